Background: an optimization exercise with open tools, aiming at a short achievable clock period. Do not read the settings as production practice.
At most, simulation tests tie the RTL to the original design; equivalence was not proved.
Order is by start time. A run may have started before the one above it ended, and the first run may already hold edits.
The series may have gaps, and a smaller design here may also do less where the tests do not look.
Only the layout flow was run in runs 3, 7, 12 and 16; the RTL was not checked for function there.
Power and IR drop assume default switching activity.

==> design.v <==
module RegFile(
     output logic [15:0] rdata1,   
     output logic [15:0] rdata2,   
     input logic clock,		
     input logic [15:0] wdata,    
     input logic [2:0] waddr,    
     input logic [2:0] raddr1,   
     input logic [2:0] raddr2,   
     input logic write     
     );			
reg [15:0] regcell[0:7];		 
always_ff @(posedge clock) 
     if (write==1) regcell[waddr]<=wdata;
always_comb
     begin
     if (raddr1 == 7) 	rdata1 = 0;
     else rdata1 = regcell[raddr1];
     end
always_comb
     begin
     if (raddr2 == 7) 	rdata2 = 0;
     else rdata2 = regcell[raddr2];
     end
endmodule
module ALU(
     output logic [15:0] result,  
     output logic zero_result,  
     input logic [15:0] indata0,      
     input logic [15:0] indata1,      
     input logic [2:0] select        
     );		
always_comb
	case(select)
	0: result = indata0 + indata1;
	1: result = indata0 - indata1;
	2: result = indata0;
	3: result = indata0 | indata1;
	4: result = indata0 & indata1;
	default: result = 0;
	endcase
always_comb  
	if (result == 0) 	zero_result = 1;
	else 			  	zero_result = 0;
endmodule
module MUX2(
     output logic [15:0] result,    
     input logic [15:0] indata0,   
     input logic [15:0] indata1,   
     input logic select     
     );	
always_comb
	case(select)
	0: result = indata0;
	1: result = indata1;
	endcase
endmodule
module Control(
     output logic reg2loc,
     output logic uncondbranch,
     output logic branch,
     output logic memread,
     output logic memtoreg,
     output logic [2:0] alu_select,
     output logic memwrite,
     output logic alusrc,
     output logic regwrite,
     input logic [3:0] opcode
     );
always_comb
	case(opcode)
	0:	 
		begin
		reg2loc = 0;		 
		uncondbranch = 0;	 
		branch = 0;   		 
		memread = 0;  		 
		memtoreg = 0;		 
		alu_select = 0; 	 
		memwrite = 0; 		 
		alusrc = 0; 		 
		regwrite = 1;		 
		end
	1:	 
		begin
		reg2loc = 0;		 
		uncondbranch = 0;	 
		branch = 0;   		 
		memread = 0;  		 
		memtoreg = 0;		 
		alu_select = 1; 	 
		memwrite = 0; 		 
		alusrc = 0; 		 
		regwrite = 1;		 
		end
	4:	 
		begin
		reg2loc = 1;		 
		uncondbranch = 1;	 
		branch = 1;   		 
		memread = 0;  		 
		memtoreg = 0;		 
		alu_select = 0; 	 
		memwrite = 0; 		 
		alusrc = 0; 		 
		regwrite = 0;		 
		end
	5:	 
		begin
		reg2loc = 1;		 
		uncondbranch = 0;	 
		branch = 0;   		 
		memread = 1;  		 
		memtoreg = 1;		 
		alu_select = 0; 	 
		memwrite = 0; 		 
		alusrc = 1; 		 
		regwrite = 1;		 
		end
	6:	 
		begin
		reg2loc = 1;		 
		uncondbranch = 0;	 
		branch = 0;   		 
		memread = 0;  		 
		memtoreg = 0;		 
		alu_select = 0; 	 
		memwrite = 1; 		 
		alusrc = 1; 		 
		regwrite = 0;		 
		end
	7:	 
		begin
		reg2loc = 1;		 
		uncondbranch = 0;	 
		branch = 1;   		 
		memread = 0;  		 
		memtoreg = 0;		 
		alu_select = 2; 	 
		memwrite = 0; 		 
		alusrc = 1; 		 
		regwrite = 0;		 
		end
	8:	 
		begin
		reg2loc = 0;		 
		uncondbranch = 0;	 
		branch = 0;   		 
		memread = 0;  		 
		memtoreg = 0;		 
		alu_select = 0; 	 
		memwrite = 0; 		 
		alusrc = 1; 		 
		regwrite = 1;		 
		end
	9:	 
		begin
		reg2loc = 0;		 
		uncondbranch = 0;	 
		branch = 0;   		 
		memread = 0;  		 
		memtoreg = 0;		 
		alu_select = 4; 	 
		memwrite = 0; 		 
		alusrc = 1; 		 
		regwrite = 1;		 
		end
	10:	 
		begin
		reg2loc = 0;		 
		uncondbranch = 0;	 
		branch = 0;   		 
		memread = 0;  		 
		memtoreg = 0;		 
		alu_select = 1; 	 
		memwrite = 0; 		 
		alusrc = 1; 		 
		regwrite = 1;		 
		end
	default:
		begin
		reg2loc = 0;
		uncondbranch = 0;
		branch = 0;   
		memread = 0;   
		memtoreg = 0;  
		alu_select = 0; 
		memwrite = 0; 
		alusrc = 0;    
		regwrite = 0;
		end
	endcase
endmodule
module PCLogic(
     output logic [15:0] pc,   
     input logic clock,  
     input logic [15:0] signext,	 
     input logic uncondbranch,
     input logic branch,	
     input logic alu_zero,	
     input logic reset	
     );
always_ff @(posedge clock)
	begin
	if (reset==1) 
		pc <= 0;
    else if(branch == 1 && alu_zero ==1) 
		pc <= pc + (signext << 1) ;
   	else if( uncondbranch == 1) 
		pc <= pc + (signext << 1) ;
	else 
		pc <= pc+2;  
	end
endmodule
module LEGLiteSingle(
	iaddr,		 
	daddr,		 
	dwrite,		 
	dread,		 
	dwdata,		 
	alu_out,	 
	clock,
	idata,		 
	ddata,		 
	reset,
	probe
	);
output [15:0] iaddr; 	 
output [15:0] daddr;	 
output dwrite;			 
output dread;			 
output [15:0] dwdata;	 
output [15:0] alu_out;	 
input clock;			 
input [15:0] idata; 	 
input [15:0] ddata;		 
input reset;
output [15:0] probe;
wire reg2loc;
wire uncondbranch;
wire branch;
wire memtoreg;
wire [2:0] alu_selec;
wire alusrc;
wire regwrite;
wire [15:0] rdata1;
wire [15:0] rdata2;
wire [15:0] readReg1;
wire [15:0] readReg2;
wire [15:0] writeDataReg;
wire [15:0] ALU_input2;
wire  mainALU_z_out;
assign alu_out = daddr;
wire [15:0] signextension;
assign signextension = {{10{idata[11]}}, idata[11:6]};
assign probe = signextension;
assign dwdata = rdata2;
Control legv8_control(
	reg2loc, 
	uncondbranch, 
	branch, 
	dread, 
	memtoreg, 
	alu_selec, 
	dwrite, 
	alusrc , 
	regwrite, 
	{idata [15:12]}
	);
RegFile legv8_register(
	rdata1, 
	rdata2, 
	clock, 
	writeDataReg, 
	{idata [2:0]}, 
	{idata [5:3]},  
	readReg2[2:0], 		 
	regwrite
	);
MUX2 reg2loc_mux(
	readReg2, 
	{{13'b0},idata [11:9]}, 
	{{13'b0},idata [2:0]}, 
	reg2loc
	);
MUX2 alusrc_mux(
	ALU_input2, 
	rdata2, 
	signextension, 
	alusrc
	);
MUX2 memtoreg_mux(
	writeDataReg,
	daddr,
  	ddata,
	memtoreg
	);
ALU legv8_mainALU(
	daddr,
	mainALU_z_out,
	rdata1,
	ALU_input2,
	alu_selec
	);
PCLogic legv8_pclogic(
	iaddr,
	clock,
	signextension,
	uncondbranch,
	branch,
	mainALU_z_out,
	reset
	);
endmodule
==> run.sh <==
#!/bin/bash
# synth_recipe.tcl (not shown) runs the flow's synth.tcl, then flattens the netlist and writes it again
# the make line also repeats each setting of config.mk as NAME=value (left out here)
make -C /OpenROAD-flow-scripts/flow DESIGN_CONFIG=/design/flow/config.mk WORK_HOME=/design/flow/orfs CLKGATE_MAP_FILE= SYNTH_SCRIPT=/design/flow/synth_recipe.tcl finish
==> config.mk <==
export PLATFORM = sky130hd
export DESIGN_NAME = LEGLiteSingle
export DESIGN_NICKNAME = LEGLiteSingle
export VERILOG_FILES = /design/flow/design.v
export SDC_FILE = /design/flow/constraint.sdc
export NUM_CORES = 4
export LEC_CHECK = 0
export CAP_MARGIN = 20
export CORE_MARGIN = 2
export CORE_UTILIZATION = 40
export SETUP_SLACK_MARGIN = 2.0
export SLEW_MARGIN = 20
==> constraint.sdc <==
create_clock -name core_clock -period 8.5 [get_ports {clock}]
set_input_delay 1.7000 -clock core_clock [delete_from_list [all_inputs] [get_ports {clock}]]
set_output_delay 1.7000 -clock core_clock [all_outputs]
set_load 0.01 [all_outputs]
==> results of run 1 <==
==> through the flow <==
step / util, % / area (µm²) / instances / hold WS, ns
5_1_grt: 59.00 / 14430 / 1578 / 0.6742
6_report: 59.01 / 14440 / 1579 / 0.6365
3_5_place_dp: 50.76 / 12420 / 1474 / 0.6055
4_1_cts: 56.97 / 13940 / 1557 / 0.6349
2_1_floorplan: - / 10220 / 954 / 0.6225
3_3_place_gp: 50.76 / 12420 / 1474 / 0.6097
==> cells by family (layout without fill, tap and decap cells) <==
logic type / Yosys count / count (layout) / synth area share (%)
AND/OR/NAND/NOR: 276 / 276 / 14.00
other: 1 / 2 / 0.03749
multiplexers: 94 / 95 / 13.06
XOR/XNOR: 46 / 46 / 4.028
flip-flops: 136 / 136 / 39.33
adder cells (fa/ha/maj): 41 / 41 / 5.279
buffers and inverters: 110 / 409 / 6.905
AO/OA/AOI/OAI: 250 / 250 / 17.36
==> worst max-delay path, cell delays in order <==
cell and delay [ns]:
buf_8 0.10, and3b_2 0.26, buf_6 0.11, a21oi_4 0.04, buf_12 0.14, buf_6 0.11, buf_6 0.12, a211oi_4 0.17
o21ai_2 0.10, a31oi_2 0.22, ha_2 0.23, buf_4 0.11, buf_6 0.09, nor2_2 0.04, xor2_1 0.18, ha_1 0.31
o21a_1 0.18, o31a_1 0.11, o31a_1 0.32, o311a_1 0.33, a31oi_2 0.20, o311a_1 0.25, or2_1 0.17, o311ai_4 0.10
nor3b_4 0.37, inv_4 0.08, buf_6 0.13
==> path summary, 6_finish.rpt <==
kind / from / slack [ns] / endpoint
worst max register to register: legv8_register.regcell[0][1]$_DFFE_PP_ / 3.21 / legv8_pclogic.pc[7]$_SDFF_PP0_
worst max-delay path: idata[15] / 0.53 / alu_out[15]
worst min register to register: legv8_pclogic.pc[13]$_SDFF_PP0_ / 0.64 / legv8_pclogic.pc[13]$_SDFF_PP0_
worst min-delay path: legv8_pclogic.pc[13]$_SDFF_PP0_ / 0.64 / legv8_pclogic.pc[13]$_SDFF_PP0_
==> cell usage after synthesis, drive strengths merged, types with 7 or more instances <==
| library cell | count | area, µm² |
|---|---|---|
| a211oi | 34 | 260.3 |
| a21o | 15 | 113.9 |
| a21oi | 53 | 272.8 |
| a22oi | 7 | 52.55 |
| a31oi | 17 | 106.4 |
| and2 | 9 | 58.80 |
| and3 | 13 | 81.33 |
| buf | 59 | 446.7 |
| clkbuf | 21 | 118.9 |
| dfxtp | 15 | 300.3 |
| edfxtp | 121 | 3633 |
| ha | 39 | 488.0 |
| inv | 28 | 105.1 |
| mux2 | 19 | 214.0 |
| mux2i | 49 | 503.0 |
| mux4 | 26 | 589.3 |
| nand2 | 77 | 301.5 |
| nand2b | 15 | 101.3 |
| nand3 | 20 | 100.1 |
| nor2 | 73 | 274.0 |
| nor3 | 19 | 95.09 |
| nor4 | 8 | 77.57 |
| o211ai | 14 | 105.1 |
| o21a | 7 | 52.55 |
| o21ai | 38 | 193.9 |
| o31ai | 7 | 52.55 |
| o32ai | 8 | 70.07 |
| or2 | 9 | 56.31 |
| or3 | 8 | 52.55 |
| xnor2 | 19 | 166.4 |
| xor2 | 27 | 236.5 |
==> routing by layer <==
metal	share of wire [%]	vias up
met5	0	-
met1	43	4481
met2	47	415
li1	-	4202
met3	7.2	70
met4	3.0	0
==> flip-flops by register name (all words and copies together), names as in the netlist <==
register	flops
legv8_register.regcell	121
legv8_pclogic.pc	15
==> where the power goes <==
| group | total [µW] | internal (µW) | switching (µW) | leakage, µW |
|---|---|---|---|---|
| Sequential | 886 | 859 | 26.9 | 0.00122 |
| Combinational | 1810 | 887 | 921 | 0.00419 |
| Clock | 724 | 409 | 315 | 0.000275 |
| Total | 3420 | 2160 | 1260 | 0.00569 |
==> area by class of cell <==
cell class	instances	area, µm²
Multi-Input combinational cell	709	6309
Clock buffer	18	429.2
Sequential cell	136	3934
Timing Repair Buffer	349	3109
Tap cell	324	405.4
Inverter	28	107.6
Antenna cell	1	2.502
Fill cell	2002	10030
Clock inverter	14	138.9
==> repair_timing <==
| item | in CTS | in global routing |
|---|---|---|
| hold buffers | 0 | 0 |
| pin swaps | 74 | 51 |
| endpoints found under the setup margin | 69 | 52 |
| cloned | 2 | 0 |
| setup buffers | 49 | 21 |
| resized for setup | 270 | 67 |
==> reports/summary.txt, run 1 <==
Pleak: 0.005689 µW
Worst Setup Path Type: primary input to output port
Post-synth EDFFs: 121
WP data arrival: 6.27 ns
Initial Utilization: 40.89%
fin nets: 1316
CTS sink cnt: 136
worst setup margin: 0.5273 ns
pre-CTS WS: -0.3710 ns
All-Layer GR Usage: 27.06%
Max-Slew Margin vs Limit: 28.15%
Vias/cell: 5.806
Initial DRT Pass Iterations: 7
Reg clk slew, reported paths: 0.07 ns
YS warnings: 5
Hold Vio Cnt, Final: 0
cell area after synthesis: 0.01000 mm²
Worst Hold Class: register to register
Die W: 162.1 µm
outcome: timing/DRC/antenna clean
Post-synth ARST share: 0%
register bit total from synthesis: 136
Final HPWL DP: 25.56 mm
max_cap viols: 0
DRC viols: 0
H-Tree Depth: 4
Startpoint Class: primary input
Skew-Pair Late Insertion Delay: 0.44 ns
CTS max path bufs: 2
P&R area growth vs syn: 44.32%
Num CTS Buffers: 17
number of global-route vias before repair: 9083
CTS tree: built
Pwr Density: 236.8 mW/mm²
most frequent cells in the layout: buf_4, edfxtp_1, clkdlybuf4s50_1
num rows: 57
Hold Path Cell Cnt: 2
initial antenna violation count: 0
met3 Use GR: 5.797%
share of layout cells above drive strength 1: 40.59%
RD Place Congestion: 0.9244
Seq/Total Area, Yosys: 39.33%
Die Area: 0.02629 mm²
GR Overflow Total: 0
worst slew pin tran: 1.074 ns
number of placed I/O pins: 116
Post-Syn Instances: 954
clk_skew: 0.01467 ns
Main synth FF type: edfxtp_1
met2 Use GR: 43.52%
crit path capture type: output port
fin. max-slew vios: 0
Critical Path RT: 6.80 ns
post-route ant nets: 0
PortBufs: 114
Synth cell types: 91
Fmax: 125.4 MHz
Core Area: 0.02446 mm²
final period utilization: 93.80%
most used routing layer: met2
first-pass GRT wire length: 53.37 mm
Iter 0 DRT Violations: 760
TNS Setup: 0 ns
commonest non-fill, non-tap cell in the layout: buf_4
Final Power: 3418 µW
GR Layer Usage met1: 35.93%
R2R cell count: 33
syn_area_per_cell: 10.48 µm²
vias: 9168
post-route minimum period: 7.973 ns
critical-path maximum fanout: 5
Final setup viols: 0
clk root buf: clkbuf_16
RSZ-0062 raised after global routing: yes
WL final: 35.90 mm
die height: 162.1 µm
largest net degree at the start of global routing: 28
drt wl/cell: 22.74 µm
VDD IR-drop max: 171.5 µV
==> run 2: changes to the inputs <==
==> design.v (replaced) <==
module RegFile(
     output logic [7:0][15:0] x,      
     output logic [7:0][9:0]  hi_m,   
     output logic [7:0][9:0]  hi_p,   
     output logic [7:0]  zero,        
     input  logic        clock,
     input  logic [15:0] wdata,
     input  logic [2:0]  waddr,
     input  logic        write
     );
logic [15:0] regcell [0:6];
always_ff @(posedge clock)
	if (write && waddr != 3'd7) regcell[waddr] <= wdata;
genvar i;
generate
	for (i = 0; i < 8; i = i + 1) begin : pre
		if (i == 7) begin : xzr
			assign x[i] = 16'd0;
		end else begin : xreg
			assign x[i] = regcell[i];
		end
		assign hi_m[i] = x[i][15:6] - 10'd1;
		assign hi_p[i] = x[i][15:6] + 10'd1;
		assign zero[i] = (x[i] == 16'd0);
	end
endgenerate
endmodule
module ImmAdd(
     output logic [15:0] result,
     input  logic [15:0] x,
     input  logic [9:0]  hi_m,
     input  logic [9:0]  hi_p,
     input  logic [5:0]  imm,
     input  logic        sub
     );
wire [5:0] b   = sub ? ~imm : imm;
wire [6:0] low = {1'b0, x[5:0]} + {1'b0, b} + {6'd0, sub};
assign result[15:6] = (low[6] == b[5]) ? x[15:6] : (low[6] ? hi_p : hi_m);
assign result[5:0]  = low[5:0];
endmodule
module Control(
     output logic       memread,
     output logic       memwrite,
     output logic       regwrite,
     output logic       taken_uncond,   
     output logic       cbz,            
     output logic       cls_reg,        
     output logic       cls_addi,       
     output logic       cls_andi,       
     output logic       cls_subi,       
     input  logic [3:0] opcode
     );
assign memread      = (opcode == 4'd5);
assign memwrite     = (opcode == 4'd6);
assign taken_uncond = (opcode == 4'd4);
assign cbz          = (opcode == 4'd7);
assign regwrite     = (opcode == 4'd0) | (opcode == 4'd1) | (opcode == 4'd5) |
                      (opcode == 4'd8) | (opcode == 4'd9) | (opcode == 4'd10);
assign cls_reg  = ~opcode[3] & ~opcode[2];
assign cls_addi = (~opcode[3] & opcode[2]) | (opcode[3] & ~opcode[1] & ~opcode[0]);
assign cls_andi = opcode[3] & opcode[0];
assign cls_subi = opcode[3] & opcode[1];
endmodule
module PCLogic(
     output logic [15:0] pc,
     input  logic        clock,
     input  logic [15:0] signext,
     input  logic        taken,
     input  logic        reset
     );
always_ff @(posedge clock)
	if (reset)
		pc <= 16'd0;
	else if (taken)
		pc <= pc + {signext[14:0], 1'b0};
	else
		pc <= pc + 16'd2;
endmodule
module LEGLiteSingle(
	iaddr,		 
	daddr,		 
	dwrite,		 
	dread,		 
	dwdata,		 
	alu_out,	 
	clock,
	idata,		 
	ddata,		 
	reset,
	probe
	);
output [15:0] iaddr;
output [15:0] daddr;
output dwrite;
output dread;
output [15:0] dwdata;
output [15:0] alu_out;
input clock;
input [15:0] idata;
input [15:0] ddata;
input reset;
output [15:0] probe;
wire [3:0] op  = idata[15:12];
wire [5:0] imm = idata[11:6];
wire [2:0] rm  = idata[11:9];
wire [2:0] rn  = idata[5:3];
wire [2:0] rd  = idata[2:0];
wire [15:0] simm = {{10{imm[5]}}, imm};
assign probe = simm;
wire regwrite, taken_uncond, cbz, cls_reg, cls_addi, cls_andi, cls_subi;
Control legv8_control(
	.memread(dread), .memwrite(dwrite), .regwrite(regwrite),
	.taken_uncond(taken_uncond), .cbz(cbz),
	.cls_reg(cls_reg), .cls_addi(cls_addi), .cls_andi(cls_andi),
	.cls_subi(cls_subi), .opcode(op));
wire [7:0][15:0] x;
wire [7:0][9:0]  hi_m;
wire [7:0][9:0]  hi_p;
wire [7:0]  zero;
wire [15:0] wdata;
RegFile legv8_register(
	.x(x), .hi_m(hi_m), .hi_p(hi_p), .zero(zero),
	.clock(clock), .wdata(wdata), .waddr(rd), .write(regwrite));
wire [7:0][15:0] addi_r;
wire [7:0][15:0] subi_r;
genvar i;
generate
	for (i = 0; i < 8; i = i + 1) begin : imm_ops
		ImmAdd add_i(.result(addi_r[i]), .x(x[i]), .hi_m(hi_m[i]),
			.hi_p(hi_p[i]), .imm(imm), .sub(1'b0));
		ImmAdd sub_i(.result(subi_r[i]), .x(x[i]), .hi_m(hi_m[i]),
			.hi_p(hi_p[i]), .imm(imm), .sub(1'b1));
	end
endgenerate
wire [15:0] xn = x[rn];
wire [15:0] xm = x[rm];
wire [15:0] addi_res  = addi_r[rn];
wire [15:0] addi_res2 = addi_r[rn];   
wire [15:0] subi_res  = subi_r[rn];
wire [15:0] reg_res   = op[0] ? (xn - xm) : (xn + xm);
wire [15:0] andi_res  = xn & simm;
logic [15:0] result;
always_comb begin
	result = 16'd0;
	if (cls_reg)  result = result | reg_res;
	if (cls_addi) result = result | addi_res;
	if (cls_andi) result = result | andi_res;
	if (cls_subi) result = result | subi_res;
end
assign alu_out = result;
assign daddr   = addi_res2;
assign dwdata  = x[rd];
assign wdata   = dread ? ddata : result;
PCLogic legv8_pclogic(
	.pc(iaddr), .clock(clock), .signext(simm),
	.taken(taken_uncond | (cbz & zero[rn])), .reset(reset));
endmodule
--- a/config.mk
+++ b/config.mk
@@ -6,7 +6,9 @@
 export NUM_CORES = 4
 export LEC_CHECK = 0
+export ABC_CLOCK_PERIOD_IN_PS = 10
 export CAP_MARGIN = 20
 export CORE_MARGIN = 2
 export CORE_UTILIZATION = 40
-export SETUP_SLACK_MARGIN = 2.0
+export SETUP_SLACK_MARGIN = 5
 export SLEW_MARGIN = 20
+export TNS_END_PERCENT = 100
==> reports/summary.txt, run 2 <==
outcome: timing/DRC/antenna clean
register bit total from synthesis: 127
YS warnings: 3
PortBufs: 114
Pwr Density: 115.9 mW/mm²
P&R area growth vs syn: 45.44%
H-Tree Depth: 4
VDD IR-drop max: 159.6 µV
WP data arrival: 5.21 ns
number of placed I/O pins: 116
largest register by flop count: legv8_register.regcell
Initial Utilization: 40.24%
Reg clk slew, reported paths: 0.07 ns
RD Place Congestion: 1.032
DRC viols: 0
fin area: 0.02847 mm²
Hold Vio Cnt, Final: 0
Synth cell types: 101
RSZ-0062 raised after global routing: yes
R2R cell count: 27
Hold Path Cell Cnt: 2
area leader, netlist: edfxtp_1
max_cap viols: 0
CTS tree: built
cell area after synthesis: 0.01958 mm²
initial antenna violation count: 3
syn_area_per_cell: 8.236 µm²
drt wl/cell: 33.27 µm
largest net degree at the start of global routing: 73
Post-synth ARST share: 0%
Fmax: 144.7 MHz
Die W: 225.2 µm
worst reg2reg startpoint: legv8_register.regcell[4][1]$_DFFE_PP_
Iter 0 DRT Violations: 3268
Skew-Pair Late Insertion Delay: 0.46 ns
Core Area: 0.04865 mm²
WL final: 110.6 mm
vias: 22710
CTS max path bufs: 2
Startpoint Class: primary input
post-route minimum period: 6.909 ns
post-route ant nets: 0
worst r2r dst: legv8_register.regcell[2][13]$_DFFE_PP_
Post-Syn Instances: 2377
number of global-route vias before repair: 21460
Critical Path RT: 6.80 ns
Hold-fix buffers, CTS: 0
Num CTS Buffers: 17
most frequent cells in the layout: buf_4, nand2_1, nor2_1
register-to-register path setup slack: 3.45 ns
crit path capture type: output port
fin. max-slew vios: 0
Pleak: 0.01097 µW
Max-Slew Margin vs Limit: 30.11%
Post-synth EDFFs: 112
max FFs per register: 112
Final setup viols: 0
clk root buf: clkbuf_16
post-synth top area share: 17.18%
share of layout cells above drive strength 1: 37.99%
Worst Setup Path Type: primary input to output port
worst slew pin tran: 1.039 ns
clk_skew: 0.01548 ns
CTS sink cnt: 127
Layout Utilization: 58.53%
GR Overflow Total: 0
All-Layer GR Usage: 42.72%
fin nets: 2875
crit path launch: idata[9]
Initial DRT Pass Iterations: 8
Top Registers: legv8_register.regcell (112), legv8_pclogic.pc (15)
Area contributors post-synth: edfxtp_1, ha_1, mux4_2
final period utilization: 81.29%
Seq/Total Area, Yosys: 18.71%
die height: 225.2 µm
first-pass GRT wire length: 154.8 mm
fillcell total: 4277
most frequent cell after synthesis: nand2_1
TNS Setup: 0 ns
top cells by count, synth: nand2_1, nor2_1, a21oi_1
Die Area: 0.05073 mm²
Main synth FF type: edfxtp_1
Vias/cell: 6.829
commonest non-fill, non-tap cell in the layout: buf_4
num rows: 81
Final HPWL DP: 77.89 mm
Area after DPL: 0.02215 mm²
Worst Hold Class: register to register
Worst Hold End: legv8_pclogic.pc[1]$_SDFF_PP0_
critical-path maximum fanout: 7
hold wc startpoint: legv8_pclogic.pc[1]$_SDFF_PP0_
[run 2: worst max path at each step]
stage                     slack, ns          end
after floorplan                2.15  alu_out[15]
after global placement         0.30  alu_out[11]
after detailed placement       0.34  alu_out[11]
after CTS                      1.69  alu_out[15]
after global routing           1.52  alu_out[13]
final                          1.59  alu_out[15]
[run 2: what timing repair did]
item | in CTS | in global routing
gates resized for setup | 710 | 243
setup endpoints to repair | 305 | 226
buffers inserted | 190 | 80
gates cloned | 16 | 2
endpoints found under the hold margin | 0 | 0
pin swaps | 158 | 137
[run 2: per-stage QoR]
stage | power [µW] | hold WS (ns) | worst slack [ns] | instances
after floorplan | 1547 | 0.6604 | 2.148 | 2377
after global placement | 2013 | 0.6133 | 0.2972 | 3002
after detailed placement | 2014 | 0.6619 | 0.3435 | 3003
after CTS | 3108 | 0.6777 | 1.687 | 3241
after global routing | 3381 | 0.7045 | 1.524 | 3323
final | 3299 | 0.6798 | 1.591 | 3325
[run 2: cells by family (layout without fill, tap and decap cells)]
group           Yosys count  in the layout  synth area share, %
simple gates            782            784                19.95
buf+inv                 308            630                6.902
flops                   127            127                18.71
fa+ha+maj               153            153                10.39
mux                     198            198                13.86
compound gates          616            616                21.58
other cells               1              3              0.01915
xor+xnor                192            192                8.589
[run 2: where the power goes]
group / internal [µW] / total (µW) / switching [µW]
registers: 729 / 778 / 48.9
clock network: 439 / 767 / 328
logic: 791 / 1750 / 963
[run 2: critical path: stages]
cell      delay, ns
buf_16         0.14
mux2i_4        0.20
a22oi_2        0.37
nand2_2        0.13
ha_4           0.28
inv_2          0.03
o21ai_4        0.14
inv_1          0.06
ha_1           0.29
nor2b_4        0.13
o31a_1         0.29
o211ai_1       0.20
buf_4          0.19
nand3_4        0.09
buf_4          0.15
a31oi_4        0.18
nor2_2         0.06
mux2i_4        0.22
o221ai_2       0.16
buf_2          0.18
[run 2: metal layers]
metal,share of wire [%],vias to the layer above,GRT usage [%]
li1,-,9475,-
met4,7.0,0,25.36
met2,42,1692,62.77
met3,13,383,12.40
met5,0,-,0
met1,38,11160,55.46
[run 2: cell type report]
class | count | area, µm² | area share [%]
Antenna cell | 2 | 5.005 | 0.01758
Clock buffer | 21 | 514.2 | 1.806
Clock inverter | 11 | 87.58 | 0.3076
Inverter | 102 | 459.2 | 1.613
Multi-Input combinational cell | 1944 | 17600 | 61.82
Sequential cell | 127 | 3664 | 12.87
Tap cell | 622 | 778.2 | 2.733
Timing Repair Buffer | 496 | 5363 | 18.83
==> run 3: changes to the inputs <==
--- a/design.v
+++ b/design.v
@@ -138,5 +138,19 @@
 wire [15:0] addi_res2 = addi_r[rn];   
 wire [15:0] subi_res  = subi_r[rn];
-wire [15:0] reg_res   = op[0] ? (xn - xm) : (xn + xm);
+wire [127:0][15:0] pair_t;
+genvar n, m;
+generate
+	for (n = 0; n < 8; n = n + 1) begin : pn
+		for (m = 0; m < 8; m = m + 1) begin : pm
+			if (m < n) begin : share
+				assign pair_t[n*8+m] = pair_t[m*8+n];
+			end else begin : own
+				assign pair_t[n*8+m] = x[n] + x[m];
+			end
+			assign pair_t[64+n*8+m] = x[n] - x[m];
+		end
+	end
+endgenerate
+wire [15:0] reg_res = pair_t[{op[0], rn, rm}];
 wire [15:0] andi_res  = xn & simm;
 logic [15:0] result;
--- a/config.mk
+++ b/config.mk
@@ -6,9 +6,7 @@
 export NUM_CORES = 4
 export LEC_CHECK = 0
-export ABC_CLOCK_PERIOD_IN_PS = 10
 export CAP_MARGIN = 20
 export CORE_MARGIN = 2
 export CORE_UTILIZATION = 40
-export SETUP_SLACK_MARGIN = 5
+export SETUP_SLACK_MARGIN = 2.0
 export SLEW_MARGIN = 20
-export TNS_END_PERCENT = 100
==> reports/summary.txt, run 3 <==
Die W: 444.3 µm
H-Tree Depth: 4
Area contributors post-synth: ha_1, xnor2_1, a21oi_1
register bit total from synthesis: 127
CTS max path bufs: 2
Seq/Total Area, Yosys: 4.724%
post-synth top area share: 18.67%
simple-gate share of the synthesized area: 18.60%
die height: 444.3 µm
Area after DPL: 0.08632 mm²
All-Layer GR Usage: 70.31%
clk root buf: clkbuf_16
Post-synth EDFFs: 112
top cells by count, synth: ha_1, nor2_1, a21oi_1
Synth cell types: 100
area leader, netlist: ha_1
num rows: 161
Post-Syn Instances: 10700
Synth Area in Compound Gates: 31.36%
cell area after synthesis: 0.07755 mm²
Post-synth ARST share: 0%
pre-CTS WS: -0.007507 ns
largest family of logic cells by synthesized area: compound AO/OA/AOI/OAI gates
outcome: stopped before the end
fraction of the mapped netlist area in adder cells: 20.68%
Post-Synth XOR/XNOR Area: 11.57%
Num CTS Buffers: 17
largest net degree at the start of global routing: 118
Final HPWL DP: 517.0 mm
GR Overflow Total: 1
RD Place Congestion: 1.368
tool error: [ERROR GRT-0232] Routing congestion too high. Check the congestion heatmap in the GUI.
PortBufs: 114
most frequent cell after synthesis: ha_1
number of placed I/O pins: 116
syn_area_per_cell: 7.248 µm²
Initial Utilization: 40.27%
post-synthesis mux area share: 6.722%
YS warnings: 3
Fail Step: global routing
Main synth FF type: edfxtp_1
Hold-fix buffers, CTS: 0
CTS sink cnt: 127
run 3: changes by cell type after synthesis, sizes merged, moves of 371 or more:
cell / previous run / this run
nor2: 186 / 1005
a21oi: 141 / 985
nand2: 205 / 658
clkbuf: 107 / 510
ha: 137 / 1157
o21ai: 122 / 721
xnor2: 119 / 854
inv: 101 / 472
run 3: what timing repair did:
| item | in CTS |
|---|---|
| pin swaps | 121 |
| gates resized for setup | 850 |
| endpoints found under the hold margin | 0 |
| cloned | 7 |
| setup endpoints to repair | 51 |
| setup buffers | 226 |
run 3: through the flow:
step             TNS, ns  std cells
4_1_cts                0      13690
3_5_place_dp   -0.007507      13430
3_3_place_gp    -0.02989      13430
2_1_floorplan          0      10700
run 3: per-layer routing:
metal / GRT usage, % / GRT overflow
met5: 25.25 / 0
met3: 54.05 / 0
met2: 87.07 / 1
met1: 71.02 / 0
met4: 68.78 / 0
run 3: power by group through the flow:
stage | Combinational (µW) | Clock, µW | Sequential (µW)
after floorplan | 2330 | 0 | 784
after global placement | 4410 | 0 | 763
after detailed placement | 4410 | 0 | 763
after CTS | 4730 | 960 | 741
run 3: cells by family after synthesis:
| group | count (synthesis) |
|---|---|
| AOI/OAI and AO/OA | 3691 |
| and+or+nand+nor | 3039 |
| buffers and inverters | 1272 |
| adders and majority gates | 1235 |
| xor gates and xnor gates | 1024 |
| muxes | 310 |
| DFF | 127 |
| other | 1 |
run 3: worst min path at each step:
| stage | to | startpoint | slack, ns |
|---|---|---|---|
| detailed placement | legv8_pclogic.pc[1]$_SDFF_PP0_ | legv8_pclogic.pc[1]$_SDFF_PP0_ | 0.60 |
| floorplan | legv8_pclogic.pc[1]$_SDFF_PP0_ | legv8_pclogic.pc[1]$_SDFF_PP0_ | 0.63 |
| global placement | legv8_pclogic.pc[1]$_SDFF_PP0_ | legv8_pclogic.pc[1]$_SDFF_PP0_ | 0.58 |
| CTS | legv8_pclogic.pc[1]$_SDFF_PP0_ | legv8_pclogic.pc[1]$_SDFF_PP0_ | 0.63 |
==> run 4: changes to the inputs <==
--- a/design.v
+++ b/design.v
@@ -138,19 +138,5 @@
 wire [15:0] addi_res2 = addi_r[rn];   
 wire [15:0] subi_res  = subi_r[rn];
-wire [127:0][15:0] pair_t;
-genvar n, m;
-generate
-	for (n = 0; n < 8; n = n + 1) begin : pn
-		for (m = 0; m < 8; m = m + 1) begin : pm
-			if (m < n) begin : share
-				assign pair_t[n*8+m] = pair_t[m*8+n];
-			end else begin : own
-				assign pair_t[n*8+m] = x[n] + x[m];
-			end
-			assign pair_t[64+n*8+m] = x[n] - x[m];
-		end
-	end
-endgenerate
-wire [15:0] reg_res = pair_t[{op[0], rn, rm}];
+wire [15:0] reg_res   = op[0] ? (xn - xm) : (xn + xm);
 wire [15:0] andi_res  = xn & simm;
 logic [15:0] result;
==> flow/run.sh (new file) <==
#!/bin/bash
# The standard layout, with yosys's full/half adder extraction turned
# off so that abc maps the adders itself.
bash standard.sh ADDER_MAP_FILE= finish > standard.log 2>&1
==> standard.sh (new file) <==
#!/bin/bash
# synth_recipe.tcl (not shown) runs the flow's synth.tcl, then flattens the netlist and writes it again
# the make line also repeats each setting of config.mk as NAME=value (left out here)
make -C /OpenROAD-flow-scripts/flow DESIGN_CONFIG=/design/flow/config.mk WORK_HOME=/design/flow/orfs CLKGATE_MAP_FILE= SYNTH_SCRIPT=/design/flow/synth_recipe.tcl "${@:-finish}"
removed: run.sh
==> reports/summary.txt, run 4 <==
outcome: timing/DRC/antenna clean
Seq/Total Area, Yosys: 19.85%
critical-path maximum fanout: 7
Post-Syn Instances: 2339
Critical Path RT: 6.80 ns
CTS sink cnt: 127
clk_skew: 0.01458 ns
num rows: 78
TNS Setup: 0 ns
Initial DRT Pass Iterations: 6
VDD IR-drop max: 156.0 µV
Hold Vio Cnt, Final: 0
Worst Hold Class: register to register
post-route ant nets: 0
post-route minimum period: 7.016 ns
Iter 0 DRT Violations: 3175
top cells by count, synth: nand2_1, nor2_1, xnor2_1
YS warnings: 3
most frequent cells in the layout: nand2_1, buf_4, nor2_1
first-pass GRT wire length: 139.1 mm
Fmax: 142.5 MHz
DRC viols: 0
PortBufs: 114
Area contributors post-synth: edfxtp_1, xnor2_1, mux2i_1
hold wc startpoint: legv8_pclogic.pc[15]$_SDFF_PP0_
Num CTS Buffers: 17
Main synth FF type: edfxtp_1
Final HPWL DP: 70.29 mm
post-synth top area share: 18.22%
final period utilization: 82.54%
crit path launch: idata[9]
largest register by flop count: legv8_register.regcell
syn_area_per_cell: 7.890 µm²
worst slew pin tran: 1.304 ns
worst reg2reg startpoint: legv8_register.regcell[3][6]$_DFFE_PP_
Synth cell types: 103
Pwr Density: 120.0 mW/mm²
initial antenna violation count: 1
RD Place Congestion: 1.089
most frequent cell after synthesis: nand2_1
register bit total from synthesis: 127
crit path capture type: output port
Skew-Pair Late Insertion Delay: 0.45 ns
vias: 21740
P&R area growth vs syn: 26.70%
worst setup margin: 1.484 ns
Post-synth EDFFs: 112
Initial Utilization: 40.58%
CTS max path bufs: 2
Top Registers: legv8_register.regcell (112), legv8_pclogic.pc (15)
Max-Slew Margin vs Limit: 12.30%
Die Area: 0.04787 mm²
max_cap viols: 0
Core Area: 0.04548 mm²
H-Tree Depth: 4
pre-CTS WS: 0.1897 ns
Worst Setup Path Type: primary input to output port
register-to-register path setup slack: 3.16 ns
drt wl/cell: 32.07 µm
WL final: 98.41 mm
number of placed I/O pins: 116
cell area after synthesis: 0.01845 mm²
area leader, netlist: edfxtp_1
commonest non-fill, non-tap cell in the layout: nand2_1
number of global-route vias before repair: 20220
Pleak: 0.008310 µW
clk root buf: clkbuf_16
Vias/cell: 7.083
fin nets: 2489
Post-synth ARST share: 0%
Startpoint Class: primary input
Die W: 218.8 µm
share of layout cells above drive strength 1: 25.65%
WP data arrival: 5.32 ns
Layout Utilization: 51.41%
All-Layer GR Usage: 39.90%
largest net degree at the start of global routing: 43
Final setup viols: 0
CTS tree: built
max FFs per register: 112
RSZ-0062 raised after global routing: yes
final hold slack: 0.5741 ns
GR Overflow Total: 0
die height: 218.8 µm
Reg clk slew, reported paths: 0.06 ns
fin. max-slew vios: 0
Hold-fix buffers, CTS: 0
run 4: changes by cell type after synthesis, sizes merged, moves of 235 or more:
cell / delta
clkbuf: -340
o21ai: -605
inv: -416
nand2: -461
ha: -1157
nor3: -235
a21oi: -878
nor2: -815
xnor2: -682
run 4: path summary, 6_finish.rpt:
| check | endpoint | cells past startpoint |
|---|---|---|
| worst max-delay path | alu_out[14] | 15 |
| worst min-delay path | legv8_pclogic.pc[15]$_SDFF_PP0_ | 2 |
| worst max register to register | legv8_pclogic.pc[15]$_SDFF_PP0_ | 10 |
| worst min register to register | legv8_pclogic.pc[15]$_SDFF_PP0_ | 2 |
run 4: cells by family (layout without fill, tap and decap cells):
| family | count (synthesis) | in the layout | share of synthesized area [%] |
|---|---|---|---|
| mux | 189 | 189 | 13.09 |
| xor+xnor | 250 | 250 | 11.87 |
| flops | 127 | 127 | 19.85 |
| compound gates | 680 | 680 | 26.58 |
| other cells | 1 | 2 | 0.02032 |
| fa+ha+maj | 21 | 21 | 1.153 |
| buf+inv | 312 | 441 | 7.221 |
| simple gates | 759 | 759 | 20.22 |
run 4: what timing repair did:
action	in CTS	in global routing
buffers inserted	76	39
endpoints found under the setup margin	33	27
hold endpoints to repair	0	0
gates cloned	13	0
pin swaps	88	70
resized for setup	318	113
run 4: layout make-up:
| type | instances | area, µm² |
|---|---|---|
| fillers | 4428 | 22100 |
| multi-input cells | 1900 | 14800 |
| flip-flops and latches | 127 | 3664 |
| repair buffers | 348 | 3323 |
| well taps | 600 | 750.7 |
| clock buffers | 17 | 425.4 |
| inverters | 61 | 246.5 |
| clock inverters | 15 | 166.4 |
| diodes | 1 | 2.502 |
run 4: metal layers:
metal | share of wire (%) | GRT usage [%] | routed length [µm]
met3 | 15 | 14.89 | 14990
met1 | 37 | 50.87 | 36460
met5 | 0 | 0 | 0
met4 | 5.8 | 18.92 | 5683
met2 | 42 | 59.43 | 41270
run 4: worst max-delay path: stages:
cell and delay, ns:
buf_12 0.11, buf_12 0.13, mux2i_1 0.46, o221ai_1 0.28
a22oi_2 0.21, buf_6 0.17, a41oi_4 0.13, mux2_4 0.35
buf_6 0.12, maj3_2 0.31, a221o_1 0.37, a31oi_4 0.20
nor2_1 0.08, or4_4 0.53, buf_6 0.14
run 4: report_power, final:
| part | total [µW] | internal, µW | switching, µW | leakage (µW) |
|---|---|---|---|---|
| Clock | 747 | 416 | 331 | 0.000282 |
| Combinational | 1260 | 528 | 735 | 0.00689 |
| Sequential | 796 | 730 | 66.5 | 0.00114 |
run 4: through the flow:
stage / cells / power, µW / area [µm²]
after global placement: 2908 / 1808 / 20100
after global routing: 3068 / 2882 / 23380
after detailed placement: 2908 / 1811 / 20100
final: 3069 / 2807 / 23380
after CTS: 3029 / 2694 / 22670
after floorplan: 2339 / 1405 / 18470
==> run 5: changes to the inputs <==
==> run.sh (new file) <==
#!/bin/bash
# synth_recipe.tcl (not shown) runs the flow's synth.tcl, then flattens the netlist and writes it again
# the make line also repeats each setting of config.mk as NAME=value (left out here)
make -C /OpenROAD-flow-scripts/flow DESIGN_CONFIG=/design/flow/config.mk WORK_HOME=/design/flow/orfs CLKGATE_MAP_FILE= SYNTH_SCRIPT=/design/flow/synth_recipe.tcl finish
removed: flow/run.sh
removed: standard.sh
==> reports/summary.txt, run 5 <==
Seq/Total Area, Yosys: 18.71%
Final HPWL DP: 71.05 mm
Hold Vio Cnt, Final: 0
Post-synth EDFFs: 112
CTS sink cnt: 127
Worst Setup Path Type: primary input to output port
syn_area_per_cell: 8.236 µm²
GR Layer Usage met1: 48.19%
RSZ-0062 raised after global routing: yes
GR Overflow Total: 0
Vias/cell: 6.853
number of global-route vias before repair: 20230
Pleak: 0.009467 µW
H-Tree Depth: 4
area leader, netlist: edfxtp_1
cell area after synthesis: 0.01958 mm²
crit path capture type: output port
TNS Setup: 0 ns
largest net degree at the start of global routing: 80
Fmax: 147.2 MHz
post-route ant nets: 0
Initial Utilization: 40.24%
drt wl/cell: 30.88 µm
YS warnings: 3
All-Layer GR Usage: 37.18%
most used routing layer: met2
Pwr Density: 120.3 mW/mm²
Initial DRT Pass Iterations: 8
first-pass GRT wire length: 137.2 mm
post-route minimum period: 6.792 ns
Post-Syn Instances: 2377
P&R area growth vs syn: 27.23%
commonest non-fill, non-tap cell in the layout: nand2_1
met3 Use GR: 8.670%
RD Place Congestion: 1.064
fin nets: 2717
Post-synth ARST share: 0%
Worst Hold Class: register to register
fillcell total: 4495
num rows: 81
Die W: 225.2 µm
clk root buf: clkbuf_16
vias: 21700
initial antenna violation count: 7
largest register by flop count: legv8_register.regcell
Top Registers: legv8_register.regcell (112), legv8_pclogic.pc (15)
critical-path maximum fanout: 5
CTS tree: built
Final setup viols: 0
met2 Use GR: 55.41%
share of layout cells above drive strength 1: 25.95%
Core Area: 0.04865 mm²
max_cap viols: 0
Num CTS Buffers: 17
Die Area: 0.05073 mm²
most frequent cell after synthesis: nand2_1
clk_skew: 0.02062 ns
PortBufs: 114
WL final: 97.79 mm
Final Power: 2998 µW
max FFs per register: 112
Hold-fix buffers, CTS: 0
VDD IR-drop max: 105.6 µV
number of placed I/O pins: 116
DRC viols: 0
Main synth FF type: edfxtp_1
final hold slack: 0.6057 ns
top cells by count, synth: nand2_1, nor2_1, a21oi_1
post-synth top area share: 17.18%
outcome: timing/DRC/antenna clean
Iter 0 DRT Violations: 3444
most frequent cells in the layout: nand2_1, buf_4, nor2_1
WP data arrival: 5.09 ns
Max-Slew Margin vs Limit: 25.48%
Reg clk slew, reported paths: 0.07 ns
Area contributors post-synth: edfxtp_1, ha_1, mux4_2
worst slew pin tran: 1.114 ns
Synth cell types: 101
CTS max path bufs: 2
Startpoint Class: primary input
register bit total from synthesis: 127
Critical Path RT: 6.80 ns
final period utilization: 79.90%
fin. max-slew vios: 0
Skew-Pair Late Insertion Delay: 0.48 ns
die height: 225.2 µm
[run 5: changes by cell type after synthesis, sizes merged, moves of 20 or more]
cell,change
a22oi,-25
xnor2,-53
mux2,-25
clkbuf,-63
inv,+45
nor3,+22
maj3,-21
a21oi,+34
ha,+137
mux4,+20
[run 5: final timing paths]
path	startpoint	endpoint	slack, ns	depth (start not counted)
setup / recovery	idata[10]	alu_out[13]	1.71	21
hold / removal	legv8_pclogic.pc[1]$_SDFF_PP0_	legv8_pclogic.pc[1]$_SDFF_PP0_	0.61	2
setup reg to reg	legv8_register.regcell[3][0]$_DFFE_PP_	legv8_register.regcell[0][8]$_DFFE_PP_	2.59	32
hold reg to reg	legv8_pclogic.pc[1]$_SDFF_PP0_	legv8_pclogic.pc[1]$_SDFF_PP0_	0.61	2
[run 5: worst max-delay path, cell delays in order]
cell,delay [ns]
buf_12,0.12
nor2b_4,0.12
buf_6,0.12
a22oi_2,0.21
nand2_2,0.12
ha_4,0.28
inv_2,0.03
o21ai_2,0.14
inv_1,0.06
ha_1,0.28
nor2b_4,0.13
o31a_1,0.31
buf_4,0.16
o211ai_1,0.15
buf_4,0.17
nand3_4,0.10
a21oi_2,0.18
xnor2_1,0.08
a222oi_1,0.36
nand2_1,0.11
buf_2,0.15
[run 5: layout make-up]
type,instances,area (µm²),share of cell area [%]
tap,622,778.2,3.124
sequential,127,3664,14.71
inverter,102,395.4,1.587
clock buffer,17,425.4,1.708
multi-input combinational,1943,16170,64.93
clock inverter,15,163.9,0.6580
timing repair buffer,339,3303,13.26
antenna,2,5.005,0.02009
[run 5: routing by layer]
metal  part of all wire [%]  up-vias
li1                       -     9134
met1                     38    10560
met2                     42     1619
met3                     12      385
met4                    7.9        6
met5                  0.032        -
[run 5: cells by family (layout without fill, tap and decap cells)]
family          after synthesis  after routing  share of synthesized area (%)
buf+inv                     308            473                          6.902
flops                       127            127                          18.71
xor+xnor                    192            192                          8.589
simple gates                782            783                          19.95
other cells                   1              3                        0.01915
mux                         198            198                          13.86
compound gates              616            616                          21.58
fa+ha+maj                   153            153                          10.39
[run 5: metrics by stage]
| step | cells | utilization, % | setup WS [ns] | instance area [µm²] |
|---|---|---|---|---|
| floorplan | 2377 | - | 2.018 | 19650 |
| global placement | 2991 | 43.64 | 0.6457 | 21230 |
| detailed placement | 2991 | 43.66 | 0.5511 | 21240 |
| CTS | 3127 | 49.20 | 1.670 | 23940 |
| global route | 3165 | 51.19 | 1.614 | 24900 |
| finish | 3167 | 51.20 | 1.708 | 24910 |
[run 5: where the power goes]
part / internal (µW) / total, µW / switching (µW)
clock: 394 / 766 / 372
sequential: 729 / 780 / 50.4
combinational: 615 / 1450 / 837
[run 5: what timing repair did]
| item | CTS | global route |
|---|---|---|
| endpoints found under the setup margin | 27 | 31 |
| resized for setup | 355 | 133 |
| setup buffers | 102 | 32 |
| cloned | 2 | 6 |
| pin swaps | 111 | 89 |
==> run 6: changes to the inputs <==
==> flow/run.sh (new file) <==
#!/bin/bash
# The standard layout with two synthesis changes, both for speed:
#  - no yosys full/half adder extraction (ADDER_MAP_FILE empty), so abc maps
#    the adders itself;
#  - the slow non-inverting complex cells (and4, or4, mux2, maj3, a221o, ...)
#    added to the platform's don't-use list, so abc and the resizer build the
#    logic from faster inverting gates.
PLATFORM_DONT_USE="sky130_fd_sc_hd__probe_p_8 sky130_fd_sc_hd__probec_p_8 sky130_fd_sc_hd__lpflow_bleeder_1 sky130_fd_sc_hd__lpflow_clkbufkapwr_1 sky130_fd_sc_hd__lpflow_clkbufkapwr_16 sky130_fd_sc_hd__lpflow_clkbufkapwr_2 sky130_fd_sc_hd__lpflow_clkbufkapwr_4 sky130_fd_sc_hd__lpflow_clkbufkapwr_8 sky130_fd_sc_hd__lpflow_clkinvkapwr_1 sky130_fd_sc_hd__lpflow_clkinvkapwr_16 sky130_fd_sc_hd__lpflow_clkinvkapwr_2 sky130_fd_sc_hd__lpflow_clkinvkapwr_4 sky130_fd_sc_hd__lpflow_clkinvkapwr_8 sky130_fd_sc_hd__lpflow_decapkapwr_12 sky130_fd_sc_hd__lpflow_decapkapwr_3 sky130_fd_sc_hd__lpflow_decapkapwr_4 sky130_fd_sc_hd__lpflow_decapkapwr_6 sky130_fd_sc_hd__lpflow_decapkapwr_8 sky130_fd_sc_hd__lpflow_inputiso0n_1 sky130_fd_sc_hd__lpflow_inputiso0p_1 sky130_fd_sc_hd__lpflow_inputiso1n_1 sky130_fd_sc_hd__lpflow_inputiso1p_1 sky130_fd_sc_hd__lpflow_inputisolatch_1 sky130_fd_sc_hd__lpflow_isobufsrc_1 sky130_fd_sc_hd__lpflow_isobufsrc_16 sky130_fd_sc_hd__lpflow_isobufsrc_2 sky130_fd_sc_hd__lpflow_isobufsrc_4 sky130_fd_sc_hd__lpflow_isobufsrc_8 sky130_fd_sc_hd__lpflow_isobufsrckapwr_16 sky130_fd_sc_hd__lpflow_lsbuf_lh_hl_isowell_tap_1 sky130_fd_sc_hd__lpflow_lsbuf_lh_hl_isowell_tap_2 sky130_fd_sc_hd__lpflow_lsbuf_lh_hl_isowell_tap_4 sky130_fd_sc_hd__lpflow_lsbuf_lh_isowell_4 sky130_fd_sc_hd__lpflow_lsbuf_lh_isowell_tap_1 sky130_fd_sc_hd__lpflow_lsbuf_lh_isowell_tap_2 sky130_fd_sc_hd__lpflow_lsbuf_lh_isowell_tap_4"
SLOW_CELLS="sky130_fd_sc_hd__a2111o_1 sky130_fd_sc_hd__a2111o_2 sky130_fd_sc_hd__a2111o_4 sky130_fd_sc_hd__a2111oi_0 sky130_fd_sc_hd__a2111oi_1 sky130_fd_sc_hd__a2111oi_2 sky130_fd_sc_hd__a2111oi_4 sky130_fd_sc_hd__a211o_1 sky130_fd_sc_hd__a211o_2 sky130_fd_sc_hd__a211o_4 sky130_fd_sc_hd__a211oi_1 sky130_fd_sc_hd__a211oi_2 sky130_fd_sc_hd__a211oi_4 sky130_fd_sc_hd__a21boi_0 sky130_fd_sc_hd__a21boi_1 sky130_fd_sc_hd__a21boi_2 sky130_fd_sc_hd__a21boi_4 sky130_fd_sc_hd__a221o_1 sky130_fd_sc_hd__a221o_2 sky130_fd_sc_hd__a221o_4 sky130_fd_sc_hd__a221oi_1 sky130_fd_sc_hd__a221oi_2 sky130_fd_sc_hd__a221oi_4 sky130_fd_sc_hd__a222oi_1 sky130_fd_sc_hd__a2bb2o_1 sky130_fd_sc_hd__a2bb2o_2 sky130_fd_sc_hd__a2bb2o_4 sky130_fd_sc_hd__a2bb2oi_1 sky130_fd_sc_hd__a2bb2oi_2 sky130_fd_sc_hd__a2bb2oi_4 sky130_fd_sc_hd__a311o_1 sky130_fd_sc_hd__a311o_2 sky130_fd_sc_hd__a311o_4 sky130_fd_sc_hd__a311oi_1 sky130_fd_sc_hd__a311oi_2 sky130_fd_sc_hd__a311oi_4 sky130_fd_sc_hd__a32o_1 sky130_fd_sc_hd__a32o_2 sky130_fd_sc_hd__a32o_4 sky130_fd_sc_hd__a32oi_1 sky130_fd_sc_hd__a32oi_2 sky130_fd_sc_hd__a32oi_4 sky130_fd_sc_hd__a41o_1 sky130_fd_sc_hd__a41o_2 sky130_fd_sc_hd__a41o_4 sky130_fd_sc_hd__a41oi_1 sky130_fd_sc_hd__a41oi_2 sky130_fd_sc_hd__a41oi_4 sky130_fd_sc_hd__and3b_1 sky130_fd_sc_hd__and3b_2 sky130_fd_sc_hd__and3b_4 sky130_fd_sc_hd__and4_1 sky130_fd_sc_hd__and4_2 sky130_fd_sc_hd__and4_4 sky130_fd_sc_hd__and4b_1 sky130_fd_sc_hd__and4b_2 sky130_fd_sc_hd__and4b_4 sky130_fd_sc_hd__and4bb_1 sky130_fd_sc_hd__and4bb_2 sky130_fd_sc_hd__and4bb_4 sky130_fd_sc_hd__maj3_1 sky130_fd_sc_hd__maj3_2 sky130_fd_sc_hd__maj3_4 sky130_fd_sc_hd__mux2_1 sky130_fd_sc_hd__mux2_2 sky130_fd_sc_hd__mux2_4 sky130_fd_sc_hd__mux2_8 sky130_fd_sc_hd__mux2i_1 sky130_fd_sc_hd__mux2i_2 sky130_fd_sc_hd__mux2i_4 sky130_fd_sc_hd__mux4_1 sky130_fd_sc_hd__mux4_2 sky130_fd_sc_hd__mux4_4 sky130_fd_sc_hd__nor4_1 sky130_fd_sc_hd__nor4_2 sky130_fd_sc_hd__nor4_4 sky130_fd_sc_hd__nor4b_1 sky130_fd_sc_hd__nor4b_2 sky130_fd_sc_hd__nor4b_4 sky130_fd_sc_hd__nor4bb_1 sky130_fd_sc_hd__nor4bb_2 sky130_fd_sc_hd__nor4bb_4 sky130_fd_sc_hd__o2111a_1 sky130_fd_sc_hd__o2111a_2 sky130_fd_sc_hd__o2111a_4 sky130_fd_sc_hd__o2111ai_1 sky130_fd_sc_hd__o2111ai_2 sky130_fd_sc_hd__o2111ai_4 sky130_fd_sc_hd__o211a_1 sky130_fd_sc_hd__o211a_2 sky130_fd_sc_hd__o211a_4 sky130_fd_sc_hd__o211ai_1 sky130_fd_sc_hd__o211ai_2 sky130_fd_sc_hd__o211ai_4 sky130_fd_sc_hd__o21ba_1 sky130_fd_sc_hd__o21ba_2 sky130_fd_sc_hd__o21ba_4 sky130_fd_sc_hd__o21bai_1 sky130_fd_sc_hd__o21bai_2 sky130_fd_sc_hd__o21bai_4 sky130_fd_sc_hd__o221a_1 sky130_fd_sc_hd__o221a_2 sky130_fd_sc_hd__o221a_4 sky130_fd_sc_hd__o221ai_1 sky130_fd_sc_hd__o221ai_2 sky130_fd_sc_hd__o221ai_4 sky130_fd_sc_hd__o2bb2a_1 sky130_fd_sc_hd__o2bb2a_2 sky130_fd_sc_hd__o2bb2a_4 sky130_fd_sc_hd__o2bb2ai_1 sky130_fd_sc_hd__o2bb2ai_2 sky130_fd_sc_hd__o2bb2ai_4 sky130_fd_sc_hd__o311a_1 sky130_fd_sc_hd__o311a_2 sky130_fd_sc_hd__o311a_4 sky130_fd_sc_hd__o311ai_0 sky130_fd_sc_hd__o311ai_1 sky130_fd_sc_hd__o311ai_2 sky130_fd_sc_hd__o311ai_4 sky130_fd_sc_hd__o32a_1 sky130_fd_sc_hd__o32a_2 sky130_fd_sc_hd__o32a_4 sky130_fd_sc_hd__o32ai_1 sky130_fd_sc_hd__o32ai_2 sky130_fd_sc_hd__o32ai_4 sky130_fd_sc_hd__o41a_1 sky130_fd_sc_hd__o41a_2 sky130_fd_sc_hd__o41a_4 sky130_fd_sc_hd__o41ai_1 sky130_fd_sc_hd__o41ai_2 sky130_fd_sc_hd__o41ai_4 sky130_fd_sc_hd__or2b_1 sky130_fd_sc_hd__or2b_2 sky130_fd_sc_hd__or2b_4 sky130_fd_sc_hd__or3_1 sky130_fd_sc_hd__or3_2 sky130_fd_sc_hd__or3_4 sky130_fd_sc_hd__or3b_1 sky130_fd_sc_hd__or3b_2 sky130_fd_sc_hd__or3b_4 sky130_fd_sc_hd__or4_1 sky130_fd_sc_hd__or4_2 sky130_fd_sc_hd__or4_4 sky130_fd_sc_hd__or4b_1 sky130_fd_sc_hd__or4b_2 sky130_fd_sc_hd__or4b_4 sky130_fd_sc_hd__or4bb_1 sky130_fd_sc_hd__or4bb_2 sky130_fd_sc_hd__or4bb_4 sky130_fd_sc_hd__xnor3_1 sky130_fd_sc_hd__xnor3_2 sky130_fd_sc_hd__xnor3_4 sky130_fd_sc_hd__xor3_1 sky130_fd_sc_hd__xor3_2 sky130_fd_sc_hd__xor3_4"
bash standard.sh ADDER_MAP_FILE= "DONT_USE_CELLS=$PLATFORM_DONT_USE $SLOW_CELLS" finish > standard.log 2>&1
==> standard.sh (new file) <==
#!/bin/bash
# synth_recipe.tcl (not shown) runs the flow's synth.tcl, then flattens the netlist and writes it again
# the make line also repeats each setting of config.mk as NAME=value (left out here)
make -C /OpenROAD-flow-scripts/flow DESIGN_CONFIG=/design/flow/config.mk WORK_HOME=/design/flow/orfs CLKGATE_MAP_FILE= SYNTH_SCRIPT=/design/flow/synth_recipe.tcl "${@:-finish}"
removed: run.sh
==> reports/summary.txt, run 6 <==
outcome: timing/DRC/antenna clean
critical-path maximum fanout: 20
Hold Vio Cnt, Final: 0
post-route minimum period: 6.606 ns
VDD IR-drop max: 135.4 µV
sequential cell area: 0.003664 mm²
hold wc startpoint: legv8_pclogic.pc[15]$_SDFF_PP0_
Skew-Pair Late Insertion Delay: 0.51 ns
Cells after DPL: 3571
number of global-route vias before repair: 21770
vias: 24370
final period utilization: 77.72%
Critical Path RT: 6.80 ns
largest register by flop count: legv8_register.regcell
fin nets: 3106
Fmax: 151.4 MHz
Main synth FF type: edfxtp_1
R2R cell count: 13
crit path capture type: output port
area occupied by multi-input gates: 0.01552 mm²
top cells by count, synth: nand2_1, o21ai_0, nor2_1
Final HPWL DP: 80.87 mm
clk_skew: 0.02131 ns
clk root buf: clkbuf_16
Num CTS Buffers: 17
Vias/cell: 6.581
PortBufs: 114
RSZ-0062 raised after global routing: yes
max_cap viols: 0
Iter 0 DRT Violations: 3532
commonest non-fill, non-tap cell in the layout: nand2_1
Pleak: 0.008778 µW
largest net degree at the start of global routing: 69
DRC viols: 0
register bit total from synthesis: 127
worst reg2reg startpoint: legv8_register.regcell[4][6]$_DFFE_PP_
post-route ant nets: 0
WP data arrival: 4.91 ns
Top Registers: legv8_register.regcell (112), legv8_pclogic.pc (15)
largest stage delay on the critical path: 0.29 ns
Startpoint Class: primary input
Core Area: 0.04765 mm²
TNS Setup: 0 ns
number of placed I/O pins: 116
Hold Path Cell Cnt: 2
max FFs per register: 112
RD Place Congestion: 1.017
H-Tree Depth: 4
fin area: 0.02396 mm²
Post-Syn Instances: 2991
Synth cell types: 63
P&R area growth vs syn: 24.12%
All-Layer GR Usage: 42.29%
Seq/Total Area, Yosys: 18.98%
Final setup viols: 0
fillcell total: 4830
Post-synth EDFFs: 112
Finished Layout Cells: 3703
CTS max path bufs: 2
drt wl/cell: 29.62 µm
Worst Hold Class: register to register
Pwr Density: 121.0 mW/mm²
YS warnings: 3
critical-path cell list: buf_16, buf_12, nand2b_1, and3_4, a31oi_4, a22oi_2, a21oi_1, xnor2_2, o22ai_1, o22ai_1, buf_4, nand3_1, a21oi_2, o21a_1, nor3_1, buf_4, nand2b_1, dlygate4sd2_1
Final Power: 2899 µW
area leader, netlist: edfxtp_1
Post-synth ARST share: 0%
Critical Path Stages: 18
share of layout cells above drive strength 1: 18.06%
Worst Path Buf+Inv: 5
GR Overflow Total: 0
worst slew pin tran: 1.290 ns
WL final: 109.7 mm
Layout Utilization: 50.29%
crit path launch: idata[9]
Max-Slew Margin vs Limit: 14.02%
syn_area_per_cell: 6.455 µm²
CTS sink cnt: 127
post-synth top area share: 17.42%
most frequent cell after synthesis: nand2_1
fin. max-slew vios: 0
Reg clk slew, reported paths: 0.07 ns
Worst Setup Path Type: primary input to output port
cell area after synthesis: 0.01931 mm²
Die W: 223.7 µm
initial antenna violation count: 10
die height: 223.7 µm
most frequent cells in the layout: nand2_1, nor2_1, o21ai_0
Area contributors post-synth: edfxtp_1, nand2_1, o21ai_0
Initial DRT Pass Iterations: 8
num rows: 80
critical path's slowest cell: dlygate4sd2_1
first-pass GRT wire length: 153.6 mm
Die Area: 0.05004 mm²
CTS tree: built
Area after DPL: 0.02085 mm²
crit-path leading delay family: compound AO/OA/AOI/OAI gates
Initial Utilization: 40.52%
==> run 6: per-layer routing <==
metal  vias to the layer above  wire length, µm  GRT usage, %
met2                      1696            47160         63.98
met5                         -               24             0
met1                     11680            43020         55.73
li1                      10680                -             -
met4                         4             5609         18.67
met3                       307            13850         12.37
==> run 6: worst reg2reg max path: stages (launching register included) <==
cell and delay, ns:
edfxtp_1 0.86, inv_1 0.48, o21ai_0 0.28, nand2_1 0.13
a21oi_4 0.34, xnor2_1 0.13, and2_1 0.16, o21ai_0 0.23
nand2_1 0.12, a21oi_2 0.21, a21o_1 0.20, and3_1 0.18
o21ai_2 0.09, a31oi_1 0.97
==> run 6: cell families (layout without fill, tap and decap cells) <==
group,Yosys count,in the layout,synth area share [%]
simple gates,1377,1378,34.52
compound gates,909,909,27.95
buf+inv,343,436,7.848
xor+xnor,234,234,10.69
flops,127,127,18.98
other cells,1,4,0.01942
==> run 6: area by class of cell <==
type                            count  share of cell area [%]
Antenna cell                        3                 0.03133
Clock buffer                       18                   1.880
Timing Repair Buffer              313                   12.71
Sequential cell                   127                   15.29
Inverter                           91                   1.478
Tap cell                          615                   3.211
Clock inverter                     14                  0.6370
Multi-Input combinational cell   2522                   64.76
==> run 6: final timing paths <==
path,end,slack (ns)
max,alu_out[10],1.89
min,legv8_pclogic.pc[15]$_SDFF_PP0_,0.55
max reg2reg,legv8_register.regcell[2][12]$_DFFE_PP_,3.73
min reg2reg,legv8_pclogic.pc[15]$_SDFF_PP0_,0.55
==> run 6: timing repair <==
item	CTS	global route
setup buffers	62	25
pin swaps	66	51
gates resized for setup	309	124
hold buffers	0	0
gates cloned	8	2
setup endpoints to repair	27	25
==> run 6: per-stage QoR <==
step	hold WS [ns]	setup WS (ns)
detailed placement	0.5378	0.4669
CTS	0.5508	1.929
floorplan	0.5495	2.560
finish	0.5462	1.894
global route	0.5736	1.827
global placement	0.5057	0.4659
==> run 6: where the power goes <==
part | switching, µW | internal [µW]
logic | 831 | 485
registers | 55.7 | 730
clock network | 386 | 411
total | 1270 | 1630
==> run 7: changes to the inputs <==
--- a/design.v
+++ b/design.v
@@ -138,5 +138,5 @@
 wire [15:0] addi_res2 = addi_r[rn];   
 wire [15:0] subi_res  = subi_r[rn];
-wire [15:0] reg_res   = op[0] ? (xn - xm) : (xn + xm);
+wire [15:0] reg_res   = xn + (op[0] ? ~xm : xm) + {15'd0, op[0]};
 wire [15:0] andi_res  = xn & simm;
 logic [15:0] result;
==> flow/run.sh (replaced) <==
#!/bin/bash
# The standard layout with two synthesis changes, both for speed:
#  - no yosys full/half adder extraction (ADDER_MAP_FILE empty), so abc maps
#    the adders itself;
#  - slow cells added to the platform's don't-use list: the non-inverting
#    complex gates (and4, or4, mux2, maj3, a221o, ...), so abc builds the logic
#    from faster inverting gates, and the delay cells (clkdlybuf4s*, dlygate*,
#    dlymetal*), which the resizer would otherwise pick as port buffers.
PLATFORM_DONT_USE="sky130_fd_sc_hd__probe_p_8 sky130_fd_sc_hd__probec_p_8 sky130_fd_sc_hd__lpflow_bleeder_1 sky130_fd_sc_hd__lpflow_clkbufkapwr_1 sky130_fd_sc_hd__lpflow_clkbufkapwr_16 sky130_fd_sc_hd__lpflow_clkbufkapwr_2 sky130_fd_sc_hd__lpflow_clkbufkapwr_4 sky130_fd_sc_hd__lpflow_clkbufkapwr_8 sky130_fd_sc_hd__lpflow_clkinvkapwr_1 sky130_fd_sc_hd__lpflow_clkinvkapwr_16 sky130_fd_sc_hd__lpflow_clkinvkapwr_2 sky130_fd_sc_hd__lpflow_clkinvkapwr_4 sky130_fd_sc_hd__lpflow_clkinvkapwr_8 sky130_fd_sc_hd__lpflow_decapkapwr_12 sky130_fd_sc_hd__lpflow_decapkapwr_3 sky130_fd_sc_hd__lpflow_decapkapwr_4 sky130_fd_sc_hd__lpflow_decapkapwr_6 sky130_fd_sc_hd__lpflow_decapkapwr_8 sky130_fd_sc_hd__lpflow_inputiso0n_1 sky130_fd_sc_hd__lpflow_inputiso0p_1 sky130_fd_sc_hd__lpflow_inputiso1n_1 sky130_fd_sc_hd__lpflow_inputiso1p_1 sky130_fd_sc_hd__lpflow_inputisolatch_1 sky130_fd_sc_hd__lpflow_isobufsrc_1 sky130_fd_sc_hd__lpflow_isobufsrc_16 sky130_fd_sc_hd__lpflow_isobufsrc_2 sky130_fd_sc_hd__lpflow_isobufsrc_4 sky130_fd_sc_hd__lpflow_isobufsrc_8 sky130_fd_sc_hd__lpflow_isobufsrckapwr_16 sky130_fd_sc_hd__lpflow_lsbuf_lh_hl_isowell_tap_1 sky130_fd_sc_hd__lpflow_lsbuf_lh_hl_isowell_tap_2 sky130_fd_sc_hd__lpflow_lsbuf_lh_hl_isowell_tap_4 sky130_fd_sc_hd__lpflow_lsbuf_lh_isowell_4 sky130_fd_sc_hd__lpflow_lsbuf_lh_isowell_tap_1 sky130_fd_sc_hd__lpflow_lsbuf_lh_isowell_tap_2 sky130_fd_sc_hd__lpflow_lsbuf_lh_isowell_tap_4"
SLOW_CELLS="sky130_fd_sc_hd__a2111o_1 sky130_fd_sc_hd__a2111o_2 sky130_fd_sc_hd__a2111o_4 sky130_fd_sc_hd__a2111oi_0 sky130_fd_sc_hd__a2111oi_1 sky130_fd_sc_hd__a2111oi_2 sky130_fd_sc_hd__a2111oi_4 sky130_fd_sc_hd__a211o_1 sky130_fd_sc_hd__a211o_2 sky130_fd_sc_hd__a211o_4 sky130_fd_sc_hd__a211oi_1 sky130_fd_sc_hd__a211oi_2 sky130_fd_sc_hd__a211oi_4 sky130_fd_sc_hd__a21boi_0 sky130_fd_sc_hd__a21boi_1 sky130_fd_sc_hd__a21boi_2 sky130_fd_sc_hd__a21boi_4 sky130_fd_sc_hd__a221o_1 sky130_fd_sc_hd__a221o_2 sky130_fd_sc_hd__a221o_4 sky130_fd_sc_hd__a221oi_1 sky130_fd_sc_hd__a221oi_2 sky130_fd_sc_hd__a221oi_4 sky130_fd_sc_hd__a222oi_1 sky130_fd_sc_hd__a2bb2o_1 sky130_fd_sc_hd__a2bb2o_2 sky130_fd_sc_hd__a2bb2o_4 sky130_fd_sc_hd__a2bb2oi_1 sky130_fd_sc_hd__a2bb2oi_2 sky130_fd_sc_hd__a2bb2oi_4 sky130_fd_sc_hd__a311o_1 sky130_fd_sc_hd__a311o_2 sky130_fd_sc_hd__a311o_4 sky130_fd_sc_hd__a311oi_1 sky130_fd_sc_hd__a311oi_2 sky130_fd_sc_hd__a311oi_4 sky130_fd_sc_hd__a32o_1 sky130_fd_sc_hd__a32o_2 sky130_fd_sc_hd__a32o_4 sky130_fd_sc_hd__a32oi_1 sky130_fd_sc_hd__a32oi_2 sky130_fd_sc_hd__a32oi_4 sky130_fd_sc_hd__a41o_1 sky130_fd_sc_hd__a41o_2 sky130_fd_sc_hd__a41o_4 sky130_fd_sc_hd__a41oi_1 sky130_fd_sc_hd__a41oi_2 sky130_fd_sc_hd__a41oi_4 sky130_fd_sc_hd__and3b_1 sky130_fd_sc_hd__and3b_2 sky130_fd_sc_hd__and3b_4 sky130_fd_sc_hd__and4_1 sky130_fd_sc_hd__and4_2 sky130_fd_sc_hd__and4_4 sky130_fd_sc_hd__and4b_1 sky130_fd_sc_hd__and4b_2 sky130_fd_sc_hd__and4b_4 sky130_fd_sc_hd__and4bb_1 sky130_fd_sc_hd__and4bb_2 sky130_fd_sc_hd__and4bb_4 sky130_fd_sc_hd__maj3_1 sky130_fd_sc_hd__maj3_2 sky130_fd_sc_hd__maj3_4 sky130_fd_sc_hd__mux2_1 sky130_fd_sc_hd__mux2_2 sky130_fd_sc_hd__mux2_4 sky130_fd_sc_hd__mux2_8 sky130_fd_sc_hd__mux2i_1 sky130_fd_sc_hd__mux2i_2 sky130_fd_sc_hd__mux2i_4 sky130_fd_sc_hd__mux4_1 sky130_fd_sc_hd__mux4_2 sky130_fd_sc_hd__mux4_4 sky130_fd_sc_hd__nor4_1 sky130_fd_sc_hd__nor4_2 sky130_fd_sc_hd__nor4_4 sky130_fd_sc_hd__nor4b_1 sky130_fd_sc_hd__nor4b_2 sky130_fd_sc_hd__nor4b_4 sky130_fd_sc_hd__nor4bb_1 sky130_fd_sc_hd__nor4bb_2 sky130_fd_sc_hd__nor4bb_4 sky130_fd_sc_hd__o2111a_1 sky130_fd_sc_hd__o2111a_2 sky130_fd_sc_hd__o2111a_4 sky130_fd_sc_hd__o2111ai_1 sky130_fd_sc_hd__o2111ai_2 sky130_fd_sc_hd__o2111ai_4 sky130_fd_sc_hd__o211a_1 sky130_fd_sc_hd__o211a_2 sky130_fd_sc_hd__o211a_4 sky130_fd_sc_hd__o211ai_1 sky130_fd_sc_hd__o211ai_2 sky130_fd_sc_hd__o211ai_4 sky130_fd_sc_hd__o21ba_1 sky130_fd_sc_hd__o21ba_2 sky130_fd_sc_hd__o21ba_4 sky130_fd_sc_hd__o21bai_1 sky130_fd_sc_hd__o21bai_2 sky130_fd_sc_hd__o21bai_4 sky130_fd_sc_hd__o221a_1 sky130_fd_sc_hd__o221a_2 sky130_fd_sc_hd__o221a_4 sky130_fd_sc_hd__o221ai_1 sky130_fd_sc_hd__o221ai_2 sky130_fd_sc_hd__o221ai_4 sky130_fd_sc_hd__o2bb2a_1 sky130_fd_sc_hd__o2bb2a_2 sky130_fd_sc_hd__o2bb2a_4 sky130_fd_sc_hd__o2bb2ai_1 sky130_fd_sc_hd__o2bb2ai_2 sky130_fd_sc_hd__o2bb2ai_4 sky130_fd_sc_hd__o311a_1 sky130_fd_sc_hd__o311a_2 sky130_fd_sc_hd__o311a_4 sky130_fd_sc_hd__o311ai_0 sky130_fd_sc_hd__o311ai_1 sky130_fd_sc_hd__o311ai_2 sky130_fd_sc_hd__o311ai_4 sky130_fd_sc_hd__o32a_1 sky130_fd_sc_hd__o32a_2 sky130_fd_sc_hd__o32a_4 sky130_fd_sc_hd__o32ai_1 sky130_fd_sc_hd__o32ai_2 sky130_fd_sc_hd__o32ai_4 sky130_fd_sc_hd__o41a_1 sky130_fd_sc_hd__o41a_2 sky130_fd_sc_hd__o41a_4 sky130_fd_sc_hd__o41ai_1 sky130_fd_sc_hd__o41ai_2 sky130_fd_sc_hd__o41ai_4 sky130_fd_sc_hd__or2b_1 sky130_fd_sc_hd__or2b_2 sky130_fd_sc_hd__or2b_4 sky130_fd_sc_hd__or3_1 sky130_fd_sc_hd__or3_2 sky130_fd_sc_hd__or3_4 sky130_fd_sc_hd__or3b_1 sky130_fd_sc_hd__or3b_2 sky130_fd_sc_hd__or3b_4 sky130_fd_sc_hd__or4_1 sky130_fd_sc_hd__or4_2 sky130_fd_sc_hd__or4_4 sky130_fd_sc_hd__or4b_1 sky130_fd_sc_hd__or4b_2 sky130_fd_sc_hd__or4b_4 sky130_fd_sc_hd__or4bb_1 sky130_fd_sc_hd__or4bb_2 sky130_fd_sc_hd__or4bb_4 sky130_fd_sc_hd__xnor3_1 sky130_fd_sc_hd__xnor3_2 sky130_fd_sc_hd__xnor3_4 sky130_fd_sc_hd__xor3_1 sky130_fd_sc_hd__xor3_2 sky130_fd_sc_hd__xor3_4 sky130_fd_sc_hd__clkdlybuf4s15_1 sky130_fd_sc_hd__clkdlybuf4s15_2 sky130_fd_sc_hd__clkdlybuf4s18_1 sky130_fd_sc_hd__clkdlybuf4s18_2 sky130_fd_sc_hd__clkdlybuf4s25_1 sky130_fd_sc_hd__clkdlybuf4s25_2 sky130_fd_sc_hd__clkdlybuf4s50_1 sky130_fd_sc_hd__clkdlybuf4s50_2 sky130_fd_sc_hd__dlygate4sd1_1 sky130_fd_sc_hd__dlygate4sd2_1 sky130_fd_sc_hd__dlygate4sd3_1 sky130_fd_sc_hd__dlymetal6s2s_1 sky130_fd_sc_hd__dlymetal6s4s_1 sky130_fd_sc_hd__dlymetal6s6s_1"
bash standard.sh ADDER_MAP_FILE= "DONT_USE_CELLS=$PLATFORM_DONT_USE $SLOW_CELLS" finish > standard.log 2>&1
==> reports/summary.txt, run 7 <==
outcome: timing/DRC/antenna clean
R2R cell count: 12
largest register by flop count: legv8_register.regcell
final period utilization: 76.14%
Reg clk slew, reported paths: 0.07 ns
sequential cell area: 0.003664 mm²
Synth cell types: 69
worst slew pin tran: 1.207 ns
CTS tree: built
VDD IR-drop max: 139.1 µV
most frequent cell after synthesis: nand2_1
largest stage delay on the critical path: 0.55 ns
Worst Path Buf+Inv: 5
register-to-register path setup slack: 3.75 ns
RD Place Congestion: 1.106
area occupied by multi-input gates: 0.01542 mm²
most frequent cells in the layout: nand2_1, nor2_1, o21ai_0
H-Tree Depth: 4
RSZ-0062 raised after global routing: yes
worst setup margin: 2.028 ns
Post-Syn Instances: 3055
area leader, netlist: edfxtp_1
die height: 226.9 µm
post-synth top area share: 16.92%
WP data arrival: 4.77 ns
All-Layer GR Usage: 43.38%
Layout Utilization: 46.04%
YS warnings: 3
fin. max-slew vios: 0
max_cap viols: 0
Seq pwr share: 28.4%
pre-CTS WS: 0.9840 ns
top cells by count, synth: nand2_1, nor2_1, o21ai_0
critical path's slowest cell: buf_2
Iter 0 DRT Violations: 3677
P&R area growth vs syn: 13.39%
Net Sw Frac: 44.55%
fin nets: 3111
TNS Setup: 0 ns
Area contributors post-synth: edfxtp_1, nand2_1, o21ai_0
max FFs per register: 112
critical-path maximum fanout: 15
worst reg2reg startpoint: legv8_register.regcell[5][6]$_DFFE_PP_
Worst Hold Class: register to register
Die W: 226.9 µm
Worst Hold End: legv8_pclogic.pc[14]$_SDFF_PP0_
Hold-fix buffers, CTS: 0
Skew-Pair Late Insertion Delay: 0.50 ns
logic gate share of total power: 42.7%
clock share of power: 28.9%
Seq/Total Area, Yosys: 18.43%
Hold Path Cell Cnt: 2
Main synth FF type: edfxtp_1
fillcell total: 5228
cell area after synthesis: 0.01988 mm²
Vias/cell: 6.658
Worst Setup Path Type: primary input to output port
Pwr Density: 124.2 mW/mm²
first-pass GRT wire length: 159.0 mm
num rows: 81
syn_area_per_cell: 6.506 µm²
vias: 25040
clk_skew: 0.01709 ns
Top Registers: legv8_register.regcell (112), legv8_pclogic.pc (15)
commonest non-fill, non-tap cell in the layout: nand2_1
hold wc startpoint: legv8_pclogic.pc[14]$_SDFF_PP0_
GR Overflow Total: 0
internal power: 1553 µW
Fmax: 154.5 MHz
PortBufs: 114
Max-Slew Margin vs Limit: 19.55%
Post-synth EDFFs: 112
number of global-route vias before repair: 21960
crit path capture type: output port
CTS sink cnt: 127
clk root buf: clkbuf_16
Initial DRT Pass Iterations: 9
post-route minimum period: 6.472 ns
drt wl/cell: 30.50 µm
Pleak: 0.007763 µW
WL final: 114.7 mm
CTS max path bufs: 2
Post-synth ARST share: 0%
Die Area: 0.05149 mm²
number of placed I/O pins: 116
Hold Vio Cnt, Final: 0
DRC viols: 0
post-route ant nets: 0
largest net degree at the start of global routing: 71
register bit total from synthesis: 127
worst r2r dst: legv8_register.regcell[3][15]$_DFFE_PP_
Critical Path RT: 6.80 ns
Startpoint Class: primary input
crit-path leading delay family: buffers and inverters
Initial Utilization: 40.61%
Final setup viols: 0
Core Area: 0.04895 mm²
P_sw: 1247 µW
initial antenna violation count: 7
critical-path cell list: clkbuf_2, clkinvlp_4, buf_2, buf_2, nand2_1, o31ai_4, a31oi_2, nand2_1, nand3_1, or2_1, clkbuf_2
share of layout cells above drive strength 1: 12.59%
Num CTS Buffers: 17
Final HPWL DP: 86.58 mm
-- run 7: worst max-delay path by stage --
stage,start,end,slack [ns],depth (start not counted)
2_1_floorplan,idata[8],alu_out[10],2.85,15
3_3_place_gp,idata[6],alu_out[15],1.00,14
3_5_place_dp,idata[6],alu_out[15],0.98,14
4_1_cts,idata[10],alu_out[6],1.96,15
5_1_grt,idata[10],alu_out[10],1.97,18
6_report,idata[5],alu_out[10],2.03,11
-- run 7: through the flow --
stage | hold slack (ns) | instances | area, µm² | total power, µW
floorplan | 0.5157 | 3055 | 19880 | 1442
global placement | 0.5099 | 3658 | 20290 | 1838
detailed placement | 0.5247 | 3658 | 20300 | 1842
CTS | 0.5348 | 3713 | 21610 | 2692
global route | 0.5522 | 3754 | 22520 | 2885
finish | 0.5200 | 3761 | 22540 | 2800
-- run 7: worst reg2reg max path: stages, from the launching register on --
cell and delay (ns):
edfxtp_1 0.75, inv_1 0.32, nor3_1 0.61, and3_1 0.43
nand4_1 0.21, nor2_1 0.17, nand2_1 0.07, a31oi_1 0.17
a21oi_1 0.10, a22oi_1 0.33, and2_1 0.23, a31oi_4 0.07
a31oi_2 0.92
-- run 7: kinds of logic after synthesis --
group | count (synthesis) | synth area share [%]
XOR/XNOR | 193 | 8.731
AND/OR/NAND/NOR | 1414 | 35.00
buffers and inverters | 360 | 8.485
other | 1 | 0.01887
AO/OA/AOI/OAI | 960 | 29.33
flip-flops | 127 | 18.43
-- run 7: final cells by class --
class	count	area share (%)
antenna	7	0.07772
clock buffer	22	2.348
clock inverter	10	0.3720
inverter	90	1.643
multi-input combinational	2568	68.44
sequential	127	16.25
tap	664	3.686
timing repair buffer	273	7.178
-- run 7: per-layer routing --
| metal | part of all wire [%] | track usage, % | up-vias |
|---|---|---|---|
| li1 | - | - | 10920 |
| met1 | 39 | 57.15 | 11940 |
| met2 | 42 | 65.41 | 1827 |
| met3 | 13 | 12.56 | 352 |
| met4 | 5.5 | 19.57 | 4 |
| met5 | 0.024 | 0 | - |
-- run 7: power by group through the flow --
stage	sequential [µW]	combinational, µW	clock (µW)
detailed placement	804	1040	0
floorplan	758	684	0
global route	796	1250	836
global placement	804	1030	0
finish	796	1190	809
CTS	791	1080	816
-- run 7: timing repair --
action	CTS	global route
resized for setup	139	160
setup buffers	22	37
pin swaps	13	25
setup endpoints to repair	23	19
cloned	1	4
==> run 8: changes to the inputs <==
--- a/design.v
+++ b/design.v
@@ -135,17 +135,9 @@
 wire [15:0] xn = x[rn];
 wire [15:0] xm = x[rm];
-wire [15:0] addi_res  = addi_r[rn];
 wire [15:0] addi_res2 = addi_r[rn];   
-wire [15:0] subi_res  = subi_r[rn];
-wire [15:0] reg_res   = xn + (op[0] ? ~xm : xm) + {15'd0, op[0]};
-wire [15:0] andi_res  = xn & simm;
-logic [15:0] result;
-always_comb begin
-	result = 16'd0;
-	if (cls_reg)  result = result | reg_res;
-	if (cls_addi) result = result | addi_res;
-	if (cls_andi) result = result | andi_res;
-	if (cls_subi) result = result | subi_res;
-end
+wire        sub     = cls_reg ? op[0] : cls_subi;
+wire [15:0] op2     = cls_reg ? xm : simm;
+wire [15:0] sum     = xn + (sub ? ~op2 : op2) + {15'd0, sub};
+wire [15:0] result  = cls_andi ? (xn & simm) : sum;
 assign alu_out = result;
 assign daddr   = addi_res2;
--- a/config.mk
+++ b/config.mk
@@ -9,4 +9,4 @@
 export CORE_MARGIN = 2
 export CORE_UTILIZATION = 40
-export SETUP_SLACK_MARGIN = 2.0
+export SETUP_SLACK_MARGIN = 4.0
 export SLEW_MARGIN = 20
==> reports/summary.txt, run 8 <==
Skew-Pair Late Insertion Delay: 0.46 ns
Worst Hold Class: register to register
Post-Syn Instances: 2073
top cells by count, synth: nand2_1, nor2_1, a21oi_1
clk_skew: 0.01561 ns
clk root buf: clkbuf_16
Fmax: 163.7 MHz
Worst Setup Path Type: primary input to output port
WL final: 69.73 mm
initial antenna violation count: 2
largest register by flop count: legv8_register.regcell
Hold Vio Cnt, Final: 0
WP data arrival: 4.41 ns
post-synth top area share: 23.63%
CTS max path bufs: 2
Seq/Total Area, Yosys: 25.74%
Startpoint Class: primary input
worst slew pin tran: 1.148 ns
area leader, netlist: edfxtp_1
P&R area growth vs syn: 40.70%
PortBufs: 114
fin. max-slew vios: 0
outcome: timing/DRC/antenna clean
first-pass GRT wire length: 99.35 mm
Final Power: 2777 µW
Num CTS Buffers: 17
Critical Path RT: 6.80 ns
Worst Path Buf+Inv: 6
cell area after synthesis: 0.01423 mm²
DRC viols: 0
fin nets: 2362
critical-path cell list: clkbuf_16, buf_12, buf_6, nor3_4, o21a_1, buf_1, o21a_1, nand4bb_4, buf_2, a21oi_2, or2_4, and3_4, o21ai_4, a31oi_4, nand4bb_1, o21a_1, nand2_2, buf_2
num rows: 69
register bit total from synthesis: 127
drt wl/cell: 24.88 µm
Max-Slew Margin vs Limit: 23.49%
crit path capture type: output port
Pwr Density: 138.7 mW/mm²
Vias/cell: 6.337
most frequent cell after synthesis: nand2_1
Post-synth EDFFs: 112
Top Registers: legv8_register.regcell (112), legv8_pclogic.pc (15)
YS warnings: 2
Die W: 192.6 µm
area occupied by multi-input gates: 0.01164 mm²
post-route ant nets: 0
sequential cell area: 0.003664 mm²
number of global-route vias before repair: 16260
GR Overflow Total: 0
Final HPWL DP: 43.43 mm
crit-path leading delay family: simple AND/OR/NAND/NOR gates
most frequent cells in the layout: nand2_1, nor2_1, buf_1
Synth cell types: 58
commonest non-fill, non-tap cell in the layout: nand2_1
number of placed I/O pins: 116
largest net degree at the start of global routing: 47
Initial Utilization: 40.30%
max_cap viols: 0
RD Place Congestion: 1.027
final hold slack: 0.5164 ns
Post-synth ARST share: 0%
critical-path maximum fanout: 7
Iter 0 DRT Violations: 2852
share of layout cells above drive strength 1: 27.77%
Die Area: 0.03710 mm²
Reg clk slew, reported paths: 0.06 ns
Final setup viols: 0
vias: 17760
fillcell total: 3163
max FFs per register: 112
post-route minimum period: 6.110 ns
Initial DRT Pass Iterations: 9
Core Area: 0.03531 mm²
Area contributors post-synth: edfxtp_1, nand2_1, xnor2_1
CTS tree: built
most frequent CP cell: o21a_1
critical path's slowest cell: nor3_4
RSZ-0062 raised after global routing: yes
Pleak: 0.007318 µW
Main synth FF type: edfxtp_1
largest stage delay on the critical path: 0.25 ns
H-Tree Depth: 4
syn_area_per_cell: 6.865 µm²
die height: 192.6 µm
VDD IR-drop max: 125.4 µV
All-Layer GR Usage: 36.22%
TNS Setup: 0 ns
final period utilization: 71.88%
CTS sink cnt: 127
## run 8: cell families (layout without fill, tap and decap cells)
kind of cell    Yosys count  after routing  share of synthesized area, %
simple gates            944            946                         32.19
compound gates          610            610                         24.98
buf+inv                 238            504                         7.543
xor+xnor                153            153                         9.522
flops                   127            127                         25.74
other cells               1              2                       0.02635
## run 8: path summary, 6_finish.rpt
| path | start | endpoint | slack, ns | cells after the start |
|---|---|---|---|---|
| max | idata[10] | alu_out[15] | 2.39 | 18 |
| min | legv8_pclogic.pc[15]$_SDFF_PP0_ | legv8_pclogic.pc[15]$_SDFF_PP0_ | 0.52 | 2 |
| max reg2reg | legv8_register.regcell[1][5]$_DFFE_PP_ | legv8_pclogic.pc[15]$_SDFF_PP0_ | 4.90 | 12 |
| min reg2reg | legv8_pclogic.pc[15]$_SDFF_PP0_ | legv8_pclogic.pc[15]$_SDFF_PP0_ | 0.52 | 2 |
## run 8: timing repair
action,4_1_cts,5_1_grt
gates cloned,25,2
resized for setup,432,214
pin swaps,160,138
buffers inserted,181,69
hold buffers,0,0
endpoints found under the setup margin,183,107
## run 8: layer usage
layer / track usage, % / wire, µm / up-vias
met5: 0 / 0 / -
met4: 24.28 / 5584 / 0
met3: 8.674 / 8771 / 409
met2: 54.71 / 29830 / 1344
met1: 45.75 / 25550 / 8249
li1: - / - / 7762
## run 8: final cells by class
type / instances / area share (%)
Multi-Input combinational cell: 1710 / 58.13
Sequential cell: 127 / 18.30
Timing Repair Buffer: 419 / 16.45
Tap cell: 461 / 2.881
Clock buffer: 17 / 2.125
Inverter: 53 / 1.112
Clock inverter: 15 / 0.9873
Antenna cell: 1 / 0.01250
## run 8: where the power goes
group	total, µW	internal [µW]	switching (µW)
Sequential	817	753	64.3
Clock	809	471	337
Combinational	1150	492	659
## run 8: worst reg2reg max path, stage by stage (launching register included)
cell	delay [ns]
edfxtp_1	0.66
nor3_2	0.39
nand4_1	0.23
o21ai_0	0.27
a31oi_1	0.11
o22a_1	0.28
a21o_4	0.29
o22a_4	0.29
o21a_1	0.24
and2_4	0.21
a22oi_1	0.27
xor2_1	0.17
nor2_1	0.05
## run 8: stage by stage
step                      utilization (%)  instance area (µm²)  setup slack, ns  std cells
after detailed placement            42.67                15070            1.526       2493
after floorplan                         -                15060            3.036       2073
final                               56.71                20020            2.390       2803
after global routing                56.70                20020            2.265       2802
after global placement              42.66                15060            1.479       2493
after CTS                           53.49                18890            2.525       2731
==> run 9: changes to the inputs <==
--- a/config.mk
+++ b/config.mk
@@ -8,5 +8,7 @@
 export CAP_MARGIN = 20
 export CORE_MARGIN = 2
-export CORE_UTILIZATION = 40
-export SETUP_SLACK_MARGIN = 4.0
+export CORE_UTILIZATION = 50
+export SETUP_SLACK_MARGIN = 5.0
 export SLEW_MARGIN = 20
+export SYNTH_HIERARCHICAL = 1
+export SYNTH_MINIMUM_KEEP_SIZE = 0
==> reports/summary.txt, run 9 <==
outcome: timing/DRC/antenna clean
WP data arrival: 4.66 ns
Worst Path Buf+Inv: 4
CTS sink cnt: 127
fin nets: 3979
clock share of power: 20.4%
Die Area: 0.05001 mm²
cell area after synthesis: 0.02412 mm²
crit path capture type: output port
vias: 28380
Final HPWL DP: 64.85 mm
max_cap viols: 0
Hold Vio Cnt, Final: 0
PortBufs: 114
Vias/cell: 6.204
Critical Path RT: 6.80 ns
internal power: 2061 µW
Core Area: 0.04765 mm²
Initial Utilization: 50.62%
crit-path leading delay family: compound AO/OA/AOI/OAI gates
Layout Utilization: 64.91%
WL final: 103.8 mm
Top Registers: legv8_register.regcell (112), legv8_pclogic.pc (15)
largest register by flop count: legv8_register.regcell
DRC viols: 0
critical path's slowest cell: o31ai_4
post-route minimum period: 6.360 ns
GR Overflow Total: 0
initial antenna violation count: 2
Reg clk slew, reported paths: 0.06 ns
Seq pwr share: 22.6%
largest net degree at the start of global routing: 77
first-pass GRT wire length: 150.6 mm
Net Sw Frac: 45.01%
RD Place Congestion: 0.9289
largest stage delay on the critical path: 0.32 ns
die height: 223.6 µm
critical-path maximum fanout: 8
Pwr Density: 121.2 mW/mm²
Die W: 223.6 µm
Iter 0 DRT Violations: 3463
TNS Setup: 0 ns
Fmax: 157.2 MHz
Pleak: 0.01237 µW
H-Tree Depth: 4
Post-Syn Instances: 3708
RSZ-0062 raised after global routing: yes
P_sw: 1688 µW
max FFs per register: 112
All-Layer GR Usage: 39.17%
num rows: 80
fin. max-slew vios: 0
Worst Setup Path Type: primary input to output port
number of global-route vias before repair: 25220
Hold-fix buffers, CTS: 0
Skew-Pair Late Insertion Delay: 0.48 ns
final period utilization: 74.83%
worst slew pin tran: 0.9765 ns
drt wl/cell: 22.70 µm
Final setup viols: 0
Startpoint Class: primary input
CTS tree: built
Num CTS Buffers: 17
number of placed I/O pins: 116
post-route ant nets: 0
most frequent cells in the layout: nand2_1, nand2b_1, inv_1
final hold slack: 0.6402 ns
share of layout cells above drive strength 1: 23.60%
syn_area_per_cell: 6.505 µm²
Initial DRT Pass Iterations: 8
critical-path cell list: buf_12, nor2_4, buf_2, nand2_4, nand2_4, clkbuf_4, nand4_1, nand4b_4, xor2_2, nand2_2, o31ai_4, a31oi_4, a22oi_4, nand4_1, a21oi_2, xnor2_1, o21ai_1, buf_2
YS warnings: 8
VDD IR-drop max: 161.8 µV
CTS max path bufs: 2
Worst Hold Class: register to register
logic gate share of total power: 57.0%
P&R area growth vs syn: 28.22%
clk_skew: 0.02364 ns
clk root buf: clkbuf_16
Max-Slew Margin vs Limit: 34.69%
commonest non-fill, non-tap cell in the layout: nand2_1
## run 9: final timing paths
kind / start / endpoint / slack, ns / cells after the start
worst min register to register: legv8_pclogic.pc[2]$_SDFF_PP0_ / legv8_pclogic.pc[2]$_SDFF_PP0_ / 0.64 / 2
worst max-delay path: idata[15] / alu_out[15] / 2.14 / 18
worst max register to register: legv8_register.regcell[2][6]$_DFFE_PP_ / legv8_pclogic.pc[10]$_SDFF_PP0_ / 4.39 / 21
worst min-delay path: legv8_pclogic.pc[2]$_SDFF_PP0_ / legv8_pclogic.pc[2]$_SDFF_PP0_ / 0.64 / 2
## run 9: per-stage QoR
step                      area (µm²)  cells  total power, µW  setup WS [ns]
after global placement         25100   4227             2379          1.526
after global routing           30920   4573             3901          2.040
after CTS                      29210   4449             3511          2.415
after floorplan                25860   3758             2006          2.887
after detailed placement       25100   4227             2395          1.525
final                          30920   4574             3749          2.140
## run 9: what timing repair did
| item | 4_1_cts | 5_1_grt |
|---|---|---|
| resized for setup | 409 | 246 |
| setup endpoints to repair | 282 | 227 |
| cloned | 40 | 7 |
| buffers inserted | 150 | 116 |
| hold endpoints to repair | 0 | 0 |
| pin swaps | 131 | 92 |
## run 9: worst reg2reg max path, delay by kind of cell (launching register included)
| kind | cells | cell delay, ns |
|---|---|---|
| buf+inv | 4 | 0.50 |
| xor+xnor | 1 | 0.17 |
| compound gates | 8 | 1.04 |
| simple gates | 8 | 1.54 |
| flops | 1 | 0.72 |
## run 9: final cells by class
class | count | area (µm²)
sequential | 127 | 3664
clock inverter | 15 | 148.9
inverter | 299 | 1134
multi-input combinational | 3034 | 20480
tap | 615 | 769.5
timing repair buffer | 466 | 4300
clock buffer | 17 | 425.4
fill | 4164 | 16720
antenna | 1 | 2.502
## run 9: power groups by stage
stage / registers [µW] / clock network, µW / logic [µW]
after detailed placement: 858 / 0 / 1540
after global placement: 857 / 0 / 1520
after global routing: 851 / 798 / 2250
after floorplan: 812 / 0 / 1190
final: 848 / 765 / 2140
after CTS: 843 / 770 / 1900
## run 9: layer usage
metal	part of all wire (%)	global-route usage (%)	up-vias	wire length, µm
met1	40	52.30	13380	41720
met2	45	62.07	1648	46620
met4	4.7	16.82	2	4870
met5	0.013	0	-	14
met3	10	7.109	304	10620
li1	-	-	13050	-
==> run 10: changes to the inputs <==
--- a/config.mk
+++ b/config.mk
@@ -11,4 +11,2 @@
 export SETUP_SLACK_MARGIN = 5.0
 export SLEW_MARGIN = 20
-export SYNTH_HIERARCHICAL = 1
-export SYNTH_MINIMUM_KEEP_SIZE = 0
==> reports/summary.txt, run 10 <==
outcome: timing/DRC/antenna clean
Vias/cell: 6.767
Seq/Total Area, Yosys: 25.74%
first-pass GRT wire length: 103.8 mm
number of global-route vias before repair: 17010
Core Area: 0.02793 mm²
RSZ-0062 raised after global routing: yes
Hold-fix buffers, CTS: 0
Worst Hold Class: register to register
Post-synth EDFFs: 112
Worst Hold End: legv8_pclogic.pc[15]$_SDFF_PP0_
post-route minimum period: 6.094 ns
most frequent cell after synthesis: nand2_1
Die W: 172.7 µm
largest register by flop count: legv8_register.regcell
Main synth FF type: edfxtp_1
share of layout cells above drive strength 1: 33.39%
Synth cell types: 58
YS warnings: 2
RD Place Congestion: 1.019
die height: 172.7 µm
All-Layer GR Usage: 45.63%
TNS Setup: 0 ns
max FFs per register: 112
worst reg2reg startpoint: legv8_register.regcell[3][0]$_DFFE_PP_
CTS sink cnt: 127
wl on met1: 26.34 mm
VDD IR-drop max: 130.6 µV
largest net degree at the start of global routing: 44
GR Overflow Total: 0
worst r2r dst: legv8_register.regcell[2][0]$_DFFE_PP_
H-Tree Depth: 4
Pleak: 0.007939 µW
DRC viols: 0
Skew-Pair Late Insertion Delay: 0.46 ns
register bit total from synthesis: 127
Hold Path Cell Cnt: 2
Routed met3 length: 11.14 mm
top routing layer in use: met5
WL met2: 31.50 mm
CTS max path bufs: 2
post-route ant nets: 0
P&R area growth vs syn: 48.87%
Layout Utilization: 75.84%
syn_area_per_cell: 6.865 µm²
initial antenna violation count: 3
top cells by count, synth: nand2_1, nor2_1, a21oi_1
post-synth top area share: 23.63%
PortBufs: 114
pre-CTS WS: 1.519 ns
most frequent cells in the layout: nand2_1, nor2_1, buf_1
fin. max-slew vios: 0
Max-Slew Margin vs Limit: 31.73%
Reg clk slew, reported paths: 0.07 ns
clk_skew: 0.02245 ns
final period utilization: 71.70%
hold wc startpoint: legv8_pclogic.pc[15]$_SDFF_PP0_
crit path capture type: output port
Area contributors post-synth: edfxtp_1, nand2_1, xnor2_1
fin nets: 2456
register-to-register path setup slack: 4.41 ns
max_cap viols: 0
Hold Vio Cnt, Final: 0
WP data arrival: 4.39 ns
worst setup margin: 2.406 ns
commonest non-fill, non-tap cell in the layout: nand2_1
drt wl/cell: 26.85 µm
Fmax: 164.1 MHz
cell area after synthesis: 0.01423 mm²
Finished Layout Cells: 2815
Worst Setup Path Type: primary input to output port
Die Area: 0.02983 mm²
CTS tree: built
Post-synth ARST share: 0%
number of placed I/O pins: 116
Iter 0 DRT Violations: 3229
Post-Syn Instances: 2073
Pwr Density: 135.1 mW/mm²
Initial Utilization: 50.95%
Top Registers: legv8_register.regcell (112), legv8_pclogic.pc (15)
vias: 19050
Final setup viols: 0
R2R cell count: 24
crit path launch: idata[11]
Cells after DPL: 2411
critical-path maximum fanout: 18
Startpoint Class: primary input
Final HPWL DP: 43.91 mm
worst slew pin tran: 1.020 ns
Num CTS Buffers: 17
area leader, netlist: edfxtp_1
Initial DRT Pass Iterations: 7
num rows: 61
Critical Path RT: 6.80 ns
WL final: 75.58 mm
clk root buf: clkbuf_16
run 10: cell count changes in the layout (fill, tap and decap cells not counted), sizes merged, moves of 62 or more:
cell,before,now
nand2b,333,63
inv,307,52
o21ai,450,221
nand2,462,307
nand3,185,78
a21oi,292,186
o22ai,128,24
xor2,123,36
and3,101,36
buf,416,478
run 10: cell type report:
cell class / instances / area [µm²]
diodes: 2 / 5.005
fillers: 2012 / 6749
repair inverters: 3 / 27.53
clock buffers: 18 / 429.2
inverters: 53 / 250.2
flip-flops and latches: 127 / 3664
multi-input cells: 1711 / 11970
repair buffers: 509 / 4189
well taps: 378 / 473.0
clock inverters: 14 / 181.4
run 10: critical path: stages:
cell	delay, ns
buf_16	0.16
clkinvlp_4	0.14
buf_2	0.19
a21oi_1	0.25
o21ai_2	0.12
a31oi_2	0.20
xnor2_2	0.11
buf_4	0.15
a31oi_4	0.21
o21ai_4	0.13
o21ai_4	0.23
buf_2	0.16
nand4_1	0.11
nand4_1	0.15
xnor2_1	0.13
o21ai_1	0.07
buf_2	0.16
run 10: cell families after synthesis:
family	share of synthesized area, %
simple gates	32.19
xor+xnor	9.522
flops	25.74
buf+inv	7.543
other cells	0.02635
compound gates	24.98
run 10: worst max-delay path by stage:
stage	depth (start not counted)	slack (ns)	end
floorplan	14	3.04	daddr[14]
global placement	13	1.59	alu_out[13]
detailed placement	14	1.52	alu_out[11]
CTS	16	2.58	alu_out[13]
global route	17	2.39	alu_out[12]
finish	17	2.41	alu_out[12]
run 10: per-stage QoR:
step                area, µm²  hold slack, ns  total power, µW
detailed placement      15220          0.4988             1599
CTS                     19670          0.5152             2664
floorplan               15610          0.5194             1410
global route            21180          0.5771             2938
finish                  21190          0.5131             2862
global placement        15220          0.4904             1591
run 10: where the power goes:
part	switching [µW]	total (µW)	internal, µW
Combinational	705	1250	544
Sequential	71.9	825	753
Clock	322	788	466
run 10: timing repair:
item                                    in CTS  in global routing
pin swaps                                  174                171
setup buffers                              224                111
endpoints found under the setup margin     260                243
resized for setup                          552                251
gates cloned                                30                  5
hold endpoints to repair                     0                  0
run 10: metal layers:
metal	track usage, %	up-vias
li1	-	7953
met1	58.33	8770
met2	68.93	1826
met3	11.65	494
met4	28.81	6
met5	0	-
==> run 11: changes to the inputs <==
--- a/flow/run.sh
+++ b/flow/run.sh
@@ -6,6 +6,7 @@
 #    complex gates (and4, or4, mux2, maj3, a221o, ...), so abc builds the logic
 #    from faster inverting gates, and the delay cells (clkdlybuf4s*, dlygate*,
-#    dlymetal*), which the resizer would otherwise pick as port buffers.
+#    dlymetal*), which the resizer would otherwise pick as port buffers;
+#  - flow/io.tcl puts the instruction and ALU output pins on one edge.
 PLATFORM_DONT_USE="sky130_fd_sc_hd__probe_p_8 sky130_fd_sc_hd__probec_p_8 sky130_fd_sc_hd__lpflow_bleeder_1 sky130_fd_sc_hd__lpflow_clkbufkapwr_1 sky130_fd_sc_hd__lpflow_clkbufkapwr_16 sky130_fd_sc_hd__lpflow_clkbufkapwr_2 sky130_fd_sc_hd__lpflow_clkbufkapwr_4 sky130_fd_sc_hd__lpflow_clkbufkapwr_8 sky130_fd_sc_hd__lpflow_clkinvkapwr_1 sky130_fd_sc_hd__lpflow_clkinvkapwr_16 sky130_fd_sc_hd__lpflow_clkinvkapwr_2 sky130_fd_sc_hd__lpflow_clkinvkapwr_4 sky130_fd_sc_hd__lpflow_clkinvkapwr_8 sky130_fd_sc_hd__lpflow_decapkapwr_12 sky130_fd_sc_hd__lpflow_decapkapwr_3 sky130_fd_sc_hd__lpflow_decapkapwr_4 sky130_fd_sc_hd__lpflow_decapkapwr_6 sky130_fd_sc_hd__lpflow_decapkapwr_8 sky130_fd_sc_hd__lpflow_inputiso0n_1 sky130_fd_sc_hd__lpflow_inputiso0p_1 sky130_fd_sc_hd__lpflow_inputiso1n_1 sky130_fd_sc_hd__lpflow_inputiso1p_1 sky130_fd_sc_hd__lpflow_inputisolatch_1 sky130_fd_sc_hd__lpflow_isobufsrc_1 sky130_fd_sc_hd__lpflow_isobufsrc_16 sky130_fd_sc_hd__lpflow_isobufsrc_2 sky130_fd_sc_hd__lpflow_isobufsrc_4 sky130_fd_sc_hd__lpflow_isobufsrc_8 sky130_fd_sc_hd__lpflow_isobufsrckapwr_16 sky130_fd_sc_hd__lpflow_lsbuf_lh_hl_isowell_tap_1 sky130_fd_sc_hd__lpflow_lsbuf_lh_hl_isowell_tap_2 sky130_fd_sc_hd__lpflow_lsbuf_lh_hl_isowell_tap_4 sky130_fd_sc_hd__lpflow_lsbuf_lh_isowell_4 sky130_fd_sc_hd__lpflow_lsbuf_lh_isowell_tap_1 sky130_fd_sc_hd__lpflow_lsbuf_lh_isowell_tap_2 sky130_fd_sc_hd__lpflow_lsbuf_lh_isowell_tap_4"
 SLOW_CELLS="sky130_fd_sc_hd__a2111o_1 sky130_fd_sc_hd__a2111o_2 sky130_fd_sc_hd__a2111o_4 sky130_fd_sc_hd__a2111oi_0 sky130_fd_sc_hd__a2111oi_1 sky130_fd_sc_hd__a2111oi_2 sky130_fd_sc_hd__a2111oi_4 sky130_fd_sc_hd__a211o_1 sky130_fd_sc_hd__a211o_2 sky130_fd_sc_hd__a211o_4 sky130_fd_sc_hd__a211oi_1 sky130_fd_sc_hd__a211oi_2 sky130_fd_sc_hd__a211oi_4 sky130_fd_sc_hd__a21boi_0 sky130_fd_sc_hd__a21boi_1 sky130_fd_sc_hd__a21boi_2 sky130_fd_sc_hd__a21boi_4 sky130_fd_sc_hd__a221o_1 sky130_fd_sc_hd__a221o_2 sky130_fd_sc_hd__a221o_4 sky130_fd_sc_hd__a221oi_1 sky130_fd_sc_hd__a221oi_2 sky130_fd_sc_hd__a221oi_4 sky130_fd_sc_hd__a222oi_1 sky130_fd_sc_hd__a2bb2o_1 sky130_fd_sc_hd__a2bb2o_2 sky130_fd_sc_hd__a2bb2o_4 sky130_fd_sc_hd__a2bb2oi_1 sky130_fd_sc_hd__a2bb2oi_2 sky130_fd_sc_hd__a2bb2oi_4 sky130_fd_sc_hd__a311o_1 sky130_fd_sc_hd__a311o_2 sky130_fd_sc_hd__a311o_4 sky130_fd_sc_hd__a311oi_1 sky130_fd_sc_hd__a311oi_2 sky130_fd_sc_hd__a311oi_4 sky130_fd_sc_hd__a32o_1 sky130_fd_sc_hd__a32o_2 sky130_fd_sc_hd__a32o_4 sky130_fd_sc_hd__a32oi_1 sky130_fd_sc_hd__a32oi_2 sky130_fd_sc_hd__a32oi_4 sky130_fd_sc_hd__a41o_1 sky130_fd_sc_hd__a41o_2 sky130_fd_sc_hd__a41o_4 sky130_fd_sc_hd__a41oi_1 sky130_fd_sc_hd__a41oi_2 sky130_fd_sc_hd__a41oi_4 sky130_fd_sc_hd__and3b_1 sky130_fd_sc_hd__and3b_2 sky130_fd_sc_hd__and3b_4 sky130_fd_sc_hd__and4_1 sky130_fd_sc_hd__and4_2 sky130_fd_sc_hd__and4_4 sky130_fd_sc_hd__and4b_1 sky130_fd_sc_hd__and4b_2 sky130_fd_sc_hd__and4b_4 sky130_fd_sc_hd__and4bb_1 sky130_fd_sc_hd__and4bb_2 sky130_fd_sc_hd__and4bb_4 sky130_fd_sc_hd__maj3_1 sky130_fd_sc_hd__maj3_2 sky130_fd_sc_hd__maj3_4 sky130_fd_sc_hd__mux2_1 sky130_fd_sc_hd__mux2_2 sky130_fd_sc_hd__mux2_4 sky130_fd_sc_hd__mux2_8 sky130_fd_sc_hd__mux2i_1 sky130_fd_sc_hd__mux2i_2 sky130_fd_sc_hd__mux2i_4 sky130_fd_sc_hd__mux4_1 sky130_fd_sc_hd__mux4_2 sky130_fd_sc_hd__mux4_4 sky130_fd_sc_hd__nor4_1 sky130_fd_sc_hd__nor4_2 sky130_fd_sc_hd__nor4_4 sky130_fd_sc_hd__nor4b_1 sky130_fd_sc_hd__nor4b_2 sky130_fd_sc_hd__nor4b_4 sky130_fd_sc_hd__nor4bb_1 sky130_fd_sc_hd__nor4bb_2 sky130_fd_sc_hd__nor4bb_4 sky130_fd_sc_hd__o2111a_1 sky130_fd_sc_hd__o2111a_2 sky130_fd_sc_hd__o2111a_4 sky130_fd_sc_hd__o2111ai_1 sky130_fd_sc_hd__o2111ai_2 sky130_fd_sc_hd__o2111ai_4 sky130_fd_sc_hd__o211a_1 sky130_fd_sc_hd__o211a_2 sky130_fd_sc_hd__o211a_4 sky130_fd_sc_hd__o211ai_1 sky130_fd_sc_hd__o211ai_2 sky130_fd_sc_hd__o211ai_4 sky130_fd_sc_hd__o21ba_1 sky130_fd_sc_hd__o21ba_2 sky130_fd_sc_hd__o21ba_4 sky130_fd_sc_hd__o21bai_1 sky130_fd_sc_hd__o21bai_2 sky130_fd_sc_hd__o21bai_4 sky130_fd_sc_hd__o221a_1 sky130_fd_sc_hd__o221a_2 sky130_fd_sc_hd__o221a_4 sky130_fd_sc_hd__o221ai_1 sky130_fd_sc_hd__o221ai_2 sky130_fd_sc_hd__o221ai_4 sky130_fd_sc_hd__o2bb2a_1 sky130_fd_sc_hd__o2bb2a_2 sky130_fd_sc_hd__o2bb2a_4 sky130_fd_sc_hd__o2bb2ai_1 sky130_fd_sc_hd__o2bb2ai_2 sky130_fd_sc_hd__o2bb2ai_4 sky130_fd_sc_hd__o311a_1 sky130_fd_sc_hd__o311a_2 sky130_fd_sc_hd__o311a_4 sky130_fd_sc_hd__o311ai_0 sky130_fd_sc_hd__o311ai_1 sky130_fd_sc_hd__o311ai_2 sky130_fd_sc_hd__o311ai_4 sky130_fd_sc_hd__o32a_1 sky130_fd_sc_hd__o32a_2 sky130_fd_sc_hd__o32a_4 sky130_fd_sc_hd__o32ai_1 sky130_fd_sc_hd__o32ai_2 sky130_fd_sc_hd__o32ai_4 sky130_fd_sc_hd__o41a_1 sky130_fd_sc_hd__o41a_2 sky130_fd_sc_hd__o41a_4 sky130_fd_sc_hd__o41ai_1 sky130_fd_sc_hd__o41ai_2 sky130_fd_sc_hd__o41ai_4 sky130_fd_sc_hd__or2b_1 sky130_fd_sc_hd__or2b_2 sky130_fd_sc_hd__or2b_4 sky130_fd_sc_hd__or3_1 sky130_fd_sc_hd__or3_2 sky130_fd_sc_hd__or3_4 sky130_fd_sc_hd__or3b_1 sky130_fd_sc_hd__or3b_2 sky130_fd_sc_hd__or3b_4 sky130_fd_sc_hd__or4_1 sky130_fd_sc_hd__or4_2 sky130_fd_sc_hd__or4_4 sky130_fd_sc_hd__or4b_1 sky130_fd_sc_hd__or4b_2 sky130_fd_sc_hd__or4b_4 sky130_fd_sc_hd__or4bb_1 sky130_fd_sc_hd__or4bb_2 sky130_fd_sc_hd__or4bb_4 sky130_fd_sc_hd__xnor3_1 sky130_fd_sc_hd__xnor3_2 sky130_fd_sc_hd__xnor3_4 sky130_fd_sc_hd__xor3_1 sky130_fd_sc_hd__xor3_2 sky130_fd_sc_hd__xor3_4 sky130_fd_sc_hd__clkdlybuf4s15_1 sky130_fd_sc_hd__clkdlybuf4s15_2 sky130_fd_sc_hd__clkdlybuf4s18_1 sky130_fd_sc_hd__clkdlybuf4s18_2 sky130_fd_sc_hd__clkdlybuf4s25_1 sky130_fd_sc_hd__clkdlybuf4s25_2 sky130_fd_sc_hd__clkdlybuf4s50_1 sky130_fd_sc_hd__clkdlybuf4s50_2 sky130_fd_sc_hd__dlygate4sd1_1 sky130_fd_sc_hd__dlygate4sd2_1 sky130_fd_sc_hd__dlygate4sd3_1 sky130_fd_sc_hd__dlymetal6s2s_1 sky130_fd_sc_hd__dlymetal6s4s_1 sky130_fd_sc_hd__dlymetal6s6s_1"
-bash standard.sh ADDER_MAP_FILE= "DONT_USE_CELLS=$PLATFORM_DONT_USE $SLOW_CELLS" finish > standard.log 2>&1
+bash standard.sh ADDER_MAP_FILE= IO_CONSTRAINTS=$PWD/flow/io.tcl "DONT_USE_CELLS=$PLATFORM_DONT_USE $SLOW_CELLS" finish > standard.log 2>&1
==> flow/io.tcl (new file) <==
# Pin placement: the instruction input and the two ALU outputs (alu_out,
# daddr), which the longest paths join, all on the top edge, so that the
# logic between them sits close to all of them.
set_io_pin_constraint -region top:* -pin_names {idata[0] idata[1] idata[2] idata[3] idata[4] idata[5] idata[6] idata[7] idata[8] idata[9] idata[10] idata[11] idata[12] idata[13] idata[14] idata[15] alu_out[0] alu_out[1] alu_out[2] alu_out[3] alu_out[4] alu_out[5] alu_out[6] alu_out[7] alu_out[8] alu_out[9] alu_out[10] alu_out[11] alu_out[12] alu_out[13] alu_out[14] alu_out[15] daddr[0] daddr[1] daddr[2] daddr[3] daddr[4] daddr[5] daddr[6] daddr[7] daddr[8] daddr[9] daddr[10] daddr[11] daddr[12] daddr[13] daddr[14] daddr[15]}
--- a/config.mk
+++ b/config.mk
@@ -8,5 +8,5 @@
 export CAP_MARGIN = 20
 export CORE_MARGIN = 2
-export CORE_UTILIZATION = 50
+export CORE_UTILIZATION = 40
 export SETUP_SLACK_MARGIN = 5.0
 export SLEW_MARGIN = 20
==> reports/summary.txt, run 11 <==
Vias/cell: 6.428
top routing layer in use: met4
register bit total from synthesis: 127
cell area after synthesis: 0.01423 mm²
Final Power: 2894 µW
WP data arrival: 4.50 ns
YS warnings: 2
Skew-Pair Late Insertion Delay: 0.46 ns
Pwr Density: 140.2 mW/mm²
Hold Vio Cnt, Final: 0
Top Registers: legv8_register.regcell (112), legv8_pclogic.pc (15)
Die Area: 0.03710 mm²
Max-Slew Margin vs Limit: 32.03%
max_cap viols: 0
num rows: 69
Fmax: 161.3 MHz
max FFs per register: 112
most frequent cell after synthesis: nand2_1
Initial Utilization: 40.30%
Core Area: 0.03531 mm²
Hold-fix buffers, CTS: 0
Die W: 192.6 µm
Iter 0 DRT Violations: 2554
All-Layer GR Usage: 39.73%
H-Tree Depth: 4
initial antenna violation count: 1
Post-synth ARST share: 0%
Synth cell types: 58
Area contributors post-synth: edfxtp_1, nand2_1, xnor2_1
number of global-route vias before repair: 16220
Routed met3 length: 9.489 mm
clk root buf: clkbuf_16
Startpoint Class: primary input
worst slew pin tran: 1.016 ns
critical path's slowest cell: or2_4
worst reg2reg startpoint: legv8_register.regcell[3][0]$_DFFE_PP_
register-to-register path setup slack: 4.48 ns
PortBufs: 114
post-route ant nets: 0
WL final: 76.74 mm
post-route minimum period: 6.200 ns
outcome: timing/DRC/antenna clean
drt wl/cell: 27.23 µm
WL met2: 33.39 mm
commonest non-fill, non-tap cell in the layout: nand2_1
most frequent cells in the layout: nand2_1, nor2_1, buf_1
crit path capture type: output port
post-synth top area share: 23.63%
RSZ-0062 raised after global routing: yes
largest register by flop count: legv8_register.regcell
Worst Hold Class: register to register
vias: 18110
first-pass GRT wire length: 106.5 mm
CTS tree: built
Critical Path RT: 6.80 ns
Post-synth EDFFs: 112
die height: 192.6 µm
Pleak: 0.007608 µW
Worst Setup Path Type: primary input to output port
fin nets: 2377
Reg clk slew, reported paths: 0.07 ns
wl on met1: 27.25 mm
largest stage delay on the critical path: 0.32 ns
fin. max-slew vios: 0
Final HPWL DP: 48.80 mm
Post-Syn Instances: 2073
GR Overflow Total: 0
Main synth FF type: edfxtp_1
number of placed I/O pins: 116
R2R cell count: 23
RD Place Congestion: 1.029
CTS sink cnt: 127
TNS Setup: 0 ns
CTS max path bufs: 2
critical-path maximum fanout: 7
clk_skew: 0.01315 ns
Num CTS Buffers: 17
worst r2r dst: legv8_register.regcell[0][0]$_DFFE_PP_
fillcell total: 3080
syn_area_per_cell: 6.865 µm²
crit path launch: idata[14]
VDD IR-drop max: 171.5 µV
final period utilization: 72.94%
area leader, netlist: edfxtp_1
Final setup viols: 0
P&R area growth vs syn: 45.02%
largest net degree at the start of global routing: 40
Seq/Total Area, Yosys: 25.74%
DRC viols: 0
top cells by count, synth: nand2_1, nor2_1, a21oi_1
crit path to: alu_out[8]
critical-path cell list: buf_16, or2_4, buf_6, o31ai_4, nand2_2, o21ai_1, nand4_1, buf_1, buf_1, o21a_1, a21oi_2, o21ai_1, xnor2_1, a22o_2, buf_6
Initial DRT Pass Iterations: 19
share of layout cells above drive strength 1: 31.66%
run 11: metrics by stage:
step | std cells | util (%) | area (µm²) | hold slack (ns) | setup WS [ns]
2_1_floorplan | 2073 | - | 15610 | 0.5194 | 3.036
3_3_place_gp | 2493 | 43.42 | 15330 | 0.4917 | 1.557
3_5_place_dp | 2493 | 43.42 | 15330 | 0.5036 | 1.501
4_1_cts | 2752 | 55.25 | 19510 | 0.5194 | 2.476
5_1_grt | 2817 | 58.44 | 20640 | 0.5402 | 2.318
6_report | 2818 | 58.45 | 20640 | 0.5143 | 2.300
run 11: worst min path at each step:
| stage | start | endpoint | cells past startpoint |
|---|---|---|---|
| finish | legv8_pclogic.pc[15]$_SDFF_PP0_ | legv8_pclogic.pc[15]$_SDFF_PP0_ | 2 |
| global route | legv8_pclogic.pc[15]$_SDFF_PP0_ | legv8_pclogic.pc[15]$_SDFF_PP0_ | 2 |
| CTS | legv8_pclogic.pc[15]$_SDFF_PP0_ | legv8_pclogic.pc[15]$_SDFF_PP0_ | 2 |
| detailed placement | legv8_pclogic.pc[15]$_SDFF_PP0_ | legv8_pclogic.pc[15]$_SDFF_PP0_ | 2 |
| global placement | legv8_pclogic.pc[15]$_SDFF_PP0_ | legv8_pclogic.pc[15]$_SDFF_PP0_ | 2 |
| floorplan | legv8_pclogic.pc[14]$_SDFF_PP0_ | legv8_pclogic.pc[14]$_SDFF_PP0_ | 2 |
run 11: cells by family (layout without fill, tap and decap cells):
group / Yosys count / in the layout / synth area share [%]
and+or+nand+nor: 944 / 945 / 32.19
AOI/OAI and AO/OA: 610 / 610 / 24.98
buffers and inverters: 238 / 520 / 7.543
xor gates and xnor gates: 153 / 153 / 9.522
DFF: 127 / 127 / 25.74
other: 1 / 2 / 0.02635
run 11: timing repair:
action                                  4_1_cts  5_1_grt
resized for setup                           498      216
hold endpoints to repair                      0        0
gates cloned                                 27        1
buffers inserted                            200       64
pin swaps                                   143      141
endpoints found under the setup margin      270      239
run 11: area by class of cell:
cell class                      count  area (µm²)  area share [%]
Tap cell                          461       576.8           2.795
Sequential cell                   127        3664           17.75
Inverter                           53       245.2           1.188
Timing Repair Buffer              433        3706           17.96
Antenna cell                        1       2.502         0.01212
Clock inverter                     15       196.4          0.9518
Timing Repair inverter              2       17.52         0.08487
Multi-Input combinational cell   1709       11810           57.20
Clock buffer                       17       425.4           2.061
run 11: per-layer routing:
metal  up-vias  track usage, %
met2      1375           61.19
met1      8552           48.60
met3       378           11.00
met5         -               0
met4         0           25.90
li1       7809               -
run 11: critical path: cells and delay by family:
| family | cells | cell delay [ns] |
|---|---|---|
| xor+xnor | 1 | 0.13 |
| compound gates | 6 | 1.27 |
| buf+inv | 5 | 0.66 |
| simple gates | 3 | 0.71 |
run 11: power by group:
part	internal [µW]	total (µW)	switching [µW]	leakage (µW)
logic	552	1280	732	0.00617
clock network	423	786	363	0.000298
registers	752	823	70.4	0.00114
total	1730	2890	1170	0.00761
==> run 12: changes to the inputs <==
--- a/design.v
+++ b/design.v
@@ -135,9 +135,17 @@
 wire [15:0] xn = x[rn];
 wire [15:0] xm = x[rm];
+wire [15:0] addi_res  = addi_r[rn];
 wire [15:0] addi_res2 = addi_r[rn];   
-wire        sub     = cls_reg ? op[0] : cls_subi;
-wire [15:0] op2     = cls_reg ? xm : simm;
-wire [15:0] sum     = xn + (sub ? ~op2 : op2) + {15'd0, sub};
-wire [15:0] result  = cls_andi ? (xn & simm) : sum;
+wire [15:0] subi_res  = subi_r[rn];
+wire [15:0] reg_res   = xn + (op[0] ? ~xm : xm) + {15'd0, op[0]};
+wire [15:0] andi_res  = xn & simm;
+logic [15:0] result;
+always_comb begin
+	result = 16'd0;
+	if (cls_reg)  result = result | reg_res;
+	if (cls_addi) result = result | addi_res;
+	if (cls_andi) result = result | andi_res;
+	if (cls_subi) result = result | subi_res;
+end
 assign alu_out = result;
 assign daddr   = addi_res2;
==> flow/run.sh: back to that of run 7 <==
--- a/config.mk
+++ b/config.mk
@@ -8,5 +8,5 @@
 export CAP_MARGIN = 20
 export CORE_MARGIN = 2
-export CORE_UTILIZATION = 40
+export CORE_UTILIZATION = 50
 export SETUP_SLACK_MARGIN = 5.0
 export SLEW_MARGIN = 20
removed: flow/io.tcl
==> reports/summary.txt, run 12 <==
Synth Area in Compound Gates: 29.33%
register bit total from synthesis: 127
pre-CTS WS: 0.8860 ns
largest family of logic cells by synthesized area: simple AND/OR/NAND/NOR gates
Post-Syn Instances: 3055
CTS max path bufs: 2
Synth cell types: 69
PortBufs: 114
Hold-fix buffers, CTS: 0
Final HPWL DP: 80.11 mm
tool error: [ERROR GRT-0232] Routing congestion too high. Check the congestion heatmap in the GUI.
post-synth top area share: 16.92%
Fail Step: global routing
CTS sink cnt: 127
Die W: 203.4 µm
Seq/Total Area, Yosys: 18.43%
simple-gate share of the synthesized area: 35.00%
H-Tree Depth: 4
Cells after DPL: 3480
clk root buf: clkbuf_16
Post-Synth XOR/XNOR Area: 8.731%
Main synth FF type: edfxtp_1
top cells by count, synth: nand2_1, nor2_1, o21ai_0
Area contributors post-synth: edfxtp_1, nand2_1, o21ai_0
All-Layer GR Usage: 79.08%
cell area after synthesis: 0.01988 mm²
num rows: 73
most frequent cell after synthesis: nand2_1
largest net degree at the start of global routing: 37
Post-synth ARST share: 0%
Num CTS Buffers: 17
number of placed I/O pins: 116
RD Place Congestion: 1.091
Initial Utilization: 50.37%
YS warnings: 3
outcome: stopped before the end
die height: 203.4 µm
syn_area_per_cell: 6.506 µm²
area leader, netlist: edfxtp_1
post-synthesis mux area share: 0%
Post-synth EDFFs: 112
GR Overflow Total: 135
Area after DPL: 0.02099 mm²
fraction of the mapped netlist area in adder cells: 0%
## run 12: cell count changes after synthesis, moves of 44 or more
| cell | change |
|---|---|
| nor3_1 | +53 |
| nor2_1 | +77 |
| a21oi_1 | +44 |
| o21ai_0 | +105 |
| nand3_1 | +102 |
| nand2_1 | +114 |
| o22ai_1 | +50 |
## run 12: kinds of logic after synthesis
kind of cell              after synthesis
AOI/OAI and AO/OA                     960
xor gates and xnor gates              193
buffers and inverters                 360
DFF                                   127
other                                   1
and+or+nand+nor                      1414
## run 12: layer usage
metal  overflow  global-route usage [%]
met2         65                   92.05
met5          0                   40.48
met1          3                   82.76
met3          9                   64.97
met4         58                   73.15
## run 12: metrics by stage
stage,hold slack [ns],utilization [%]
4_1_cts,0.5418,69.30
2_1_floorplan,0.5157,-
3_3_place_gp,0.5209,53.10
3_5_place_dp,0.5331,53.19
## run 12: worst min path at each step
stage / startpoint / endpoint / slack, ns / cells past startpoint
2_1_floorplan: legv8_pclogic.pc[14]$_SDFF_PP0_ / legv8_pclogic.pc[14]$_SDFF_PP0_ / 0.52 / 2
3_5_place_dp: legv8_pclogic.pc[14]$_SDFF_PP0_ / legv8_pclogic.pc[14]$_SDFF_PP0_ / 0.53 / 2
4_1_cts: legv8_pclogic.pc[14]$_SDFF_PP0_ / legv8_pclogic.pc[14]$_SDFF_PP0_ / 0.54 / 2
3_3_place_gp: legv8_pclogic.pc[14]$_SDFF_PP0_ / legv8_pclogic.pc[14]$_SDFF_PP0_ / 0.52 / 2
## run 12: power groups by stage
stage | clock, µW | combinational [µW] | sequential (µW)
floorplan | 0 | 782 | 758
global placement | 0 | 1070 | 804
detailed placement | 0 | 1080 | 804
CTS | 745 | 1500 | 793
## run 12: what timing repair did
item	4_1_cts
setup endpoints to repair	305
buffers inserted	311
pin swaps	214
resized for setup	759
gates cloned	47
==> run 13: changes to the inputs <==
--- a/design.v
+++ b/design.v
@@ -135,17 +135,9 @@
 wire [15:0] xn = x[rn];
 wire [15:0] xm = x[rm];
-wire [15:0] addi_res  = addi_r[rn];
 wire [15:0] addi_res2 = addi_r[rn];   
-wire [15:0] subi_res  = subi_r[rn];
-wire [15:0] reg_res   = xn + (op[0] ? ~xm : xm) + {15'd0, op[0]};
-wire [15:0] andi_res  = xn & simm;
-logic [15:0] result;
-always_comb begin
-	result = 16'd0;
-	if (cls_reg)  result = result | reg_res;
-	if (cls_addi) result = result | addi_res;
-	if (cls_andi) result = result | andi_res;
-	if (cls_subi) result = result | subi_res;
-end
+wire        sub     = cls_reg ? op[0] : cls_subi;
+wire [15:0] op2     = cls_reg ? xm : simm;
+wire [15:0] sum     = xn + (sub ? ~op2 : op2) + {15'd0, sub};
+wire [15:0] result  = cls_andi ? (xn & simm) : sum;
 assign alu_out = result;
 assign daddr   = addi_res2;
--- a/flow/run.sh
+++ b/flow/run.sh
@@ -3,4 +3,7 @@
 #  - no yosys full/half adder extraction (ADDER_MAP_FILE empty), so abc maps
 #    the adders itself;
+#  - abc maps with flow/abc_speed.script, which adds two rounds of the
+#    classic delay mapper (dch; map) to ORFS's speed script; the ORFS scripts
+#    folder is mirrored with links in ./scripts_abc with only that file replaced;
 #  - slow cells added to the platform's don't-use list: the non-inverting
 #    complex gates (and4, or4, mux2, maj3, a221o, ...), so abc builds the logic
@@ -9,3 +12,8 @@
 PLATFORM_DONT_USE="sky130_fd_sc_hd__probe_p_8 sky130_fd_sc_hd__probec_p_8 sky130_fd_sc_hd__lpflow_bleeder_1 sky130_fd_sc_hd__lpflow_clkbufkapwr_1 sky130_fd_sc_hd__lpflow_clkbufkapwr_16 sky130_fd_sc_hd__lpflow_clkbufkapwr_2 sky130_fd_sc_hd__lpflow_clkbufkapwr_4 sky130_fd_sc_hd__lpflow_clkbufkapwr_8 sky130_fd_sc_hd__lpflow_clkinvkapwr_1 sky130_fd_sc_hd__lpflow_clkinvkapwr_16 sky130_fd_sc_hd__lpflow_clkinvkapwr_2 sky130_fd_sc_hd__lpflow_clkinvkapwr_4 sky130_fd_sc_hd__lpflow_clkinvkapwr_8 sky130_fd_sc_hd__lpflow_decapkapwr_12 sky130_fd_sc_hd__lpflow_decapkapwr_3 sky130_fd_sc_hd__lpflow_decapkapwr_4 sky130_fd_sc_hd__lpflow_decapkapwr_6 sky130_fd_sc_hd__lpflow_decapkapwr_8 sky130_fd_sc_hd__lpflow_inputiso0n_1 sky130_fd_sc_hd__lpflow_inputiso0p_1 sky130_fd_sc_hd__lpflow_inputiso1n_1 sky130_fd_sc_hd__lpflow_inputiso1p_1 sky130_fd_sc_hd__lpflow_inputisolatch_1 sky130_fd_sc_hd__lpflow_isobufsrc_1 sky130_fd_sc_hd__lpflow_isobufsrc_16 sky130_fd_sc_hd__lpflow_isobufsrc_2 sky130_fd_sc_hd__lpflow_isobufsrc_4 sky130_fd_sc_hd__lpflow_isobufsrc_8 sky130_fd_sc_hd__lpflow_isobufsrckapwr_16 sky130_fd_sc_hd__lpflow_lsbuf_lh_hl_isowell_tap_1 sky130_fd_sc_hd__lpflow_lsbuf_lh_hl_isowell_tap_2 sky130_fd_sc_hd__lpflow_lsbuf_lh_hl_isowell_tap_4 sky130_fd_sc_hd__lpflow_lsbuf_lh_isowell_4 sky130_fd_sc_hd__lpflow_lsbuf_lh_isowell_tap_1 sky130_fd_sc_hd__lpflow_lsbuf_lh_isowell_tap_2 sky130_fd_sc_hd__lpflow_lsbuf_lh_isowell_tap_4"
 SLOW_CELLS="sky130_fd_sc_hd__a2111o_1 sky130_fd_sc_hd__a2111o_2 sky130_fd_sc_hd__a2111o_4 sky130_fd_sc_hd__a2111oi_0 sky130_fd_sc_hd__a2111oi_1 sky130_fd_sc_hd__a2111oi_2 sky130_fd_sc_hd__a2111oi_4 sky130_fd_sc_hd__a211o_1 sky130_fd_sc_hd__a211o_2 sky130_fd_sc_hd__a211o_4 sky130_fd_sc_hd__a211oi_1 sky130_fd_sc_hd__a211oi_2 sky130_fd_sc_hd__a211oi_4 sky130_fd_sc_hd__a21boi_0 sky130_fd_sc_hd__a21boi_1 sky130_fd_sc_hd__a21boi_2 sky130_fd_sc_hd__a21boi_4 sky130_fd_sc_hd__a221o_1 sky130_fd_sc_hd__a221o_2 sky130_fd_sc_hd__a221o_4 sky130_fd_sc_hd__a221oi_1 sky130_fd_sc_hd__a221oi_2 sky130_fd_sc_hd__a221oi_4 sky130_fd_sc_hd__a222oi_1 sky130_fd_sc_hd__a2bb2o_1 sky130_fd_sc_hd__a2bb2o_2 sky130_fd_sc_hd__a2bb2o_4 sky130_fd_sc_hd__a2bb2oi_1 sky130_fd_sc_hd__a2bb2oi_2 sky130_fd_sc_hd__a2bb2oi_4 sky130_fd_sc_hd__a311o_1 sky130_fd_sc_hd__a311o_2 sky130_fd_sc_hd__a311o_4 sky130_fd_sc_hd__a311oi_1 sky130_fd_sc_hd__a311oi_2 sky130_fd_sc_hd__a311oi_4 sky130_fd_sc_hd__a32o_1 sky130_fd_sc_hd__a32o_2 sky130_fd_sc_hd__a32o_4 sky130_fd_sc_hd__a32oi_1 sky130_fd_sc_hd__a32oi_2 sky130_fd_sc_hd__a32oi_4 sky130_fd_sc_hd__a41o_1 sky130_fd_sc_hd__a41o_2 sky130_fd_sc_hd__a41o_4 sky130_fd_sc_hd__a41oi_1 sky130_fd_sc_hd__a41oi_2 sky130_fd_sc_hd__a41oi_4 sky130_fd_sc_hd__and3b_1 sky130_fd_sc_hd__and3b_2 sky130_fd_sc_hd__and3b_4 sky130_fd_sc_hd__and4_1 sky130_fd_sc_hd__and4_2 sky130_fd_sc_hd__and4_4 sky130_fd_sc_hd__and4b_1 sky130_fd_sc_hd__and4b_2 sky130_fd_sc_hd__and4b_4 sky130_fd_sc_hd__and4bb_1 sky130_fd_sc_hd__and4bb_2 sky130_fd_sc_hd__and4bb_4 sky130_fd_sc_hd__maj3_1 sky130_fd_sc_hd__maj3_2 sky130_fd_sc_hd__maj3_4 sky130_fd_sc_hd__mux2_1 sky130_fd_sc_hd__mux2_2 sky130_fd_sc_hd__mux2_4 sky130_fd_sc_hd__mux2_8 sky130_fd_sc_hd__mux2i_1 sky130_fd_sc_hd__mux2i_2 sky130_fd_sc_hd__mux2i_4 sky130_fd_sc_hd__mux4_1 sky130_fd_sc_hd__mux4_2 sky130_fd_sc_hd__mux4_4 sky130_fd_sc_hd__nor4_1 sky130_fd_sc_hd__nor4_2 sky130_fd_sc_hd__nor4_4 sky130_fd_sc_hd__nor4b_1 sky130_fd_sc_hd__nor4b_2 sky130_fd_sc_hd__nor4b_4 sky130_fd_sc_hd__nor4bb_1 sky130_fd_sc_hd__nor4bb_2 sky130_fd_sc_hd__nor4bb_4 sky130_fd_sc_hd__o2111a_1 sky130_fd_sc_hd__o2111a_2 sky130_fd_sc_hd__o2111a_4 sky130_fd_sc_hd__o2111ai_1 sky130_fd_sc_hd__o2111ai_2 sky130_fd_sc_hd__o2111ai_4 sky130_fd_sc_hd__o211a_1 sky130_fd_sc_hd__o211a_2 sky130_fd_sc_hd__o211a_4 sky130_fd_sc_hd__o211ai_1 sky130_fd_sc_hd__o211ai_2 sky130_fd_sc_hd__o211ai_4 sky130_fd_sc_hd__o21ba_1 sky130_fd_sc_hd__o21ba_2 sky130_fd_sc_hd__o21ba_4 sky130_fd_sc_hd__o21bai_1 sky130_fd_sc_hd__o21bai_2 sky130_fd_sc_hd__o21bai_4 sky130_fd_sc_hd__o221a_1 sky130_fd_sc_hd__o221a_2 sky130_fd_sc_hd__o221a_4 sky130_fd_sc_hd__o221ai_1 sky130_fd_sc_hd__o221ai_2 sky130_fd_sc_hd__o221ai_4 sky130_fd_sc_hd__o2bb2a_1 sky130_fd_sc_hd__o2bb2a_2 sky130_fd_sc_hd__o2bb2a_4 sky130_fd_sc_hd__o2bb2ai_1 sky130_fd_sc_hd__o2bb2ai_2 sky130_fd_sc_hd__o2bb2ai_4 sky130_fd_sc_hd__o311a_1 sky130_fd_sc_hd__o311a_2 sky130_fd_sc_hd__o311a_4 sky130_fd_sc_hd__o311ai_0 sky130_fd_sc_hd__o311ai_1 sky130_fd_sc_hd__o311ai_2 sky130_fd_sc_hd__o311ai_4 sky130_fd_sc_hd__o32a_1 sky130_fd_sc_hd__o32a_2 sky130_fd_sc_hd__o32a_4 sky130_fd_sc_hd__o32ai_1 sky130_fd_sc_hd__o32ai_2 sky130_fd_sc_hd__o32ai_4 sky130_fd_sc_hd__o41a_1 sky130_fd_sc_hd__o41a_2 sky130_fd_sc_hd__o41a_4 sky130_fd_sc_hd__o41ai_1 sky130_fd_sc_hd__o41ai_2 sky130_fd_sc_hd__o41ai_4 sky130_fd_sc_hd__or2b_1 sky130_fd_sc_hd__or2b_2 sky130_fd_sc_hd__or2b_4 sky130_fd_sc_hd__or3_1 sky130_fd_sc_hd__or3_2 sky130_fd_sc_hd__or3_4 sky130_fd_sc_hd__or3b_1 sky130_fd_sc_hd__or3b_2 sky130_fd_sc_hd__or3b_4 sky130_fd_sc_hd__or4_1 sky130_fd_sc_hd__or4_2 sky130_fd_sc_hd__or4_4 sky130_fd_sc_hd__or4b_1 sky130_fd_sc_hd__or4b_2 sky130_fd_sc_hd__or4b_4 sky130_fd_sc_hd__or4bb_1 sky130_fd_sc_hd__or4bb_2 sky130_fd_sc_hd__or4bb_4 sky130_fd_sc_hd__xnor3_1 sky130_fd_sc_hd__xnor3_2 sky130_fd_sc_hd__xnor3_4 sky130_fd_sc_hd__xor3_1 sky130_fd_sc_hd__xor3_2 sky130_fd_sc_hd__xor3_4 sky130_fd_sc_hd__clkdlybuf4s15_1 sky130_fd_sc_hd__clkdlybuf4s15_2 sky130_fd_sc_hd__clkdlybuf4s18_1 sky130_fd_sc_hd__clkdlybuf4s18_2 sky130_fd_sc_hd__clkdlybuf4s25_1 sky130_fd_sc_hd__clkdlybuf4s25_2 sky130_fd_sc_hd__clkdlybuf4s50_1 sky130_fd_sc_hd__clkdlybuf4s50_2 sky130_fd_sc_hd__dlygate4sd1_1 sky130_fd_sc_hd__dlygate4sd2_1 sky130_fd_sc_hd__dlygate4sd3_1 sky130_fd_sc_hd__dlymetal6s2s_1 sky130_fd_sc_hd__dlymetal6s4s_1 sky130_fd_sc_hd__dlymetal6s6s_1"
-bash standard.sh ADDER_MAP_FILE= "DONT_USE_CELLS=$PLATFORM_DONT_USE $SLOW_CELLS" finish > standard.log 2>&1
+rm -rf scripts_abc
+mkdir scripts_abc
+for f in "$FLOW_HOME"/scripts/*; do ln -s "$f" scripts_abc/; done
+rm scripts_abc/abc_speed.script
+cp flow/abc_speed.script scripts_abc/abc_speed.script
+bash standard.sh SCRIPTS_DIR=$PWD/scripts_abc ADDER_MAP_FILE= "DONT_USE_CELLS=$PLATFORM_DONT_USE $SLOW_CELLS" finish > standard.log 2>&1
==> flow/abc_speed.script (new file) <==
strash
&get -n
&st
&syn2
&if -g -K 6
&synch2
&put
dch -f
map -D 10
strash
dch -f
map -D 10
&get -n
&st
&syn2
&if -g -K 6
&synch2
&nf
&put
buffer -c
topo
stime -c
upsize -c
dnsize -c
--- a/config.mk
+++ b/config.mk
@@ -8,5 +8,5 @@
 export CAP_MARGIN = 20
 export CORE_MARGIN = 2
-export CORE_UTILIZATION = 50
+export CORE_UTILIZATION = 40
 export SETUP_SLACK_MARGIN = 5.0
 export SLEW_MARGIN = 20
==> reports/summary.txt, run 13 <==
Worst Setup Path Type: primary input to register
Top Registers: legv8_register.regcell (112), legv8_pclogic.pc (15)
fraction of the mapped netlist area in adder cells: 0%
worst reg2reg startpoint: legv8_register.regcell[4][5]$_DFFE_PP_
Area contributors post-synth: edfxtp_1, nand2_1, nand3_1
CTS tree: built
largest family of logic cells by synthesized area: simple AND/OR/NAND/NOR gates
WP data arrival: 6.30 ns
Critical Path RT: 8.69 ns
Fmax: 163.5 MHz
post-route minimum period: 6.117 ns
Post-Synth XOR/XNOR Area: 5.181%
logic gate share of total power: 48.2%
R2R cell count: 34
GR Overflow Total: 0
Net Sw Frac: 42.11%
Startpoint Class: primary input
largest register by flop count: legv8_register.regcell
Synth cell types: 68
initial antenna violation count: 1
crit-path leading delay family: buffers and inverters
CTS sink cnt: 127
num rows: 74
vias: 22800
Synth Area in Compound Gates: 23.98%
Post-synth ARST share: 0%
simple-gate share of the synthesized area: 40.09%
RD Place Congestion: 1.022
Pleak: 0.009398 µW
Post-Syn Instances: 2537
Initial DRT Pass Iterations: 9
number of placed I/O pins: 116
outcome: timing/DRC/antenna clean
worst slew pin tran: 1.219 ns
critical-path maximum fanout: 7
crit path to: legv8_register.regcell[6][15]$_DFFE_PP_
number of global-route vias before repair: 20670
fin nets: 2979
Die W: 206.5 µm
most frequent CP cell: buf_2
largest stage delay on the critical path: 0.27 ns
Area after DPL: 0.01750 mm²
fin area: 0.02458 mm²
Final HPWL DP: 59.46 mm
hold wc startpoint: legv8_pclogic.pc[15]$_SDFF_PP0_
Num CTS Buffers: 17
die height: 206.5 µm
YS warnings: 2
most frequent cells in the layout: nand2_1, nor2_1, buf_1
crit path launch: idata[11]
top cells by count, synth: nand2_1, nand3_1, nor2_1
share of layout cells above drive strength 1: 33.67%
max_cap viols: 0
Worst Hold Class: register to register
Worst Path Buf+Inv: 23
Seq pwr share: 27.2%
register-to-register path setup slack: 2.67 ns
drt wl/cell: 26.94 µm
post-synth top area share: 20.51%
Skew-Pair Late Insertion Delay: 0.46 ns
register bit total from synthesis: 127
CTS max path bufs: 2
Final setup viols: 0
first-pass GRT wire length: 131.6 mm
internal power: 1703 µW
P_sw: 1239 µW
Main synth FF type: edfxtp_1
All-Layer GR Usage: 42.11%
Die Area: 0.04263 mm²
area leader, netlist: edfxtp_1
worst r2r dst: legv8_register.regcell[3][12]$_DFFE_PP_
Pwr Density: 119.7 mW/mm²
WL final: 94.07 mm
clk root buf: clkbuf_16
Core Area: 0.04065 mm²
Post-synth EDFFs: 112
final period utilization: 71.97%
post-synthesis mux area share: 0%
largest net degree at the start of global routing: 41
syn_area_per_cell: 6.464 µm²
H-Tree Depth: 4
Iter 0 DRT Violations: 3577
Vias/cell: 6.528
most frequent cell after synthesis: nand2_1
clk_skew: 0.01245 ns
critical path's slowest cell: a22oi_2
Initial Utilization: 40.34%
commonest non-fill, non-tap cell in the layout: nand2_1
DRC viols: 0
max FFs per register: 112
PortBufs: 114
Max-Slew Margin vs Limit: 18.10%
VDD IR-drop max: 153.9 µV
TNS Setup: 0 ns
Hold Vio Cnt, Final: 0
Critical Path Stages: 35
RSZ-0062 raised after global routing: yes
cell area after synthesis: 0.01640 mm²
P&R area growth vs syn: 49.88%
clock share of power: 24.6%
post-route ant nets: 0
Seq/Total Area, Yosys: 22.34%
fillcell total: 3585
crit path capture type: register
Reg clk slew, reported paths: 0.07 ns
fin. max-slew vios: 0
## run 13: changes by cell type after synthesis, moves of 48 or more
cell,before,now
nor3_1,120,72
nor2_1,298,222
nand2_1,421,556
a21oi_1,229,167
o21ai_0,285,186
clkbuf_1,128,74
xnor2_1,152,26
## run 13: area by class of cell
| cell class | instances | area (µm²) | share of cell area (%) |
|---|---|---|---|
| Antenna cell | 2 | 5.005 | 0.02036 |
| Clock buffer | 17 | 425.4 | 1.731 |
| Clock inverter | 15 | 140.1 | 0.5702 |
| Inverter | 84 | 396.6 | 1.614 |
| Multi-Input combinational cell | 2138 | 14580 | 59.31 |
| Sequential cell | 127 | 3664 | 14.91 |
| Tap cell | 532 | 665.6 | 2.708 |
| Timing Repair Buffer | 577 | 4705 | 19.14 |
## run 13: power groups by stage
stage	logic, µW	registers, µW	clock network, µW
2_1_floorplan	671	769	0
3_3_place_gp	868	806	0
3_5_place_dp	872	806	0
4_1_cts	1220	794	719
5_1_grt	1480	801	750
6_report	1420	801	723
## run 13: worst min-delay path, delay by kind of cell (launching register included)
kind | cells | cell delay [ns]
DFF | 1 | 0.34
and+or+nand+nor | 1 | 0.07
xor gates and xnor gates | 1 | 0.09
AOI/OAI and AO/OA | 1 | 0.06
## run 13: cell families (layout without fill, tap and decap cells)
group / Yosys count / after routing
AO/OA/AOI/OAI: 645 / 646
buffers and inverters: 282 / 693
flip-flops: 127 / 127
XOR/XNOR: 97 / 97
AND/OR/NAND/NOR: 1385 / 1394
other: 1 / 3
## run 13: timing repair
| action | 4_1_cts | 5_1_grt |
|---|---|---|
| setup buffers | 289 | 108 |
| endpoints found under the setup margin | 304 | 212 |
| hold buffers | 0 | 0 |
| pin swaps | 215 | 194 |
| gates resized for setup | 668 | 312 |
| cloned | 43 | 1 |
## run 13: worst min-delay path by stage
| stage | end | slack (ns) | depth (start not counted) |
|---|---|---|---|
| after global routing | legv8_pclogic.pc[15]$_SDFF_PP0_ | 0.67 | 3 |
| after global placement | legv8_pclogic.pc[15]$_SDFF_PP0_ | 0.57 | 3 |
| after detailed placement | legv8_pclogic.pc[15]$_SDFF_PP0_ | 0.59 | 3 |
| after CTS | legv8_pclogic.pc[15]$_SDFF_PP0_ | 0.60 | 3 |
| final | legv8_pclogic.pc[15]$_SDFF_PP0_ | 0.60 | 3 |
| after floorplan | legv8_pclogic.pc[15]$_SDFF_PP0_ | 0.62 | 3 |
## run 13: per-layer routing
metal	track usage, %	part of all wire (%)	vias up
li1	-	-	9795
met5	0	0.11	-
met3	12.58	13	541
met2	62.72	42	1782
met4	29.87	8.5	4
met1	51.68	36	10670
## run 13: stage by stage
step | util, % | instances | total power, µW | hold slack, ns | setup WS [ns]
after floorplan | - | 2537 | 1440 | 0.6189 | 3.195
after global placement | 43.02 | 3016 | 1674 | 0.5697 | 1.582
after detailed placement | 43.05 | 3017 | 1679 | 0.5891 | 1.522
after CTS | 56.39 | 3381 | 2738 | 0.6049 | 2.671
after global routing | 60.45 | 3490 | 3029 | 0.6747 | 2.320
final | 60.47 | 3492 | 2942 | 0.5974 | 2.383
==> run 14: changes to the inputs <==
--- a/design.v
+++ b/design.v
@@ -123,5 +123,4 @@
 	.clock(clock), .wdata(wdata), .waddr(rd), .write(regwrite));
 wire [7:0][15:0] addi_r;
-wire [7:0][15:0] subi_r;
 genvar i;
 generate
@@ -129,11 +128,8 @@
 		ImmAdd add_i(.result(addi_r[i]), .x(x[i]), .hi_m(hi_m[i]),
 			.hi_p(hi_p[i]), .imm(imm), .sub(1'b0));
-		ImmAdd sub_i(.result(subi_r[i]), .x(x[i]), .hi_m(hi_m[i]),
-			.hi_p(hi_p[i]), .imm(imm), .sub(1'b1));
 	end
 endgenerate
 wire [15:0] xn = x[rn];
 wire [15:0] xm = x[rm];
-wire [15:0] addi_res2 = addi_r[rn];   
 wire        sub     = cls_reg ? op[0] : cls_subi;
 wire [15:0] op2     = cls_reg ? xm : simm;
@@ -141,5 +137,5 @@
 wire [15:0] result  = cls_andi ? (xn & simm) : sum;
 assign alu_out = result;
-assign daddr   = addi_res2;
+assign daddr   = addi_r[rn];
 assign dwdata  = x[rd];
 assign wdata   = dread ? ddata : result;
--- a/flow/run.sh
+++ b/flow/run.sh
@@ -1,4 +1,4 @@
 #!/bin/bash
-# The standard layout with two synthesis changes, both for speed:
+# The standard layout with three synthesis changes, all for speed:
 #  - no yosys full/half adder extraction (ADDER_MAP_FILE empty), so abc maps
 #    the adders itself;
--- a/config.mk
+++ b/config.mk
@@ -9,4 +9,4 @@
 export CORE_MARGIN = 2
 export CORE_UTILIZATION = 40
-export SETUP_SLACK_MARGIN = 5.0
+export SETUP_SLACK_MARGIN = 4.0
 export SLEW_MARGIN = 20
==> reports/summary.txt, run 14 <==
post-synth top area share: 22.13%
Net Sw Frac: 39.91%
YS warnings: 2
clock share of power: 28.3%
Worst Hold Class: register to register
fin nets: 2711
Iter 0 DRT Violations: 3240
Area contributors post-synth: edfxtp_1, nand2_1, o21ai_0
post-route ant nets: 0
Seq pwr share: 29.6%
internal power: 1635 µW
Hold Path Cell Cnt: 2
Finished Layout Cells: 3200
hold wc startpoint: legv8_pclogic.pc[11]$_SDFF_PP0_
Startpoint Class: primary input
largest register by flop count: legv8_register.regcell
All-Layer GR Usage: 39.53%
WL final: 81.83 mm
worst r2r dst: legv8_register.regcell[2][4]$_DFFE_PP_
first-pass GRT wire length: 115.1 mm
vias: 20500
CTS max path bufs: 2
cell area after synthesis: 0.01520 mm²
Worst Hold End: legv8_pclogic.pc[11]$_SDFF_PP0_
commonest non-fill, non-tap cell in the layout: nand2_1
Seq/Total Area, Yosys: 24.10%
P&R area growth vs syn: 38.91%
worst reg2reg startpoint: legv8_register.regcell[2][1]$_DFFE_PP_
final hold slack: 0.5326 ns
Hold Vio Cnt, Final: 0
register bit total from synthesis: 127
Critical Path RT: 6.80 ns
initial antenna violation count: 1
diode count: 0
P_sw: 1086 µW
Top Registers: legv8_register.regcell (112), legv8_pclogic.pc (15)
crit path capture type: output port
DRC viols: 0
max_cap viols: 0
Hold-fix buffers, CTS: 0
GR Overflow Total: 0
Die Area: 0.03958 mm²
worst slew pin tran: 1.202 ns
PortBufs: 114
Main synth FF type: edfxtp_1
Die W: 198.9 µm
Max-Slew Margin vs Limit: 19.87%
Synth cell types: 57
Core Area: 0.03758 mm²
H-Tree Depth: 4
fin. max-slew vios: 0
most frequent cell after synthesis: nand2_1
logic gate share of total power: 42.2%
R2R cell count: 31
clk_skew: 0.01738 ns
CTS tree: built
RD Place Congestion: 1.023
num rows: 71
final period utilization: 70.46%
max FFs per register: 112
register-to-register path setup slack: 3.57 ns
Worst Setup Path Type: primary input to output port
Num CTS Buffers: 17
Reg clk slew, reported paths: 0.07 ns
Skew-Pair Late Insertion Delay: 0.45 ns
syn_area_per_cell: 6.406 µm²
Initial DRT Pass Iterations: 8
RSZ-0062 raised after global routing: yes
Pwr Density: 128.8 mW/mm²
VDD IR-drop max: 118.2 µV
number of global-route vias before repair: 18360
Fmax: 167.0 MHz
Post-Syn Instances: 2373
die height: 198.9 µm
drt wl/cell: 25.57 µm
Post-synth ARST share: 0%
CTS sink cnt: 127
Initial Utilization: 40.45%
Post-synth EDFFs: 112
Pleak: 0.008085 µW
top cells by count, synth: nand2_1, nor2_1, o21ai_0
largest net degree at the start of global routing: 38
Final HPWL DP: 54.27 mm
share of layout cells above drive strength 1: 26.33%
Final setup viols: 0
TNS Setup: 0 ns
WP data arrival: 4.29 ns
Cells after DPL: 2856
outcome: timing/DRC/antenna clean
number of placed I/O pins: 116
most frequent cells in the layout: nand2_1, buf_1, nor2_1
critical-path maximum fanout: 8
clk root buf: clkbuf_16
area leader, netlist: edfxtp_1
fillcell total: 3587
post-route minimum period: 5.989 ns
Vias/cell: 6.406
-- run 14: cell families after synthesis --
logic type	Yosys count	synth area share (%)
flops	127	24.10
other cells	1	0.02467
xor+xnor	100	5.762
simple gates	1204	36.46
compound gates	673	25.69
buf+inv	268	7.960
-- run 14: worst max path at each step --
stage | endpoint | cells after the start | slack (ns) | startpoint
6_report | alu_out[7] | 17 | 2.51 | idata[4]
5_1_grt | alu_out[10] | 17 | 2.44 | idata[4]
4_1_cts | alu_out[12] | 17 | 2.69 | idata[5]
3_5_place_dp | alu_out[15] | 14 | 1.56 | idata[15]
3_3_place_gp | alu_out[15] | 14 | 1.61 | idata[15]
2_1_floorplan | alu_out[15] | 13 | 3.25 | idata[15]
-- run 14: power by group through the flow --
stage / combinational (µW) / sequential, µW / clock [µW]
floorplan: 604 / 774 / 0
global placement: 805 / 811 / 0
detailed placement: 807 / 811 / 0
CTS: 1010 / 798 / 766
global route: 1210 / 804 / 793
finish: 1150 / 805 / 769
-- run 14: critical path, stage by stage --
cell and delay [ns]:
clkbuf_16 0.19, buf_8 0.16, nand2_1 0.11, a21oi_2 0.08, o21ai_2 0.23, nand4_1 0.25
buf_1 0.18, buf_1 0.11, a21oi_2 0.20, nor3_2 0.06, nand4_1 0.19, buf_2 0.16
nand4_1 0.13, and3_1 0.20, o21ai_2 0.14, nand2_1 0.06, buf_2 0.13
-- run 14: area by class of cell --
type / instances / area [µm²] / area share [%]
clock buffers: 17 / 425.4 / 2.015
repair inverters: 1 / 8.758 / 0.04148
repair buffers: 460 / 3272 / 15.50
inverters: 89 / 396.6 / 1.878
well taps: 511 / 639.4 / 3.028
clock inverters: 14 / 166.4 / 0.7881
multi-input cells: 1981 / 12540 / 59.40
flip-flops and latches: 127 / 3664 / 17.35
-- run 14: through the flow --
step | total power [µW] | utilization [%] | setup WS [ns] | area [µm²]
floorplan | 1378 | - | 3.246 | 16340
global placement | 1616 | 43.57 | 1.609 | 16370
detailed placement | 1617 | 43.58 | 1.561 | 16370
CTS | 2576 | 52.55 | 2.689 | 19750
global route | 2810 | 56.19 | 2.443 | 21120
finish | 2721 | 56.19 | 2.511 | 21120
-- run 14: routing by layer --
metal / vias up / track usage (%) / wire (µm)
li1: 8945 / - / -
met5: - / 0.2554 / 0
met4: 0 / 21.39 / 5495
met3: 363 / 9.393 / 11180
met2: 1711 / 59.74 / 34780
met1: 9479 / 51.95 / 30380
-- run 14: repair_timing --
item	in CTS	in global routing
pin swaps	115	131
endpoints found under the setup margin	171	106
buffers inserted	188	95
gates cloned	20	10
resized for setup	406	218
==> run 15: changes to the inputs <==
--- a/config.mk
+++ b/config.mk
@@ -9,4 +9,4 @@
 export CORE_MARGIN = 2
 export CORE_UTILIZATION = 40
-export SETUP_SLACK_MARGIN = 4.0
+export SETUP_SLACK_MARGIN = 3.0
 export SLEW_MARGIN = 20
==> reports/summary.txt, run 15 <==
share of layout cells above drive strength 1: 20.78%
H-Tree Depth: 4
vias: 19850
die height: 198.9 µm
TNS Setup: 0 ns
RD Place Congestion: 1.002
Die W: 198.9 µm
PortBufs: 114
fin nets: 2615
CTS max path bufs: 2
commonest non-fill, non-tap cell in the layout: nand2_1
Top Registers: legv8_register.regcell (112), legv8_pclogic.pc (15)
Initial Utilization: 40.45%
Skew-Pair Late Insertion Delay: 0.46 ns
Final setup viols: 0
Pleak: 0.007463 µW
Hold-fix buffers, CTS: 0
Fmax: 168.2 MHz
Seq/Total Area, Yosys: 24.10%
max_cap viols: 0
Die Area: 0.03958 mm²
crit path capture type: output port
Pwr Density: 131.9 mW/mm²
fillcell total: 3816
Reg clk slew, reported paths: 0.07 ns
post-route ant nets: 0
Critical Path RT: 6.80 ns
Post-Syn Instances: 2373
Num CTS Buffers: 17
WL final: 81.37 mm
Iter 0 DRT Violations: 3133
most frequent cells in the layout: nand2_1, nor2_1, buf_1
post-route minimum period: 5.944 ns
Post-synth ARST share: 0%
VDD IR-drop max: 98.52 µV
Hold Vio Cnt, Final: 0
Post-synth EDFFs: 112
drt wl/cell: 26.19 µm
most frequent cell after synthesis: nand2_1
Vias/cell: 6.389
syn_area_per_cell: 6.406 µm²
Final Power: 2608 µW
max FFs per register: 112
All-Layer GR Usage: 40.08%
YS warnings: 2
largest net degree at the start of global routing: 73
outcome: timing/DRC/antenna clean
register bit total from synthesis: 127
first-pass GRT wire length: 115.7 mm
fin. max-slew vios: 0
Worst Setup Path Type: primary input to output port
Core Area: 0.03758 mm²
final hold slack: 0.5256 ns
CTS tree: built
Startpoint Class: primary input
top cells by count, synth: nand2_1, nor2_1, o21ai_0
Synth cell types: 57
clk_skew: 0.008843 ns
cell area after synthesis: 0.01520 mm²
worst slew pin tran: 1.183 ns
Final HPWL DP: 56.47 mm
num rows: 71
P&R area growth vs syn: 30.10%
post-synth top area share: 22.13%
Cells after DPL: 2863
clk root buf: clkbuf_16
final period utilization: 69.92%
largest register by flop count: legv8_register.regcell
GR Overflow Total: 0
initial antenna violation count: 2
Initial DRT Pass Iterations: 8
Main synth FF type: edfxtp_1
number of placed I/O pins: 116
area leader, netlist: edfxtp_1
RSZ-0062 raised after global routing: yes
DRC viols: 0
WP data arrival: 4.24 ns
Area contributors post-synth: edfxtp_1, nand2_1, o21ai_0
Finished Layout Cells: 3107
critical-path maximum fanout: 8
Max-Slew Margin vs Limit: 20.85%
CTS sink cnt: 127
number of global-route vias before repair: 17800
Worst Hold Class: register to register
run 15: cell counts after synthesis:
Identical to the previous run, type by type.
run 15: cell type report:
cell class | instances | area, µm² | area share [%]
Timing Repair Buffer | 366 | 2469 | 12.48
Tap cell | 511 | 639.4 | 3.233
Clock buffer | 18 | 429.2 | 2.170
Inverter | 89 | 381.6 | 1.930
Multi-Input combinational cell | 1979 | 12040 | 60.86
Timing Repair inverter | 1 | 8.758 | 0.04429
Sequential cell | 127 | 3664 | 18.52
Clock inverter | 14 | 143.9 | 0.7276
Antenna cell | 2 | 5.005 | 0.02531
run 15: layer usage:
layer	track usage (%)	share of wire (%)	wire [µm]
met5	0	0.011	9
met4	19.54	6.2	5016
met3	9.105	13	10210
met2	60.81	43	34600
met1	53.60	39	31530
run 15: where the power goes:
group          leakage (µW)  switching [µW]  total (µW)  internal [µW]
Sequential          0.00114            58.3         802            744
Clock              0.000275             339         751            412
Combinational       0.00605             689        1060            367
run 15: final timing paths:
kind / startpoint / endpoint / slack, ns / cells after the start
worst min-delay path: legv8_pclogic.pc[11]$_SDFF_PP0_ / legv8_pclogic.pc[11]$_SDFF_PP0_ / 0.53 / 2
worst max register to register: legv8_register.regcell[0][5]$_DFFE_PP_ / legv8_register.regcell[1][6]$_DFFE_PP_ / 4.36 / 15
worst max-delay path: idata[6] / daddr[13] / 2.56 / 19
worst min register to register: legv8_pclogic.pc[11]$_SDFF_PP0_ / legv8_pclogic.pc[11]$_SDFF_PP0_ / 0.53 / 2
run 15: kinds of logic after synthesis:
kind of cell / count (synthesis) / share of synthesized area, %
DFF: 127 / 24.10
other: 1 / 0.02467
and+or+nand+nor: 1204 / 36.46
AOI/OAI and AO/OA: 673 / 25.69
xor gates and xnor gates: 100 / 5.762
buffers and inverters: 268 / 7.960
run 15: critical path, cell delays in order:
cell	delay [ns]
buf_12	0.11
buf_8	0.14
buf_2	0.12
a22oi_2	0.07
o22ai_2	0.24
nand3_1	0.13
nand2_2	0.12
a31oi_4	0.11
buf_6	0.14
o21ai_4	0.28
nor2_1	0.08
nand2_1	0.12
o31ai_2	0.08
nand2b_1	0.14
nand3_1	0.08
nand2_1	0.07
a21oi_2	0.22
nand3_2	0.13
buf_6	0.14
run 15: timing repair:
| item | 4_1_cts | 5_1_grt |
|---|---|---|
| cloned | 16 | 2 |
| gates resized for setup | 409 | 179 |
| endpoints found under the setup margin | 86 | 32 |
| buffers inserted | 143 | 49 |
| pin swaps | 100 | 78 |
run 15: per-stage QoR:
| stage | utilization [%] | setup slack [ns] | instance area, µm² |
|---|---|---|---|
| final | 52.63 | 2.556 | 19780 |
| after CTS | 50.15 | 2.608 | 18840 |
| after floorplan | - | 3.049 | 15200 |
| after detailed placement | 41.65 | 1.404 | 15650 |
| after global placement | 41.62 | 1.452 | 15640 |
| after global routing | 52.62 | 2.435 | 19770 |
==> run 16: changes to the inputs <==
--- a/design.v
+++ b/design.v
@@ -123,4 +123,5 @@
 	.clock(clock), .wdata(wdata), .waddr(rd), .write(regwrite));
 wire [7:0][15:0] addi_r;
+wire [7:0][15:0] subi_r;
 genvar i;
 generate
@@ -128,14 +129,25 @@
 		ImmAdd add_i(.result(addi_r[i]), .x(x[i]), .hi_m(hi_m[i]),
 			.hi_p(hi_p[i]), .imm(imm), .sub(1'b0));
+		ImmAdd sub_i(.result(subi_r[i]), .x(x[i]), .hi_m(hi_m[i]),
+			.hi_p(hi_p[i]), .imm(imm), .sub(1'b1));
 	end
 endgenerate
 wire [15:0] xn = x[rn];
 wire [15:0] xm = x[rm];
-wire        sub     = cls_reg ? op[0] : cls_subi;
-wire [15:0] op2     = cls_reg ? xm : simm;
-wire [15:0] sum     = xn + (sub ? ~op2 : op2) + {15'd0, sub};
-wire [15:0] result  = cls_andi ? (xn & simm) : sum;
+wire [15:0] addi_res  = addi_r[rn];
+wire [15:0] addi_res2 = addi_r[rn];   
+wire [15:0] subi_res  = subi_r[rn];
+wire [15:0] reg_res   = xn + (op[0] ? ~xm : xm) + {15'd0, op[0]};
+wire [15:0] andi_res  = xn & simm;
+logic [15:0] result;
+always_comb begin
+	result = 16'd0;
+	if (cls_reg)  result = result | reg_res;
+	if (cls_addi) result = result | addi_res;
+	if (cls_andi) result = result | andi_res;
+	if (cls_subi) result = result | subi_res;
+end
 assign alu_out = result;
-assign daddr   = addi_r[rn];
+assign daddr   = addi_res2;
 assign dwdata  = x[rd];
 assign wdata   = dread ? ddata : result;
--- a/config.mk
+++ b/config.mk
@@ -8,5 +8,5 @@
 export CAP_MARGIN = 20
 export CORE_MARGIN = 2
-export CORE_UTILIZATION = 40
-export SETUP_SLACK_MARGIN = 3.0
+export CORE_UTILIZATION = 35
+export SETUP_SLACK_MARGIN = 4.0
 export SLEW_MARGIN = 20
==> reports/summary.txt, run 16 <==
Post-synth ARST share: 0%
largest net degree at the start of global routing: 46
P&R area growth vs syn: 37.57%
WL final: 143.8 mm
largest family of logic cells by synthesized area: simple AND/OR/NAND/NOR gates
Initial DRT Pass Iterations: 13
most frequent CP cell: buf_1
critical-path maximum fanout: 16
Worst Hold Class: register to register
GR Layer Usage met1: 52.49%
met2 Use GR: 57.54%
DRC viols: 0
Worst Path Buf+Inv: 29
Core Area: 0.06308 mm²
Synth Area in Compound Gates: 22.19%
area leader, netlist: edfxtp_1
Worst Setup Path Type: primary input to register
Seq pwr share: 23.7%
Net Sw Frac: 45.55%
drt wl/cell: 28.92 µm
Post-synth EDFFs: 112
Final Power: 3315 µW
Pwr Density: 108.1 mW/mm²
most frequent cells in the layout: nand2_1, nand3_1, nor2_1
H-Tree Depth: 4
worst slew pin tran: 1.147 ns
initial antenna violation count: 4
CTS sink cnt: 127
Main synth FF type: edfxtp_1
max FFs per register: 112
Fmax: 155.0 MHz
GR Overflow Total: 0
YS warnings: 3
Critical Path RT: 8.87 ns
Num CTS Buffers: 17
largest stage delay on the critical path: 0.40 ns
fin area: 0.03067 mm²
hold wc startpoint: legv8_pclogic.pc[10]$_SDFF_PP0_
Post-Syn Instances: 3779
cell area after synthesis: 0.02229 mm²
Layout Utilization: 48.62%
critical path's slowest cell: buf_4
share of layout cells above drive strength 1: 25.24%
most used routing layer: met2
Synth cell types: 64
RSZ-0062 raised after global routing: yes
VDD IR-drop max: 139.0 µV
internal power: 1805 µW
CTS max path bufs: 2
number of placed I/O pins: 116
fin nets: 4146
number of global-route vias before repair: 29260
Area contributors post-synth: edfxtp_1, nand2_1, nand3_1
Vias/cell: 6.672
Hold Vio Cnt, Final: 0
largest register by flop count: legv8_register.regcell
P_sw: 1510 µW
Skew-Pair Late Insertion Delay: 0.52 ns
first-pass GRT wire length: 202.0 mm
post-route minimum period: 6.452 ns
Iter 0 DRT Violations: 5831
Final HPWL DP: 93.74 mm
Die Area: 0.06573 mm²
max_cap viols: 0
Initial Utilization: 35.34%
fin. max-slew vios: 0
PortBufs: 114
crit path launch: idata[3]
fraction of the mapped netlist area in adder cells: 0%
Top Registers: legv8_register.regcell (112), legv8_pclogic.pc (15)
Hold-fix buffers, CTS: 0
vias: 33180
die height: 256.4 µm
post-route ant nets: 0
Post-Synth XOR/XNOR Area: 2.121%
outcome: timing/DRC/antenna clean
WP data arrival: 6.82 ns
All-Layer GR Usage: 41.35%
Final setup viols: 0
num rows: 92
crit-path leading delay family: buffers and inverters
crit path capture type: register
CTS tree: built
met3 Use GR: 15.32%
final period utilization: 75.91%
post-synth top area share: 15.09%
Pleak: 0.01193 µW
clock share of power: 25.4%
worst reg2reg startpoint: legv8_register.regcell[6][3]$_DFFE_PP_
simple-gate share of the synthesized area: 50.09%
commonest non-fill, non-tap cell in the layout: nand2_1
TNS Setup: 0 ns
logic gate share of total power: 50.8%
register bit total from synthesis: 127
Startpoint Class: primary input
RD Place Congestion: 1.122
clk_skew: 0.01664 ns
Area after DPL: 0.02311 mm²
syn_area_per_cell: 5.899 µm²
Max-Slew Margin vs Limit: 23.47%
clk root buf: clkbuf_16
top cells by count, synth: nand2_1, nand3_1, nor2_1
Reg clk slew, reported paths: 0.07 ns
Die W: 256.4 µm
Seq/Total Area, Yosys: 16.43%
post-synthesis mux area share: 0%
most frequent cell after synthesis: nand2_1
run 16: cell count changes in the layout (fill, tap and decap cells not counted), moves of 46 or more:
cell / delta
nand3_1: +309
nand2_1: +238
nand4_1: +132
nor2_1: +122
buf_2: +102
nand2b_1: +57
buf_6: +47
xor2_1: -47
nand2_2: +46
run 16: worst paths after layout:
path                                                                end  depth (start not counted)  slack (ns)
worst max-delay path            legv8_register.regcell[0][10]$_DFFE_PP_                         37        2.05
worst min-delay path                    legv8_pclogic.pc[10]$_SDFF_PP0_                          2        0.54
worst max register to register  legv8_register.regcell[0][10]$_DFFE_PP_                         37        2.67
worst min register to register          legv8_pclogic.pc[10]$_SDFF_PP0_                          2        0.54
run 16: power groups by stage:
stage | Combinational [µW] | Clock [µW] | Sequential, µW
after floorplan | 756 | 0 | 749
after global routing | 1730 | 863 | 788
final | 1680 | 844 | 787
after detailed placement | 1090 | 0 | 793
after CTS | 1440 | 844 | 781
after global placement | 1090 | 0 | 794
run 16: cell type report:
class,instances,area [µm²]
well taps,846,1059
flip-flops and latches,127,3664
clock buffers,25,583.1
diodes,2,5.005
repair buffers,625,5064
inverters,105,508.0
clock inverters,7,52.55
repair inverters,2,17.52
multi-input cells,3234,19720
fillers,6448,32410
run 16: kinds of logic after synthesis:
group | Yosys count
and+or+nand+nor | 2335
buffers and inverters | 421
other | 1
xor gates and xnor gates | 54
AOI/OAI and AO/OA | 841
DFF | 127
run 16: what timing repair did:
action,CTS,global route
setup endpoints to repair,176,106
gates cloned,40,7
buffers inserted,294,87
pin swaps,163,116
gates resized for setup,697,367
run 16: through the flow:
step	std cells	setup slack, ns	hold WS [ns]
2_1_floorplan	3779	3.305	0.5271
3_3_place_gp	4510	1.414	0.5343
3_5_place_dp	4510	1.401	0.5411
4_1_cts	4876	2.595	0.5507
5_1_grt	4971	2.055	0.5981
6_report	4973	2.048	0.5386
run 16: routing by layer:
| metal | wire length, µm | up-vias |
|---|---|---|
| met2 | 56030 | 3056 |
| met4 | 13190 | 4 |
| li1 | - | 14070 |
| met1 | 51660 | 15180 |
| met5 | 106 | - |
| met3 | 22810 | 872 |
run 16: worst reg2reg max path, delay by kind of cell (launching register included):
kind                   cells  cell delay, ns
AO/OA/AOI/OAI              5            1.07
buffers and inverters     27            3.27
flip-flops                 1            0.67
AND/OR/NAND/NOR            5            0.65

-- static timing again, ports no longer ideal --
In the flow no input, the clock included, has a driving cell. The finished layouts below were timed again as built, in two steps.
Step 1 (the two cells are an assumption about what drives the block):
set clk [get_ports {clock}]
set_driving_cell -lib_cell sky130_fd_sc_hd__clkbuf_16 $clk
set_driving_cell -lib_cell sky130_fd_sc_hd__buf_2 [delete_from_list [all_inputs] $clk]
Step 2, shift: input delay + t, output delay - t, t = (earliest + latest rising clock arrival at the registers) / 2. This alone moves slack from input paths to output paths.
Three values: no drivers, after step 1, after step 2; two values: the first two.
| run | t (ns) | setup slack, ns | cell pins on the clock port's net |
|---|---|---|---|
| run 1 | 0.477 | 0.527 / 0.472 / 0.472 | 1 |
| run 2 | 0.510 | 1.591 / 1.356 / 1.356 | 1 |
| run 4 | 0.496 | 1.484 / 1.401 / 1.401 | 1 |
| run 5 | 0.518 | 1.708 / 1.566 / 1.207 | 1 |
| run 6 | 0.557 | 1.894 / 1.801 / 1.801 | 1 |
| run 7 | 0.562 | 2.028 / 1.972 / 1.972 | 1 |
| run 8 | 0.508 | 2.390 / 2.243 / 2.243 | 1 |
| run 9 | 0.529 | 2.140 / 1.909 / 1.909 | 1 |
| run 10 | 0.498 | 2.406 / 2.224 / 2.224 | 1 |
| run 11 | 0.506 | 2.300 / 2.163 / 2.163 | 1 |
| run 13 | 0.516 | 2.383 / 2.130 / 1.622 | 1 |
| run 14 | 0.496 | 2.511 / 2.323 / 2.195 | 1 |
| run 15 | 0.504 | 2.556 / 2.354 / 2.354 | 1 |
| run 16 | 0.577 | 2.048 / 1.860 / 1.283 | 1 |
After both steps every run listed still meets setup and hold. The setup slack of run 16, which loses most, moves by -0.188 ns with the drivers and by -0.765 ns with both steps.
